Source: an optimization exercise on an open RTL-to-GDS flow (aim: small area, a short achievable clock period and few clock cycles). Production flows keep margins and buffers that such runs may drop. Where RTL was checked, it was by simulation tests only, not by an equivalence proof against the original. The runs stand in the order in which they began. Some may have run side by side, so a run need not build on the results above it, and the first need not be the original design. Not every run is shown, and edits may drop behaviour that the tests do not exercise. Only the layout flow was run in runs 3 and 4; the RTL was not checked for function there. No activity file was given, so power comes from the tool's default toggle rates.

===== flow/config.mk =====
export PLATFORM = sky130hd
export DESIGN_NAME = cpu3
export DESIGN_NICKNAME = cpu3
export VERILOG_FILES = /design/flow/design.v
export SDC_FILE = /design/flow/constraint.sdc
export NUM_CORES = 4
export LEC_CHECK = 0
export CAP_MARGIN = 20
export CORE_MARGIN = 2
export CORE_UTILIZATION = 40
export PLACE_DENSITY = 0.6
export SLEW_MARGIN = 20

===== flow/constraint.sdc =====
create_clock -name core_clock -period 6.0 [get_ports {clock}]
set_input_delay 1.2000 -clock core_clock [delete_from_list [all_inputs] [get_ports {clock}]]
set_output_delay 1.2000 -clock core_clock [all_outputs]
set_load 0.01 [all_outputs]

===== flow/design.v =====
module alu #(parameter WORD_W = 8)
            (input logic clock, n_reset, load_REG, ALU_REG, ALU_add, ALU_sub, ALU_xor,
             input logic [WORD_W-1:0] Adata,
             output logic [WORD_W-1:0] Wdata,
             output logic z_flag);
always_comb
  if (Wdata == 0)
    z_flag = 1'b1;
  else
    z_flag = 1'b0;
always_ff @(posedge clock, negedge n_reset)
  begin
  if (!n_reset)
    Wdata <= 0;
  else
    if (load_REG)
      if (ALU_REG)
        begin
        if (ALU_add)
          Wdata <= Wdata + Adata;
        else if (ALU_sub)
          Wdata <= Wdata - Adata;
        else if (ALU_xor)
          Wdata <= Wdata ^ Adata;
        end
      else
        Wdata <= Adata;
  end
endmodule
module buffer #(parameter WORD_W = 8, OP_W = 3)
               (output logic [WORD_W-1:0] Sdata, 
                input logic [WORD_W-1:0] switches,
                input logic clock);
always_ff @(posedge clock)
  Sdata <= switches;
endmodule
module decoder #(parameter OP_W = 3)
                  (input logic clock, n_reset, z_flag,
                   input logic [OP_W-1:0] op,
                   output logic load_REG, load_PC, load_IR,  ALU_REG, 
                                ALU_add, ALU_sub, ALU_xor, INC_PC, WE, IMM, IND);
enum logic {fetch, execute} Present_State, Next_State;
always_ff @(posedge clock, negedge n_reset)
  begin: seq
    if (!n_reset)
      Present_State <= fetch;
    else
      Present_State <= Next_State;
    end
always_comb
  begin: com
  load_REG = 1'b0;
  load_IR = 1'b0;
  ALU_REG = 1'b0;
  ALU_add = 1'b0;
  ALU_sub = 1'b0;
  ALU_xor = 1'b0;
  INC_PC = 1'b0;
  load_PC = 1'b0;
  IND = 1'b0;
  WE = 1'b0;
  IMM = 1'b0;
  unique case (Present_State)
    fetch:  begin
      load_IR = 1'b1;
      Next_State = execute;
    end
    execute: begin
      load_PC = 1'b1;
      INC_PC = 1'b1;
      unique case (op)
      3'b001: begin
              WE = 1'b1;
              end
      3'b000:  begin
              load_REG = 1'b1;
              end
      3'b100:   begin
              if (z_flag == 1'b0)
                INC_PC = 1'b0;
              end    
      3'b010:   begin
              load_REG = 1'b1;
              ALU_REG = 1'b1;
              ALU_add = 1'b1;
              end    
      3'b011:   begin
              load_REG = 1'b1;
              ALU_REG = 1'b1;
              ALU_sub = 1'b1;
              end 
      3'b101:  begin
              IMM = 1'b1;
              load_REG = 1'b1;
              end
      3'b110:   begin
              load_REG = 1'b1;
              ALU_REG = 1'b1;
              ALU_xor = 1'b1;
              end  
      3'b111: begin
              load_REG = 1'b1;
              IND = 1'b1;
              end
      default:; 
      endcase
      Next_State = fetch;
      end
  endcase
  end
endmodule
module dmem #(parameter WORD_W = 8, OP_W = 3)
               (output logic [WORD_W-1:0] Mdata,
                input logic [WORD_W-1:0] Wdata,
                input logic [WORD_W-OP_W-1:0] Daddress,
                input logic WE, clock);
logic [WORD_W-1:0] mem [0:(2**(WORD_W-OP_W))-1]; 
always_ff @(posedge clock)
  if (WE)
    mem[Daddress] <= Wdata;
always_comb begin
  Mdata = mem[Daddress];
  case (Daddress)
    1: Mdata = 5'b01111;
    2: Mdata = 5'b01001;
    3: Mdata = 5'b11001;
    4: Mdata = 5'b10100;
    5: Mdata = 5'b01101;
    6: Mdata = 5'b01101;
    7: Mdata = 5'b10110;
    8: Mdata = 5'b01011;
    default: Mdata = mem[Daddress];
  endcase
end
endmodule
module ir  #(parameter WORD_W = 8, OP_W = 3)
             (input logic clock, n_reset, load_IR,
              input logic[WORD_W-1:0] Idata,
              output logic [WORD_W-OP_W-1:0] operand,
              output logic [OP_W-1:0] op);
logic  [WORD_W-1:0] instr_reg;
always_comb
  {op, operand} = instr_reg;
always_ff @(posedge clock, negedge n_reset)
  begin
  if (!n_reset)
    instr_reg <= 0;
  else
    if (load_IR)
      instr_reg <= Idata;
  end
endmodule
module pc #(parameter WORD_W = 8, OP_W = 3)
               (input logic clock, n_reset, INC_PC, load_PC,
                input logic [WORD_W-OP_W-1:0] branchaddr,
                output logic [WORD_W-OP_W-1:0] Iaddress);
always_ff @(posedge clock, negedge n_reset)
  begin
  if (!n_reset)
    Iaddress <= 0;
  else
    if (load_PC)
      if (INC_PC)
        Iaddress <= Iaddress + 1;
      else
        Iaddress <= branchaddr;
  end
endmodule
module register #(parameter WORD_W = 8, OP_W = 3)
                (output logic [WORD_W-1:0] digits,
                input logic [WORD_W-1:0] Wdata,
                input logic WE, clock);
always_ff @(posedge clock)
  begin
  if (WE) 
    digits <= Wdata;
  end
endmodule
module sevenseg(output logic [6:0] seg, 
                input logic [3:0] digit);
always_comb
  unique case (digit)
    4'b0000 : seg = 7'b1000000;
    4'b0001 : seg = 7'b1111001;
    4'b0010 : seg = 7'b0100100;
    4'b0011 : seg = 7'b0110000;
    4'b0100 : seg = 7'b0011001;
    4'b0101 : seg = 7'b0010010;
    4'b0110 : seg = 7'b0000010;
    4'b0111 : seg = 7'b1111000;
    4'b1000 : seg = 7'b0000000;
    4'b1001 : seg = 7'b0010000;
    4'b1010 : seg = 7'b0001000;
    4'b1011 : seg = 7'b0000011;
    4'b1100 : seg = 7'b1000110;
    4'b1101 : seg = 7'b0100001;
    4'b1110 : seg = 7'b0000110;
    4'b1111 : seg = 7'b0001110;
    default : seg = 7'b1111111;
  endcase
endmodule
module cpu3 #(parameter WORD_W = 8, OP_W = 3)
             (input logic clock, n_reset,
              input logic [WORD_W-1:0] switches,
              input logic [WORD_W-1:0] Idata,
              output logic [WORD_W-OP_W-1:0] Iaddress,
              output logic [6:0] disp0, disp1);
logic load_REG,  load_IR, ALU_REG, ALU_add, ALU_sub, ALU_xor, INC_PC, load_PC, WE, IMM, z_flag, IND;
logic [OP_W-1:0] op;
logic [WORD_W-OP_W-1:0] branchaddr;
logic [WORD_W-OP_W-1:0] operand;
logic [WORD_W-OP_W-1:0] Daddress;
logic [WORD_W-1:0] Wdata;
logic [WORD_W-1:0] Rdata;
logic [WORD_W-1:0] Adata;
logic [WORD_W-1:0] Sdata;
logic [WORD_W-1:0] Mdata;
logic [WORD_W-1:0] digits;
always_comb begin
  if (IND)
    Daddress = Wdata;
  else
    Daddress = operand;
end
always_comb begin
  branchaddr = operand;
  if (IMM) 
    Adata = {{OP_W{1'b0}},operand};
  else 
    Adata = Rdata;
end
pc #(.WORD_W(WORD_W), .OP_W(OP_W)) pc0 (.*);
ir #(.WORD_W(WORD_W), .OP_W(OP_W)) ir0  (.*);
decoder #(.OP_W(OP_W)) decoder0  (.*);
alu #(.WORD_W(WORD_W)) alu0 (.*);
dmem #(.WORD_W(WORD_W), .OP_W(OP_W)) dmem0 (.*);
register #(.WORD_W(WORD_W), .OP_W(OP_W)) reg0 (.WE(WE && (Daddress == (2**(WORD_W-OP_W) - 2))), .*);
sevenseg d0 (.digit(digits[3:0]), .seg(disp0));
sevenseg d1 (.digit(digits[7:4]), .seg(disp1));
buffer #(.WORD_W(WORD_W), .OP_W(OP_W)) buf0 (.*);
always_comb begin
  if (Daddress == (2**(WORD_W-OP_W) - 1))
    Rdata = Sdata;
  else
    Rdata = Mdata;
end
endmodule

===== flow/run.sh =====
#!/bin/bash
# synth_recipe.tcl (not shown) runs the flow's synth.tcl, then flattens the netlist and writes it again
# the make line also repeats each setting of config.mk as NAME=value (left out here)
make -C /OpenROAD-flow-scripts/flow DESIGN_CONFIG=/design/flow/config.mk WORK_HOME=/design/flow/orfs CLKGATE_MAP_FILE= SYNTH_SCRIPT=/design/flow/synth_recipe.tcl finish

==> results.sh, run 1 <==
export IMPL_cts_root_buf="clkbuf_16"
export IMPL_max_slew_margin_pct=34.7
export IMPL_seqCellArea_mm2=0.00781
export IMPL_grt_pass1_vias=7813
export IMPL_die_width_um=180
export IMPL_antenna_found_initial=1
export IMPL_post_cts_resized_instances=0
export IMPL_worstPathArrival_ns=5.74
export IMPL_hpwl_mm=21.5
export IMPL_async_flop_share_pct=8.12
export IMPL_grt_total_usage_pct=19.8
export IMPL_synth_area_mm2=0.0124
export IMPL_ys_ff_latch=271
export IMPL_rsz0062_at_grt="no"
export IMPL_dieHeight_um=180
export IMPL_synth_top_area_share_pct=55.1
export IMPL_worstSetupPathType="flop to flop"
export IMPL_vias=8127
export IMPL_cts_htree_levels=1
export IMPL_clkSinkCount=271
export IMPL_status="timing/DRC/antenna clean"
export IMPL_vdd_drop_max_uv=220
export IMPL_post_route_util_pct=46.2
export IMPL_hold_depth=2
export IMPL_fin_area_mm2=0.0141
export IMPL_cts_hold_buf=0
export IMPL_overflow=0
export IMPL_antenna_cells=0
export IMPL_synth_main_ff_cell="edfxtp_1"
export IMPL_clock_path_buffers=3
export IMPL_post_route_min_period_ns=5.24
export IMPL_end_kind="flop"
export IMPL_routed_wl_mm=32.6
export IMPL_multiInputGateArea_mm2=0.00423
export IMPL_grt_max_degree=51
export IMPL_worstPathRequired_ns=6.49
export IMPL_synth_edf_count=227
export IMPL_nets=1075
export IMPL_row_count=64
export IMPL_hold_class="flop to flop"
export IMPL_synth_nets=1023
export IMPL_drc_errors=0
export IMPL_die_area_mm2=0.0324
export IMPL_fin_skew_ns=0.0283
export IMPL_fmaxAchievable_mhz=191
export IMPL_syn_inst=974
export IMPL_start_util_pct=40.6
export IMPL_viasPerCell=5.64
export IMPL_maxSlewViolCount=0
export IMPL_io_buffers=36
export IMPL_setup_tns_final_ns=0
export IMPL_cap_violations=0
export IMPL_yosysWarnings=9
export IMPL_yosys_area_top_type="edfxtp_1"
export IMPL_coreArea_mm2=0.0305
export IMPL_regMostFlops="dmem0.mem"
export IMPL_start_kind="flop"
export IMPL_clkTransAtPathRegs_ns=0.07
export IMPL_cts_tree="built"
export IMPL_clock_latency_ns=0.57
export IMPL_postRouteAntennaNets=0
export IMPL_worst_r2r_cell_count=18
export IMPL_synth_top_cells_by_area="edfxtp_1, mux2i_1, dfrtp_1"
export IMPL_post_cts_setup_buffer_count=0
export IMPL_setup_violations=0
export IMPL_hold_ws_ns=0.579
export IMPL_tightest_slew_ns=0.952
export IMPL_area_growth_pct=13.9
export IMPL_synth_cell_type_count=74
export IMPL_filler_cell_count=2707
export IMPL_finalHoldViolations=0
export IMPL_leakagePower_nw=5.05
export IMPL_wl_per_cell_um=22.6
export IMPL_grt_pass1_wl_mm=49.1
export IMPL_syn_avg_cell_area_um2=12.7
export IMPL_total_power_mw=5.19
export IMPL_first_iter_violations=769
export IMPL_min_period_over_period_pct=87.4
export IMPL_power_density_mw_per_mm2=368
export IMPL_yosysSeqAreaShare_pct=63.1
export IMPL_largest_reg_flops=219
export IMPL_cts_buffers=29
export IMPL_first_pass_iters=7
export IMPL_routabilityCongestion=0.896
export IMPL_drive_above_1_share_pct=10.5
export IMPL_ios=37
export IMPL_placed_cell_area_mm2=0.0132
export IMPL_cp_max_fo=29
[logic make-up after synthesis]
kind of cell,Yosys count,share of synthesized area [%]
and+or+nand+nor,321,11.8
AOI/OAI and AO/OA,164,8.85
adders and majority gates,31,3.26
muxes,109,9.57
buffers and inverters,71,2.92
xor gates and xnor gates,7,0.495
DFF,271,63.1
[worst max-delay path: stages (launching register included)]
cell       delay [ns]
dfrtp_1          0.51
and4_4           0.39
mux2i_4          0.60
buf_12           0.28
nor2_1           0.05
o21ai_0          0.36
o211ai_1         0.16
or4_1            0.49
a211o_1          0.34
nand2_1          0.15
ha_1             0.28
o21bai_1         0.15
a21oi_1          0.11
o31ai_1          0.27
o21ai_0          0.15
a22o_1           0.25
or2_2            0.30
a31oi_1          0.18
o2bb2ai_1        0.13
[path summary, 6_finish.rpt]
check,from,endpoint,slack (ns)
max reg2reg,ir0.instr_reg[6]$_DFFE_PN0N_,alu0.Wdata[7]$_DFFE_PN0P_,0.76
max,ir0.instr_reg[6]$_DFFE_PN0N_,alu0.Wdata[7]$_DFFE_PN0P_,0.76
max in group asynchronous,n_reset,decoder0.Present_State$_DFF_PN0_,5.01
min,pc0.Iaddress[4]$_DFFE_PN0P_,pc0.Iaddress[4]$_DFFE_PN0P_,0.58
min reg2reg,pc0.Iaddress[4]$_DFFE_PN0P_,pc0.Iaddress[4]$_DFFE_PN0P_,0.58
min in group asynchronous,n_reset,ir0.instr_reg[6]$_DFFE_PN0N_,0.61
[cell type report]
cell class	count	area share, %
Tap cell	396	3.51
Multi-Input combinational cell	632	30.0
Clock inverter	12	0.692
Clock buffer	38	5.39
Inverter	20	0.532
Sequential cell	271	55.4
Timing Repair Buffer	72	4.53
[power by group]
part | switching, mW | total (mW) | internal (mW)
clock network | 0.726 | 1.66 | 0.930
logic | 0.737 | 1.14 | 0.404
registers | 0.105 | 2.39 | 2.29
total | 1.57 | 5.19 | 3.62
[through the flow]
step           std cells  setup WS [ns]
6_report            1441          0.755
5_1_grt             1441          0.397
4_1_cts             1441          0.784
3_5_place_dp        1391          0.809
3_3_place_gp        1391          0.948
2_1_floorplan        974           1.79
[per-layer routing]
metal	track usage, %	up-vias	wire (um)
met5	0	-	0
met3	3.93	52	2520
li1	-	3755	-
met2	32.0	306	15200
met4	5.89	0	917
met1	27.1	4014	13900
[synth_stat cells (all sizes together), types with 7 or more instances]
master,count
edfxtp,227
nand2,110
nor2,105
mux2i,83
o21ai,37
nand3,36
a21oi,30
ha,29
buf,27
clkbuf,24
mux2,23
dfrtp,22
dfxtp,22
inv,20
nand4,14
o22ai,13
a32oi,12
nor3,11
a31oi,10
nand2b,7
nand3b,7
nor3b,7
o31ai,7
xnor2,7
[cell usage in the layout (no fill, tap or decap), types with 4 or more instances in the layout]
cell,count
a22oi_1,6
inv_1,19
nor3b_1,7
o211ai_1,6
nor2_1,104
xnor2_1,7
buf_4,35
o21ai_1,5
dfxtp_1,22
clkbuf_16,29
o21ai_0,32
a31oi_1,10
edfxtp_1,227
clkdlybuf4s50_1,35
mux2_2,18
a21o_1,6
dfrtp_1,22
nand4_1,14
mux2i_1,79
nor4_1,5
nor3_1,10
clkinv_1,4
nand3_1,35
ha_1,29
o2111ai_1,5
o22ai_1,13
nand3b_1,7
nand2_1,110
clkbuf_1,9
clkinv_2,5
o31ai_1,7
and2_1,5
o21bai_1,4
nand2b_1,7
a21oi_1,30
a32oi_1,12
Testbench counts, summed over its fixed seeds: cycles 161,240.
==> run 2, diff against run 1 <==
--- a/flow/design.v
+++ b/flow/design.v
@@ -112,25 +112,30 @@
 module dmem #(parameter WORD_W = 8, OP_W = 3)
                (output logic [WORD_W-1:0] Mdata,
+                output logic [WORD_W-1:0] digits,
                 input logic [WORD_W-1:0] Wdata,
-                input logic [WORD_W-OP_W-1:0] Daddress,
+                input logic [WORD_W-1:0] switches,
+                input logic [WORD_W-OP_W-1:0] Raddress,
+                input logic [WORD_W-OP_W-1:0] Waddress,
                 input logic WE, clock);
-logic [WORD_W-1:0] mem [0:(2**(WORD_W-OP_W))-1]; 
+logic [WORD_W-1:0] mem [0:30];
 always_ff @(posedge clock)
   if (WE)
-    mem[Daddress] <= Wdata;
-always_comb begin
-  Mdata = mem[Daddress];
-  case (Daddress)
-    1: Mdata = 5'b01111;
-    2: Mdata = 5'b01001;
-    3: Mdata = 5'b11001;
-    4: Mdata = 5'b10100;
-    5: Mdata = 5'b01101;
-    6: Mdata = 5'b01101;
-    7: Mdata = 5'b10110;
-    8: Mdata = 5'b01011;
-    default: Mdata = mem[Daddress];
-  endcase
-end
+    for (int i = 0; i <= 30; i++)
+      if ((i == 0 || i >= 9) && Waddress == i)
+        mem[i] <= Wdata;
+assign digits = mem[30];
+always_comb
+  case (Raddress)
+    1: Mdata = 8'd15;
+    2: Mdata = 8'd9;
+    3: Mdata = 8'd25;
+    4: Mdata = 8'd20;
+    5: Mdata = 8'd13;
+    6: Mdata = 8'd13;
+    7: Mdata = 8'd22;
+    8: Mdata = 8'd11;
+    31: Mdata = switches;
+    default: Mdata = mem[Raddress];
+  endcase
 endmodule
 module ir  #(parameter WORD_W = 8, OP_W = 3)
@@ -206,42 +211,62 @@
               output logic [WORD_W-OP_W-1:0] Iaddress,
               output logic [6:0] disp0, disp1);
-logic load_REG,  load_IR, ALU_REG, ALU_add, ALU_sub, ALU_xor, INC_PC, load_PC, WE, IMM, z_flag, IND;
-logic [OP_W-1:0] op;
-logic [WORD_W-OP_W-1:0] branchaddr;
-logic [WORD_W-OP_W-1:0] operand;
-logic [WORD_W-OP_W-1:0] Daddress;
-logic [WORD_W-1:0] Wdata;
-logic [WORD_W-1:0] Rdata;
-logic [WORD_W-1:0] Adata;
-logic [WORD_W-1:0] Sdata;
-logic [WORD_W-1:0] Mdata;
-logic [WORD_W-1:0] digits;
+localparam A_W = WORD_W - OP_W;
+logic [WORD_W-1:0] instr_reg;
+logic [OP_W-1:0]   op;
+logic [A_W-1:0]    operand;
+logic [WORD_W-1:0] A, A_next, Mdata, digits, cmp;
+logic [A_W-1:0]    Raddress;
+logic              z_next, mem_op, taken;
+assign {op, operand} = instr_reg;
+assign Raddress = (op == 3'b111) ? A[A_W-1:0] : operand;
+dmem #(.WORD_W(WORD_W), .OP_W(OP_W)) dmem0
+  (.Mdata(Mdata), .digits(digits), .Wdata(A), .switches(switches),
+   .Raddress(Raddress), .Waddress(operand), .WE(op == 3'b001), .clock(clock));
+always_comb
+  case (op)
+    3'b000, 3'b111: A_next = Mdata;
+    3'b010:          A_next = A + Mdata;
+    3'b011:          A_next = A - Mdata;
+    3'b110:          A_next = A ^ Mdata;
+    3'b101:        A_next = {{OP_W{1'b0}}, operand};
+    default:       A_next = A;
+  endcase
 always_comb begin
-  if (IND)
-    Daddress = Wdata;
-  else
-    Daddress = operand;
+  mem_op = 1'b1;
+  case (op)
+    3'b010:          cmp = -A;
+    3'b011, 3'b110:    cmp = A;
+    default:       cmp = '0;
+  endcase
+  case (op)
+    3'b000, 3'b111, 3'b010, 3'b011, 3'b110: mem_op = 1'b1;
+    default:                         mem_op = 1'b0;
+  endcase
 end
-always_comb begin
-  branchaddr = operand;
-  if (IMM) 
-    Adata = {{OP_W{1'b0}},operand};
-  else 
-    Adata = Rdata;
-end
-pc #(.WORD_W(WORD_W), .OP_W(OP_W)) pc0 (.*);
-ir #(.WORD_W(WORD_W), .OP_W(OP_W)) ir0  (.*);
-decoder #(.OP_W(OP_W)) decoder0  (.*);
-alu #(.WORD_W(WORD_W)) alu0 (.*);
-dmem #(.WORD_W(WORD_W), .OP_W(OP_W)) dmem0 (.*);
-register #(.WORD_W(WORD_W), .OP_W(OP_W)) reg0 (.WE(WE && (Daddress == (2**(WORD_W-OP_W) - 2))), .*);
+always_comb
+  if (mem_op)
+    z_next = (Mdata == cmp);
+  else if (op == 3'b101)
+    z_next = (operand == 0);
+  else
+    z_next = (A == 0);
+always_ff @(posedge clock, negedge n_reset)
+  if (!n_reset)
+    A <= '0;
+  else
+    A <= A_next;
+assign taken = (Idata[WORD_W-1:A_W] == 3'b100) && !z_next;
+always_ff @(posedge clock, negedge n_reset)
+  if (!n_reset)
+    begin
+    Iaddress <= '0;
+    instr_reg <= {3'b100, {A_W{1'b0}}};
+    end
+  else
+    begin
+    Iaddress <= taken ? Idata[A_W-1:0] : Iaddress + 1'b1;
+    instr_reg <= Idata;
+    end
 sevenseg d0 (.digit(digits[3:0]), .seg(disp0));
 sevenseg d1 (.digit(digits[7:4]), .seg(disp1));
-buffer #(.WORD_W(WORD_W), .OP_W(OP_W)) buf0 (.*);
-always_comb begin
-  if (Daddress == (2**(WORD_W-OP_W) - 1))
-    Rdata = Sdata;
-  else
-    Rdata = Mdata;
-end
-endmodule
+endmodule
==> run 2 against run 1 <==
Net effect: non-clock buffer count up 56; maximum frequency down 7.0%; worst setup slack worse by 0.40 ns; combinational power up 52%; utilization up 1.5 points; clock skew down 0.010 ns; global-route usage up 9.1 points; via count up 26%.
==> results.sh, run 2 <==
export IMPL_first_pass_iters=5
export IMPL_routabilityCongestion=1.04
export IMPL_viasPerCell=6.44
export IMPL_worstPathArrival_ns=6.07
export IMPL_pre_cts_slack_ns=0.219
export IMPL_setup_violations=0
export IMPL_hp_start="Iaddress[0]$_DFF_PN0_"
export IMPL_hold_depth=1
export IMPL_largest_reg_flops=184
export IMPL_worstSetupPathType="flop to flop"
export IMPL_syn_avg_cell_area_um2=10.8
export IMPL_postRouteAntennaNets=0
export IMPL_overflow=0
export IMPL_yosys_area_top_type="edfxtp_1"
export IMPL_start_util_pct=40.5
export IMPL_area_growth_pct=17.6
export IMPL_grt_use_met1_pct=39.9
export IMPL_busiest_layer="met2"
export IMPL_dieHeight_um=177
export IMPL_clkTransAtPathRegs_ns=0.06
export IMPL_r2r_slack_ns=0.36
export IMPL_leakagePower_nw=5.02
export IMPL_clock_path_buffers=3
export IMPL_wl_per_cell_um=28.6
export IMPL_finalHoldViolations=0
export IMPL_cts_tree="built"
export IMPL_grt_total_usage_pct=28.8
export IMPL_status="timing/DRC/antenna clean"
export IMPL_cts_buffers=24
export IMPL_coreArea_mm2=0.0296
export IMPL_worstReg2RegStart="instr_reg[4]$_DFF_PN0_"
export IMPL_fin_skew_ns=0.0178
export IMPL_min_period_over_period_pct=94.0
export IMPL_drive_above_1_share_pct=14.3
export IMPL_worstReg2RegEnd="A[7]$_DFFE_PN0P_"
export IMPL_nets=1229
export IMPL_io_buffers=36
export IMPL_cts_htree_levels=1
export IMPL_synth_top_area_share_pct=46.1
export IMPL_grt_max_degree=45
export IMPL_row_count=63
export IMPL_setup_ws_ns=0.360
export IMPL_vdd_drop_max_uv=229
export IMPL_hold_end="Iaddress[0]$_DFF_PN0_"
export IMPL_ys_ff_latch=219
export IMPL_synth_main_ff_cell="edfxtp_1"
export IMPL_hpwl_mm=32.2
export IMPL_end_kind="flop"
export IMPL_synth_top_cells_by_area="edfxtp_1, dfrtp_1, nand2_1"
export IMPL_tightest_slew_ns=1.24
export IMPL_clkSinkCount=219
export IMPL_first_iter_violations=1450
export IMPL_mostFrequentLayoutCells="edfxtp_1, nand2_1, buf_4, nor2_1, o21ai_0"
export IMPL_total_power_mw=5.33
export IMPL_grt_pass1_wl_mm=66.5
export IMPL_cts_root_buf="clkbuf_16"
export IMPL_synth_area_mm2=0.0120
export IMPL_vias=10273
export IMPL_ios=37
export IMPL_hold_class="flop to flop"
export IMPL_die_width_um=177
export IMPL_worst_r2r_cell_count=24
export IMPL_synth_nets=1152
export IMPL_antenna_found_initial=0
export IMPL_async_flop_share_pct=9.59
export IMPL_use_met3_pct=4.68
export IMPL_clock_latency_ns=0.56
export IMPL_power_density_mw_per_mm2=378
export IMPL_worstPathRequired_ns=6.43
export IMPL_grt_pass1_vias=9690
export IMPL_fmaxAchievable_mhz=177
export IMPL_synth_cell_type_count=89
export IMPL_synth_most_common_cell="edfxtp_1"
export IMPL_rsz0062_at_grt="no"
export IMPL_dp_cells=1548
export IMPL_yosysSeqAreaShare_pct=52.8
export IMPL_cap_violations=0
export IMPL_stdcell_count=1596
export IMPL_grtUsageMet2_pct=44.4
export IMPL_drc_errors=0
export IMPL_die_area_mm2=0.0314
export IMPL_setup_tns_final_ns=0
export IMPL_start_kind="flop"
export IMPL_routed_wl_mm=45.6
export IMPL_synth_edf_count=184
export IMPL_final_common_cell="edfxtp_1"
export IMPL_yosysWarnings=4
export IMPL_post_route_min_period_ns=5.64
export IMPL_synth_common_cells="edfxtp_1, nand2_1, nor2_1"
export IMPL_cp_max_fo=12
export IMPL_max_slew_margin_pct=17.3
export IMPL_maxSlewViolCount=0
export IMPL_antenna_cells=0
export IMPL_syn_inst=1111
run 2: cell count changes after synthesis, sizes merged, moves of 19 or more:
cell and change:
nor3 +19, o21ai +25, edfxtp -43, a22oi +19
mux2i -55, nor2 -24
run 2: worst max-delay path, cell delays in order (launching register included):
cell and delay, ns:
dfrtp_1 0.56, buf_4 0.27, or4bb_1 0.52, mux2_2 0.32, o2111ai_1 0.27, nor4_1 0.10
buf_4 0.14, a21oi_2 0.37, inv_1 0.16, ha_1 0.31, nand2_1 0.05, o21ai_0 0.13
inv_1 0.08, ha_1 0.27, nor2b_1 0.12, o21ai_0 0.16, nand2b_1 0.09, a21o_1 0.19
a21o_1 0.20, a21o_1 0.18, a21oi_1 0.17, xor2_1 0.27, nor3b_1 0.10, o21a_1 0.20
o31a_1 0.28
run 2: worst max-delay path by stage:
| stage | endpoint | slack [ns] | cells after the start | from |
|---|---|---|---|---|
| after floorplan | A[7]$_DFFE_PN0P_ | 0.89 | 24 | A[2]$_DFFE_PN0P_ |
| after global placement | A[7]$_DFFE_PN0P_ | 0.35 | 24 | A[0]$_DFFE_PN0P_ |
| after detailed placement | A[7]$_DFFE_PN0P_ | 0.22 | 24 | instr_reg[7]$_DFF_PN1_ |
| after CTS | A[7]$_DFFE_PN0P_ | 0.19 | 24 | instr_reg[7]$_DFF_PN1_ |
| after global routing | A[7]$_DFFE_PN0P_ | 0.01 | 24 | instr_reg[4]$_DFF_PN0_ |
| final | A[7]$_DFFE_PN0P_ | 0.36 | 24 | instr_reg[4]$_DFF_PN0_ |
run 2: timing repair:
action	4_1_cts	5_1_grt
hold endpoints to repair	0	0
endpoints found under the setup margin	0	1
resized for setup	0	12
setup buffers	0	4
hold buffers	0	0
run 2: final cells by class:
class | instances | area [um2]
Fill cell | 2725 | 15500
Sequential cell | 219 | 6350
Multi-Input combinational cell | 787 | 5210
Timing Repair Buffer | 128 | 1120
Clock buffer | 29 | 619
Tap cell | 390 | 488
Clock inverter | 15 | 204
Inverter | 28 | 105
run 2: cells by family after synthesis:
kind of cell | count (synthesis) | share of synthesized area (%)
simple gates | 422 | 18.9
xor+xnor | 22 | 1.61
buf+inv | 105 | 3.99
compound gates | 276 | 16.3
fa+ha+maj | 23 | 2.46
flops | 219 | 52.8
mux | 44 | 3.91
run 2: layer usage:
layer,share of wire (%),routed length (um),up-vias
li1,-,-,4452
met4,5.4,2480,0
met2,44,20200,627
met3,8.9,4050,148
met5,0,0,-
met1,42,18900,5046
run 2: through the flow:
| step | instance area (um2) | utilization, % | hold WS [ns] |
|---|---|---|---|
| after global placement | 13200 | 44.6 | 0.512 |
| after detailed placement | 13200 | 44.7 | 0.523 |
| final | 14100 | 47.7 | 0.533 |
| after CTS | 14000 | 47.5 | 0.532 |
| after floorplan | 12000 | - | 0.538 |
| after global routing | 14100 | 47.7 | 0.553 |
run 2: report_power, final:
part | switching [mW] | total (mW) | internal [mW]
Combinational | 1.07 | 1.73 | 0.660
Clock | 0.650 | 1.56 | 0.915
Sequential | 0.173 | 2.04 | 1.87
Total | 1.89 | 5.33 | 3.44
Testbench counts for the RTL of run 2, summed over its fixed seeds: cycles 80,620.
==> run 3, diff against run 2 <==
--- a/flow/design.v
+++ b/flow/design.v
@@ -217,5 +217,6 @@
 logic [WORD_W-1:0] A, A_next, Mdata, digits, cmp;
 logic [A_W-1:0]    Raddress;
-logic              z_next, mem_op, taken;
+logic              z_next, mem_op, taken, sub;
+logic [WORD_W:0]   sum;
 assign {op, operand} = instr_reg;
 assign Raddress = (op == 3'b111) ? A[A_W-1:0] : operand;
@@ -223,9 +224,10 @@
   (.Mdata(Mdata), .digits(digits), .Wdata(A), .switches(switches),
    .Raddress(Raddress), .Waddress(operand), .WE(op == 3'b001), .clock(clock));
+assign sub = (op == 3'b011);
+assign sum = {A, 1'b1} + {Mdata ^ {WORD_W{sub}}, sub};
 always_comb
   case (op)
     3'b000, 3'b111: A_next = Mdata;
-    3'b010:          A_next = A + Mdata;
-    3'b011:          A_next = A - Mdata;
+    3'b010, 3'b011:    A_next = sum[WORD_W:1];
     3'b110:          A_next = A ^ Mdata;
     3'b101:        A_next = {{OP_W{1'b0}}, operand};
@@ -233,5 +235,4 @@
   endcase
 always_comb begin
-  mem_op = 1'b1;
   case (op)
     3'b010:          cmp = -A;
@@ -261,11 +262,13 @@
     begin
     Iaddress <= '0;
-    instr_reg <= {3'b100, {A_W{1'b0}}};
+    instr_reg[WORD_W-1:A_W] <= 3'b100;
     end
   else
     begin
     Iaddress <= taken ? Idata[A_W-1:0] : Iaddress + 1'b1;
-    instr_reg <= Idata;
-    end
+    instr_reg[WORD_W-1:A_W] <= Idata[WORD_W-1:A_W];
+    end
+always_ff @(posedge clock)
+  instr_reg[A_W-1:0] <= Idata[A_W-1:0];
 sevenseg d0 (.digit(digits[3:0]), .seg(disp0));
 sevenseg d1 (.digit(digits[7:4]), .seg(disp1));
--- a/flow/config.mk
+++ b/flow/config.mk
@@ -6,7 +6,9 @@
 export NUM_CORES = 4
 export LEC_CHECK = 0
+export ABC_AREA = 1
 export CAP_MARGIN = 20
 export CORE_MARGIN = 2
-export CORE_UTILIZATION = 40
-export PLACE_DENSITY = 0.6
+export CORE_UTILIZATION = 60
+export PLACE_DENSITY = 0.7
+export SETUP_SLACK_MARGIN = 3.0
 export SLEW_MARGIN = 20
==> run 3 against run 2 <==
Net effect: still clean; die area is 41% lower; sequential power fell by 6%; count of clock-buffer cells in the layout up 4; first-iteration DRC count shrank 26%; worst hold slack better by 0.049 ns; power is 15% lower; synthesized cell count is 1.7% lower.
==> results.sh, run 3 <==
export IMPL_area_growth_pct=24.4
export IMPL_setup_tns_final_ns=0
export IMPL_finalHoldViolations=0
export IMPL_synth_compound_gate_area_share_pct=5.47
export IMPL_syn_avg_cell_area_um2=9.57
export IMPL_grt_use_met1_pct=46.7
export IMPL_cts_root_buf="clkbuf_16"
export IMPL_cts_htree_levels=1
export IMPL_die_width_um=136
export IMPL_maxSlewViolCount=0
export IMPL_grt_max_degree=30
export IMPL_r2r_slack_ns=2.01
export IMPL_fin_skew_ns=0.0122
export IMPL_cp_max_fo=7
export IMPL_start_kind="flop"
export IMPL_clkTransAtPathRegs_ns=0.06
export IMPL_grt_total_usage_pct=31.9
export IMPL_first_pass_iters=6
export IMPL_seqCellArea_mm2=0.00632
export IMPL_start_util_pct=60.8
export IMPL_clock_path_buffers=3
export IMPL_worstReg2RegStart="instr_reg[7]$_DFF_PN1_"
export IMPL_critPathTopFamily="simple AND/OR/NAND/NOR gates"
export IMPL_hold_end="Iaddress[4]$_DFF_PN0_"
export IMPL_hpwl_mm=19.2
export IMPL_viasPerCell=5.85
export IMPL_post_route_util_pct=75.6
export IMPL_stdcell_count=1462
export IMPL_fin_area_mm2=0.0130
export IMPL_setup_ws_ns=2.01
export IMPL_die_area_mm2=0.0185
export IMPL_hp_start="Iaddress[4]$_DFF_PN0_"
export IMPL_ys_ff_latch=219
export IMPL_async_flop_share_pct=7.31
export IMPL_drive_above_1_share_pct=21.2
export IMPL_yosysWarnings=4
export IMPL_synth_simple_gate_area_share_pct=26.8
export IMPL_worstPathArrival_ns=4.39
export IMPL_pre_cts_slack_ns=1.12
export IMPL_power_density_mw_per_mm2=348
export IMPL_filler_cell_count=1216
export IMPL_synth_nets=1131
export IMPL_min_period_over_period_pct=66.5
export IMPL_synth_top_family_by_area="simple AND/OR/NAND/NOR gates"
export IMPL_hold_ws_ns=0.582
export IMPL_end_kind="flop"
export IMPL_nets=1258
export IMPL_wl_per_cell_um=20.1
export IMPL_post_route_min_period_ns=3.99
export IMPL_total_power_mw=4.52
export IMPL_largest_reg_flops=184
export IMPL_clock_latency_ns=0.52
export IMPL_grtUsageMet2_pct=49.1
export IMPL_status="timing/DRC/antenna clean"
export IMPL_vias=8553
export IMPL_swShare_pct=30.3
export IMPL_syn_inst=1092
export IMPL_synth_cell_type_count=44
export IMPL_fmaxAchievable_mhz=251
export IMPL_leakagePower_nw=5.19
export IMPL_worstPathRequired_ns=6.40
export IMPL_routed_wl_mm=29.4
export IMPL_critPathMaxStageDelay_ns=0.59
export IMPL_cts_buffers=24
export IMPL_worstSetupPathType="flop to flop"
export IMPL_routabilityCongestion=0.947
export IMPL_yosysSeqAreaShare_pct=60.4
export IMPL_hold_class="flop to flop"
export IMPL_synth_most_common_cell="nand2_1"
export IMPL_synth_main_ff_cell="edfxtp_1"
export IMPL_comb_power_share_pct=23.2
export IMPL_clockPowerShare_pct=34.6
export IMPL_yosys_area_top_type="edfxtp_1"
export IMPL_muxShareOfSynthArea_pct=0
export IMPL_synth_edf_count=184
export IMPL_postRouteAntennaNets=0
export IMPL_tightest_slew_ns=1.14
export IMPL_dieHeight_um=136
export IMPL_crit_slowest_cell="dfstp_2"
export IMPL_cts_hold_buf=0
export IMPL_synth_area_mm2=0.0104
export IMPL_busiest_layer="met2"
export IMPL_internal_power_mw=3.15
export IMPL_overflow=0
export IMPL_hold_depth=3
export IMPL_antenna_found_initial=0
export IMPL_dp_cells=1354
export IMPL_first_iter_violations=1079
export IMPL_crit_buf_inv=6
export IMPL_vdd_drop_max_uv=362
export IMPL_synth_fa_ha_area_share_pct=2.51
export IMPL_synth_xor_xnor_area_share_pct=1.01
export IMPL_placed_cell_area_mm2=0.0112
export IMPL_ios=37
export IMPL_cap_violations=0
export IMPL_path_common_cell="nand2_1"
export IMPL_power_switching_mw=1.37
export IMPL_seqPwrFrac_pct=42.2
export IMPL_synth_top_area_share_pct=52.9
export IMPL_coreArea_mm2=0.0172
export IMPL_mostFrequentLayoutCells="nand2_1, edfxtp_1, nor2_1, nand3_1, inv_1"
export IMPL_io_buffers=36
export IMPL_antenna_cells=0
export IMPL_final_common_cell="nand2_1"
export IMPL_rsz0062_at_grt="yes"
export IMPL_grt_pass1_vias=7888
export IMPL_row_count=48
export IMPL_cts_tree="built"
export IMPL_drc_errors=0
export IMPL_startpoint="instr_reg[7]$_DFF_PN1_"
export IMPL_setup_violations=0
export IMPL_synth_top_cells_by_area="edfxtp_1, nand2_1, nand3_1"
export IMPL_grt_pass1_wl_mm=44.0
export IMPL_worstReg2RegEnd="A[4]$_DFFE_PN0P_"
export IMPL_max_slew_margin_pct=24.0
export IMPL_worst_r2r_cell_count=29
export IMPL_multiInputGateArea_mm2=0.00423
export IMPL_clkSinkCount=219
export IMPL_use_met3_pct=5.37
export IMPL_synth_common_cells="nand2_1, edfxtp_1, nor2_1"
run 3: changes by cell type after synthesis, moves of 25 or more:
cell and change:
clkbuf_1 -30, a22oi_1 -25, buf_2 -32, nand3_1 +25
mux2i_1 -28, nand2_1 +267, inv_1 +55
run 3: routing by layer:
| metal | part of all wire, % | vias up |
|---|---|---|
| met5 | 0 | - |
| met4 | 3.4 | 0 |
| met3 | 11 | 79 |
| met2 | 45 | 500 |
| met1 | 41 | 4001 |
| li1 | - | 3973 |
run 3: power groups by stage:
stage / registers, mW / logic, mW / clock network, mW
after global placement: 1.95 / 0.807 / 0
final: 1.91 / 1.05 / 1.56
after CTS: 1.91 / 0.974 / 1.57
after global routing: 1.92 / 1.14 / 1.63
after floorplan: 1.94 / 0.504 / 0
after detailed placement: 1.95 / 0.817 / 0
run 3: cells by family (layout without fill, tap and decap cells):
group | count (synthesis) | in the layout
flops | 219 | 219
fa+ha+maj | 21 | 21
xor+xnor | 12 | 12
simple gates | 644 | 645
compound gates | 98 | 99
buf+inv | 98 | 241
run 3: final cells by class:
cell class,instances,area share [%]
tap,225,2.17
clock buffer,33,5.20
multi-input combinational,777,32.6
sequential,219,48.6
inverter,89,2.70
timing repair buffer,108,7.30
clock inverter,11,1.43
run 3: how the worst max path moves through the flow:
stage	end	depth (start not counted)
after floorplan	A[6]$_DFFE_PN0P_	30
after global placement	A[6]$_DFFE_PN0P_	25
after detailed placement	A[6]$_DFFE_PN0P_	26
after CTS	A[6]$_DFFE_PN0P_	26
after global routing	A[6]$_DFFE_PN0P_	30
final	A[4]$_DFFE_PN0P_	29
run 3: repair_timing:
action | CTS | global route
gates resized for setup | 90 | 42
endpoints found under the hold margin | 0 | 0
endpoints found under the setup margin | 27 | 27
buffers inserted | 47 | 15
cloned | 2 | 0
pin swaps | 34 | 19
run 3: tightest hold or removal path: stages, from the launching register on:
cell and delay [ns]:
dfrtp_1 0.36, xnor2_1 0.08, nand2_1 0.06, nand2_1 0.05
==> run 4, diff against run 3 <==
--- a/flow/config.mk
+++ b/flow/config.mk
@@ -6,9 +6,9 @@
 export NUM_CORES = 4
 export LEC_CHECK = 0
-export ABC_AREA = 1
+export ABC_CLOCK_PERIOD_IN_PS = 2500
 export CAP_MARGIN = 20
 export CORE_MARGIN = 2
-export CORE_UTILIZATION = 60
-export PLACE_DENSITY = 0.7
+export CORE_UTILIZATION = 40
+export PLACE_DENSITY = 0.6
 export SETUP_SLACK_MARGIN = 3.0
 export SLEW_MARGIN = 20
==> run 4 against run 3 <==
Net effect: still clean; sequential cell count unchanged; maximum frequency fell by 15%; utilization is 24 points lower; synthesized cell count fell by 6.4%; count of clock-buffer cells in the layout is 8 lower; critical path type unchanged; highest routed layer unchanged.
==> results.sh, run 4 <==
export IMPL_synth_common_cells="edfxtp_1, nand2_1, nor2_1"
export IMPL_die_area_mm2=0.0298
export IMPL_ios=37
export IMPL_mostFrequentLayoutCells="edfxtp_1, nand2_1, buf_4, nor2_1, o21ai_0"
export IMPL_first_iter_violations=1138
export IMPL_synth_most_common_cell="edfxtp_1"
export IMPL_hold_class="flop to flop"
export IMPL_clockPowerShare_pct=28.4
export IMPL_grt_pass1_wl_mm=59.1
export IMPL_maxSlewViolCount=0
export IMPL_finalHoldViolations=0
export IMPL_dr_wl_met3_mm=3.95
export IMPL_viasPerCell=6.41
export IMPL_synth_top_cells_by_area="edfxtp_1, dfxtp_1, dfrtp_1"
export IMPL_wl_per_cell_um=26.9
export IMPL_end_kind="flop"
export IMPL_clock_latency_ns=0.55
export IMPL_hpwl_mm=26.5
export IMPL_fin_skew_ns=0.0388
export IMPL_start_util_pct=40.8
export IMPL_worstPathRequired_ns=6.39
export IMPL_yosys_area_top_type="edfxtp_1"
export IMPL_swShare_pct=35.0
export IMPL_dieHeight_um=173
export IMPL_nets=1154
export IMPL_grt_total_usage_pct=26.1
export IMPL_vias=9667
export IMPL_yosysSeqAreaShare_pct=55.4
export IMPL_coreArea_mm2=0.0279
export IMPL_first_pass_iters=8
export IMPL_hp_start="Iaddress[0]$_DFF_PN0_"
export IMPL_rsz0062_at_grt="yes"
export IMPL_cp_max_fo=6
export IMPL_ys_ff_latch=219
export IMPL_setup_ws_ns=1.30
export IMPL_largest_reg_flops=184
export IMPL_setup_violations=0
export IMPL_vdd_drop_max_uv=254
export IMPL_multiInputGateArea_mm2=0.00530
export IMPL_max_slew_margin_pct=29.5
export IMPL_hold_ws_ns=0.532
export IMPL_synth_nets=1061
export IMPL_power_density_mw_per_mm2=374
export IMPL_syn_avg_cell_area_um2=11.1
export IMPL_yosysWarnings=4
export IMPL_async_flop_share_pct=7.31
export IMPL_filler_cell_count=2502
export IMPL_worstReg2RegStart="instr_reg[7]$_DFF_PN1_"
export IMPL_fmaxAchievable_mhz=213
export IMPL_tightest_slew_ns=1.05
export IMPL_internal_power_mw=3.48
export IMPL_cap_violations=0
export IMPL_syn_inst=1022
export IMPL_area_growth_pct=25.9
export IMPL_die_width_um=173
export IMPL_seqCellArea_mm2=0.00634
export IMPL_wl_met2_mm=18.0
export IMPL_clkSinkCount=219
export IMPL_antenna_cells=0
export IMPL_overflow=0
export IMPL_synth_edf_count=184
export IMPL_clkTransAtPathRegs_ns=0.07
export IMPL_drc_errors=0
export IMPL_io_buffers=36
export IMPL_antenna_found_initial=0
export IMPL_postRouteAntennaNets=0
export IMPL_grt_pass1_vias=9110
export IMPL_highest_layer="met4"
export IMPL_setup_tns_final_ns=0
export IMPL_cts_root_buf="clkbuf_16"
export IMPL_cts_htree_levels=1
export IMPL_leakagePower_nw=5.06
export IMPL_final_common_cell="edfxtp_1"
export IMPL_synth_cell_type_count=84
export IMPL_min_period_over_period_pct=78.3
export IMPL_worstSetupPathType="flop to flop"
export IMPL_pre_cts_slack_ns=0.578
export IMPL_cts_buffers=24
export IMPL_start_kind="flop"
export IMPL_met1_length_mm=16.5
export IMPL_routabilityCongestion=0.971
export IMPL_worstPathArrival_ns=5.09
export IMPL_cts_hold_buf=0
export IMPL_synth_top_area_share_pct=48.5
export IMPL_seqPwrFrac_pct=38.3
export IMPL_cts_tree="built"
export IMPL_drive_above_1_share_pct=23.1
export IMPL_routed_wl_mm=40.6
export IMPL_startpoint="instr_reg[7]$_DFF_PN1_"
export IMPL_clock_path_buffers=3
export IMPL_row_count=61
export IMPL_status="timing/DRC/antenna clean"
export IMPL_grt_max_degree=37
export IMPL_synth_area_mm2=0.0114
export IMPL_synth_main_ff_cell="edfxtp_1"
export IMPL_comb_power_share_pct=33.3
export IMPL_power_switching_mw=1.87
export IMPL_post_route_min_period_ns=4.70
run 4: changes by cell type after synthesis, moves of 22 or more:
cell,change
mux2i_1,+26
nand3_1,-31
nand2_2,-22
nand2_1,-278
clkbuf_1,+42
nor2_1,-35
inv_1,-56
run 4: final timing paths:
check	to	slack (ns)	depth (start not counted)
setup reg to reg	A[7]$_DFFE_PN0P_	1.30	16
setup / recovery	A[7]$_DFFE_PN0P_	1.30	16
max in group asynchronous	A[3]$_DFFE_PN0P_	4.24	1
min in group asynchronous	Iaddress[3]$_DFF_PN0_	1.12	1
hold reg to reg	Iaddress[0]$_DFF_PN0_	0.53	1
hold / removal	Iaddress[0]$_DFF_PN0_	0.53	1
run 4: metal layers:
layer / vias up / GRT usage (%)
met5: - / 0
met4: 0 / 10.9
met3: 142 / 4.88
met2: 615 / 40.7
met1: 4747 / 35.9
li1: 4163 / -
run 4: power by group through the flow:
| stage | Sequential (mW) | Clock [mW] | Combinational (mW) |
|---|---|---|---|
| 5_1_grt | 2.05 | 1.60 | 1.87 |
| 3_3_place_gp | 2.10 | 0 | 1.38 |
| 3_5_place_dp | 2.10 | 0 | 1.39 |
| 4_1_cts | 2.03 | 1.54 | 1.65 |
| 6_report | 2.05 | 1.52 | 1.79 |
| 2_1_floorplan | 2.03 | 0 | 0.902 |
run 4: final cells by class:
type                       instances  area share [%]
clock buffer                      25            4.22
multi-input combinational        710            36.9
tap                              378            3.30
timing repair buffer             136            9.24
inverter                          24           0.655
sequential                       219            44.2
clock inverter                    16            1.44
run 4: kinds of logic (layout without fill, tap and decap cells):
kind of cell,Yosys count,in the layout,share of synthesized area (%)
AND/OR/NAND/NOR,356,359,16.9
buffers and inverters,96,201,3.58
multiplexers,35,35,3.18
adder cells (fa/ha/maj),21,21,2.31
AO/OA/AOI/OAI,273,273,17.0
XOR/XNOR,22,22,1.69
flip-flops,219,219,55.4
run 4: timing repair:
action / CTS / global route
setup buffers: 44 / 15
gates resized for setup: 83 / 59
setup endpoints to repair: 37 / 45
cloned: 5 / 2
pin swaps: 24 / 17
run 4: per-stage QoR:
step / utilization, % / instances / power, mW / instance area, um2
CTS: 49.9 / 1491 / 5.22 / 13900
finish: 51.3 / 1508 / 5.36 / 14300
detailed placement: 44.1 / 1401 / 3.49 / 12300
global route: 51.3 / 1508 / 5.52 / 14300
global placement: 44.1 / 1401 / 3.47 / 12300
floorplan: - / 1022 / 2.93 / 11600
run 4: worst max-delay path, stage by stage, from the launching register on:
cell and delay (ns):
dfstp_2 0.64, nand3_4 0.14, buf_12 0.17, buf_6 0.12
mux2i_1 0.11, buf_4 0.15, and3_1 0.18, a2111oi_0 0.70
and4_1 0.37, a32oi_2 0.21, xor2_1 0.19, ha_1 0.39
o21ai_0 0.16, a31oi_4 0.25, o21ai_1 0.08, nor4b_1 0.16
or4_1 0.51
==> run 5, diff against run 4 <==
--- a/flow/design.v
+++ b/flow/design.v
@@ -212,42 +212,42 @@
               output logic [6:0] disp0, disp1);
 localparam A_W = WORD_W - OP_W;
-logic [WORD_W-1:0] instr_reg;
-logic [OP_W-1:0]   op;
-logic [A_W-1:0]    operand;
+logic do_load, do_store, do_add, do_sub, do_xor, do_loadi;
+logic [A_W-1:0]    Daddress;
 logic [WORD_W-1:0] A, A_next, Mdata, digits, cmp;
-logic [A_W-1:0]    Raddress;
-logic              z_next, mem_op, taken, sub;
-logic [WORD_W:0]   sum;
-assign {op, operand} = instr_reg;
-assign Raddress = (op == 3'b111) ? A[A_W-1:0] : operand;
+logic [WORD_W-1:0] sum, b;
+logic [WORD_W:0]   g0, p0, g1, p1, g2, p2, g3;
+logic              keep;
+logic [OP_W-1:0]   fop;
+logic              z_next, taken;
 dmem #(.WORD_W(WORD_W), .OP_W(OP_W)) dmem0
   (.Mdata(Mdata), .digits(digits), .Wdata(A), .switches(switches),
-   .Raddress(Raddress), .Waddress(operand), .WE(op == 3'b001), .clock(clock));
-assign sub = (op == 3'b011);
-assign sum = {A, 1'b1} + {Mdata ^ {WORD_W{sub}}, sub};
-always_comb
-  case (op)
-    3'b000, 3'b111: A_next = Mdata;
-    3'b010, 3'b011:    A_next = sum[WORD_W:1];
-    3'b110:          A_next = A ^ Mdata;
-    3'b101:        A_next = {{OP_W{1'b0}}, operand};
-    default:       A_next = A;
-  endcase
-always_comb begin
-  case (op)
-    3'b010:          cmp = -A;
-    3'b011, 3'b110:    cmp = A;
-    default:       cmp = '0;
-  endcase
-  case (op)
-    3'b000, 3'b111, 3'b010, 3'b011, 3'b110: mem_op = 1'b1;
-    default:                         mem_op = 1'b0;
-  endcase
-end
-always_comb
-  if (mem_op)
+   .Raddress(Daddress), .Waddress(Daddress), .WE(do_store), .clock(clock));
+assign b = Mdata ^ {WORD_W{do_sub}};
+assign g0 = {A & b, do_sub};
+assign p0 = {A | b, 1'b0};
+assign g1 = {g0[WORD_W:1] | (p0[WORD_W:1] & g0[WORD_W-1:0]), g0[0]};
+assign p1 = {p0[WORD_W:1] & p0[WORD_W-1:0], p0[0]};
+assign g2 = {g1[WORD_W:2] | (p1[WORD_W:2] & g1[WORD_W-2:0]), g1[1:0]};
+assign p2 = {p1[WORD_W:2] & p1[WORD_W-2:0], p1[1:0]};
+assign g3 = {g2[WORD_W:4] | (p2[WORD_W:4] & g2[WORD_W-4:0]), g2[3:0]};
+assign sum = A ^ b ^ g3[WORD_W-1:0];
+assign keep = !(do_load || do_add || do_sub || do_xor || do_loadi);
+assign A_next = ({WORD_W{do_load}} & Mdata)
+              | ({WORD_W{do_add || do_sub}} & sum)
+              | ({WORD_W{do_xor}} & (A ^ Mdata))
+              | ({WORD_W{do_loadi}} & {{OP_W{1'b0}}, Daddress})
+              | ({WORD_W{keep}} & A);
+always_comb
+  if (do_add)
+    cmp = -A;
+  else if (do_sub || do_xor)
+    cmp = A;
+  else
+    cmp = '0;
+always_comb
+  if (do_load || do_add || do_sub || do_xor)
     z_next = (Mdata == cmp);
-  else if (op == 3'b101)
-    z_next = (operand == 0);
+  else if (do_loadi)
+    z_next = (Daddress == 0);
   else
     z_next = (A == 0);
@@ -257,18 +257,29 @@
   else
     A <= A_next;
-assign taken = (Idata[WORD_W-1:A_W] == 3'b100) && !z_next;
+assign fop = Idata[WORD_W-1:A_W];
+assign taken = (fop == 3'b100) && !z_next;
 always_ff @(posedge clock, negedge n_reset)
   if (!n_reset)
     begin
     Iaddress <= '0;
-    instr_reg[WORD_W-1:A_W] <= 3'b100;
+    do_load  <= 1'b0;
+    do_store <= 1'b0;
+    do_add   <= 1'b0;
+    do_sub   <= 1'b0;
+    do_xor   <= 1'b0;
+    do_loadi <= 1'b0;
     end
   else
     begin
     Iaddress <= taken ? Idata[A_W-1:0] : Iaddress + 1'b1;
-    instr_reg[WORD_W-1:A_W] <= Idata[WORD_W-1:A_W];
-    end
-always_ff @(posedge clock)
-  instr_reg[A_W-1:0] <= Idata[A_W-1:0];
+    do_load  <= (fop == 3'b000) || (fop == 3'b111);
+    do_store <= (fop == 3'b001);
+    do_add   <= (fop == 3'b010);
+    do_sub   <= (fop == 3'b011);
+    do_xor   <= (fop == 3'b110);
+    do_loadi <= (fop == 3'b101);
+    end
+always_ff @(posedge clock)
+  Daddress <= (fop == 3'b111) ? A_next[A_W-1:0] : Idata[A_W-1:0];
 sevenseg d0 (.digit(digits[3:0]), .seg(disp0));
 sevenseg d1 (.digit(digits[7:4]), .seg(disp1));
--- a/flow/config.mk
+++ b/flow/config.mk
@@ -6,9 +6,9 @@
 export NUM_CORES = 4
 export LEC_CHECK = 0
-export ABC_CLOCK_PERIOD_IN_PS = 2500
+export ABC_AREA = 1
 export CAP_MARGIN = 20
 export CORE_MARGIN = 2
-export CORE_UTILIZATION = 40
-export PLACE_DENSITY = 0.6
+export CORE_UTILIZATION = 60
+export PLACE_DENSITY = 0.7
 export SETUP_SLACK_MARGIN = 3.0
 export SLEW_MARGIN = 20
==> run 5 against run 4 <==
Net effect: combinational power is 16% lower; critical path type unchanged; utilization is 27 points higher; via count is 11% lower; clock power is 5% lower; largest power group unchanged; global-route usage is 3.7 points higher; die area is 38% lower; non-clock buffer count is 5 higher; sequential power hardly changed; final cell count is 0.73% lower.
==> results.sh, run 5 <==
export IMPL_swShare_pct=33.2
export IMPL_synth_nets=1147
export IMPL_synth_edf_count=184
export IMPL_die_width_um=136
export IMPL_grtUsageMet2_pct=47.5
export IMPL_yosys_area_top_type="edfxtp_1"
export IMPL_yosysSeqAreaShare_pct=60.8
export IMPL_clock_latency_ns=0.51
export IMPL_start_util_pct=61.1
export IMPL_tightest_slew_ns=1.02
export IMPL_clkSinkCount=222
export IMPL_first_pass_iters=7
export IMPL_regMostFlops="dmem0.mem"
export IMPL_worstSetupPathType="flop to flop"
export IMPL_seqCellArea_mm2=0.00640
export IMPL_coreArea_mm2=0.0172
export IMPL_synth_area_mm2=0.0105
export IMPL_routabilityCongestion=0.980
export IMPL_grt_pass1_vias=7882
export IMPL_hold_class="flop to flop"
export IMPL_power_switching_mw=1.65
export IMPL_die_area_mm2=0.0186
export IMPL_vdd_drop_max_uv=393
export IMPL_hpwl_mm=17.2
export IMPL_power_density_mw_per_mm2=373
export IMPL_synth_top_cells_by_area="edfxtp_1, nand2_1, dfrtp_1"
export IMPL_routed_wl_mm=28.2
export IMPL_finalHoldViolations=0
export IMPL_largest_reg_flops=184
export IMPL_cap_violations=0
export IMPL_antenna_found_initial=0
export IMPL_max_slew_margin_pct=31.8
export IMPL_overflow=0
export IMPL_ios=37
export IMPL_wl_per_cell_um=18.8
export IMPL_cts_buffers=24
export IMPL_cts_root_buf="clkbuf_16"
export IMPL_internal_power_mw=3.34
export IMPL_filler_cell_count=1112
export IMPL_syn_avg_cell_area_um2=9.53
export IMPL_async_flop_share_pct=8.56
export IMPL_worstPathArrival_ns=3.61
export IMPL_viasPerCell=5.75
export IMPL_cts_hold_buf=0
export IMPL_postRouteAntennaNets=0
export IMPL_busiest_layer="met2"
export IMPL_use_met3_pct=6.30
export IMPL_fmaxAchievable_mhz=310
export IMPL_clkTransAtPathRegs_ns=0.06
export IMPL_synth_main_ff_cell="edfxtp_1"
export IMPL_ys_ff_latch=222
export IMPL_syn_inst=1101
export IMPL_setup_tns_final_ns=0
export IMPL_leakagePower_nw=5.61
export IMPL_antenna_cells=0
export IMPL_synth_common_cells="nand2_1, edfxtp_1, nor2_1"
export IMPL_vias=8607
export IMPL_io_buffers=36
export IMPL_synth_cell_type_count=42
export IMPL_post_route_min_period_ns=3.23
export IMPL_total_power_mw=4.99
export IMPL_rsz0062_at_grt="yes"
export IMPL_cts_tree="built"
export IMPL_mostFrequentLayoutCells="nand2_1, edfxtp_1, buf_4, nor2_1, nand3_1"
export IMPL_seqPwrFrac_pct=40.9
export IMPL_cp_max_fo=6
export IMPL_min_period_over_period_pct=53.8
export IMPL_multiInputGateArea_mm2=0.00431
export IMPL_drc_errors=0
export IMPL_worstPathRequired_ns=6.38
export IMPL_first_iter_violations=968
export IMPL_grt_max_degree=31
export IMPL_cts_htree_levels=1
export IMPL_grt_pass1_wl_mm=41.8
export IMPL_end_kind="flop"
export IMPL_setup_violations=0
export IMPL_drive_above_1_share_pct=24.1
export IMPL_nets=1300
export IMPL_comb_power_share_pct=30.1
export IMPL_clockPowerShare_pct=29.0
export IMPL_maxSlewViolCount=0
export IMPL_yosysWarnings=4
export IMPL_final_common_cell="nand2_1"
export IMPL_dieHeight_um=136
export IMPL_synth_top_area_share_pct=52.7
export IMPL_fin_skew_ns=0.00766
export IMPL_status="timing/DRC/antenna clean"
export IMPL_clock_path_buffers=3
export IMPL_grt_use_met1_pct=40.2
export IMPL_synth_most_common_cell="nand2_1"
export IMPL_area_growth_pct=27.6
export IMPL_start_kind="flop"
export IMPL_row_count=48
export IMPL_grt_total_usage_pct=29.8
-- run 5: cell count changes after synthesis, sizes merged, moves of 23 or more --
cell | before | now
nand3 | 48 | 94
a21oi | 43 | 16
clkbuf | 43 | 5
nor2 | 69 | 119
inv | 24 | 91
nand2 | 81 | 401
mux2i | 26 | 0
o21ai | 63 | 40
-- run 5: cell type report --
class | instances | area share (%)
clock buffer | 29 | 4.79
clock inverter | 15 | 1.02
inverter | 92 | 2.94
multi-input combinational | 773 | 32.2
sequential | 222 | 47.8
tap | 225 | 2.10
timing repair buffer | 141 | 9.17
-- run 5: logic make-up after synthesis --
| family | count (synthesis) | share of synthesized area [%] |
|---|---|---|
| AO/OA/AOI/OAI | 77 | 4.30 |
| adder cells (fa/ha/maj) | 28 | 3.34 |
| XOR/XNOR | 11 | 0.918 |
| AND/OR/NAND/NOR | 657 | 26.6 |
| flip-flops | 222 | 60.8 |
| buffers and inverters | 106 | 4.05 |
-- run 5: critical path: stages (launching register included) --
cell	delay, ns
dfxtp_4	0.39
nor2_4	0.29
nand2_2	0.15
nor2_4	0.18
buf_4	0.14
nand2_1	0.04
nand2_1	0.09
nor2_2	0.06
nand2_1	0.12
nor2_2	0.07
nand4_1	0.17
nand2_2	0.10
xor2_2	0.16
inv_1	0.07
ha_1	0.16
inv_1	0.07
a21oi_2	0.15
o21ai_2	0.09
a21oi_2	0.14
o21ai_2	0.07
or2_4	0.23
nand3_2	0.05
o2111ai_1	0.09
-- run 5: power groups by stage --
stage          clock (mW)  combinational [mW]  sequential [mW]
3_5_place_dp            0                1.05             2.07
5_1_grt              1.51                1.61             2.05
4_1_cts              1.46                1.30             2.04
6_report             1.45                1.50             2.04
2_1_floorplan           0               0.619             2.09
3_3_place_gp            0                1.05             2.06
-- run 5: per-layer routing --
| layer | vias to the layer above | wire length [um] | part of all wire (%) |
|---|---|---|---|
| li1 | 3996 | - | - |
| met1 | 4029 | 11100 | 40 |
| met3 | 126 | 2620 | 9.3 |
| met4 | 0 | 1410 | 5.0 |
| met5 | - | 0 | 0 |
| met2 | 456 | 13000 | 46 |
-- run 5: worst paths after layout --
check,startpoint,endpoint,slack (ns),cells after the start
max,Daddress[2]$_DFF_P_,A[6]$_DFF_PN0_,2.77,22
min,Iaddress[4]$_DFF_PN0_,Iaddress[4]$_DFF_PN0_,0.58,3
max reg2reg,Daddress[2]$_DFF_P_,A[6]$_DFF_PN0_,2.77,22
min reg2reg,Iaddress[4]$_DFF_PN0_,Iaddress[4]$_DFF_PN0_,0.58,3
max in group asynchronous,n_reset,Iaddress[4]$_DFF_PN0_,4.22,1
min in group asynchronous,n_reset,A[5]$_DFF_PN0_,1.21,1
-- run 5: through the flow --
stage,instance area [um2],worst slack [ns],hold WS [ns],utilization [%],instances
detailed placement,11100,2.27,0.566,64.7,1355
global route,13400,2.63,0.605,77.9,1497
global placement,11100,2.26,0.558,64.7,1355
finish,13400,2.77,0.575,77.9,1497
CTS,12800,2.86,0.580,74.6,1455
floorplan,10500,2.98,0.590,-,1101
-- run 5: timing repair --
item / 4_1_cts / 5_1_grt
setup buffers: 56 / 42
resized for setup: 154 / 61
pin swaps: 58 / 45
setup endpoints to repair: 32 / 29
Testbench counts for the RTL of run 5, summed over its fixed seeds: cycles 80,620.
==> run 6, diff against run 5 <==
--- a/flow/design.v
+++ b/flow/design.v
@@ -111,9 +111,9 @@
 endmodule
 module dmem #(parameter WORD_W = 8, OP_W = 3)
-               (output logic [WORD_W-1:0] Mdata,
+               (output logic [WORD_W-1:0] Mdata, Ndata,
                 output logic [WORD_W-1:0] digits,
                 input logic [WORD_W-1:0] Wdata,
                 input logic [WORD_W-1:0] switches,
-                input logic [WORD_W-OP_W-1:0] Raddress,
+                input logic [WORD_W-OP_W-1:0] Raddress, Naddress,
                 input logic [WORD_W-OP_W-1:0] Waddress,
                 input logic WE, clock);
@@ -125,17 +125,20 @@
         mem[i] <= Wdata;
 assign digits = mem[30];
-always_comb
-  case (Raddress)
-    1: Mdata = 8'd15;
-    2: Mdata = 8'd9;
-    3: Mdata = 8'd25;
-    4: Mdata = 8'd20;
-    5: Mdata = 8'd13;
-    6: Mdata = 8'd13;
-    7: Mdata = 8'd22;
-    8: Mdata = 8'd11;
-    31: Mdata = switches;
-    default: Mdata = mem[Raddress];
+function automatic logic [WORD_W-1:0] rd(input logic [WORD_W-OP_W-1:0] a);
+  case (a)
+    1: rd = 8'd15;
+    2: rd = 8'd9;
+    3: rd = 8'd25;
+    4: rd = 8'd20;
+    5: rd = 8'd13;
+    6: rd = 8'd13;
+    7: rd = 8'd22;
+    8: rd = 8'd11;
+    31: rd = switches;
+    default: rd = mem[a];
   endcase
+endfunction
+assign Mdata = rd(Raddress);
+assign Ndata = rd(Naddress);
 endmodule
 module ir  #(parameter WORD_W = 8, OP_W = 3)
@@ -212,16 +215,17 @@
               output logic [6:0] disp0, disp1);
 localparam A_W = WORD_W - OP_W;
-logic do_load, do_store, do_add, do_sub, do_xor, do_loadi;
+logic do_load, do_loadr, do_store, do_add, do_sub, do_xor, do_loadi;
 logic [A_W-1:0]    Daddress;
-logic [WORD_W-1:0] A, A_next, Mdata, digits, cmp;
-logic [WORD_W-1:0] sum, b;
+logic [WORD_W-1:0] Mreg;
+logic [WORD_W-1:0] A, A_next, Mdata, Ndata, digits, sum, b;
 logic [WORD_W:0]   g0, p0, g1, p1, g2, p2, g3;
-logic              keep;
 logic [OP_W-1:0]   fop;
-logic              z_next, taken;
+logic [A_W-1:0]    fadr;
+logic              z_next, taken, keep, fwd, stall;
 dmem #(.WORD_W(WORD_W), .OP_W(OP_W)) dmem0
-  (.Mdata(Mdata), .digits(digits), .Wdata(A), .switches(switches),
-   .Raddress(Daddress), .Waddress(Daddress), .WE(do_store), .clock(clock));
-assign b = Mdata ^ {WORD_W{do_sub}};
+  (.Mdata(Mdata), .Ndata(Ndata), .digits(digits), .Wdata(A), .switches(switches),
+   .Raddress(fadr), .Naddress(A[A_W-1:0]), .Waddress(Daddress), .WE(do_store),
+   .clock(clock));
+assign b = Mreg ^ {WORD_W{do_sub}};
 assign g0 = {A & b, do_sub};
 assign p0 = {A | b, 1'b0};
@@ -232,24 +236,16 @@
 assign g3 = {g2[WORD_W:4] | (p2[WORD_W:4] & g2[WORD_W-4:0]), g2[3:0]};
 assign sum = A ^ b ^ g3[WORD_W-1:0];
-assign keep = !(do_load || do_add || do_sub || do_xor || do_loadi);
-assign A_next = ({WORD_W{do_load}} & Mdata)
+assign keep = !(do_load || do_loadr || do_add || do_sub || do_xor || do_loadi);
+assign A_next = ({WORD_W{do_load}} & Mreg)
+              | ({WORD_W{do_loadr}} & Ndata)
               | ({WORD_W{do_add || do_sub}} & sum)
-              | ({WORD_W{do_xor}} & (A ^ Mdata))
+              | ({WORD_W{do_xor}} & (A ^ Mreg))
               | ({WORD_W{do_loadi}} & {{OP_W{1'b0}}, Daddress})
               | ({WORD_W{keep}} & A);
-always_comb
-  if (do_add)
-    cmp = -A;
-  else if (do_sub || do_xor)
-    cmp = A;
-  else
-    cmp = '0;
-always_comb
-  if (do_load || do_add || do_sub || do_xor)
-    z_next = (Mdata == cmp);
-  else if (do_loadi)
-    z_next = (Daddress == 0);
-  else
-    z_next = (A == 0);
+assign z_next = (({WORD_W{do_load}} & Mreg)
+               | ({WORD_W{do_add || do_sub}} & sum)
+               | ({WORD_W{do_xor}} & (A ^ Mreg))
+               | ({WORD_W{do_loadi}} & {{OP_W{1'b0}}, Daddress})
+               | ({WORD_W{keep}} & A)) == 0;
 always_ff @(posedge clock, negedge n_reset)
   if (!n_reset)
@@ -258,5 +254,8 @@
     A <= A_next;
 assign fop = Idata[WORD_W-1:A_W];
+assign fadr = Idata[A_W-1:0];
+assign stall = (fop == 3'b100) && do_loadr;
 assign taken = (fop == 3'b100) && !z_next;
+assign fwd = do_store && (Daddress == fadr) && (fadr == 0 || (fadr >= 9 && fadr <= 30));
 always_ff @(posedge clock, negedge n_reset)
   if (!n_reset)
@@ -264,4 +263,5 @@
     Iaddress <= '0;
     do_load  <= 1'b0;
+    do_loadr <= 1'b0;
     do_store <= 1'b0;
     do_add   <= 1'b0;
@@ -272,6 +272,8 @@
   else
     begin
-    Iaddress <= taken ? Idata[A_W-1:0] : Iaddress + 1'b1;
-    do_load  <= (fop == 3'b000) || (fop == 3'b111);
+    if (!stall)
+      Iaddress <= taken ? fadr : Iaddress + 1'b1;
+    do_load  <= (fop == 3'b000);
+    do_loadr <= (fop == 3'b111);
     do_store <= (fop == 3'b001);
     do_add   <= (fop == 3'b010);
@@ -281,5 +283,8 @@
     end
 always_ff @(posedge clock)
-  Daddress <= (fop == 3'b111) ? A_next[A_W-1:0] : Idata[A_W-1:0];
+  begin
+  Daddress <= fadr;
+  Mreg <= fwd ? A : Mdata;
+  end
 sevenseg d0 (.digit(digits[3:0]), .seg(disp0));
 sevenseg d1 (.digit(digits[7:4]), .seg(disp1));
--- a/flow/config.mk
+++ b/flow/config.mk
@@ -11,4 +11,4 @@
 export CORE_UTILIZATION = 60
 export PLACE_DENSITY = 0.7
-export SETUP_SLACK_MARGIN = 3.0
+export SETUP_SLACK_MARGIN = 3.5
 export SLEW_MARGIN = 20
==> run 6 against run 5 <==
Net effect: still clean; utilization down 4.2 points; synthesized cell count increased by 21%; power up 15%; die area rose by 14%; final cell count grew 15%; sequential cell count rose by 9; count of clock-buffer cells in the layout up 1; critical path type unchanged; critical endpoint is now A[1]$_DFF_PN0_.
==> results.sh, run 6 <==
export IMPL_status="timing/DRC/antenna clean"
export IMPL_overflow=0
export IMPL_synth_compound_gate_area_share_pct=12.6
export IMPL_grt_total_usage_pct=37.0
export IMPL_synth_xor_xnor_area_share_pct=0.951
export IMPL_leakagePower_nw=6.06
export IMPL_vias=10889
export IMPL_clock_path_buffers=3
export IMPL_yosysWarnings=4
export IMPL_yosysSeqAreaShare_pct=54.8
export IMPL_synth_most_common_cell="nand2_1"
export IMPL_critPathMaxStageDelay_ns=0.50
export IMPL_max_slew_margin_pct=33.6
export IMPL_die_area_mm2=0.0211
export IMPL_synth_area_mm2=0.0120
export IMPL_worstPathRequired_ns=6.41
export IMPL_async_flop_share_pct=8.66
export IMPL_cts_htree_levels=1
export IMPL_crit_path_cell_trace="buf_4 -> inv_2 -> nor2_4 -> buf_4 -> nand2_2 -> inv_1 -> nand2_1 -> o21ai_0 -> nor3_2 -> nand3_1 -> nor3_1 -> nand3_1 -> nand3_1 -> nand2_1"
export IMPL_start_util_pct=61.3
export IMPL_start_kind="flop"
export IMPL_end_kind="flop"
export IMPL_ys_ff_latch=231
export IMPL_finalHoldViolations=0
export IMPL_worstSetupPathType="flop to flop"
export IMPL_cts_tree="built"
export IMPL_clock_latency_ns=0.55
export IMPL_synth_cell_type_count=50
export IMPL_nets=1478
export IMPL_setup_violations=0
export IMPL_tightest_slew_ns=0.992
export IMPL_synth_simple_gate_area_share_pct=21.1
export IMPL_post_route_min_period_ns=2.52
export IMPL_synth_top_family_by_area="simple AND/OR/NAND/NOR gates"
export IMPL_ios=37
export IMPL_synth_nets=1375
export IMPL_setup_tns_final_ns=0
export IMPL_hpwl_mm=28.2
export IMPL_wl_met2_mm=18.1
export IMPL_fin_skew_ns=0.0226
export IMPL_area_growth_pct=20.2
export IMPL_clkTransAtPathRegs_ns=0.06
export IMPL_grt_pass1_wl_mm=59.1
export IMPL_mostFrequentLayoutCells="nand2_1, inv_1, edfxtp_1, nand3_1, nor2_1"
export IMPL_highest_layer="met4"
export IMPL_drc_errors=0
export IMPL_filler_cell_count=1420
export IMPL_postRouteAntennaNets=0
export IMPL_final_common_cell="nand2_1"
export IMPL_power_density_mw_per_mm2=400
export IMPL_cts_buffers=25
export IMPL_drive_above_1_share_pct=17.3
export IMPL_dieHeight_um=145
export IMPL_post_route_util_pct=73.8
export IMPL_synth_common_cells="nand2_1, inv_1, edfxtp_1"
export IMPL_first_iter_violations=1542
export IMPL_routed_wl_mm=40.5
export IMPL_synth_top_cells_by_area="edfxtp_1, nand2_1, inv_1"
export IMPL_row_count=51
export IMPL_cts_root_buf="clkbuf_16"
export IMPL_yosys_area_top_type="edfxtp_1"
export IMPL_largest_reg_flops=184
export IMPL_synth_fa_ha_area_share_pct=2.61
export IMPL_coreArea_mm2=0.0195
export IMPL_viasPerCell=6.34
export IMPL_first_pass_iters=9
export IMPL_worstPathArrival_ns=2.93
export IMPL_regMostFlops="dmem0.mem"
export IMPL_synth_edf_count=184
export IMPL_routabilityCongestion=1.08
export IMPL_vdd_drop_max_uv=279
export IMPL_met1_length_mm=14.8
export IMPL_io_buffers=36
export IMPL_dr_wl_met3_mm=5.07
export IMPL_synth_main_ff_cell="edfxtp_1"
export IMPL_grt_max_degree=29
export IMPL_rsz0062_at_grt="yes"
export IMPL_syn_inst=1332
export IMPL_clkSinkCount=231
export IMPL_maxSlewViolCount=0
export IMPL_synth_top_area_share_pct=46.1
export IMPL_grt_pass1_vias=9973
export IMPL_fmaxAchievable_mhz=397
export IMPL_die_width_um=145
export IMPL_antenna_found_initial=1
export IMPL_min_period_over_period_pct=42.0
export IMPL_muxShareOfSynthArea_pct=0
export IMPL_hold_class="flop to flop"
export IMPL_path_common_cell="nand3_1"
export IMPL_crit_slowest_cell="dfrtp_4"
export IMPL_cp_max_fo=6
export IMPL_cap_violations=0
export IMPL_wl_per_cell_um=23.6
export IMPL_syn_avg_cell_area_um2=8.99
-- run 6: changes by cell type in the layout (fill, tap and decap cells not counted), sizes merged, moves of 15 or more --
cell	delta
a21oi	+35
buf	-44
clkdlybuf4s50	-25
dlygate4sd2	+19
inv	+134
nand2	-135
nand3	+15
nand4	+18
o21ai	+26
o22ai	+88
-- run 6: routing by layer --
layer,up-vias,GRT usage [%]
met5,-,0
met4,0,19.1
met3,201,7.39
met2,834,56.9
met1,5050,50.2
li1,4804,-
-- run 6: timing repair --
item,CTS,global route
pin swaps,8,42
hold buffers,0,0
cloned,0,1
endpoints found under the setup margin,52,31
setup buffers,19,28
resized for setup,106,88
-- run 6: worst max-delay path, delay by kind of cell (launching register included) --
kind | cells | cell delay [ns]
compound gates | 1 | 0.11
simple gates | 9 | 1.25
buf+inv | 4 | 0.55
flops | 1 | 0.50
-- run 6: cells by family after synthesis --
group,count (synthesis)
compound gates,247
xor+xnor,13
fa+ha+maj,25
buf+inv,244
flops,231
simple gates,572
-- run 6: worst paths after layout --
check | startpoint | end | slack [ns] | depth (start not counted)
max in group asynchronous | n_reset | A[2]$_DFF_PN0_ | 4.96 | 1
worst min register to register | Iaddress[4]$_DFFE_PN0N_ | Iaddress[4]$_DFFE_PN0N_ | 0.52 | 2
worst min-delay path | Iaddress[4]$_DFFE_PN0N_ | Iaddress[4]$_DFFE_PN0N_ | 0.52 | 2
worst max register to register | A[0]$_DFF_PN0_ | A[1]$_DFF_PN0_ | 3.48 | 14
worst max-delay path | A[0]$_DFF_PN0_ | A[1]$_DFF_PN0_ | 3.48 | 14
min in group asynchronous | n_reset | do_loadr$_DFF_PN0_ | 0.63 | 1
-- run 6: final cells by class --
type                    instances  area, um2  share of cell area (%)
diodes                          1       2.50                  0.0174
clock buffers                  30        654                    4.54
clock inverters                14        155                    1.08
inverters                     225        867                    6.02
multi-input cells             857       4940                    34.3
flip-flops and latches        231       6580                    45.7
well taps                     265        332                    2.30
repair buffers                 95        866                    6.01
-- run 6: per-stage QoR --
step | area [um2] | cells | power [mW] | worst slack (ns) | hold WS, ns
2_1_floorplan | 12000 | 1332 | 3.06 | 3.48 | 0.549
3_3_place_gp | 12700 | 1625 | 3.69 | 2.02 | 0.520
3_5_place_dp | 12700 | 1625 | 3.71 | 1.97 | 0.514
4_1_cts | 13800 | 1688 | 5.38 | 3.50 | 0.523
5_1_grt | 14400 | 1717 | 5.92 | 3.43 | 0.587
6_report | 14400 | 1718 | 5.76 | 3.48 | 0.520
-- run 6: power by group --
group	switching [mW]	leakage, nW	internal [mW]
combinational	1.42	3.53	0.710
clock	0.649	0.394	0.906
sequential	0.0900	2.13	1.98
Testbench counts for the RTL of run 6, summed over its fixed seeds: cycles 80,948.
==> run 7, diff against run 6 <==
--- a/flow/design.v
+++ b/flow/design.v
@@ -118,5 +118,6 @@
                 input logic [WORD_W-OP_W-1:0] Waddress,
                 input logic WE, clock);
-logic [WORD_W-1:0] mem [0:30];
+localparam N = 2**(WORD_W-OP_W);
+logic [WORD_W-1:0] mem [0:N-1];
 always_ff @(posedge clock)
   if (WE)
@@ -125,20 +126,29 @@
         mem[i] <= Wdata;
 assign digits = mem[30];
-function automatic logic [WORD_W-1:0] rd(input logic [WORD_W-OP_W-1:0] a);
-  case (a)
-    1: rd = 8'd15;
-    2: rd = 8'd9;
-    3: rd = 8'd25;
-    4: rd = 8'd20;
-    5: rd = 8'd13;
-    6: rd = 8'd13;
-    7: rd = 8'd22;
-    8: rd = 8'd11;
-    31: rd = switches;
-    default: rd = mem[a];
-  endcase
-endfunction
-assign Mdata = rd(Raddress);
-assign Ndata = rd(Naddress);
+logic [WORD_W-1:0] word [0:N-1];
+always_comb
+  for (int i = 0; i < N; i++)
+    case (i)
+      1: word[i] = 8'd15;
+      2: word[i] = 8'd9;
+      3: word[i] = 8'd25;
+      4: word[i] = 8'd20;
+      5: word[i] = 8'd13;
+      6: word[i] = 8'd13;
+      7: word[i] = 8'd22;
+      8: word[i] = 8'd11;
+      31: word[i] = switches;
+      default: word[i] = mem[i];
+    endcase
+always_comb
+  begin
+  Mdata = '0;
+  Ndata = '0;
+  for (int i = 0; i < N; i++)
+    begin
+    Mdata = Mdata | ({WORD_W{Raddress == i}} & word[i]);
+    Ndata = Ndata | ({WORD_W{Naddress == i}} & word[i]);
+    end
+  end
 endmodule
 module ir  #(parameter WORD_W = 8, OP_W = 3)
@@ -218,5 +228,5 @@
 logic [A_W-1:0]    Daddress;
 logic [WORD_W-1:0] Mreg;
-logic [WORD_W-1:0] A, A_next, Mdata, Ndata, digits, sum, b;
+logic [WORD_W-1:0] A, A_next, Mdata, Ndata, digits, sum, b, x, k;
 logic [WORD_W:0]   g0, p0, g1, p1, g2, p2, g3;
 logic [OP_W-1:0]   fop;
@@ -235,17 +245,25 @@
 assign p2 = {p1[WORD_W:2] & p1[WORD_W-2:0], p1[1:0]};
 assign g3 = {g2[WORD_W:4] | (p2[WORD_W:4] & g2[WORD_W-4:0]), g2[3:0]};
-assign sum = A ^ b ^ g3[WORD_W-1:0];
+assign sum = x ^ g3[WORD_W-1:0];
 assign keep = !(do_load || do_loadr || do_add || do_sub || do_xor || do_loadi);
 assign A_next = ({WORD_W{do_load}} & Mreg)
               | ({WORD_W{do_loadr}} & Ndata)
               | ({WORD_W{do_add || do_sub}} & sum)
-              | ({WORD_W{do_xor}} & (A ^ Mreg))
+              | ({WORD_W{do_xor}} & x)
               | ({WORD_W{do_loadi}} & {{OP_W{1'b0}}, Daddress})
               | ({WORD_W{keep}} & A);
-assign z_next = (({WORD_W{do_load}} & Mreg)
-               | ({WORD_W{do_add || do_sub}} & sum)
-               | ({WORD_W{do_xor}} & (A ^ Mreg))
-               | ({WORD_W{do_loadi}} & {{OP_W{1'b0}}, Daddress})
-               | ({WORD_W{keep}} & A)) == 0;
+assign x = A ^ b;
+assign k = {A[WORD_W-2:0] | b[WORD_W-2:0], do_sub};
+always_comb
+  if (do_add || do_sub)
+    z_next = (x == k);
+  else if (do_xor)
+    z_next = (x == 0);
+  else if (do_load)
+    z_next = (Mreg == 0);
+  else if (do_loadi)
+    z_next = (Daddress == 0);
+  else
+    z_next = (A == 0);
 always_ff @(posedge clock, negedge n_reset)
   if (!n_reset)
--- a/flow/config.mk
+++ b/flow/config.mk
@@ -10,5 +10,8 @@
 export CORE_MARGIN = 2
 export CORE_UTILIZATION = 60
+export CTS_BUF_LIST = sky130_fd_sc_hd__clkbuf_8
+export CTS_CLUSTER_DIAMETER = 50
+export CTS_CLUSTER_SIZE = 16
 export PLACE_DENSITY = 0.7
-export SETUP_SLACK_MARGIN = 3.5
+export SETUP_SLACK_MARGIN = 3.7
 export SLEW_MARGIN = 20
==> run 7 against run 6 <==
Net effect: count of clock-buffer cells in the layout is 1 lower; sequential cell count stayed put; worst hold slack better by 0.088 ns; utilization is 0.23 points higher.
==> results.sh, run 7 <==
export IMPL_coreArea_mm2=0.0197
export IMPL_first_pass_iters=9
export IMPL_nets=1572
export IMPL_min_period_over_period_pct=40.0
export IMPL_tightest_slew_ns=1.05
export IMPL_mostFrequentLayoutCells="nand2_1, edfxtp_1, inv_1, nor2_1, nand3_1"
export IMPL_clock_path_buffers=3
export IMPL_fin_skew_ns=0.0629
export IMPL_worstPathArrival_ns=2.93
export IMPL_grt_pass1_vias=10984
export IMPL_status="timing/DRC/antenna clean"
export IMPL_yosys_area_top_type="edfxtp_1"
export IMPL_start_kind="flop"
export IMPL_worstSetupPathType="flop to flop"
export IMPL_worst_r2r_cell_count=12
export IMPL_grt_max_degree=31
export IMPL_start_util_pct=61.6
export IMPL_regMostFlops="dmem0.mem"
export IMPL_cts_buffers=28
export IMPL_fin_area_mm2=0.0145
export IMPL_endpoint="Iaddress[2]$_DFFE_PN0N_"
export IMPL_drive_above_1_share_pct=19.2
export IMPL_ys_ff_latch=231
export IMPL_antenna_found_initial=4
export IMPL_cts_hold_buf=0
export IMPL_hold_class="flop to flop"
export IMPL_vias=12159
export IMPL_synth_main_ff_cell="edfxtp_1"
export IMPL_synth_top_area_share_pct=45.7
export IMPL_routed_wl_mm=51.2
export IMPL_wl_per_cell_um=28.2
export IMPL_worstReg2RegEnd="Iaddress[2]$_DFFE_PN0N_"
export IMPL_viasPerCell=6.70
export IMPL_async_flop_share_pct=8.66
export IMPL_final_common_cell="nand2_1"
export IMPL_clkTransAtPathRegs_ns=0.09
export IMPL_grt_total_usage_pct=46.6
export IMPL_routabilityCongestion=1.20
export IMPL_cap_violations=0
export IMPL_end_kind="flop"
export IMPL_setup_tns_final_ns=0
export IMPL_worstPathRequired_ns=6.52
export IMPL_worstReg2RegStart="do_sub$_DFF_PN0_"
export IMPL_synth_edf_count=184
export IMPL_overflow=0
export IMPL_io_buffers=36
export IMPL_synth_nets=1456
export IMPL_row_count=51
export IMPL_rsz0062_at_grt="yes"
export IMPL_power_density_mw_per_mm2=380
export IMPL_cts_tree="built"
export IMPL_synth_most_common_cell="nand2_1"
export IMPL_cts_htree_levels=1
export IMPL_vdd_drop_max_uv=300
export IMPL_post_route_min_period_ns=2.40
export IMPL_hpwl_mm=36.3
export IMPL_placed_cell_area_mm2=0.0129
export IMPL_synth_cell_type_count=45
export IMPL_synth_common_cells="nand2_1, edfxtp_1, inv_1"
export IMPL_startpoint="do_sub$_DFF_PN0_"
export IMPL_clkSinkCount=231
export IMPL_max_slew_margin_pct=30.1
export IMPL_largest_reg_flops=184
export IMPL_leakagePower_nw=6.11
export IMPL_setup_violations=0
export IMPL_r2r_slack_ns=3.60
export IMPL_maxSlewViolCount=0
export IMPL_drc_errors=0
export IMPL_yosysSeqAreaShare_pct=54.3
export IMPL_ios=37
export IMPL_postRouteAntennaNets=0
export IMPL_finalHoldViolations=0
export IMPL_synth_top_cells_by_area="edfxtp_1, nand2_1, inv_1"
export IMPL_area_growth_pct=20.2
export IMPL_total_power_mw=5.53
export IMPL_filler_cell_count=1431
export IMPL_syn_avg_cell_area_um2=8.58
export IMPL_fmaxAchievable_mhz=416
export IMPL_syn_inst=1411
export IMPL_grt_pass1_wl_mm=71.7
export IMPL_clock_latency_ns=0.63
export IMPL_die_area_mm2=0.0213
export IMPL_first_iter_violations=2077
export IMPL_dieHeight_um=146
export IMPL_die_width_um=146
export IMPL_yosysWarnings=5
export IMPL_cp_max_fo=7
export IMPL_cts_root_buf="clkbuf_8"
export IMPL_synth_area_mm2=0.0121
==> run 7: cell count changes in the layout (fill, tap and decap cells not counted), sizes merged, moves of 21 or more <==
cell / delta
nor2: +48
nand2: +197
buf: +21
inv: -40
o22ai: -67
nand3: -40
==> run 7: timing repair <==
action,4_1_cts,5_1_grt
resized for setup,182,112
pin swaps,7,24
gates cloned,1,1
setup buffers,18,31
setup endpoints to repair,53,39
==> run 7: power breakdown <==
| group | switching, mW | internal [mW] | total [mW] | leakage [nW] |
|---|---|---|---|---|
| clock network | 0.716 | 0.557 | 1.27 | 0.346 |
| registers | 0.0919 | 1.98 | 2.07 | 2.13 |
| logic | 1.50 | 0.682 | 2.19 | 3.64 |
==> run 7: cells by family after synthesis <==
family | share of synthesized area (%)
AND/OR/NAND/NOR | 27.2
flip-flops | 54.3
buffers and inverters | 5.97
AO/OA/AOI/OAI | 8.89
adder cells (fa/ha/maj) | 2.79
XOR/XNOR | 0.869
==> run 7: critical path, stage by stage (launching register included) <==
cell	delay [ns]
dfrtp_4	0.58
buf_8	0.18
nor2_1	0.55
a21oi_1	0.15
nand2_1	0.11
nor2_1	0.06
nand3_1	0.09
nor2_2	0.06
nor2_4	0.20
nand2_4	0.10
nand2_2	0.10
nand3_2	0.09
nand2_1	0.08
==> run 7: layout make-up <==
class                      count  area, um2  share of cell area (%)
sequential                   231       6590                    45.3
inverter                     175        684                    4.71
clock inverter                23        258                    1.77
multi-input combinational    992       5400                    37.1
clock buffer                  29        399                    2.74
tap                          265        332                    2.28
timing repair buffer          99        878                    6.04
antenna                        1       2.50                  0.0172
==> run 7: routing by layer <==
metal	vias up	routed length [um]	GRT usage, %
met5	-	39	0
met4	6	4860	28.6
met3	368	7980	15.8
met2	1275	20900	67.3
met1	5529	17500	61.0
li1	4981	-	-
==> run 7: stage by stage <==
step / util, % / hold WS (ns) / instances / setup slack, ns
final: 74.0 / 0.608 / 1815 / 3.60
after global routing: 74.0 / 0.649 / 1814 / 3.54
after CTS: 70.6 / 0.598 / 1782 / 3.63
after detailed placement: 65.4 / 0.523 / 1711 / 2.20
after global placement: 65.4 / 0.512 / 1710 / 2.20
after floorplan: - / 0.506 / 1411 / 3.70
==> run 7: how the worst min path moves through the flow <==
stage                                        from                 endpoint  depth (start not counted)  slack (ns)
after global placement    Iaddress[4]$_DFFE_PN0N_  Iaddress[4]$_DFFE_PN0N_                          2        0.51
after global routing      Iaddress[1]$_DFFE_PN0N_  Iaddress[1]$_DFFE_PN0N_                          3        0.65
after detailed placement  Iaddress[4]$_DFFE_PN0N_  Iaddress[4]$_DFFE_PN0N_                          2        0.52
after CTS                 Iaddress[4]$_DFFE_PN0N_  Iaddress[4]$_DFFE_PN0N_                          3        0.60
final                     Iaddress[4]$_DFFE_PN0N_  Iaddress[4]$_DFFE_PN0N_                          3        0.61
after floorplan                   Mreg[6]$_DFF_P_           A[6]$_DFF_PN0_                          2        0.51
Testbench counts for the RTL of run 7, summed over its fixed seeds: cycles 80,948.
==> run 8, diff against run 7 <==
==> flow/flow/run.sh (new file) <==
#!/bin/bash
# Layout flow: the standard flow (standard.sh, unchanged synthesis and
# steps), except that the ports are buffered with sky130_fd_sc_hd__buf_4
# cells instead of the delay buffer that buffer_ports picks on its own.
# The make output goes to standard.log; ORFS keeps each step's log under
# orfs/logs/.
set -euo pipefail
export BUFFER_PORTS_ARGS="-buffer_cell sky130_fd_sc_hd__buf_4"
bash standard.sh > standard.log 2>&1
==> flow/standard.sh (new file) <==
#!/bin/bash
# synth_recipe.tcl (not shown) runs the flow's synth.tcl, then flattens the netlist and writes it again
# the make line also repeats each setting of config.mk as NAME=value (left out here)
make -C /OpenROAD-flow-scripts/flow DESIGN_CONFIG=/design/flow/config.mk WORK_HOME=/design/flow/orfs CLKGATE_MAP_FILE= SYNTH_SCRIPT=/design/flow/synth_recipe.tcl "${@:-finish}"
removed: flow/run.sh
==> run 8 against run 7 <==
Net effect: still clean on timing, DRC and antenna; largest cell class unchanged; clock power shrank 11%; cell area grew 1.0%; largest power group unchanged; synthesized area is the same; first-iteration DRC count grew 12%; highest routed layer is now met4.
==> results.sh, run 8 <==
export IMPL_cts_tree="built"
export IMPL_finalHoldViolations=0
export IMPL_crit_slowest_cell="dfrtp_2"
export IMPL_clock_latency_ns=0.61
export IMPL_synth_edf_count=184
export IMPL_synth_nets=1456
export IMPL_max_slew_margin_pct=28.7
export IMPL_die_width_um=146
export IMPL_nets=1591
export IMPL_first_iter_violations=2326
export IMPL_fmaxAchievable_mhz=402
export IMPL_drc_errors=0
export IMPL_ys_ff_latch=231
export IMPL_yosysSeqAreaShare_pct=54.3
export IMPL_start_util_pct=61.6
export IMPL_antenna_found_initial=1
export IMPL_grt_max_degree=31
export IMPL_worstSetupPathType="flop to flop"
export IMPL_fin_area_mm2=0.0147
export IMPL_grt_total_usage_pct=47.5
export IMPL_drive_above_1_share_pct=20.6
export IMPL_ios=37
export IMPL_cap_violations=0
export IMPL_cts_htree_levels=1
export IMPL_cts_root_buf="clkbuf_8"
export IMPL_clock_path_buffers=3
export IMPL_overflow=0
export IMPL_dieHeight_um=146
export IMPL_largest_reg_flops=184
export IMPL_grt_pass1_wl_mm=73.0
export IMPL_synth_cell_type_count=45
export IMPL_synth_most_common_cell="nand2_1"
export IMPL_row_count=51
export IMPL_cp_max_fo=5
export IMPL_rsz0062_at_grt="yes"
export IMPL_setup_tns_final_ns=0
export IMPL_clkTransAtPathRegs_ns=0.09
export IMPL_viasPerCell=6.79
export IMPL_synth_area_mm2=0.0121
export IMPL_cts_buffers=25
export IMPL_tightest_slew_ns=1.07
export IMPL_critPathTopFamily="simple AND/OR/NAND/NOR gates"
export IMPL_synth_top_area_share_pct=45.7
export IMPL_vdd_drop_max_uv=271
export IMPL_worstReg2RegStart="do_sub$_DFF_PN0_"
export IMPL_routabilityCongestion=1.18
export IMPL_vias=12412
export IMPL_area_growth_pct=21.4
export IMPL_worstReg2RegEnd="A[5]$_DFF_PN0_"
export IMPL_maxSlewViolCount=0
export IMPL_r2r_slack_ns=3.52
export IMPL_placed_cell_area_mm2=0.0128
export IMPL_synth_common_cells="nand2_1, edfxtp_1, inv_1"
export IMPL_worstPathRequired_ns=6.42
export IMPL_grt_pass1_vias=11188
export IMPL_regMostFlops="dmem0.mem"
export IMPL_wl_per_cell_um=29.6
export IMPL_hold_class="input pin to asynchronous set/reset pin"
export IMPL_fin_skew_ns=0.0525
export IMPL_startpoint="do_sub$_DFF_PN0_"
export IMPL_routed_wl_mm=54.1
export IMPL_postRouteAntennaNets=0
export IMPL_clkSinkCount=231
export IMPL_hold_ws_ns=0.502
export IMPL_start_kind="flop"
export IMPL_mostFrequentLayoutCells="nand2_1, edfxtp_1, inv_1, nor2_1, buf_4"
export IMPL_leakagePower_nw=6.18
export IMPL_io_buffers=36
export IMPL_synth_main_ff_cell="edfxtp_1"
export IMPL_setup_violations=0
export IMPL_coreArea_mm2=0.0197
export IMPL_async_flop_share_pct=8.66
export IMPL_cts_hold_buf=0
export IMPL_yosys_area_top_type="edfxtp_1"
export IMPL_synth_top_cells_by_area="edfxtp_1, nand2_1, inv_1"
export IMPL_post_route_min_period_ns=2.48
export IMPL_first_pass_iters=12
export IMPL_crit_buf_inv=3
export IMPL_worstPathArrival_ns=2.90
export IMPL_end_kind="flop"
export IMPL_status="timing/DRC/antenna clean"
export IMPL_path_common_cell="nor2_1"
export IMPL_min_period_over_period_pct=41.4
export IMPL_power_density_mw_per_mm2=373
export IMPL_critPathMaxStageDelay_ns=0.49
export IMPL_yosysWarnings=5
export IMPL_die_area_mm2=0.0213
export IMPL_crit_path_cell_trace="buf_4 -> xnor2_2 -> inv_1 -> ha_1 -> inv_1 -> nor2_1 -> nor2_1 -> o311ai_0 -> nor2_1 -> nor2_1 -> nand2_1 -> nand3_1"
export IMPL_final_common_cell="nand2_1"
export IMPL_hpwl_mm=37.2
export IMPL_syn_inst=1411
export IMPL_worst_r2r_cell_count=12
export IMPL_syn_avg_cell_area_um2=8.58
[run 8: cell types whose count changed in the layout (fill, tap and decap cells not counted), sizes merged]
cell | before | now
clkbuf | 33 | 28
buf | 82 | 118
clkdlybuf4s50 | 12 | 0
clkinvlp | 5 | 6
bufbuf | 1 | 0
clkinv | 7 | 9
inv | 185 | 177
[run 8: through the flow]
step / utilization, % / power (mW) / setup WS (ns) / instances
2_1_floorplan: - / 2.96 / 3.70 / 1411
3_3_place_gp: 65.1 / 3.60 / 2.86 / 1714
3_5_place_dp: 65.1 / 3.62 / 2.84 / 1714
4_1_cts: 69.9 / 4.91 / 3.60 / 1773
5_1_grt: 74.8 / 5.57 / 3.48 / 1827
6_report: 74.8 / 5.48 / 3.52 / 1828
[run 8: layout make-up]
type / count / area (um2)
diodes: 1 / 2.50
fillers: 1395 / 4960
clock inverters: 18 / 196
well taps: 265 / 332
inverters: 175 / 704
multi-input cells: 992 / 5380
clock buffers: 25 / 344
flip-flops and latches: 231 / 6580
repair buffers: 121 / 1150
[run 8: worst register-to-register path: cells and delay by family (launching register included)]
| family | cells | cell delay [ns] |
|---|---|---|
| flops | 1 | 0.49 |
| xor+xnor | 1 | 0.20 |
| compound gates | 1 | 0.24 |
| simple gates | 6 | 0.81 |
| buf+inv | 3 | 0.41 |
| fa+ha+maj | 1 | 0.18 |
[run 8: worst max-delay path by stage]
stage	cells past startpoint	slack [ns]	endpoint
after floorplan	11	3.70	Mreg[3]$_DFF_P_
after detailed placement	13	2.84	Mreg[2]$_DFF_P_
after global placement	13	2.86	Mreg[2]$_DFF_P_
final	12	3.52	A[5]$_DFF_PN0_
after global routing	12	3.48	A[5]$_DFF_PN0_
after CTS	12	3.60	Mreg[2]$_DFF_P_
[run 8: logic make-up (layout without fill, tap and decap cells)]
group / Yosys count / in the layout / share of synthesized area (%)
buffers and inverters: 188 / 339 / 5.97
AO/OA/AOI/OAI: 168 / 168 / 8.89
flip-flops: 231 / 231 / 54.3
adder cells (fa/ha/maj): 27 / 27 / 2.79
XOR/XNOR: 12 / 12 / 0.869
other: 0 / 1 / 0
AND/OR/NAND/NOR: 785 / 785 / 27.2
[run 8: timing repair]
action | CTS | global route
endpoints found under the setup margin | 39 | 36
pin swaps | 3 | 36
setup buffers | 16 | 51
gates cloned | 0 | 3
resized for setup | 77 | 121
hold endpoints to repair | 0 | 0
[run 8: where the power goes]
group	switching, mW	internal (mW)	total (mW)	leakage, nW
logic	1.55	0.725	2.28	3.78
registers	0.0898	1.98	2.07	2.13
clock network	0.656	0.478	1.13	0.278
[run 8: layer usage]
layer	track usage, %	wire length (um)	share of wire, %
met2	70.3	22100	41
met4	29.7	5210	9.6
met1	62.8	17600	33
met3	12.4	9070	17
met5	0	0	0
==> run 9, diff against run 8 <==
--- a/flow/design.v
+++ b/flow/design.v
@@ -112,5 +112,5 @@
 module dmem #(parameter WORD_W = 8, OP_W = 3)
                (output logic [WORD_W-1:0] Mdata, Ndata,
-                output logic [WORD_W-1:0] digits,
+                output logic [WORD_W-1:0] digits_n,
                 input logic [WORD_W-1:0] Wdata,
                 input logic [WORD_W-1:0] switches,
@@ -124,6 +124,6 @@
     for (int i = 0; i <= 30; i++)
       if ((i == 0 || i >= 9) && Waddress == i)
-        mem[i] <= Wdata;
-assign digits = mem[30];
+        mem[i] <= ~Wdata;
+assign digits_n = mem[30];
 logic [WORD_W-1:0] word [0:N-1];
 always_comb
@@ -139,5 +139,5 @@
       8: word[i] = 8'd11;
       31: word[i] = switches;
-      default: word[i] = mem[i];
+      default: word[i] = ~mem[i];
     endcase
 always_comb
@@ -218,4 +218,27 @@
   endcase
 endmodule
+module sevenseg_n(output logic [6:0] seg,
+                  input logic [3:0] digit_n);
+always_comb
+  unique case (digit_n)
+    4'b1111 : seg = 7'b1000000;
+    4'b1110 : seg = 7'b1111001;
+    4'b1101 : seg = 7'b0100100;
+    4'b1100 : seg = 7'b0110000;
+    4'b1011 : seg = 7'b0011001;
+    4'b1010 : seg = 7'b0010010;
+    4'b1001 : seg = 7'b0000010;
+    4'b1000 : seg = 7'b1111000;
+    4'b0111 : seg = 7'b0000000;
+    4'b0110 : seg = 7'b0010000;
+    4'b0101 : seg = 7'b0001000;
+    4'b0100 : seg = 7'b0000011;
+    4'b0011 : seg = 7'b1000110;
+    4'b0010 : seg = 7'b0100001;
+    4'b0001 : seg = 7'b0000110;
+    4'b0000 : seg = 7'b0001110;
+    default : seg = 7'b1111111;
+  endcase
+endmodule
 module cpu3 #(parameter WORD_W = 8, OP_W = 3)
              (input logic clock, n_reset,
@@ -228,5 +251,5 @@
 logic [A_W-1:0]    Daddress;
 logic [WORD_W-1:0] Mreg;
-logic [WORD_W-1:0] A, A_next, Mdata, Ndata, digits, sum, b, x, k;
+logic [WORD_W-1:0] A, A_next, Mdata, Ndata, digits_n, sum, b, x, k;
 logic [WORD_W:0]   g0, p0, g1, p1, g2, p2, g3;
 logic [OP_W-1:0]   fop;
@@ -234,5 +257,5 @@
 logic              z_next, taken, keep, fwd, stall;
 dmem #(.WORD_W(WORD_W), .OP_W(OP_W)) dmem0
-  (.Mdata(Mdata), .Ndata(Ndata), .digits(digits), .Wdata(A), .switches(switches),
+  (.Mdata(Mdata), .Ndata(Ndata), .digits_n(digits_n), .Wdata(A), .switches(switches),
    .Raddress(fadr), .Naddress(A[A_W-1:0]), .Waddress(Daddress), .WE(do_store),
    .clock(clock));
@@ -305,5 +328,5 @@
   Mreg <= fwd ? A : Mdata;
   end
-sevenseg d0 (.digit(digits[3:0]), .seg(disp0));
-sevenseg d1 (.digit(digits[7:4]), .seg(disp1));
+sevenseg_n d0 (.digit_n(digits_n[3:0]), .seg(disp0));
+sevenseg_n d1 (.digit_n(digits_n[7:4]), .seg(disp1));
 endmodule
==> flow/run.sh (new file) <==
#!/bin/bash
# synth_recipe.tcl (not shown) runs the flow's synth.tcl, then flattens the netlist and writes it again
# the make line also repeats each setting of config.mk as NAME=value (left out here)
make -C /OpenROAD-flow-scripts/flow DESIGN_CONFIG=/design/flow/config.mk WORK_HOME=/design/flow/orfs CLKGATE_MAP_FILE= SYNTH_SCRIPT=/design/flow/synth_recipe.tcl finish
removed: flow/flow/run.sh
removed: flow/standard.sh
==> run 9 against run 8 <==
Net effect: still clean; register-to-register slack got worse by 0.05 ns; worst setup slack got worse by 0.049 ns; non-clock buffer count fell by 17; utilization down 0.18 points; via count down 2.1%; critical endpoint is now Iaddress[0]$_DFFE_PN0N_.
==> results.sh, run 9 <==
export IMPL_status="timing/DRC/antenna clean"
export IMPL_ios=37
export IMPL_rsz0062_at_grt="yes"
export IMPL_row_count=51
export IMPL_maxSlewViolCount=0
export IMPL_async_flop_share_pct=8.66
export IMPL_grt_pass1_wl_mm=73.0
export IMPL_io_buffers=36
export IMPL_regMostFlops="dmem0.mem"
export IMPL_synth_top_cells_by_area="edfxtp_1, nand2_1, nor2_1"
export IMPL_synth_main_ff_cell="edfxtp_1"
export IMPL_clock_path_buffers=3
export IMPL_path_common_cell="nand2_1"
export IMPL_coreArea_mm2=0.0193
export IMPL_area_growth_pct=23.2
export IMPL_setup_tns_final_ns=0
export IMPL_worstSetupPathType="flop to flop"
export IMPL_dp_cells=1549
export IMPL_power_density_mw_per_mm2=393
export IMPL_grt_max_degree=29
export IMPL_cp_max_fo=7
export IMPL_drive_above_1_share_pct=25.2
export IMPL_routed_wl_mm=54.6
export IMPL_cts_htree_levels=1
export IMPL_hold_class="flop to flop"
export IMPL_vdd_drop_max_uv=243
export IMPL_synth_nets=1301
export IMPL_dieHeight_um=144
export IMPL_ys_ff_latch=231
export IMPL_antenna_found_initial=2
export IMPL_start_util_pct=60.5
export IMPL_synth_top_area_share_pct=47.2
export IMPL_mostFrequentLayoutCells="edfxtp_1, nand2_1, nor2_1, inv_1, o22ai_1"
export IMPL_viasPerCell=7.30
export IMPL_critPathMaxStageDelay_ns=0.49
export IMPL_worstPathRequired_ns=6.49
export IMPL_cts_buffers=26
export IMPL_first_iter_violations=2431
export IMPL_yosysSeqAreaShare_pct=56.1
export IMPL_finalHoldViolations=0
export IMPL_leakagePower_nw=5.71
export IMPL_stdcell_count=1666
export IMPL_synth_cell_type_count=45
export IMPL_hpwl_mm=36.1
export IMPL_drc_errors=0
export IMPL_clock_latency_ns=0.59
export IMPL_synth_common_cells="nand2_1, nor2_1, edfxtp_1"
export IMPL_synth_area_mm2=0.0117
export IMPL_crit_path_cell_trace="clkinvlp_4 -> ha_4 -> xor2_1 -> nand2_1 -> nor2_1 -> nand3_1 -> nor2_2 -> nor2_4 -> buf_4 -> nand3_1 -> nand2_1 -> nand2_1 -> nand2_1"
export IMPL_vias=12155
export IMPL_largest_reg_flops=184
export IMPL_yosysWarnings=5
export IMPL_nets=1422
export IMPL_cts_root_buf="clkbuf_8"
export IMPL_cts_hold_buf=0
export IMPL_grt_pass1_vias=10964
export IMPL_postRouteAntennaNets=0
export IMPL_yosys_area_top_type="edfxtp_1"
export IMPL_routabilityCongestion=1.14
export IMPL_fin_area_mm2=0.0144
export IMPL_max_slew_margin_pct=14.4
export IMPL_syn_avg_cell_area_um2=9.32
export IMPL_crit_buf_inv=2
export IMPL_placed_cell_area_mm2=0.0125
export IMPL_min_period_over_period_pct=42.2
export IMPL_syn_inst=1256
export IMPL_cap_violations=0
export IMPL_filler_cell_count=1333
export IMPL_fmaxAchievable_mhz=395
export IMPL_final_common_cell="edfxtp_1"
export IMPL_start_kind="flop"
export IMPL_setup_violations=0
export IMPL_post_route_min_period_ns=2.53
export IMPL_crit_slowest_cell="dfrtp_4"
export IMPL_worstPathArrival_ns=3.02
export IMPL_critPathTopFamily="simple AND/OR/NAND/NOR gates"
export IMPL_wl_per_cell_um=32.8
export IMPL_grt_total_usage_pct=50.6
export IMPL_tightest_slew_ns=1.28
export IMPL_fin_skew_ns=0.0250
export IMPL_die_width_um=144
export IMPL_overflow=0
export IMPL_synth_most_common_cell="nand2_1"
export IMPL_first_pass_iters=19
export IMPL_clkTransAtPathRegs_ns=0.11
export IMPL_synth_edf_count=184
export IMPL_die_area_mm2=0.0206
export IMPL_clkSinkCount=231
export IMPL_end_kind="flop"
export IMPL_cts_tree="built"
-- run 9: per-layer routing --
layer,part of all wire [%],GRT usage [%]
met5,0.23,0
met4,11,38.0
met3,16,18.6
met2,41,73.5
met1,31,61.6
-- run 9: cells by family after synthesis --
group                    count (synthesis)  share of synthesized area (%)
AO/OA/AOI/OAI                          234                           12.8
XOR/XNOR                                16                           1.20
adder cells (fa/ha/maj)                 27                           2.89
buffers and inverters                  152                           5.01
flip-flops                             231                           56.1
AND/OR/NAND/NOR                        596                           22.0
-- run 9: repair_timing --
action | in CTS | in global routing
gates resized for setup | 211 | 144
endpoints found under the hold margin | 0 | 0
gates cloned | 4 | 0
buffers inserted | 44 | 17
setup endpoints to repair | 45 | 75
pin swaps | 10 | 26
-- run 9: final cells by class --
| cell class | instances | area, um2 | share of cell area, % |
|---|---|---|---|
| Sequential cell | 231 | 6580 | 45.6 |
| Multi-Input combinational cell | 874 | 5420 | 37.6 |
| Timing Repair Buffer | 104 | 901 | 6.25 |
| Inverter | 138 | 553 | 3.83 |
| Clock buffer | 28 | 385 | 2.67 |
| Tap cell | 265 | 332 | 2.30 |
| Clock inverter | 20 | 231 | 1.60 |
| Timing Repair inverter | 2 | 10.0 | 0.0694 |
| Antenna cell | 4 | 10.0 | 0.0694 |
-- run 9: worst reg2reg max path, stage by stage, from the launching register on --
cell and delay, ns:
dfrtp_4 0.49, clkinvlp_4 0.28, ha_4 0.42, xor2_1 0.18
nand2_1 0.12, nor2_1 0.14, nand3_1 0.11, nor2_2 0.21
nor2_4 0.07, buf_4 0.14, nand3_1 0.08, nand2_1 0.06
nand2_1 0.07, nand2_1 0.05
-- run 9: metrics by stage --
stage	power, mW	util [%]	worst slack [ns]	hold WS, ns
floorplan	2.94	-	3.71	0.515
global placement	3.60	64.3	1.82	0.524
detailed placement	3.63	64.4	1.84	0.533
CTS	5.14	71.3	3.62	0.555
global route	5.73	74.5	3.33	0.607
finish	5.66	74.6	3.47	0.593
-- run 9: final timing paths --
check	end	from	slack (ns)	depth (start not counted)
setup / recovery	Iaddress[0]$_DFFE_PN0N_	A[4]$_DFF_PN0_	3.47	13
hold reg to reg	Iaddress[4]$_DFFE_PN0N_	Iaddress[4]$_DFFE_PN0N_	0.59	2
max in group asynchronous	A[4]$_DFF_PN0_	n_reset	4.10	1
hold / removal	Iaddress[4]$_DFFE_PN0N_	Iaddress[4]$_DFFE_PN0N_	0.59	2
setup reg to reg	Iaddress[0]$_DFFE_PN0N_	A[4]$_DFF_PN0_	3.47	13
min in group asynchronous	A[5]$_DFF_PN0_	n_reset	1.16	1
-- run 9: where the power goes --
part / internal [mW] / leakage [nW] / switching [mW] / total [mW]
registers: 1.98 / 2.11 / 0.129 / 2.11
logic: 0.725 / 3.28 / 1.58 / 2.30
clock network: 0.566 / 0.321 / 0.688 / 1.25
total: 3.27 / 5.71 / 2.39 / 5.66
Testbench counts for the RTL of run 9, summed over its fixed seeds: cycles 80,948.
==> run 10, diff against run 9 <==
--- a/flow/design.v
+++ b/flow/design.v
@@ -112,5 +112,5 @@
 module dmem #(parameter WORD_W = 8, OP_W = 3)
                (output logic [WORD_W-1:0] Mdata, Ndata,
-                output logic [WORD_W-1:0] digits_n,
+                output logic [WORD_W-1:0] digits,
                 input logic [WORD_W-1:0] Wdata,
                 input logic [WORD_W-1:0] switches,
@@ -124,6 +124,6 @@
     for (int i = 0; i <= 30; i++)
       if ((i == 0 || i >= 9) && Waddress == i)
-        mem[i] <= ~Wdata;
-assign digits_n = mem[30];
+        mem[i] <= Wdata;
+assign digits = mem[30];
 logic [WORD_W-1:0] word [0:N-1];
 always_comb
@@ -139,5 +139,5 @@
       8: word[i] = 8'd11;
       31: word[i] = switches;
-      default: word[i] = ~mem[i];
+      default: word[i] = mem[i];
     endcase
 always_comb
@@ -218,27 +218,4 @@
   endcase
 endmodule
-module sevenseg_n(output logic [6:0] seg,
-                  input logic [3:0] digit_n);
-always_comb
-  unique case (digit_n)
-    4'b1111 : seg = 7'b1000000;
-    4'b1110 : seg = 7'b1111001;
-    4'b1101 : seg = 7'b0100100;
-    4'b1100 : seg = 7'b0110000;
-    4'b1011 : seg = 7'b0011001;
-    4'b1010 : seg = 7'b0010010;
-    4'b1001 : seg = 7'b0000010;
-    4'b1000 : seg = 7'b1111000;
-    4'b0111 : seg = 7'b0000000;
-    4'b0110 : seg = 7'b0010000;
-    4'b0101 : seg = 7'b0001000;
-    4'b0100 : seg = 7'b0000011;
-    4'b0011 : seg = 7'b1000110;
-    4'b0010 : seg = 7'b0100001;
-    4'b0001 : seg = 7'b0000110;
-    4'b0000 : seg = 7'b0001110;
-    default : seg = 7'b1111111;
-  endcase
-endmodule
 module cpu3 #(parameter WORD_W = 8, OP_W = 3)
              (input logic clock, n_reset,
@@ -251,5 +228,5 @@
 logic [A_W-1:0]    Daddress;
 logic [WORD_W-1:0] Mreg;
-logic [WORD_W-1:0] A, A_next, Mdata, Ndata, digits_n, sum, b, x, k;
+logic [WORD_W-1:0] A, A_next, Mdata, Ndata, digits, sum, b, x, k;
 logic [WORD_W:0]   g0, p0, g1, p1, g2, p2, g3;
 logic [OP_W-1:0]   fop;
@@ -257,5 +234,5 @@
 logic              z_next, taken, keep, fwd, stall;
 dmem #(.WORD_W(WORD_W), .OP_W(OP_W)) dmem0
-  (.Mdata(Mdata), .Ndata(Ndata), .digits_n(digits_n), .Wdata(A), .switches(switches),
+  (.Mdata(Mdata), .Ndata(Ndata), .digits(digits), .Wdata(A), .switches(switches),
    .Raddress(fadr), .Naddress(A[A_W-1:0]), .Waddress(Daddress), .WE(do_store),
    .clock(clock));
@@ -268,5 +245,5 @@
 assign p2 = {p1[WORD_W:2] & p1[WORD_W-2:0], p1[1:0]};
 assign g3 = {g2[WORD_W:4] | (p2[WORD_W:4] & g2[WORD_W-4:0]), g2[3:0]};
-assign sum = x ^ g3[WORD_W-1:0];
+assign sum = A ^ b ^ g3[WORD_W-1:0];
 assign keep = !(do_load || do_loadr || do_add || do_sub || do_xor || do_loadi);
 assign A_next = ({WORD_W{do_load}} & Mreg)
@@ -276,10 +253,10 @@
               | ({WORD_W{do_loadi}} & {{OP_W{1'b0}}, Daddress})
               | ({WORD_W{keep}} & A);
-assign x = A ^ b;
-assign k = {A[WORD_W-2:0] | b[WORD_W-2:0], do_sub};
+assign x = A ^ Mreg;
+assign k = {A[WORD_W-2:0] | Mreg[WORD_W-2:0], 1'b0};
 always_comb
-  if (do_add || do_sub)
+  if (do_add)
     z_next = (x == k);
-  else if (do_xor)
+  else if (do_sub || do_xor)
     z_next = (x == 0);
   else if (do_load)
@@ -328,5 +305,5 @@
   Mreg <= fwd ? A : Mdata;
   end
-sevenseg_n d0 (.digit_n(digits_n[3:0]), .seg(disp0));
-sevenseg_n d1 (.digit_n(digits_n[7:4]), .seg(disp1));
+sevenseg d0 (.digit(digits[3:0]), .seg(disp0));
+sevenseg d1 (.digit(digits[7:4]), .seg(disp1));
 endmodule
==> run 10 against run 9 <==
Net effect: still clean on timing, DRC and antenna; clock skew grew 0.00087 ns; via count down 0.17%; sequential power down 2%; count of clock-buffer cells in the layout decreased by 1; utilization is 2.1 points lower; final cell count increased by 8.6%; register-to-register slack improved by 0.17 ns; clock power is 9% lower; synthesized cell count grew 11%; sequential share of layout area down 0.35 points; synthesized area grew 3.8%; critical path type is now flop to primary output; critical endpoint is now Iaddress[4].
==> results.sh, run 10 <==
export IMPL_regMostFlops="dmem0.mem"
export IMPL_clockPowerShare_pct=21.4
export IMPL_cts_buffers=26
export IMPL_vias=12134
export IMPL_clock_path_buffers=3
export IMPL_hold_class="flop to flop"
export IMPL_synth_main_ff_cell="edfxtp_1"
export IMPL_start_kind="flop"
export IMPL_wl_per_cell_um=29.7
export IMPL_die_width_um=146
export IMPL_rsz0062_at_grt="yes"
export IMPL_synth_edf_count=184
export IMPL_leakagePower_nw=5.96
export IMPL_status="timing/DRC/antenna clean"
export IMPL_first_iter_violations=2096
export IMPL_fin_skew_ns=0.0259
export IMPL_cts_htree_levels=1
export IMPL_post_route_util_pct=72.5
export IMPL_syn_avg_cell_area_um2=8.73
export IMPL_routabilityCongestion=1.23
export IMPL_synth_nets=1442
export IMPL_clkSinkCount=231
export IMPL_worstSetupPathType="flop to primary output"
export IMPL_placed_cell_area_mm2=0.0129
export IMPL_crit_buf_inv=1
export IMPL_critPathMaxStageDelay_ns=0.41
export IMPL_worstPathRequired_ns=4.80
export IMPL_setup_violations=0
export IMPL_tightest_slew_ns=1.20
export IMPL_hpwl_mm=38.6
export IMPL_antenna_found_initial=2
export IMPL_syn_inst=1392
export IMPL_seqPwrFrac_pct=38.7
export IMPL_postRouteAntennaNets=0
export IMPL_grt_pass1_vias=10888
export IMPL_synth_most_common_cell="nand2_1"
export IMPL_post_route_min_period_ns=2.36
export IMPL_synth_area_mm2=0.0122
export IMPL_ios=37
export IMPL_fin_area_mm2=0.0145
export IMPL_setup_tns_final_ns=0
export IMPL_synth_common_cells="nand2_1, edfxtp_1, inv_1"
export IMPL_row_count=52
export IMPL_yosys_area_top_type="edfxtp_1"
export IMPL_cts_tree="built"
export IMPL_synth_top_area_share_pct=45.5
export IMPL_area_growth_pct=19.6
export IMPL_async_flop_share_pct=8.66
export IMPL_vdd_drop_max_uv=238
export IMPL_end_kind="primary output"
export IMPL_start_util_pct=60.6
export IMPL_synth_cell_type_count=49
export IMPL_yosysSeqAreaShare_pct=54.0
export IMPL_die_area_mm2=0.0214
export IMPL_ys_ff_latch=231
export IMPL_cp_max_fo=2
export IMPL_dieHeight_um=146
export IMPL_cap_violations=0
export IMPL_swShare_pct=41.5
export IMPL_io_buffers=36
export IMPL_antenna_cells=0
export IMPL_clkTransAtPathRegs_ns=0.09
export IMPL_synth_top_cells_by_area="edfxtp_1, nand2_1, inv_1"
export IMPL_drc_errors=0
export IMPL_crit_slowest_cell="dfrtp_1"
export IMPL_comb_power_share_pct=39.9
export IMPL_worstPathArrival_ns=1.16
export IMPL_stdcell_count=1810
export IMPL_viasPerCell=6.70
export IMPL_coreArea_mm2=0.0200
export IMPL_crit_path_cell_trace="buf_2"
export IMPL_critPathTopFamily="flip-flops"
export IMPL_grt_total_usage_pct=48.6
export IMPL_final_common_cell="nand2_1"
export IMPL_yosysWarnings=5
export IMPL_largest_reg_flops=184
export IMPL_total_power_mw=5.33
export IMPL_power_density_mw_per_mm2=367
export IMPL_internal_power_mw=3.12
export IMPL_nets=1574
export IMPL_mostFrequentLayoutCells="nand2_1, edfxtp_1, inv_1, nor2_1, buf_4"
export IMPL_routed_wl_mm=53.8
export IMPL_finalHoldViolations=0
export IMPL_maxSlewViolCount=0
export IMPL_max_slew_margin_pct=19.8
export IMPL_drive_above_1_share_pct=19.4
export IMPL_cts_root_buf="clkbuf_8"
export IMPL_overflow=0
export IMPL_fmaxAchievable_mhz=424
export IMPL_clock_latency_ns=0.61
export IMPL_dp_cells=1700
export IMPL_grt_pass1_wl_mm=73.6
export IMPL_power_switching_mw=2.21
export IMPL_min_period_over_period_pct=39.3
export IMPL_first_pass_iters=12
export IMPL_grt_max_degree=31
## run 10: area by class of cell
class                           count  area [um2]
Clock buffer                       27         372
Timing Repair Buffer              114        1020
Inverter                          190         758
Clock inverter                     17         185
Multi-Input combinational cell    960        5280
Sequential cell                   231        6580
Tap cell                          270         338
Fill cell                        1552        5500
Timing Repair inverter              1        5.00
## run 10: logic make-up after synthesis
kind of cell    Yosys count  share of synthesized area [%]
flops                   231                           54.0
compound gates          171                           9.09
fa+ha+maj                32                           3.30
xor+xnor                 13                          0.937
simple gates            743                           26.2
buf+inv                 202                           6.44
## run 10: repair_timing
| item | in CTS | in global routing |
|---|---|---|
| buffers inserted | 29 | 32 |
| pin swaps | 9 | 22 |
| setup endpoints to repair | 54 | 48 |
| cloned | 1 | 2 |
| resized for setup | 186 | 79 |
| hold buffers | 0 | 0 |
## run 10: metrics by stage
step           worst slack [ns]  hold WS (ns)
4_1_cts                    3.62         0.638
3_3_place_gp               2.01         0.540
5_1_grt                    3.62         0.667
3_5_place_dp               1.95         0.549
6_report                   3.64         0.633
2_1_floorplan              3.71         0.515
## run 10: final timing paths
path	startpoint	to	slack (ns)	cells past startpoint
worst max-delay path	Iaddress[4]$_DFFE_PN0N_	Iaddress[4]	3.64	1
worst min-delay path	Daddress[1]$_DFF_P_	A[1]$_DFF_PN0_	0.63	2
min in group asynchronous	n_reset	Iaddress[4]$_DFFE_PN0N_	1.15	1
worst max register to register	A[0]$_DFF_PN0_	A[2]$_DFF_PN0_	3.64	13
max in group asynchronous	n_reset	A[5]$_DFF_PN0_	4.12	1
worst min register to register	Daddress[1]$_DFF_P_	A[1]$_DFF_PN0_	0.63	2
## run 10: power groups by stage
stage | Clock (mW) | Sequential, mW | Combinational [mW]
detailed placement | 0 | 2.13 | 1.52
floorplan | 0 | 2.18 | 0.787
global route | 1.18 | 2.07 | 2.17
CTS | 1.13 | 2.07 | 1.75
finish | 1.14 | 2.06 | 2.13
global placement | 0 | 2.13 | 1.48
## run 10: per-layer routing
metal	vias to the layer above	share of wire (%)	global-route usage (%)
met1	5571	33	61.3
met4	2	10	34.3
met3	373	15	14.8
li1	4978	-	-
met2	1210	42	71.8
met5	-	0.024	0
Testbench counts for the RTL of run 10, summed over its fixed seeds: cycles 80,948.
==> run 11, diff against run 10 <==
--- a/flow/design.v
+++ b/flow/design.v
@@ -225,15 +225,17 @@
               output logic [6:0] disp0, disp1);
 localparam A_W = WORD_W - OP_W;
-logic do_load, do_loadr, do_store, do_add, do_sub, do_xor, do_loadi;
+logic do_load, do_loadr, do_store, do_add, do_dbl, do_sub, do_xor, do_loadi,
+      do_keep;
 logic [A_W-1:0]    Daddress;
 logic [WORD_W-1:0] Mreg;
+logic [A_W-1:0]    Aaddr_n;
 logic [WORD_W-1:0] A, A_next, Mdata, Ndata, digits, sum, b, x, k;
 logic [WORD_W:0]   g0, p0, g1, p1, g2, p2, g3;
 logic [OP_W-1:0]   fop;
 logic [A_W-1:0]    fadr;
-logic              z_next, taken, keep, fwd, stall;
+logic              z_next, taken, fwd, stall;
 dmem #(.WORD_W(WORD_W), .OP_W(OP_W)) dmem0
   (.Mdata(Mdata), .Ndata(Ndata), .digits(digits), .Wdata(A), .switches(switches),
-   .Raddress(fadr), .Naddress(A[A_W-1:0]), .Waddress(Daddress), .WE(do_store),
+   .Raddress(fadr), .Naddress(~Aaddr_n), .Waddress(Daddress), .WE(do_store),
    .clock(clock));
 assign b = Mreg ^ {WORD_W{do_sub}};
@@ -246,12 +248,12 @@
 assign g3 = {g2[WORD_W:4] | (p2[WORD_W:4] & g2[WORD_W-4:0]), g2[3:0]};
 assign sum = A ^ b ^ g3[WORD_W-1:0];
-assign keep = !(do_load || do_loadr || do_add || do_sub || do_xor || do_loadi);
+assign x = A ^ Mreg;
 assign A_next = ({WORD_W{do_load}} & Mreg)
               | ({WORD_W{do_loadr}} & Ndata)
               | ({WORD_W{do_add || do_sub}} & sum)
+              | ({WORD_W{do_dbl}} & {A[WORD_W-2:0], 1'b0})
               | ({WORD_W{do_xor}} & x)
               | ({WORD_W{do_loadi}} & {{OP_W{1'b0}}, Daddress})
-              | ({WORD_W{keep}} & A);
-assign x = A ^ Mreg;
+              | ({WORD_W{do_keep}} & A);
 assign k = {A[WORD_W-2:0] | Mreg[WORD_W-2:0], 1'b0};
 always_comb
@@ -264,11 +266,21 @@
   else if (do_loadi)
     z_next = (Daddress == 0);
-  else
+  else if (do_keep)
     z_next = (A == 0);
+  else if (do_dbl)
+    z_next = (A[WORD_W-2:0] == 0);
+  else
+    z_next = 1'b1;
 always_ff @(posedge clock, negedge n_reset)
   if (!n_reset)
+    begin
     A <= '0;
+    Aaddr_n <= '1;
+    end
   else
+    begin
     A <= A_next;
+    Aaddr_n <= ~A_next[A_W-1:0];
+    end
 assign fop = Idata[WORD_W-1:A_W];
 assign fadr = Idata[A_W-1:0];
@@ -284,7 +296,9 @@
     do_store <= 1'b0;
     do_add   <= 1'b0;
+    do_dbl   <= 1'b0;
     do_sub   <= 1'b0;
     do_xor   <= 1'b0;
     do_loadi <= 1'b0;
+    do_keep  <= 1'b0;
     end
   else
@@ -292,16 +306,18 @@
     if (!stall)
       Iaddress <= taken ? fadr : Iaddress + 1'b1;
-    do_load  <= (fop == 3'b000);
+    do_load  <= (fop == 3'b000) && !fwd;
     do_loadr <= (fop == 3'b111);
     do_store <= (fop == 3'b001);
-    do_add   <= (fop == 3'b010);
-    do_sub   <= (fop == 3'b011);
-    do_xor   <= (fop == 3'b110);
+    do_add   <= (fop == 3'b010) && !fwd;
+    do_dbl   <= (fop == 3'b010) && fwd;
+    do_sub   <= (fop == 3'b011) && !fwd;
+    do_xor   <= (fop == 3'b110) && !fwd;
     do_loadi <= (fop == 3'b101);
+    do_keep  <= (fop == 3'b001) || (fop == 3'b100) || ((fop == 3'b000) && fwd);
     end
 always_ff @(posedge clock)
   begin
   Daddress <= fadr;
-  Mreg <= fwd ? A : Mdata;
+  Mreg <= Mdata;
   end
 sevenseg d0 (.digit(digits[3:0]), .seg(disp0));
==> run 11 against run 10 <==
Net effect: still clean; final cell count fell by 0.83%; count of clock-buffer cells in the layout rose by 5; maximum frequency barely moved; synthesized area rose by 1.7%; non-clock buffer count fell by 39; clock skew fell by 0.0040 ns; combinational power fell by 16%; utilization fell by 2.0 points; worst setup slack got worse by 0.0020 ns; first-iteration DRC count rose by 1.5%.
==> results.sh, run 11 <==
export IMPL_status="timing/DRC/antenna clean"
export IMPL_overflow=0
export IMPL_antenna_cells=0
export IMPL_synth_common_cells="nand2_1, edfxtp_1, inv_1"
export IMPL_coreArea_mm2=0.0202
export IMPL_die_width_um=148
export IMPL_cp_max_fo=2
export IMPL_mostFrequentLayoutCells="nand2_1, edfxtp_1, inv_1, nor2_1, nand3_1"
export IMPL_swShare_pct=40.3
export IMPL_rsz0062_at_grt="yes"
export IMPL_area_growth_pct=15.5
export IMPL_total_power_mw=5.33
export IMPL_power_switching_mw=2.15
export IMPL_crit_path_cell_trace="buf_2"
export IMPL_async_flop_share_pct=11.3
export IMPL_crit_buf_inv=1
export IMPL_cts_tree="built"
export IMPL_cts_hold_buf=0
export IMPL_startpoint="Iaddress[0]$_DFFE_PN0N_"
export IMPL_final_common_cell="nand2_1"
export IMPL_stdcell_count=1795
export IMPL_fin_skew_ns=0.0219
export IMPL_worstSetupPathType="flop to primary output"
export IMPL_hold_ws_ns=0.576
export IMPL_setup_violations=0
export IMPL_syn_avg_cell_area_um2=8.78
export IMPL_cts_root_buf="clkbuf_8"
export IMPL_antenna_found_initial=1
export IMPL_setup_ws_ns=3.64
export IMPL_nets=1553
export IMPL_first_pass_iters=7
export IMPL_hpwl_mm=36.2
export IMPL_drc_errors=0
export IMPL_worstReg2RegStart="Aaddr_n[2]$_DFF_PN1_"
export IMPL_seqPwrFrac_pct=40.1
export IMPL_finalHoldViolations=0
export IMPL_comb_power_share_pct=33.6
export IMPL_end_kind="primary output"
export IMPL_fmaxAchievable_mhz=423
export IMPL_leakagePower_nw=5.99
export IMPL_post_route_min_period_ns=2.36
export IMPL_dieHeight_um=148
export IMPL_power_density_mw_per_mm2=373
export IMPL_first_iter_violations=2128
export IMPL_clockPowerShare_pct=26.3
export IMPL_yosys_area_top_type="edfxtp_1"
export IMPL_setup_tns_final_ns=0
export IMPL_internal_power_mw=3.18
export IMPL_synth_top_cells_by_area="edfxtp_1, nand2_1, inv_1"
export IMPL_largest_reg_flops=184
export IMPL_crit_slowest_cell="dfrtp_1"
export IMPL_min_period_over_period_pct=39.4
export IMPL_critPathTopFamily="flip-flops"
export IMPL_wl_per_cell_um=27.6
export IMPL_pre_cts_slack_ns=2.09
export IMPL_clock_path_buffers=3
export IMPL_vdd_drop_max_uv=386
export IMPL_regMostFlops="dmem0.mem"
export IMPL_maxSlewViolCount=0
export IMPL_grt_pass1_wl_mm=70.7
export IMPL_synth_most_common_cell="nand2_1"
export IMPL_tightest_slew_ns=1.35
export IMPL_clkSinkCount=238
export IMPL_cts_buffers=30
export IMPL_synth_top_area_share_pct=44.7
export IMPL_drive_above_1_share_pct=16.8
export IMPL_die_area_mm2=0.0218
export IMPL_synth_main_ff_cell="edfxtp_1"
export IMPL_clock_latency_ns=0.62
export IMPL_ios=37
export IMPL_cap_violations=0
export IMPL_synth_nets=1458
export IMPL_routabilityCongestion=1.22
export IMPL_cts_htree_levels=1
export IMPL_yosysWarnings=5
export IMPL_io_buffers=36
export IMPL_yosysSeqAreaShare_pct=54.6
export IMPL_dp_cells=1711
export IMPL_critPathMaxStageDelay_ns=0.41
export IMPL_row_count=52
export IMPL_max_slew_margin_pct=9.41
export IMPL_grt_pass1_vias=10511
export IMPL_synth_area_mm2=0.0124
export IMPL_worstPathRequired_ns=4.80
export IMPL_synth_cell_type_count=50
export IMPL_vias=11674
export IMPL_syn_inst=1408
export IMPL_grt_total_usage_pct=45.5
export IMPL_viasPerCell=6.50
export IMPL_clkTransAtPathRegs_ns=0.08
export IMPL_grt_max_degree=30
export IMPL_hp_start="dmem0.mem[21][4]$_DFFE_PP_"
export IMPL_postRouteAntennaNets=0
export IMPL_synth_edf_count=184
export IMPL_start_util_pct=61.1
export IMPL_ys_ff_latch=238
export IMPL_worstPathArrival_ns=1.16
export IMPL_start_kind="flop"
export IMPL_routed_wl_mm=49.5
export IMPL_hold_class="flop to flop"
## run 11: worst register-to-register path: cells and delay by family (launching register included)
family | cells | cell delay [ns]
buf+inv | 2 | 0.27
flops | 1 | 0.59
simple gates | 9 | 1.35
## run 11: power groups by stage
stage	combinational (mW)	sequential (mW)	clock (mW)
5_1_grt	1.87	2.15	1.46
6_report	1.79	2.14	1.40
3_5_place_dp	1.49	2.19	0
4_1_cts	1.56	2.14	1.39
3_3_place_gp	1.47	2.19	0
2_1_floorplan	0.792	2.25	0
## run 11: final cells by class
cell class	count	area, um2
clock buffer	32	440
clock inverter	22	285
sequential	238	6760
fill	1520	5960
tap	270	338
inverter	178	688
multi-input combinational	980	5170
timing repair buffer	75	596
## run 11: repair_timing
item | in CTS | in global routing
gates cloned | 0 | 0
endpoints found under the setup margin | 60 | 45
pin swaps | 3 | 14
resized for setup | 129 | 72
hold endpoints to repair | 0 | 0
buffers inserted | 14 | 16
## run 11: logic make-up after synthesis
kind of cell,share of synthesized area (%)
fa+ha+maj,3.24
compound gates,8.01
buf+inv,5.96
xor+xnor,0.921
flops,54.6
simple gates,27.3
## run 11: metal layers
layer | routed length (um) | share of wire, % | GRT usage (%)
met1 | 18200 | 37 | 65.1
met2 | 19500 | 39 | 63.2
met3 | 8020 | 16 | 14.4
met4 | 3680 | 7.4 | 21.3
met5 | 87 | 0.18 | 2.50
## run 11: path summary, 6_finish.rpt
check / end / cells after the start / slack (ns)
hold / removal: Mreg[4]$_DFF_P_ / 2 / 0.58
setup reg to reg: A[1]$_DFF_PN0_ / 11 / 3.67
hold reg to reg: Mreg[4]$_DFF_P_ / 2 / 0.58
setup / recovery: Iaddress[0] / 1 / 3.64
min in group asynchronous: A[0]$_DFF_PN0_ / 2 / 0.97
max in group asynchronous: do_sub$_DFF_PN0_ / 2 / 4.74
## run 11: through the flow
stage | util, % | area, um2
after floorplan | - | 12400
after global placement | 64.6 | 13100
after detailed placement | 64.6 | 13100
after CTS | 68.8 | 13900
after global routing | 70.6 | 14300
final | 70.6 | 14300
Testbench counts for the RTL of run 11, summed over its fixed seeds: cycles 80,948.
==> run 12, diff against run 11 <==
--- a/flow/design.v
+++ b/flow/design.v
@@ -229,5 +229,5 @@
 logic [A_W-1:0]    Daddress;
 logic [WORD_W-1:0] Mreg;
-logic [A_W-1:0]    Aaddr_n;
+logic [A_W-1:0]    Aaddr;
 logic [WORD_W-1:0] A, A_next, Mdata, Ndata, digits, sum, b, x, k;
 logic [WORD_W:0]   g0, p0, g1, p1, g2, p2, g3;
@@ -237,5 +237,5 @@
 dmem #(.WORD_W(WORD_W), .OP_W(OP_W)) dmem0
   (.Mdata(Mdata), .Ndata(Ndata), .digits(digits), .Wdata(A), .switches(switches),
-   .Raddress(fadr), .Naddress(~Aaddr_n), .Waddress(Daddress), .WE(do_store),
+   .Raddress(fadr), .Naddress(Aaddr), .Waddress(Daddress), .WE(do_store),
    .clock(clock));
 assign b = Mreg ^ {WORD_W{do_sub}};
@@ -274,13 +274,9 @@
 always_ff @(posedge clock, negedge n_reset)
   if (!n_reset)
-    begin
     A <= '0;
-    Aaddr_n <= '1;
-    end
   else
-    begin
     A <= A_next;
-    Aaddr_n <= ~A_next[A_W-1:0];
-    end
+always_ff @(posedge clock)
+  Aaddr <= A_next[A_W-1:0];
 assign fop = Idata[WORD_W-1:A_W];
 assign fadr = Idata[A_W-1:0];
==> run 12 against run 11 <==
Net effect: still clean; non-clock buffer count fell by 8; wire length increased by 7.2%; count of clock-buffer cells in the layout shrank 5; global-route usage is 2.5 points higher; worst hold slack got worse by 0.011 ns; die area down 0.95%; final cell count decreased by 2.5%; worst setup slack got worse by 0.085 ns; maximum frequency is 3.5% lower; sequential power is essentially flat; critical path depth up 10; power fell by 2.4%; critical endpoint is now A[2]$_DFF_PN0_.
==> results.sh, run 12 <==
export IMPL_status="timing/DRC/antenna clean"
export IMPL_cts_tree="built"
export IMPL_grt_max_degree=29
export IMPL_synth_common_cells="nand2_1, inv_1, edfxtp_1"
export IMPL_min_period_over_period_pct=40.8
export IMPL_clock_latency_ns=0.61
export IMPL_yosysSeqAreaShare_pct=54.9
export IMPL_clkSinkCount=238
export IMPL_synth_nets=1423
export IMPL_worstReg2RegStart="Aaddr[3]$_DFF_P_"
export IMPL_start_util_pct=60.9
export IMPL_viasPerCell=6.78
export IMPL_final_common_cell="nand2_1"
export IMPL_cp_max_fo=6
export IMPL_dp_cells=1676
export IMPL_cts_buffers=26
export IMPL_stdcell_count=1751
export IMPL_seqCellArea_mm2=0.00673
export IMPL_leakagePower_nw=5.92
export IMPL_routabilityCongestion=1.23
export IMPL_row_count=52
export IMPL_worstPathArrival_ns=2.92
export IMPL_cts_hold_buf=0
export IMPL_hpwl_mm=39.1
export IMPL_hold_ws_ns=0.565
export IMPL_nets=1509
export IMPL_finalHoldViolations=0
export IMPL_async_flop_share_pct=9.24
export IMPL_largest_reg_flops=184
export IMPL_post_route_min_period_ns=2.45
export IMPL_setup_violations=0
export IMPL_r2r_slack_ns=3.55
export IMPL_worstPathRequired_ns=6.47
export IMPL_worstReg2RegEnd="A[2]$_DFF_PN0_"
export IMPL_ios=37
export IMPL_power_density_mw_per_mm2=369
export IMPL_end_kind="flop"
export IMPL_grt_pass1_vias=11003
export IMPL_vias=11880
export IMPL_synth_area_mm2=0.0122
export IMPL_cts_root_buf="clkbuf_8"
export IMPL_syn_avg_cell_area_um2=8.91
export IMPL_total_power_mw=5.20
export IMPL_routed_wl_mm=53.1
export IMPL_worst_r2r_cell_count=11
export IMPL_area_growth_pct=15.1
export IMPL_synth_edf_count=184
export IMPL_vdd_drop_max_uv=305
export IMPL_wl_per_cell_um=30.3
export IMPL_synth_cell_type_count=49
export IMPL_first_iter_violations=2245
export IMPL_filler_cell_count=1493
export IMPL_endpoint="A[2]$_DFF_PN0_"
export IMPL_fin_skew_ns=0.0263
export IMPL_yosys_area_top_type="edfxtp_1"
export IMPL_overflow=0
export IMPL_clkTransAtPathRegs_ns=0.10
export IMPL_postRouteAntennaNets=0
export IMPL_grt_total_usage_pct=48.0
export IMPL_tightest_slew_ns=1.14
export IMPL_max_slew_margin_pct=23.5
export IMPL_drc_errors=0
export IMPL_rsz0062_at_grt="yes"
export IMPL_setup_tns_final_ns=0
export IMPL_first_pass_iters=11
export IMPL_start_kind="flop"
export IMPL_cap_violations=0
export IMPL_mostFrequentLayoutCells="nand2_1, inv_1, edfxtp_1, nor2_1, nand3_1"
export IMPL_hold_class="input pin to asynchronous set/reset pin"
export IMPL_maxSlewViolCount=0
export IMPL_yosysWarnings=5
export IMPL_die_width_um=147
export IMPL_multiInputGateArea_mm2=0.00498
export IMPL_synth_main_ff_cell="edfxtp_1"
export IMPL_clock_path_buffers=3
export IMPL_regMostFlops="dmem0.mem"
export IMPL_dieHeight_um=147
export IMPL_coreArea_mm2=0.0201
export IMPL_grt_pass1_wl_mm=73.3
export IMPL_io_buffers=36
export IMPL_synth_top_area_share_pct=45.1
export IMPL_synth_most_common_cell="nand2_1"
export IMPL_drive_above_1_share_pct=15.1
export IMPL_fmaxAchievable_mhz=408
export IMPL_syn_inst=1373
export IMPL_cts_htree_levels=1
export IMPL_startpoint="Aaddr[3]$_DFF_P_"
export IMPL_worstSetupPathType="flop to flop"
export IMPL_antenna_found_initial=2
export IMPL_die_area_mm2=0.0216
export IMPL_synth_top_cells_by_area="edfxtp_1, nand2_1, inv_1"
export IMPL_ys_ff_latch=238
[run 12: changes by cell type in the layout (fill, tap and decap cells not counted), sizes merged, moves of 9 or more]
cell	before	now
nand2	495	380
inv	185	227
o22ai	11	49
nor2	139	155
nor3	31	16
nand3	71	60
nand4	33	23
o221ai	4	14
buf	62	53
[run 12: where the power goes]
| group | internal (mW) | switching (mW) | total, mW |
|---|---|---|---|
| clock network | 0.510 | 0.694 | 1.20 |
| registers | 2.04 | 0.130 | 2.17 |
| logic | 0.543 | 1.29 | 1.83 |
[run 12: timing repair]
action | 4_1_cts | 5_1_grt
gates resized for setup | 161 | 59
cloned | 0 | 3
setup buffers | 12 | 10
pin swaps | 3 | 5
setup endpoints to repair | 61 | 48
[run 12: logic make-up (layout without fill, tap and decap cells)]
group	after synthesis	count (layout)	synth area share [%]
AOI/OAI and AO/OA	208	208	11.5
xor gates and xnor gates	12	12	0.859
adders and majority gates	32	32	3.27
buffers and inverters	231	337	7.23
DFF	238	238	54.9
other	0	2	0
and+or+nand+nor	652	652	22.3
[run 12: layout make-up]
cell class	count	area share, %
timing repair inverter	1	0.0355
sequential	238	47.8
clock buffer	27	2.64
tap	270	2.40
inverter	221	6.02
multi-input combinational	904	35.4
clock inverter	21	1.52
antenna	2	0.0355
timing repair buffer	67	4.21
[run 12: metal layers]
layer	track usage [%]	up-vias	part of all wire, %
met1	65.5	5436	35
met3	17.3	332	17
met5	0	-	0.021
li1	-	4843	-
met4	27.7	2	8.5
met2	66.3	1267	39
[run 12: through the flow]
step	instance area, um2	setup WS (ns)	util [%]
floorplan	12200	3.76	-
global placement	12900	1.96	64.4
detailed placement	12900	1.87	64.4
CTS	13800	3.67	68.4
global route	14100	3.54	70.0
finish	14100	3.55	70.1
[run 12: how the worst min path moves through the flow]
stage          cells past startpoint                       start                       to  slack (ns)
5_1_grt                            2  dmem0.mem[20][5]$_DFFE_PP_          Mreg[5]$_DFF_P_        0.60
6_report                           1                     n_reset           A[2]$_DFF_PN0_        0.57
2_1_floorplan                      2   dmem0.mem[9][4]$_DFFE_PP_          Mreg[4]$_DFF_P_        0.47
4_1_cts                            2  dmem0.mem[20][5]$_DFFE_PP_          Mreg[5]$_DFF_P_        0.57
3_5_place_dp                       2     Iaddress[4]$_DFFE_PN0N_  Iaddress[4]$_DFFE_PN0N_        0.53
3_3_place_gp                       2     Iaddress[4]$_DFFE_PN0N_  Iaddress[4]$_DFFE_PN0N_        0.53
[run 12: critical path, stage by stage, from the launching register on]
cell and delay [ns]:
dfxtp_1 0.42, inv_1 0.08, nand2_1 0.14, inv_2 0.10, nand2_1 0.15, nand2_1 0.10, o21ai_0 0.58, nand4_1 0.16
nor2_1 0.25, nand3_1 0.14, nand2_1 0.08, nand2_1 0.12
Testbench counts for the RTL of run 12, summed over its fixed seeds: cycles 80,948.
==> run 13, diff against run 12 <==
--- a/flow/config.mk
+++ b/flow/config.mk
@@ -14,4 +14,4 @@
 export CTS_CLUSTER_SIZE = 16
 export PLACE_DENSITY = 0.7
-export SETUP_SLACK_MARGIN = 3.7
+export SETUP_SLACK_MARGIN = 3.8
 export SLEW_MARGIN = 20
==> run 13 against run 12 <==
Net effect: utilization grew 2.6 points; maximum frequency rose by 2.3%; sequential power hardly changed; clock power up 9%; synthesized cell count is the same; worst hold slack got worse by 0.0083 ns; final cell count grew 1.7%; register-to-register slack better by 0.07 ns; combinational power up 9%; first-iteration DRC count rose by 28%; critical path depth down 10; via count up 5.5%.
==> results.sh, run 13 <==
export IMPL_grt_pass1_wl_mm=78.6
export IMPL_path_depth=1
export IMPL_worst_r2r_cell_count=12
export IMPL_worstReg2RegStart="Aaddr[3]$_DFF_P_"
export IMPL_synth_area_mm2=0.0122
export IMPL_routed_wl_mm=57.8
export IMPL_hold_class="input pin to asynchronous set/reset pin"
export IMPL_drc_errors=0
export IMPL_area_growth_pct=19.4
export IMPL_post_route_min_period_ns=2.39
export IMPL_clkSinkCount=238
export IMPL_crit_slowest_cell="dfrtp_1"
export IMPL_syn_avg_cell_area_um2=8.91
export IMPL_ios=37
export IMPL_internal_power_mw=3.20
export IMPL_dieHeight_um=147
export IMPL_status="timing/DRC/antenna clean"
export IMPL_row_count=52
export IMPL_clockPowerShare_pct=24.1
export IMPL_largest_reg_flops=184
export IMPL_coreArea_mm2=0.0201
export IMPL_synth_top_area_share_pct=45.1
export IMPL_wl_per_cell_um=32.5
export IMPL_grt_max_degree=28
export IMPL_highest_layer="met5"
export IMPL_yosysSeqAreaShare_pct=54.9
export IMPL_routabilityCongestion=1.15
export IMPL_grt_total_usage_pct=51.5
export IMPL_end_kind="primary output"
export IMPL_cap_violations=0
export IMPL_drive_above_1_share_pct=19.9
export IMPL_comb_power_share_pct=36.5
export IMPL_met1_length_mm=19.3
export IMPL_syn_inst=1373
export IMPL_synth_top_cells_by_area="edfxtp_1, nand2_1, inv_1"
export IMPL_mostFrequentLayoutCells="nand2_1, inv_1, edfxtp_1, nor2_1, buf_4"
export IMPL_regMostFlops="dmem0.mem"
export IMPL_yosys_area_top_type="edfxtp_1"
export IMPL_antenna_found_initial=2
export IMPL_first_pass_iters=17
export IMPL_synth_common_cells="nand2_1, inv_1, edfxtp_1"
export IMPL_startpoint="Iaddress[4]$_DFFE_PN0N_"
export IMPL_synth_most_common_cell="nand2_1"
export IMPL_die_width_um=147
export IMPL_synth_edf_count=184
export IMPL_cp_max_fo=3
export IMPL_grt_pass1_vias=11403
export IMPL_power_switching_mw=2.25
export IMPL_min_period_over_period_pct=39.9
export IMPL_wl_met2_mm=22.8
export IMPL_crit_path_cell_trace="buf_2"
export IMPL_fmaxAchievable_mhz=418
export IMPL_clkTransAtPathRegs_ns=0.11
export IMPL_ys_ff_latch=238
export IMPL_finalHoldViolations=0
export IMPL_vdd_drop_max_uv=312
export IMPL_seqPwrFrac_pct=39.4
export IMPL_max_slew_margin_pct=16.8
export IMPL_worstReg2RegEnd="A[7]$_DFF_PN0_"
export IMPL_die_area_mm2=0.0216
export IMPL_overflow=0
export IMPL_synth_main_ff_cell="edfxtp_1"
export IMPL_filler_cell_count=1378
export IMPL_yosysWarnings=5
export IMPL_critPathMaxStageDelay_ns=0.43
export IMPL_dr_wl_met3_mm=10.7
export IMPL_hpwl_mm=39.5
export IMPL_vias=12537
export IMPL_start_kind="flop"
export IMPL_worstSetupPathType="flop to primary output"
export IMPL_cts_root_buf="clkbuf_8"
export IMPL_power_density_mw_per_mm2=373
export IMPL_synth_cell_type_count=49
export IMPL_worstPathArrival_ns=1.19
export IMPL_clock_latency_ns=0.62
export IMPL_synth_nets=1423
export IMPL_maxSlewViolCount=0
export IMPL_leakagePower_nw=6.17
export IMPL_cts_htree_levels=1
export IMPL_setup_tns_final_ns=0
export IMPL_postRouteAntennaNets=0
export IMPL_tightest_slew_ns=1.24
export IMPL_async_flop_share_pct=9.24
export IMPL_swShare_pct=41.3
export IMPL_start_util_pct=60.9
export IMPL_nets=1539
export IMPL_setup_violations=0
export IMPL_io_buffers=36
export IMPL_cts_tree="built"
export IMPL_fin_skew_ns=0.0391
export IMPL_endpoint="Iaddress[4]"
export IMPL_rsz0062_at_grt="yes"
export IMPL_critPathTopFamily="flip-flops"
export IMPL_worstPathRequired_ns=4.80
export IMPL_final_common_cell="nand2_1"
export IMPL_post_route_util_pct=72.7
export IMPL_r2r_slack_ns=3.62
export IMPL_viasPerCell=7.04
export IMPL_crit_buf_inv=1
export IMPL_cts_buffers=26
export IMPL_first_iter_violations=2877
export IMPL_clock_path_buffers=3
run 13: cell counts after synthesis:
Identical to the previous run, type by type.
run 13: stage by stage:
stage	power, mW	std cells	cell area, um2	hold slack, ns	setup WS, ns
floorplan	2.99	1373	12200	0.472	3.80
global placement	3.60	1675	12900	0.521	1.92
detailed placement	3.64	1675	12900	0.528	1.91
CTS	5.04	1751	14000	0.566	3.61
global route	5.50	1779	14600	0.600	3.62
finish	5.45	1780	14600	0.557	3.61
run 13: layer usage:
metal	track usage (%)	vias up
li1	-	4900
met1	68.8	5678
met2	72.7	1533
met3	19.7	422
met4	28.3	4
met5	0	-
run 13: repair_timing:
action,4_1_cts,5_1_grt
buffers inserted,27,26
endpoints found under the setup margin,60,84
resized for setup,191,101
pin swaps,8,19
hold buffers,0,0
cloned,1,2
run 13: how the worst min path moves through the flow:
stage	from	end	slack (ns)	depth (start not counted)
after CTS	dmem0.mem[20][5]$_DFFE_PP_	Mreg[5]$_DFF_P_	0.57	2
after global routing	Iaddress[4]$_DFFE_PN0N_	Iaddress[4]$_DFFE_PN0N_	0.60	2
after detailed placement	dmem0.mem[20][5]$_DFFE_PP_	Mreg[5]$_DFF_P_	0.53	2
after global placement	dmem0.mem[20][5]$_DFFE_PP_	Mreg[5]$_DFF_P_	0.52	2
final	n_reset	A[3]$_DFF_PN0_	0.56	1
after floorplan	dmem0.mem[9][4]$_DFFE_PP_	Mreg[4]$_DFF_P_	0.47	2
run 13: layout make-up:
cell class                      count  area (um2)  share of cell area [%]
Antenna cell                        1        2.50                  0.0171
Multi-Input combinational cell    905        5180                    35.4
Clock buffer                       27         372                    2.54
Timing Repair Buffer               97         860                    5.88
Tap cell                          270         338                    2.31
Inverter                          221         856                    5.86
Sequential cell                   238        6750                    46.2
Clock inverter                     21         254                    1.74
run 13: power groups by stage:
| stage | clock (mW) | combinational [mW] | sequential, mW |
|---|---|---|---|
| detailed placement | 0 | 1.41 | 2.23 |
| finish | 1.31 | 1.99 | 2.15 |
| global placement | 0 | 1.38 | 2.23 |
| CTS | 1.28 | 1.63 | 2.13 |
| global route | 1.34 | 2.01 | 2.15 |
| floorplan | 0 | 0.755 | 2.24 |
run 13: kinds of logic after synthesis:
kind of cell / count (synthesis) / share of synthesized area [%]
simple gates: 652 / 22.3
flops: 238 / 54.9
buf+inv: 231 / 7.23
compound gates: 208 / 11.5
fa+ha+maj: 32 / 3.27
xor+xnor: 12 / 0.859
==> run 14, diff against run 13 <==
--- a/flow/design.v
+++ b/flow/design.v
@@ -229,5 +229,5 @@
 logic [A_W-1:0]    Daddress;
 logic [WORD_W-1:0] Mreg;
-logic [A_W-1:0]    Aaddr;
+logic [A_W-1:0]    Aaddr_n;
 logic [WORD_W-1:0] A, A_next, Mdata, Ndata, digits, sum, b, x, k;
 logic [WORD_W:0]   g0, p0, g1, p1, g2, p2, g3;
@@ -237,5 +237,5 @@
 dmem #(.WORD_W(WORD_W), .OP_W(OP_W)) dmem0
   (.Mdata(Mdata), .Ndata(Ndata), .digits(digits), .Wdata(A), .switches(switches),
-   .Raddress(fadr), .Naddress(Aaddr), .Waddress(Daddress), .WE(do_store),
+   .Raddress(fadr), .Naddress(~Aaddr_n), .Waddress(Daddress), .WE(do_store),
    .clock(clock));
 assign b = Mreg ^ {WORD_W{do_sub}};
@@ -274,9 +274,13 @@
 always_ff @(posedge clock, negedge n_reset)
   if (!n_reset)
+    begin
     A <= '0;
+    Aaddr_n <= '1;
+    end
   else
+    begin
     A <= A_next;
-always_ff @(posedge clock)
-  Aaddr <= A_next[A_W-1:0];
+    Aaddr_n <= ~A_next[A_W-1:0];
+    end
 assign fop = Idata[WORD_W-1:A_W];
 assign fadr = Idata[A_W-1:0];
==> run 14 against run 13 <==
Net effect: clock power is essentially flat; register-to-register slack gained 0.10 ns; sequential power is essentially flat; utilization shrank 0.75 points; clock skew shrank 0.0065 ns; cell area shrank 0.39%; worst hold slack gained 0.056 ns; count of clock-buffer cells in the layout is the same; die area grew 0.96%; combinational power shrank 3%; power shrank 1.3%; via count shrank 3.3%; largest cell class unchanged; highest routed layer unchanged.
==> results.sh, run 14 <==
export IMPL_start_util_pct=61.1
export IMPL_clock_latency_ns=0.61
export IMPL_wl_per_cell_um=28.6
export IMPL_leakagePower_nw=6.08
export IMPL_grt_max_degree=29
export IMPL_setup_ws_ns=3.66
export IMPL_yosysSeqAreaShare_pct=54.6
export IMPL_r2r_slack_ns=3.72
export IMPL_dieHeight_um=148
export IMPL_post_route_min_period_ns=2.34
export IMPL_worstPathArrival_ns=1.14
export IMPL_synth_nets=1458
export IMPL_yosysWarnings=5
export IMPL_worstPathRequired_ns=4.80
export IMPL_tightest_slew_ns=1.24
export IMPL_cts_root_buf="clkbuf_8"
export IMPL_cap_violations=0
export IMPL_nets=1561
export IMPL_row_count=52
export IMPL_worstReg2RegStart="Aaddr_n[2]$_DFF_PN1_"
export IMPL_mostFrequentLayoutCells="nand2_1, edfxtp_1, inv_1, nor2_1, nand3_1"
export IMPL_end_kind="primary output"
export IMPL_regMostFlops="dmem0.mem"
export IMPL_final_common_cell="nand2_1"
export IMPL_area_growth_pct=17.8
export IMPL_largest_reg_flops=184
export IMPL_power_density_mw_per_mm2=369
export IMPL_startpoint="Iaddress[0]$_DFFE_PN0N_"
export IMPL_coreArea_mm2=0.0202
export IMPL_vdd_drop_max_uv=530
export IMPL_status="timing/DRC/antenna clean"
export IMPL_first_iter_violations=2169
export IMPL_routed_wl_mm=51.6
export IMPL_clkTransAtPathRegs_ns=0.09
export IMPL_ios=37
export IMPL_synth_top_cells_by_area="edfxtp_1, nand2_1, inv_1"
export IMPL_start_kind="flop"
export IMPL_vias=12119
export IMPL_hpwl_mm=36.6
export IMPL_fin_skew_ns=0.0326
export IMPL_crit_buf_inv=1
export IMPL_synth_cell_type_count=50
export IMPL_critPathTopFamily="flip-flops"
export IMPL_cts_tree="built"
export IMPL_drc_errors=0
export IMPL_max_slew_margin_pct=17.0
export IMPL_cp_max_fo=2
export IMPL_die_width_um=148
export IMPL_worstReg2RegEnd="Aaddr_n[4]$_DFF_PN1_"
export IMPL_grt_pass1_wl_mm=70.4
export IMPL_fmaxAchievable_mhz=427
export IMPL_ys_ff_latch=238
export IMPL_worst_r2r_cell_count=12
export IMPL_synth_edf_count=184
export IMPL_endpoint="Iaddress[0]"
export IMPL_cts_buffers=27
export IMPL_antenna_found_initial=1
export IMPL_postRouteAntennaNets=0
export IMPL_worstSetupPathType="flop to primary output"
export IMPL_die_area_mm2=0.0218
export IMPL_viasPerCell=6.73
export IMPL_syn_inst=1408
export IMPL_first_pass_iters=10
export IMPL_setup_violations=0
export IMPL_cts_htree_levels=1
export IMPL_async_flop_share_pct=11.3
export IMPL_yosys_area_top_type="edfxtp_1"
export IMPL_synth_most_common_cell="nand2_1"
export IMPL_critPathMaxStageDelay_ns=0.41
export IMPL_min_period_over_period_pct=39.0
export IMPL_maxSlewViolCount=0
export IMPL_cts_hold_buf=0
export IMPL_pre_cts_slack_ns=1.98
export IMPL_crit_path_cell_trace="buf_2"
export IMPL_clkSinkCount=238
export IMPL_clock_path_buffers=3
export IMPL_hold_class="flop to flop"
export IMPL_finalHoldViolations=0
export IMPL_grt_total_usage_pct=45.4
export IMPL_hold_ws_ns=0.613
export IMPL_synth_main_ff_cell="edfxtp_1"
export IMPL_io_buffers=36
export IMPL_grt_pass1_vias=10570
export IMPL_synth_area_mm2=0.0124
export IMPL_path_depth=1
export IMPL_syn_avg_cell_area_um2=8.78
export IMPL_rsz0062_at_grt="yes"
export IMPL_crit_slowest_cell="dfrtp_1"
export IMPL_routabilityCongestion=1.19
export IMPL_setup_tns_final_ns=0
export IMPL_drive_above_1_share_pct=19.7
export IMPL_synth_top_area_share_pct=44.7
export IMPL_overflow=0
export IMPL_synth_common_cells="nand2_1, edfxtp_1, inv_1"
[run 14: cell count changes in the layout (fill, tap and decap cells not counted), sizes merged, moves of 10 or more]
cell	change
nand2	+114
nor3	+15
o22ai	-38
nand4	+10
buf	-13
nand3	+11
o221ai	-10
inv	-43
nor2	-16
[run 14: cell families (layout without fill, tap and decap cells)]
logic type / Yosys count / after routing / synth area share (%)
buffers and inverters: 190 / 311 / 5.96
other: 0 / 1 / 0
flip-flops: 238 / 238 / 54.6
AND/OR/NAND/NOR: 785 / 785 / 27.3
XOR/XNOR: 13 / 13 / 0.921
adder cells (fa/ha/maj): 32 / 32 / 3.24
AO/OA/AOI/OAI: 150 / 150 / 8.01
[run 14: worst min-delay path by stage]
stage / startpoint / endpoint / slack [ns] / cells past startpoint
2_1_floorplan: dmem0.mem[20][7]$_DFFE_PP_ / Mreg[7]$_DFF_P_ / 0.46 / 2
3_3_place_gp: Iaddress[4]$_DFFE_PN0N_ / Iaddress[4]$_DFFE_PN0N_ / 0.54 / 2
3_5_place_dp: Iaddress[1]$_DFFE_PN0N_ / Iaddress[1]$_DFFE_PN0N_ / 0.55 / 2
4_1_cts: dmem0.mem[29][7]$_DFFE_PP_ / Mreg[7]$_DFF_P_ / 0.59 / 2
5_1_grt: dmem0.mem[27][7]$_DFFE_PP_ / Mreg[7]$_DFF_P_ / 0.64 / 2
6_report: dmem0.mem[11][5]$_DFFE_PP_ / Mreg[5]$_DFF_P_ / 0.61 / 4
[run 14: final cells by class]
class                           count  area (um2)
Sequential cell                   238        6770
Fill cell                        1465        5680
Multi-Input combinational cell    980        5310
Timing Repair Buffer               86         808
Inverter                          178         687
Clock buffer                       27         372
Tap cell                          270         338
Clock inverter                     20         270
Antenna cell                        1        2.50
[run 14: repair_timing]
| action | 4_1_cts | 5_1_grt |
|---|---|---|
| cloned | 0 | 2 |
| endpoints found under the setup margin | 65 | 58 |
| gates resized for setup | 177 | 83 |
| pin swaps | 13 | 29 |
| setup buffers | 15 | 24 |
[run 14: stage by stage]
stage	cells	total power, mW	area, um2	util, %
2_1_floorplan	1408	3.04	12400	-
3_3_place_gp	1711	3.65	13100	64.6
3_5_place_dp	1711	3.68	13100	64.6
4_1_cts	1773	5.01	14000	69.2
5_1_grt	1799	5.48	14600	71.9
6_report	1800	5.38	14600	71.9
[run 14: report_power, final]
group / switching [mW] / internal, mW / leakage (nW)
registers: 0.0992 / 2.04 / 2.23
clock network: 0.709 / 0.598 / 0.315
logic: 1.35 / 0.573 / 3.54
total: 2.16 / 3.21 / 6.08
[run 14: metal layers]
layer	wire length, um	vias to the layer above	track usage, %
met5	45	-	2.50
met4	4580	2	23.6
met3	8880	345	16.7
met2	20000	1332	62.0
met1	18100	5512	63.2
li1	-	4928	-
Testbench counts for the RTL of run 14, summed over its fixed seeds: cycles 80,948.

what the ideal ports hide:
Ports are ideal in the flow. The routed layouts listed here were re-timed in OpenROAD. Step 1: set_driving_cell puts a clkbuf_16 on clock and a buf_2 on each other input, an assumption about the parent block. Step 2 also shifts input and output timing later by t, the mid clock arrival at the registers, as if the neighbouring blocks saw the same clock. Three values: no drivers, after step 1, after step 2; two values: the first two.
run	shift t [ns]	setup WS [ns]	worst slew at a driven data input, ns
run 1	0.607	0.755 / 0.755 / 0.755	0.05
run 2	0.596	0.360 / 0.360 / 0.360	0.04
run 3	0.566	2.011 / 2.011 / 2.011	0.04
run 4	0.582	1.299 / 1.299 / 1.299	0.05
run 5	0.557	2.775 / 2.775 / 2.267	0.03
run 6	0.587	3.480 / 3.470 / 2.928	0.04
run 7	0.640	3.598 / 3.598 / 3.049	0.04
run 8	0.634	3.515 / 3.515 / 2.978	0.07
run 9	0.623	3.467 / 3.467 / 3.081	0.04
run 10	0.641	3.639 / 3.593 / 3.053	0.06
run 11	0.660	3.637 / 3.589 / 3.067	0.04
run 12	0.643	3.552 / 3.552 / 2.970	0.08
run 13	0.650	3.608 / 3.561 / 3.042	0.16
run 14	0.639	3.657 / 3.610 / 3.172	0.07
After both steps every run listed still meets setup and hold. The setup slack of run 10, which loses most, moves by -0.046 ns with the drivers and by -0.586 ns with both steps.
